Context: an optimization exercise on an open-source flow, tuned for small area and a short achievable clock period. The choices shown serve that exercise and are no tape-out recipe.
RTL that was checked went through simulation tests only; none was proved equivalent to the original.
Order is by start time. A run may have started before the one above it ended, and the first run may already hold edits.
Some runs may be left out. An edit can pass the tests and still lose a function that they never use.
Function not checked in runs 2, 3, 11, 12, 15 to 18, 21 and 22: the RTL went through the layout flow alone.

## flow/run.sh

```bash
#!/bin/bash
# synth_recipe.tcl (not shown) runs the flow's synth.tcl, then flattens the netlist and writes it again
# the make line also repeats each setting of config.mk as NAME=value (left out here)
make -C /OpenROAD-flow-scripts/flow DESIGN_CONFIG=/design/flow/config.mk WORK_HOME=/design/flow/orfs CLKGATE_MAP_FILE= SYNTH_SCRIPT=/design/flow/synth_recipe.tcl finish
```

## flow/config.mk

```make
export PLATFORM = sky130hd
export DESIGN_NAME = alu_stage
export DESIGN_NICKNAME = alu_stage
export VERILOG_FILES = /design/flow/design.v
export SDC_FILE = /design/flow/constraint.sdc
export NUM_CORES = 4
export LEC_CHECK = 0
export CAP_MARGIN = 20
export CORE_MARGIN = 2
export CORE_UTILIZATION = 40
export SLEW_MARGIN = 20
```

## flow/constraint.sdc

```tcl
create_clock -name core_clock -period 33.0 [get_ports {clk}]
set_input_delay 6.6000 -clock core_clock [delete_from_list [all_inputs] [get_ports {clk}]]
set_output_delay 6.6000 -clock core_clock [all_outputs]
set_load 0.01 [all_outputs]
```

## flow/design.v

```verilog
module alu(input signed [15:0] a,b, input [3:0] funct,
				output reg signed [15:0] out, output reg signed [15:0] r15);
reg signed [31:0] prod;
always@(*)
begin
		prod = a * b;
		out = 16'sd0;
		r15 = 16'sd0;
		case(funct)
			4'b0000:begin
				out = a + b;
			end
			4'b0001:begin
				out = a - b;
			end
			4'b0100:begin
				out = prod[15:0];
				r15 = prod[31:16];
			end
			4'b0101:begin
				if (b == 16'sd0) begin
					out = -16'sd1;
					r15 = a;
				end else begin
					out = a / b;
					r15 = a % b;
				end
			end
			default:begin
				out = 16'sd0;
				r15 = 16'sd0;
			end
		endcase
end
endmodule
module alu_stage(input clk, input [15:0] a, b, input [3:0] funct,
				output [15:0] out, output [15:0] r15);
reg [15:0] a_q, b_q;
reg [3:0]  funct_q;
reg [15:0] out_q, r15_q;
wire [15:0] alu_out, alu_r15;
alu u_alu(.a(a_q), .b(b_q), .funct(funct_q), .out(alu_out), .r15(alu_r15));
always@(posedge clk)
begin
	a_q     <= a;
	b_q     <= b;
	funct_q <= funct;
	out_q   <= alu_out;
	r15_q   <= alu_r15;
end
assign out = out_q;
assign r15 = r15_q;
endmodule
```

==> out/results.ini, run 1 <==
[floorplan]
rows=86
die_w_um=240
initial_core_util=0.404
die-height_um=240
core_area_mm2=0.0550
die_area_mm2=0.0574
pin_count=69

[synthesis]
async_reset_ff_frac=0
yosys.cell_types.count=96
synth_seq_cells=68
ys_top_cells_by_area=fa_1 24%, ha_1 14%, dfxtp_1 6.1%
synth_area_leader_cell=fa_1
synth_top_area_share=0.238
synth_edf_count=0
synth_area_per_cell_um2=7.93
seq_area_frac_synth=0.0613
synth.cell_area_mm2=0.0222
ys.flop_type=dfxtp_1
yosysWarnings=2
netlist_instances=2801

[worst_setup_path]
start_kind=flop
worstPathMaxFanout=20
cp.arrival_ns=31.65
cp.required_ns=33.26
worstSetupEndpointType=flop
crit_top_cell=ha_1
max_stage_delay_ns=0.59
worst-setup-path-type=reg -> reg
cp_top_family=compound AO/OA/AOI/OAI gates
crit_path_top_delay_cell=or4_4
cp_num_buf_inv=15

[clock_network]
insertion_delay_ns=0.39
holdBufCountCts=0
cts.clk_slew.worst_paths_ns=0.07
clockRootBuffer=clkbuf_16
cts_tree=done
cts_buffers=9
cts_max_level=3
cts_max_path_buffers=2
cts.sinks=68

[sta]
layout_setup_ws_ns=1.61
relSlewSlack=0.270
fin_skew_ns=0.0204
setup_viol=0
max_freq_mhz=31.9
hold_viol_final=0
drv_slew=0
period_share=0.951
fin_tns_setup_ns=0
period_needed_ns=31.39
tightest_slew_ns=1.09

[global_routing]
antenna_found_initial=0
grt_pass1_wl_mm=124
grt_max_degree=49
globalRouteOverflowTotal=0
grt_usage=0.285
grt_pass1_vias=21200

[finish]
syn2layout_area_growth_pct=11.8
final_nets=3410
drive_gt1_frac=0.0870
num-fill-cells=5474
antenna_cells=0
seq_area_mm2=0.00136
multi_input_area_mm2=0.0195
mostFrequentLayoutCells=335 x inv_1, 288 x nand2_1, 264 x fa_1
final_common_cell=inv_1

[outcome]
outcome=timing/DRC/antenna clean

[routing]
drt_iter0_drc=2266
postRouteWirelength_mm=81.6
vias=21500
first_pass_iters=8
postRouteAntennaNets=0
drcViolationCount=0
via_per_inst=5.93
drt-wirelength-per-cell_um=22.5

[placement]
dp_hpwl_mm=63.5
place_ws_ns=-1.25
numPortBuffers=68
place_congestion=1.03

[run]
drv_cap=0

[min_path]
hold_path_class=reg -> reg

[per-layer routing]
metal / vias up / global-route usage / share of wire
met5: - / 0 / 0
met1: 10600 / 0.380 / 0.42
met2: 988 / 0.448 / 0.45
met4: 0 / 0.106 / 0.039
met3: 165 / 0.0641 / 0.090
li1: 9713 / - / -
[state kept, by name, indices dropped and copies added (netlist names)]
signal,count
funct_q,4
r15_q,16
a_q,16
out_q,16
b_q,16
[stage by stage]
step / cells / area [µm²] / utilization / hold slack (ns)
after floorplan: 2801 / 22200 / - / 0.534
after global placement: 3587 / 24100 / 0.438 / 0.656
after detailed placement: 3587 / 24100 / 0.438 / 0.637
after CTS: 3605 / 24400 / 0.444 / 0.657
after global routing: 3621 / 24800 / 0.452 / 0.697
final: 3621 / 24800 / 0.452 / 0.679
[Yosys cell counts, types with 11 or more instances]
library cell	instances
inv_1	337
nand2_1	293
fa_1	264
ha_1	240
nor2_1	198
a21oi_1	156
o21ai_0	121
and2_1	112
xnor2_1	105
clkbuf_1	103
xor2_1	73
nor3_1	69
dfxtp_1	68
o21a_1	60
nand3_1	51
a21o_1	49
nand2b_1	28
o211ai_1	28
a31oi_1	26
nand4_1	23
or3_1	23
o22ai_1	21
nor2b_1	19
and3_1	18
mux2i_1	17
o31ai_1	17
a21boi_0	16
a211oi_1	14
or2_2	14
nor4_1	13
o41ai_1	11
[cell families (layout without fill, tap and decap cells)]
group | after synthesis | count (layout) | share of synthesized area
XOR/XNOR | 179 | 179 | 0.0709
AND/OR/NAND/NOR | 898 | 898 | 0.196
flip-flops | 68 | 68 | 0.0613
adder cells (fa/ha/maj) | 504 | 504 | 0.373
AO/OA/AOI/OAI | 666 | 666 | 0.208
multiplexers | 25 | 25 | 0.0117
buffers and inverters | 461 | 533 | 0.0790
[path summary, 6_finish.rpt]
kind | from | endpoint | slack, ns | depth (start not counted)
setup / recovery | b_q[1] | r15_q[12] | 1.61 | 132
hold / removal | funct_q[3] | out_q[8] | 0.68 | 2
setup reg to reg | b_q[1] | r15_q[12] | 1.61 | 132
hold reg to reg | funct_q[3] | out_q[8] | 0.68 | 2
[what timing repair did]
item | 4_1_cts | 5_1_grt
buffers inserted | 2 | 14
pin swaps | 1 | 8
hold endpoints to repair | 0 | 0
setup endpoints to repair | 27 | 32
gates resized for setup | 13 | 66
gates cloned | 1 | 2
[area by class of cell]
class / instances / share of cell area
multi-input combinational: 2272 / 0.784
timing repair buffer: 178 / 0.0612
sequential: 68 / 0.0549
inverter: 338 / 0.0514
tap: 748 / 0.0377
clock buffer: 11 / 0.00977
clock inverter: 4 / 0.00106
timing repair inverter: 2 / 0.000504
[worst min-delay path, stage by stage (launching register included)]
cell,delay (ns)
dfxtp_1,0.37
nor2_1,0.11
o21a_1,0.14
Power of run 1 is not shown: the default activity estimate is doubtful for this run.
==> run 2: changes to the inputs <==
==> flow/design.v (replaced) <==
module divrow #(parameter W = 15)
	(input [W-1:0] rs, input [15:0] bx, input cin,
	 output q, output [W-1:0] r);
wire [17:0] t = {{(18-W){1'b0}}, rs} + {2'b01, bx} + {17'd0, cin};
assign q = t[17];
assign r = t[17] ? t[W-1:0] : rs;
endmodule
module mul16(input [15:0] a, input [15:0] b, output [31:0] p);
wire pp_0_0 = a[0] & b[0];
wire pp_0_1 = a[0] & b[1];
wire pp_0_2 = a[0] & b[2];
wire pp_0_3 = a[0] & b[3];
wire pp_0_4 = a[0] & b[4];
wire pp_0_5 = a[0] & b[5];
wire pp_0_6 = a[0] & b[6];
wire pp_0_7 = a[0] & b[7];
wire pp_0_8 = a[0] & b[8];
wire pp_0_9 = a[0] & b[9];
wire pp_0_10 = a[0] & b[10];
wire pp_0_11 = a[0] & b[11];
wire pp_0_12 = a[0] & b[12];
wire pp_0_13 = a[0] & b[13];
wire pp_0_14 = a[0] & b[14];
wire pp_0_15 = ~(a[0] & b[15]);
wire pp_1_0 = a[1] & b[0];
wire pp_1_1 = a[1] & b[1];
wire pp_1_2 = a[1] & b[2];
wire pp_1_3 = a[1] & b[3];
wire pp_1_4 = a[1] & b[4];
wire pp_1_5 = a[1] & b[5];
wire pp_1_6 = a[1] & b[6];
wire pp_1_7 = a[1] & b[7];
wire pp_1_8 = a[1] & b[8];
wire pp_1_9 = a[1] & b[9];
wire pp_1_10 = a[1] & b[10];
wire pp_1_11 = a[1] & b[11];
wire pp_1_12 = a[1] & b[12];
wire pp_1_13 = a[1] & b[13];
wire pp_1_14 = a[1] & b[14];
wire pp_1_15 = ~(a[1] & b[15]);
wire pp_2_0 = a[2] & b[0];
wire pp_2_1 = a[2] & b[1];
wire pp_2_2 = a[2] & b[2];
wire pp_2_3 = a[2] & b[3];
wire pp_2_4 = a[2] & b[4];
wire pp_2_5 = a[2] & b[5];
wire pp_2_6 = a[2] & b[6];
wire pp_2_7 = a[2] & b[7];
wire pp_2_8 = a[2] & b[8];
wire pp_2_9 = a[2] & b[9];
wire pp_2_10 = a[2] & b[10];
wire pp_2_11 = a[2] & b[11];
wire pp_2_12 = a[2] & b[12];
wire pp_2_13 = a[2] & b[13];
wire pp_2_14 = a[2] & b[14];
wire pp_2_15 = ~(a[2] & b[15]);
wire pp_3_0 = a[3] & b[0];
wire pp_3_1 = a[3] & b[1];
wire pp_3_2 = a[3] & b[2];
wire pp_3_3 = a[3] & b[3];
wire pp_3_4 = a[3] & b[4];
wire pp_3_5 = a[3] & b[5];
wire pp_3_6 = a[3] & b[6];
wire pp_3_7 = a[3] & b[7];
wire pp_3_8 = a[3] & b[8];
wire pp_3_9 = a[3] & b[9];
wire pp_3_10 = a[3] & b[10];
wire pp_3_11 = a[3] & b[11];
wire pp_3_12 = a[3] & b[12];
wire pp_3_13 = a[3] & b[13];
wire pp_3_14 = a[3] & b[14];
wire pp_3_15 = ~(a[3] & b[15]);
wire pp_4_0 = a[4] & b[0];
wire pp_4_1 = a[4] & b[1];
wire pp_4_2 = a[4] & b[2];
wire pp_4_3 = a[4] & b[3];
wire pp_4_4 = a[4] & b[4];
wire pp_4_5 = a[4] & b[5];
wire pp_4_6 = a[4] & b[6];
wire pp_4_7 = a[4] & b[7];
wire pp_4_8 = a[4] & b[8];
wire pp_4_9 = a[4] & b[9];
wire pp_4_10 = a[4] & b[10];
wire pp_4_11 = a[4] & b[11];
wire pp_4_12 = a[4] & b[12];
wire pp_4_13 = a[4] & b[13];
wire pp_4_14 = a[4] & b[14];
wire pp_4_15 = ~(a[4] & b[15]);
wire pp_5_0 = a[5] & b[0];
wire pp_5_1 = a[5] & b[1];
wire pp_5_2 = a[5] & b[2];
wire pp_5_3 = a[5] & b[3];
wire pp_5_4 = a[5] & b[4];
wire pp_5_5 = a[5] & b[5];
wire pp_5_6 = a[5] & b[6];
wire pp_5_7 = a[5] & b[7];
wire pp_5_8 = a[5] & b[8];
wire pp_5_9 = a[5] & b[9];
wire pp_5_10 = a[5] & b[10];
wire pp_5_11 = a[5] & b[11];
wire pp_5_12 = a[5] & b[12];
wire pp_5_13 = a[5] & b[13];
wire pp_5_14 = a[5] & b[14];
wire pp_5_15 = ~(a[5] & b[15]);
wire pp_6_0 = a[6] & b[0];
wire pp_6_1 = a[6] & b[1];
wire pp_6_2 = a[6] & b[2];
wire pp_6_3 = a[6] & b[3];
wire pp_6_4 = a[6] & b[4];
wire pp_6_5 = a[6] & b[5];
wire pp_6_6 = a[6] & b[6];
wire pp_6_7 = a[6] & b[7];
wire pp_6_8 = a[6] & b[8];
wire pp_6_9 = a[6] & b[9];
wire pp_6_10 = a[6] & b[10];
wire pp_6_11 = a[6] & b[11];
wire pp_6_12 = a[6] & b[12];
wire pp_6_13 = a[6] & b[13];
wire pp_6_14 = a[6] & b[14];
wire pp_6_15 = ~(a[6] & b[15]);
wire pp_7_0 = a[7] & b[0];
wire pp_7_1 = a[7] & b[1];
wire pp_7_2 = a[7] & b[2];
wire pp_7_3 = a[7] & b[3];
wire pp_7_4 = a[7] & b[4];
wire pp_7_5 = a[7] & b[5];
wire pp_7_6 = a[7] & b[6];
wire pp_7_7 = a[7] & b[7];
wire pp_7_8 = a[7] & b[8];
wire pp_7_9 = a[7] & b[9];
wire pp_7_10 = a[7] & b[10];
wire pp_7_11 = a[7] & b[11];
wire pp_7_12 = a[7] & b[12];
wire pp_7_13 = a[7] & b[13];
wire pp_7_14 = a[7] & b[14];
wire pp_7_15 = ~(a[7] & b[15]);
wire pp_8_0 = a[8] & b[0];
wire pp_8_1 = a[8] & b[1];
wire pp_8_2 = a[8] & b[2];
wire pp_8_3 = a[8] & b[3];
wire pp_8_4 = a[8] & b[4];
wire pp_8_5 = a[8] & b[5];
wire pp_8_6 = a[8] & b[6];
wire pp_8_7 = a[8] & b[7];
wire pp_8_8 = a[8] & b[8];
wire pp_8_9 = a[8] & b[9];
wire pp_8_10 = a[8] & b[10];
wire pp_8_11 = a[8] & b[11];
wire pp_8_12 = a[8] & b[12];
wire pp_8_13 = a[8] & b[13];
wire pp_8_14 = a[8] & b[14];
wire pp_8_15 = ~(a[8] & b[15]);
wire pp_9_0 = a[9] & b[0];
wire pp_9_1 = a[9] & b[1];
wire pp_9_2 = a[9] & b[2];
wire pp_9_3 = a[9] & b[3];
wire pp_9_4 = a[9] & b[4];
wire pp_9_5 = a[9] & b[5];
wire pp_9_6 = a[9] & b[6];
wire pp_9_7 = a[9] & b[7];
wire pp_9_8 = a[9] & b[8];
wire pp_9_9 = a[9] & b[9];
wire pp_9_10 = a[9] & b[10];
wire pp_9_11 = a[9] & b[11];
wire pp_9_12 = a[9] & b[12];
wire pp_9_13 = a[9] & b[13];
wire pp_9_14 = a[9] & b[14];
wire pp_9_15 = ~(a[9] & b[15]);
wire pp_10_0 = a[10] & b[0];
wire pp_10_1 = a[10] & b[1];
wire pp_10_2 = a[10] & b[2];
wire pp_10_3 = a[10] & b[3];
wire pp_10_4 = a[10] & b[4];
wire pp_10_5 = a[10] & b[5];
wire pp_10_6 = a[10] & b[6];
wire pp_10_7 = a[10] & b[7];
wire pp_10_8 = a[10] & b[8];
wire pp_10_9 = a[10] & b[9];
wire pp_10_10 = a[10] & b[10];
wire pp_10_11 = a[10] & b[11];
wire pp_10_12 = a[10] & b[12];
wire pp_10_13 = a[10] & b[13];
wire pp_10_14 = a[10] & b[14];
wire pp_10_15 = ~(a[10] & b[15]);
wire pp_11_0 = a[11] & b[0];
wire pp_11_1 = a[11] & b[1];
wire pp_11_2 = a[11] & b[2];
wire pp_11_3 = a[11] & b[3];
wire pp_11_4 = a[11] & b[4];
wire pp_11_5 = a[11] & b[5];
wire pp_11_6 = a[11] & b[6];
wire pp_11_7 = a[11] & b[7];
wire pp_11_8 = a[11] & b[8];
wire pp_11_9 = a[11] & b[9];
wire pp_11_10 = a[11] & b[10];
wire pp_11_11 = a[11] & b[11];
wire pp_11_12 = a[11] & b[12];
wire pp_11_13 = a[11] & b[13];
wire pp_11_14 = a[11] & b[14];
wire pp_11_15 = ~(a[11] & b[15]);
wire pp_12_0 = a[12] & b[0];
wire pp_12_1 = a[12] & b[1];
wire pp_12_2 = a[12] & b[2];
wire pp_12_3 = a[12] & b[3];
wire pp_12_4 = a[12] & b[4];
wire pp_12_5 = a[12] & b[5];
wire pp_12_6 = a[12] & b[6];
wire pp_12_7 = a[12] & b[7];
wire pp_12_8 = a[12] & b[8];
wire pp_12_9 = a[12] & b[9];
wire pp_12_10 = a[12] & b[10];
wire pp_12_11 = a[12] & b[11];
wire pp_12_12 = a[12] & b[12];
wire pp_12_13 = a[12] & b[13];
wire pp_12_14 = a[12] & b[14];
wire pp_12_15 = ~(a[12] & b[15]);
wire pp_13_0 = a[13] & b[0];
wire pp_13_1 = a[13] & b[1];
wire pp_13_2 = a[13] & b[2];
wire pp_13_3 = a[13] & b[3];
wire pp_13_4 = a[13] & b[4];
wire pp_13_5 = a[13] & b[5];
wire pp_13_6 = a[13] & b[6];
wire pp_13_7 = a[13] & b[7];
wire pp_13_8 = a[13] & b[8];
wire pp_13_9 = a[13] & b[9];
wire pp_13_10 = a[13] & b[10];
wire pp_13_11 = a[13] & b[11];
wire pp_13_12 = a[13] & b[12];
wire pp_13_13 = a[13] & b[13];
wire pp_13_14 = a[13] & b[14];
wire pp_13_15 = ~(a[13] & b[15]);
wire pp_14_0 = a[14] & b[0];
wire pp_14_1 = a[14] & b[1];
wire pp_14_2 = a[14] & b[2];
wire pp_14_3 = a[14] & b[3];
wire pp_14_4 = a[14] & b[4];
wire pp_14_5 = a[14] & b[5];
wire pp_14_6 = a[14] & b[6];
wire pp_14_7 = a[14] & b[7];
wire pp_14_8 = a[14] & b[8];
wire pp_14_9 = a[14] & b[9];
wire pp_14_10 = a[14] & b[10];
wire pp_14_11 = a[14] & b[11];
wire pp_14_12 = a[14] & b[12];
wire pp_14_13 = a[14] & b[13];
wire pp_14_14 = a[14] & b[14];
wire pp_14_15 = ~(a[14] & b[15]);
wire pp_15_0 = ~(a[15] & b[0]);
wire pp_15_1 = ~(a[15] & b[1]);
wire pp_15_2 = ~(a[15] & b[2]);
wire pp_15_3 = ~(a[15] & b[3]);
wire pp_15_4 = ~(a[15] & b[4]);
wire pp_15_5 = ~(a[15] & b[5]);
wire pp_15_6 = ~(a[15] & b[6]);
wire pp_15_7 = ~(a[15] & b[7]);
wire pp_15_8 = ~(a[15] & b[8]);
wire pp_15_9 = ~(a[15] & b[9]);
wire pp_15_10 = ~(a[15] & b[10]);
wire pp_15_11 = ~(a[15] & b[11]);
wire pp_15_12 = ~(a[15] & b[12]);
wire pp_15_13 = ~(a[15] & b[13]);
wire pp_15_14 = ~(a[15] & b[14]);
wire pp_15_15 = a[15] & b[15];
wire hs0 = pp_0_13 ^ pp_1_12;
wire hc0 = pp_0_13 & pp_1_12;
wire fs1 = pp_0_14 ^ pp_1_13 ^ pp_2_12;
wire fc1 = (pp_0_14 & pp_1_13) | (pp_2_12 & (pp_0_14 ^ pp_1_13));
wire hs2 = pp_3_11 ^ pp_4_10;
wire hc2 = pp_3_11 & pp_4_10;
wire fs3 = pp_0_15 ^ pp_1_14 ^ pp_2_13;
wire fc3 = (pp_0_15 & pp_1_14) | (pp_2_13 & (pp_0_15 ^ pp_1_14));
wire fs4 = pp_3_12 ^ pp_4_11 ^ pp_5_10;
wire fc4 = (pp_3_12 & pp_4_11) | (pp_5_10 & (pp_3_12 ^ pp_4_11));
wire hs5 = pp_6_9 ^ pp_7_8;
wire hc5 = pp_6_9 & pp_7_8;
wire fs6 = pp_1_15 ^ pp_2_14 ^ pp_3_13;
wire fc6 = (pp_1_15 & pp_2_14) | (pp_3_13 & (pp_1_15 ^ pp_2_14));
wire fs7 = pp_4_12 ^ pp_5_11 ^ pp_6_10;
wire fc7 = (pp_4_12 & pp_5_11) | (pp_6_10 & (pp_4_12 ^ pp_5_11));
wire fs8 = pp_7_9 ^ pp_8_8 ^ pp_9_7;
wire fc8 = (pp_7_9 & pp_8_8) | (pp_9_7 & (pp_7_9 ^ pp_8_8));
wire fs9 = pp_2_15 ^ pp_3_14 ^ pp_4_13;
wire fc9 = (pp_2_15 & pp_3_14) | (pp_4_13 & (pp_2_15 ^ pp_3_14));
wire fs10 = pp_5_12 ^ pp_6_11 ^ pp_7_10;
wire fc10 = (pp_5_12 & pp_6_11) | (pp_7_10 & (pp_5_12 ^ pp_6_11));
wire fs11 = pp_3_15 ^ pp_4_14 ^ pp_5_13;
wire fc11 = (pp_3_15 & pp_4_14) | (pp_5_13 & (pp_3_15 ^ pp_4_14));
wire hs12 = pp_0_9 ^ pp_1_8;
wire hc12 = pp_0_9 & pp_1_8;
wire fs13 = pp_0_10 ^ pp_1_9 ^ pp_2_8;
wire fc13 = (pp_0_10 & pp_1_9) | (pp_2_8 & (pp_0_10 ^ pp_1_9));
wire hs14 = pp_3_7 ^ pp_4_6;
wire hc14 = pp_3_7 & pp_4_6;
wire fs15 = pp_0_11 ^ pp_1_10 ^ pp_2_9;
wire fc15 = (pp_0_11 & pp_1_10) | (pp_2_9 & (pp_0_11 ^ pp_1_10));
wire fs16 = pp_3_8 ^ pp_4_7 ^ pp_5_6;
wire fc16 = (pp_3_8 & pp_4_7) | (pp_5_6 & (pp_3_8 ^ pp_4_7));
wire hs17 = pp_6_5 ^ pp_7_4;
wire hc17 = pp_6_5 & pp_7_4;
wire fs18 = pp_0_12 ^ pp_1_11 ^ pp_2_10;
wire fc18 = (pp_0_12 & pp_1_11) | (pp_2_10 & (pp_0_12 ^ pp_1_11));
wire fs19 = pp_3_9 ^ pp_4_8 ^ pp_5_7;
wire fc19 = (pp_3_9 & pp_4_8) | (pp_5_7 & (pp_3_9 ^ pp_4_8));
wire fs20 = pp_6_6 ^ pp_7_5 ^ pp_8_4;
wire fc20 = (pp_6_6 & pp_7_5) | (pp_8_4 & (pp_6_6 ^ pp_7_5));
wire hs21 = pp_9_3 ^ pp_10_2;
wire hc21 = pp_9_3 & pp_10_2;
wire fs22 = hs0 ^ pp_2_11 ^ pp_3_10;
wire fc22 = (hs0 & pp_2_11) | (pp_3_10 & (hs0 ^ pp_2_11));
wire fs23 = pp_4_9 ^ pp_5_8 ^ pp_6_7;
wire fc23 = (pp_4_9 & pp_5_8) | (pp_6_7 & (pp_4_9 ^ pp_5_8));
wire fs24 = pp_7_6 ^ pp_8_5 ^ pp_9_4;
wire fc24 = (pp_7_6 & pp_8_5) | (pp_9_4 & (pp_7_6 ^ pp_8_5));
wire fs25 = pp_10_3 ^ pp_11_2 ^ pp_12_1;
wire fc25 = (pp_10_3 & pp_11_2) | (pp_12_1 & (pp_10_3 ^ pp_11_2));
wire fs26 = hc0 ^ fs1 ^ hs2;
wire fc26 = (hc0 & fs1) | (hs2 & (hc0 ^ fs1));
wire fs27 = pp_5_9 ^ pp_6_8 ^ pp_7_7;
wire fc27 = (pp_5_9 & pp_6_8) | (pp_7_7 & (pp_5_9 ^ pp_6_8));
wire fs28 = pp_8_6 ^ pp_9_5 ^ pp_10_4;
wire fc28 = (pp_8_6 & pp_9_5) | (pp_10_4 & (pp_8_6 ^ pp_9_5));
wire fs29 = pp_11_3 ^ pp_12_2 ^ pp_13_1;
wire fc29 = (pp_11_3 & pp_12_2) | (pp_13_1 & (pp_11_3 ^ pp_12_2));
wire fs30 = fc1 ^ hc2 ^ fs3;
wire fc30 = (fc1 & hc2) | (fs3 & (fc1 ^ hc2));
wire fs31 = fs4 ^ hs5 ^ pp_8_7;
wire fc31 = (fs4 & hs5) | (pp_8_7 & (fs4 ^ hs5));
wire fs32 = pp_9_6 ^ pp_10_5 ^ pp_11_4;
wire fc32 = (pp_9_6 & pp_10_5) | (pp_11_4 & (pp_9_6 ^ pp_10_5));
wire fs33 = pp_12_3 ^ pp_13_2 ^ pp_14_1;
wire fc33 = (pp_12_3 & pp_13_2) | (pp_14_1 & (pp_12_3 ^ pp_13_2));
wire fs34 = fc3 ^ fc4 ^ hc5;
wire fc34 = (fc3 & fc4) | (hc5 & (fc3 ^ fc4));
wire fs35 = fs6 ^ fs7 ^ fs8;
wire fc35 = (fs6 & fs7) | (fs8 & (fs6 ^ fs7));
wire fs36 = pp_10_6 ^ pp_11_5 ^ pp_12_4;
wire fc36 = (pp_10_6 & pp_11_5) | (pp_12_4 & (pp_10_6 ^ pp_11_5));
wire fs37 = pp_13_3 ^ pp_14_2 ^ pp_15_1;
wire fc37 = (pp_13_3 & pp_14_2) | (pp_15_1 & (pp_13_3 ^ pp_14_2));
wire fs38 = fc6 ^ fc7 ^ fc8;
wire fc38 = (fc6 & fc7) | (fc8 & (fc6 ^ fc7));
wire fs39 = fs9 ^ fs10 ^ pp_8_9;
wire fc39 = (fs9 & fs10) | (pp_8_9 & (fs9 ^ fs10));
wire fs40 = pp_9_8 ^ pp_10_7 ^ pp_11_6;
wire fc40 = (pp_9_8 & pp_10_7) | (pp_11_6 & (pp_9_8 ^ pp_10_7));
wire fs41 = pp_12_5 ^ pp_13_4 ^ pp_14_3;
wire fc41 = (pp_12_5 & pp_13_4) | (pp_14_3 & (pp_12_5 ^ pp_13_4));
wire fs42 = fc9 ^ fc10 ^ fs11;
wire fc42 = (fc9 & fc10) | (fs11 & (fc9 ^ fc10));
wire fs43 = pp_6_12 ^ pp_7_11 ^ pp_8_10;
wire fc43 = (pp_6_12 & pp_7_11) | (pp_8_10 & (pp_6_12 ^ pp_7_11));
wire fs44 = pp_9_9 ^ pp_10_8 ^ pp_11_7;
wire fc44 = (pp_9_9 & pp_10_8) | (pp_11_7 & (pp_9_9 ^ pp_10_8));
wire fs45 = pp_12_6 ^ pp_13_5 ^ pp_14_4;
wire fc45 = (pp_12_6 & pp_13_5) | (pp_14_4 & (pp_12_6 ^ pp_13_5));
wire fs46 = fc11 ^ pp_4_15 ^ pp_5_14;
wire fc46 = (fc11 & pp_4_15) | (pp_5_14 & (fc11 ^ pp_4_15));
wire fs47 = pp_6_13 ^ pp_7_12 ^ pp_8_11;
wire fc47 = (pp_6_13 & pp_7_12) | (pp_8_11 & (pp_6_13 ^ pp_7_12));
wire fs48 = pp_9_10 ^ pp_10_9 ^ pp_11_8;
wire fc48 = (pp_9_10 & pp_10_9) | (pp_11_8 & (pp_9_10 ^ pp_10_9));
wire fs49 = pp_12_7 ^ pp_13_6 ^ pp_14_5;
wire fc49 = (pp_12_7 & pp_13_6) | (pp_14_5 & (pp_12_7 ^ pp_13_6));
wire fs50 = pp_5_15 ^ pp_6_14 ^ pp_7_13;
wire fc50 = (pp_5_15 & pp_6_14) | (pp_7_13 & (pp_5_15 ^ pp_6_14));
wire fs51 = pp_8_12 ^ pp_9_11 ^ pp_10_10;
wire fc51 = (pp_8_12 & pp_9_11) | (pp_10_10 & (pp_8_12 ^ pp_9_11));
wire fs52 = pp_11_9 ^ pp_12_8 ^ pp_13_7;
wire fc52 = (pp_11_9 & pp_12_8) | (pp_13_7 & (pp_11_9 ^ pp_12_8));
wire fs53 = pp_6_15 ^ pp_7_14 ^ pp_8_13;
wire fc53 = (pp_6_15 & pp_7_14) | (pp_8_13 & (pp_6_15 ^ pp_7_14));
wire fs54 = pp_9_12 ^ pp_10_11 ^ pp_11_10;
wire fc54 = (pp_9_12 & pp_10_11) | (pp_11_10 & (pp_9_12 ^ pp_10_11));
wire fs55 = pp_7_15 ^ pp_8_14 ^ pp_9_13;
wire fc55 = (pp_7_15 & pp_8_14) | (pp_9_13 & (pp_7_15 ^ pp_8_14));
wire hs56 = pp_0_6 ^ pp_1_5;
wire hc56 = pp_0_6 & pp_1_5;
wire fs57 = pp_0_7 ^ pp_1_6 ^ pp_2_5;
wire fc57 = (pp_0_7 & pp_1_6) | (pp_2_5 & (pp_0_7 ^ pp_1_6));
wire hs58 = pp_3_4 ^ pp_4_3;
wire hc58 = pp_3_4 & pp_4_3;
wire fs59 = pp_0_8 ^ pp_1_7 ^ pp_2_6;
wire fc59 = (pp_0_8 & pp_1_7) | (pp_2_6 & (pp_0_8 ^ pp_1_7));
wire fs60 = pp_3_5 ^ pp_4_4 ^ pp_5_3;
wire fc60 = (pp_3_5 & pp_4_4) | (pp_5_3 & (pp_3_5 ^ pp_4_4));
wire hs61 = pp_6_2 ^ pp_7_1;
wire hc61 = pp_6_2 & pp_7_1;
wire fs62 = hs12 ^ pp_2_7 ^ pp_3_6;
wire fc62 = (hs12 & pp_2_7) | (pp_3_6 & (hs12 ^ pp_2_7));
wire fs63 = pp_4_5 ^ pp_5_4 ^ pp_6_3;
wire fc63 = (pp_4_5 & pp_5_4) | (pp_6_3 & (pp_4_5 ^ pp_5_4));
wire fs64 = pp_7_2 ^ pp_8_1 ^ pp_9_0;
wire fc64 = (pp_7_2 & pp_8_1) | (pp_9_0 & (pp_7_2 ^ pp_8_1));
wire fs65 = hc12 ^ fs13 ^ hs14;
wire fc65 = (hc12 & fs13) | (hs14 & (hc12 ^ fs13));
wire fs66 = pp_5_5 ^ pp_6_4 ^ pp_7_3;
wire fc66 = (pp_5_5 & pp_6_4) | (pp_7_3 & (pp_5_5 ^ pp_6_4));
wire fs67 = pp_8_2 ^ pp_9_1 ^ pp_10_0;
wire fc67 = (pp_8_2 & pp_9_1) | (pp_10_0 & (pp_8_2 ^ pp_9_1));
wire fs68 = fc13 ^ hc14 ^ fs15;
wire fc68 = (fc13 & hc14) | (fs15 & (fc13 ^ hc14));
wire fs69 = fs16 ^ hs17 ^ pp_8_3;
wire fc69 = (fs16 & hs17) | (pp_8_3 & (fs16 ^ hs17));
wire fs70 = pp_9_2 ^ pp_10_1 ^ pp_11_0;
wire fc70 = (pp_9_2 & pp_10_1) | (pp_11_0 & (pp_9_2 ^ pp_10_1));
wire fs71 = fc15 ^ fc16 ^ hc17;
wire fc71 = (fc15 & fc16) | (hc17 & (fc15 ^ fc16));
wire fs72 = fs18 ^ fs19 ^ fs20;
wire fc72 = (fs18 & fs19) | (fs20 & (fs18 ^ fs19));
wire fs73 = hs21 ^ pp_11_1 ^ pp_12_0;
wire fc73 = (hs21 & pp_11_1) | (pp_12_0 & (hs21 ^ pp_11_1));
wire fs74 = fc18 ^ fc19 ^ fc20;
wire fc74 = (fc18 & fc19) | (fc20 & (fc18 ^ fc19));
wire fs75 = hc21 ^ fs22 ^ fs23;
wire fc75 = (hc21 & fs22) | (fs23 & (hc21 ^ fs22));
wire fs76 = fs24 ^ fs25 ^ pp_13_0;
wire fc76 = (fs24 & fs25) | (pp_13_0 & (fs24 ^ fs25));
wire fs77 = fc22 ^ fc23 ^ fc24;
wire fc77 = (fc22 & fc23) | (fc24 & (fc22 ^ fc23));
wire fs78 = fc25 ^ fs26 ^ fs27;
wire fc78 = (fc25 & fs26) | (fs27 & (fc25 ^ fs26));
wire fs79 = fs28 ^ fs29 ^ pp_14_0;
wire fc79 = (fs28 & fs29) | (pp_14_0 & (fs28 ^ fs29));
wire fs80 = fc26 ^ fc27 ^ fc28;
wire fc80 = (fc26 & fc27) | (fc28 & (fc26 ^ fc27));
wire fs81 = fc29 ^ fs30 ^ fs31;
wire fc81 = (fc29 & fs30) | (fs31 & (fc29 ^ fs30));
wire fs82 = fs32 ^ fs33 ^ pp_15_0;
wire fc82 = (fs32 & fs33) | (pp_15_0 & (fs32 ^ fs33));
wire fs83 = fc30 ^ fc31 ^ fc32;
wire fc83 = (fc30 & fc31) | (fc32 & (fc30 ^ fc31));
wire fs84 = fc33 ^ fs34 ^ fs35;
wire fc84 = (fc33 & fs34) | (fs35 & (fc33 ^ fs34));
wire fs85 = fs36 ^ fs37 ^ 1'b1;
wire fc85 = (fs36 & fs37) | (1'b1 & (fs36 ^ fs37));
wire fs86 = fc34 ^ fc35 ^ fc36;
wire fc86 = (fc34 & fc35) | (fc36 & (fc34 ^ fc35));
wire fs87 = fc37 ^ fs38 ^ fs39;
wire fc87 = (fc37 & fs38) | (fs39 & (fc37 ^ fs38));
wire fs88 = fs40 ^ fs41 ^ pp_15_2;
wire fc88 = (fs40 & fs41) | (pp_15_2 & (fs40 ^ fs41));
wire fs89 = fc38 ^ fc39 ^ fc40;
wire fc89 = (fc38 & fc39) | (fc40 & (fc38 ^ fc39));
wire fs90 = fc41 ^ fs42 ^ fs43;
wire fc90 = (fc41 & fs42) | (fs43 & (fc41 ^ fs42));
wire fs91 = fs44 ^ fs45 ^ pp_15_3;
wire fc91 = (fs44 & fs45) | (pp_15_3 & (fs44 ^ fs45));
wire fs92 = fc42 ^ fc43 ^ fc44;
wire fc92 = (fc42 & fc43) | (fc44 & (fc42 ^ fc43));
wire fs93 = fc45 ^ fs46 ^ fs47;
wire fc93 = (fc45 & fs46) | (fs47 & (fc45 ^ fs46));
wire fs94 = fs48 ^ fs49 ^ pp_15_4;
wire fc94 = (fs48 & fs49) | (pp_15_4 & (fs48 ^ fs49));
wire fs95 = fc46 ^ fc47 ^ fc48;
wire fc95 = (fc46 & fc47) | (fc48 & (fc46 ^ fc47));
wire fs96 = fc49 ^ fs50 ^ fs51;
wire fc96 = (fc49 & fs50) | (fs51 & (fc49 ^ fs50));
wire fs97 = fs52 ^ pp_14_6 ^ pp_15_5;
wire fc97 = (fs52 & pp_14_6) | (pp_15_5 & (fs52 ^ pp_14_6));
wire fs98 = fc50 ^ fc51 ^ fc52;
wire fc98 = (fc50 & fc51) | (fc52 & (fc50 ^ fc51));
wire fs99 = fs53 ^ fs54 ^ pp_12_9;
wire fc99 = (fs53 & fs54) | (pp_12_9 & (fs53 ^ fs54));
wire fs100 = pp_13_8 ^ pp_14_7 ^ pp_15_6;
wire fc100 = (pp_13_8 & pp_14_7) | (pp_15_6 & (pp_13_8 ^ pp_14_7));
wire fs101 = fc53 ^ fc54 ^ fs55;
wire fc101 = (fc53 & fc54) | (fs55 & (fc53 ^ fc54));
wire fs102 = pp_10_12 ^ pp_11_11 ^ pp_12_10;
wire fc102 = (pp_10_12 & pp_11_11) | (pp_12_10 & (pp_10_12 ^ pp_11_11));
wire fs103 = pp_13_9 ^ pp_14_8 ^ pp_15_7;
wire fc103 = (pp_13_9 & pp_14_8) | (pp_15_7 & (pp_13_9 ^ pp_14_8));
wire fs104 = fc55 ^ pp_8_15 ^ pp_9_14;
wire fc104 = (fc55 & pp_8_15) | (pp_9_14 & (fc55 ^ pp_8_15));
wire fs105 = pp_10_13 ^ pp_11_12 ^ pp_12_11;
wire fc105 = (pp_10_13 & pp_11_12) | (pp_12_11 & (pp_10_13 ^ pp_11_12));
wire fs106 = pp_13_10 ^ pp_14_9 ^ pp_15_8;
wire fc106 = (pp_13_10 & pp_14_9) | (pp_15_8 & (pp_13_10 ^ pp_14_9));
wire fs107 = pp_9_15 ^ pp_10_14 ^ pp_11_13;
wire fc107 = (pp_9_15 & pp_10_14) | (pp_11_13 & (pp_9_15 ^ pp_10_14));
wire fs108 = pp_12_12 ^ pp_13_11 ^ pp_14_10;
wire fc108 = (pp_12_12 & pp_13_11) | (pp_14_10 & (pp_12_12 ^ pp_13_11));
wire fs109 = pp_10_15 ^ pp_11_14 ^ pp_12_13;
wire fc109 = (pp_10_15 & pp_11_14) | (pp_12_13 & (pp_10_15 ^ pp_11_14));
wire hs110 = pp_0_4 ^ pp_1_3;
wire hc110 = pp_0_4 & pp_1_3;
wire fs111 = pp_0_5 ^ pp_1_4 ^ pp_2_3;
wire fc111 = (pp_0_5 & pp_1_4) | (pp_2_3 & (pp_0_5 ^ pp_1_4));
wire hs112 = pp_3_2 ^ pp_4_1;
wire hc112 = pp_3_2 & pp_4_1;
wire fs113 = hs56 ^ pp_2_4 ^ pp_3_3;
wire fc113 = (hs56 & pp_2_4) | (pp_3_3 & (hs56 ^ pp_2_4));
wire fs114 = pp_4_2 ^ pp_5_1 ^ pp_6_0;
wire fc114 = (pp_4_2 & pp_5_1) | (pp_6_0 & (pp_4_2 ^ pp_5_1));
wire fs115 = hc56 ^ fs57 ^ hs58;
wire fc115 = (hc56 & fs57) | (hs58 & (hc56 ^ fs57));
wire fs116 = pp_5_2 ^ pp_6_1 ^ pp_7_0;
wire fc116 = (pp_5_2 & pp_6_1) | (pp_7_0 & (pp_5_2 ^ pp_6_1));
wire fs117 = fc57 ^ hc58 ^ fs59;
wire fc117 = (fc57 & hc58) | (fs59 & (fc57 ^ hc58));
wire fs118 = fs60 ^ hs61 ^ pp_8_0;
wire fc118 = (fs60 & hs61) | (pp_8_0 & (fs60 ^ hs61));
wire fs119 = fc59 ^ fc60 ^ hc61;
wire fc119 = (fc59 & fc60) | (hc61 & (fc59 ^ fc60));
wire fs120 = fs62 ^ fs63 ^ fs64;
wire fc120 = (fs62 & fs63) | (fs64 & (fs62 ^ fs63));
wire fs121 = fc62 ^ fc63 ^ fc64;
wire fc121 = (fc62 & fc63) | (fc64 & (fc62 ^ fc63));
wire fs122 = fs65 ^ fs66 ^ fs67;
wire fc122 = (fs65 & fs66) | (fs67 & (fs65 ^ fs66));
wire fs123 = fc65 ^ fc66 ^ fc67;
wire fc123 = (fc65 & fc66) | (fc67 & (fc65 ^ fc66));
wire fs124 = fs68 ^ fs69 ^ fs70;
wire fc124 = (fs68 & fs69) | (fs70 & (fs68 ^ fs69));
wire fs125 = fc68 ^ fc69 ^ fc70;
wire fc125 = (fc68 & fc69) | (fc70 & (fc68 ^ fc69));
wire fs126 = fs71 ^ fs72 ^ fs73;
wire fc126 = (fs71 & fs72) | (fs73 & (fs71 ^ fs72));
wire fs127 = fc71 ^ fc72 ^ fc73;
wire fc127 = (fc71 & fc72) | (fc73 & (fc71 ^ fc72));
wire fs128 = fs74 ^ fs75 ^ fs76;
wire fc128 = (fs74 & fs75) | (fs76 & (fs74 ^ fs75));
wire fs129 = fc74 ^ fc75 ^ fc76;
wire fc129 = (fc74 & fc75) | (fc76 & (fc74 ^ fc75));
wire fs130 = fs77 ^ fs78 ^ fs79;
wire fc130 = (fs77 & fs78) | (fs79 & (fs77 ^ fs78));
wire fs131 = fc77 ^ fc78 ^ fc79;
wire fc131 = (fc77 & fc78) | (fc79 & (fc77 ^ fc78));
wire fs132 = fs80 ^ fs81 ^ fs82;
wire fc132 = (fs80 & fs81) | (fs82 & (fs80 ^ fs81));
wire fs133 = fc80 ^ fc81 ^ fc82;
wire fc133 = (fc80 & fc81) | (fc82 & (fc80 ^ fc81));
wire fs134 = fs83 ^ fs84 ^ fs85;
wire fc134 = (fs83 & fs84) | (fs85 & (fs83 ^ fs84));
wire fs135 = fc83 ^ fc84 ^ fc85;
wire fc135 = (fc83 & fc84) | (fc85 & (fc83 ^ fc84));
wire fs136 = fs86 ^ fs87 ^ fs88;
wire fc136 = (fs86 & fs87) | (fs88 & (fs86 ^ fs87));
wire fs137 = fc86 ^ fc87 ^ fc88;
wire fc137 = (fc86 & fc87) | (fc88 & (fc86 ^ fc87));
wire fs138 = fs89 ^ fs90 ^ fs91;
wire fc138 = (fs89 & fs90) | (fs91 & (fs89 ^ fs90));
wire fs139 = fc89 ^ fc90 ^ fc91;
wire fc139 = (fc89 & fc90) | (fc91 & (fc89 ^ fc90));
wire fs140 = fs92 ^ fs93 ^ fs94;
wire fc140 = (fs92 & fs93) | (fs94 & (fs92 ^ fs93));
wire fs141 = fc92 ^ fc93 ^ fc94;
wire fc141 = (fc92 & fc93) | (fc94 & (fc92 ^ fc93));
wire fs142 = fs95 ^ fs96 ^ fs97;
wire fc142 = (fs95 & fs96) | (fs97 & (fs95 ^ fs96));
wire fs143 = fc95 ^ fc96 ^ fc97;
wire fc143 = (fc95 & fc96) | (fc97 & (fc95 ^ fc96));
wire fs144 = fs98 ^ fs99 ^ fs100;
wire fc144 = (fs98 & fs99) | (fs100 & (fs98 ^ fs99));
wire fs145 = fc98 ^ fc99 ^ fc100;
wire fc145 = (fc98 & fc99) | (fc100 & (fc98 ^ fc99));
wire fs146 = fs101 ^ fs102 ^ fs103;
wire fc146 = (fs101 & fs102) | (fs103 & (fs101 ^ fs102));
wire fs147 = fc101 ^ fc102 ^ fc103;
wire fc147 = (fc101 & fc102) | (fc103 & (fc101 ^ fc102));
wire fs148 = fs104 ^ fs105 ^ fs106;
wire fc148 = (fs104 & fs105) | (fs106 & (fs104 ^ fs105));
wire fs149 = fc104 ^ fc105 ^ fc106;
wire fc149 = (fc104 & fc105) | (fc106 & (fc104 ^ fc105));
wire fs150 = fs107 ^ fs108 ^ pp_15_9;
wire fc150 = (fs107 & fs108) | (pp_15_9 & (fs107 ^ fs108));
wire fs151 = fc107 ^ fc108 ^ fs109;
wire fc151 = (fc107 & fc108) | (fs109 & (fc107 ^ fc108));
wire fs152 = pp_13_12 ^ pp_14_11 ^ pp_15_10;
wire fc152 = (pp_13_12 & pp_14_11) | (pp_15_10 & (pp_13_12 ^ pp_14_11));
wire fs153 = fc109 ^ pp_11_15 ^ pp_12_14;
wire fc153 = (fc109 & pp_11_15) | (pp_12_14 & (fc109 ^ pp_11_15));
wire fs154 = pp_13_13 ^ pp_14_12 ^ pp_15_11;
wire fc154 = (pp_13_13 & pp_14_12) | (pp_15_11 & (pp_13_13 ^ pp_14_12));
wire fs155 = pp_12_15 ^ pp_13_14 ^ pp_14_13;
wire fc155 = (pp_12_15 & pp_13_14) | (pp_14_13 & (pp_12_15 ^ pp_13_14));
wire hs156 = pp_0_3 ^ pp_1_2;
wire hc156 = pp_0_3 & pp_1_2;
wire fs157 = hs110 ^ pp_2_2 ^ pp_3_1;
wire fc157 = (hs110 & pp_2_2) | (pp_3_1 & (hs110 ^ pp_2_2));
wire fs158 = hc110 ^ fs111 ^ hs112;
wire fc158 = (hc110 & fs111) | (hs112 & (hc110 ^ fs111));
wire fs159 = fc111 ^ hc112 ^ fs113;
wire fc159 = (fc111 & hc112) | (fs113 & (fc111 ^ hc112));
wire fs160 = fc113 ^ fc114 ^ fs115;
wire fc160 = (fc113 & fc114) | (fs115 & (fc113 ^ fc114));
wire fs161 = fc115 ^ fc116 ^ fs117;
wire fc161 = (fc115 & fc116) | (fs117 & (fc115 ^ fc116));
wire fs162 = fc117 ^ fc118 ^ fs119;
wire fc162 = (fc117 & fc118) | (fs119 & (fc117 ^ fc118));
wire fs163 = fc119 ^ fc120 ^ fs121;
wire fc163 = (fc119 & fc120) | (fs121 & (fc119 ^ fc120));
wire fs164 = fc121 ^ fc122 ^ fs123;
wire fc164 = (fc121 & fc122) | (fs123 & (fc121 ^ fc122));
wire fs165 = fc123 ^ fc124 ^ fs125;
wire fc165 = (fc123 & fc124) | (fs125 & (fc123 ^ fc124));
wire fs166 = fc125 ^ fc126 ^ fs127;
wire fc166 = (fc125 & fc126) | (fs127 & (fc125 ^ fc126));
wire fs167 = fc127 ^ fc128 ^ fs129;
wire fc167 = (fc127 & fc128) | (fs129 & (fc127 ^ fc128));
wire fs168 = fc129 ^ fc130 ^ fs131;
wire fc168 = (fc129 & fc130) | (fs131 & (fc129 ^ fc130));
wire fs169 = fc131 ^ fc132 ^ fs133;
wire fc169 = (fc131 & fc132) | (fs133 & (fc131 ^ fc132));
wire fs170 = fc133 ^ fc134 ^ fs135;
wire fc170 = (fc133 & fc134) | (fs135 & (fc133 ^ fc134));
wire fs171 = fc135 ^ fc136 ^ fs137;
wire fc171 = (fc135 & fc136) | (fs137 & (fc135 ^ fc136));
wire fs172 = fc137 ^ fc138 ^ fs139;
wire fc172 = (fc137 & fc138) | (fs139 & (fc137 ^ fc138));
wire fs173 = fc139 ^ fc140 ^ fs141;
wire fc173 = (fc139 & fc140) | (fs141 & (fc139 ^ fc140));
wire fs174 = fc141 ^ fc142 ^ fs143;
wire fc174 = (fc141 & fc142) | (fs143 & (fc141 ^ fc142));
wire fs175 = fc143 ^ fc144 ^ fs145;
wire fc175 = (fc143 & fc144) | (fs145 & (fc143 ^ fc144));
wire fs176 = fc145 ^ fc146 ^ fs147;
wire fc176 = (fc145 & fc146) | (fs147 & (fc145 ^ fc146));
wire fs177 = fc147 ^ fc148 ^ fs149;
wire fc177 = (fc147 & fc148) | (fs149 & (fc147 ^ fc148));
wire fs178 = fc149 ^ fc150 ^ fs151;
wire fc178 = (fc149 & fc150) | (fs151 & (fc149 ^ fc150));
wire fs179 = fc151 ^ fc152 ^ fs153;
wire fc179 = (fc151 & fc152) | (fs153 & (fc151 ^ fc152));
wire fs180 = fc153 ^ fc154 ^ fs155;
wire fc180 = (fc153 & fc154) | (fs155 & (fc153 ^ fc154));
wire fs181 = fc155 ^ pp_13_15 ^ pp_14_14;
wire fc181 = (fc155 & pp_13_15) | (pp_14_14 & (fc155 ^ pp_13_15));
wire hs182 = pp_0_2 ^ pp_1_1;
wire hc182 = pp_0_2 & pp_1_1;
wire fs183 = hs156 ^ pp_2_1 ^ pp_3_0;
wire fc183 = (hs156 & pp_2_1) | (pp_3_0 & (hs156 ^ pp_2_1));
wire fs184 = hc156 ^ fs157 ^ pp_4_0;
wire fc184 = (hc156 & fs157) | (pp_4_0 & (hc156 ^ fs157));
wire fs185 = fc157 ^ fs158 ^ pp_5_0;
wire fc185 = (fc157 & fs158) | (pp_5_0 & (fc157 ^ fs158));
wire fs186 = fc158 ^ fs159 ^ fs114;
wire fc186 = (fc158 & fs159) | (fs114 & (fc158 ^ fs159));
wire fs187 = fc159 ^ fs160 ^ fs116;
wire fc187 = (fc159 & fs160) | (fs116 & (fc159 ^ fs160));
wire fs188 = fc160 ^ fs161 ^ fs118;
wire fc188 = (fc160 & fs161) | (fs118 & (fc160 ^ fs161));
wire fs189 = fc161 ^ fs162 ^ fs120;
wire fc189 = (fc161 & fs162) | (fs120 & (fc161 ^ fs162));
wire fs190 = fc162 ^ fs163 ^ fs122;
wire fc190 = (fc162 & fs163) | (fs122 & (fc162 ^ fs163));
wire fs191 = fc163 ^ fs164 ^ fs124;
wire fc191 = (fc163 & fs164) | (fs124 & (fc163 ^ fs164));
wire fs192 = fc164 ^ fs165 ^ fs126;
wire fc192 = (fc164 & fs165) | (fs126 & (fc164 ^ fs165));
wire fs193 = fc165 ^ fs166 ^ fs128;
wire fc193 = (fc165 & fs166) | (fs128 & (fc165 ^ fs166));
wire fs194 = fc166 ^ fs167 ^ fs130;
wire fc194 = (fc166 & fs167) | (fs130 & (fc166 ^ fs167));
wire fs195 = fc167 ^ fs168 ^ fs132;
wire fc195 = (fc167 & fs168) | (fs132 & (fc167 ^ fs168));
wire fs196 = fc168 ^ fs169 ^ fs134;
wire fc196 = (fc168 & fs169) | (fs134 & (fc168 ^ fs169));
wire fs197 = fc169 ^ fs170 ^ fs136;
wire fc197 = (fc169 & fs170) | (fs136 & (fc169 ^ fs170));
wire fs198 = fc170 ^ fs171 ^ fs138;
wire fc198 = (fc170 & fs171) | (fs138 & (fc170 ^ fs171));
wire fs199 = fc171 ^ fs172 ^ fs140;
wire fc199 = (fc171 & fs172) | (fs140 & (fc171 ^ fs172));
wire fs200 = fc172 ^ fs173 ^ fs142;
wire fc200 = (fc172 & fs173) | (fs142 & (fc172 ^ fs173));
wire fs201 = fc173 ^ fs174 ^ fs144;
wire fc201 = (fc173 & fs174) | (fs144 & (fc173 ^ fs174));
wire fs202 = fc174 ^ fs175 ^ fs146;
wire fc202 = (fc174 & fs175) | (fs146 & (fc174 ^ fs175));
wire fs203 = fc175 ^ fs176 ^ fs148;
wire fc203 = (fc175 & fs176) | (fs148 & (fc175 ^ fs176));
wire fs204 = fc176 ^ fs177 ^ fs150;
wire fc204 = (fc176 & fs177) | (fs150 & (fc176 ^ fs177));
wire fs205 = fc177 ^ fs178 ^ fs152;
wire fc205 = (fc177 & fs178) | (fs152 & (fc177 ^ fs178));
wire fs206 = fc178 ^ fs179 ^ fs154;
wire fc206 = (fc178 & fs179) | (fs154 & (fc178 ^ fs179));
wire fs207 = fc179 ^ fs180 ^ pp_15_12;
wire fc207 = (fc179 & fs180) | (pp_15_12 & (fc179 ^ fs180));
wire fs208 = fc180 ^ fs181 ^ pp_15_13;
wire fc208 = (fc180 & fs181) | (pp_15_13 & (fc180 ^ fs181));
wire fs209 = fc181 ^ pp_14_15 ^ pp_15_14;
wire fc209 = (fc181 & pp_14_15) | (pp_15_14 & (fc181 ^ pp_14_15));
wire [31:0] x = {1'b1, fc209, fc208, fc207, fc206, fc205, fc204, fc203, fc202, fc201, fc200, fc199, fc198, fc197, fc196, fc195, fc194, fc193, fc192, fc191, fc190, fc189, fc188, fc187, fc186, fc185, fc184, fc183, hc182, hs182, pp_0_1, pp_0_0};
wire [31:0] y = {1'b0, pp_15_15, fs209, fs208, fs207, fs206, fs205, fs204, fs203, fs202, fs201, fs200, fs199, fs198, fs197, fs196, fs195, fs194, fs193, fs192, fs191, fs190, fs189, fs188, fs187, fs186, fs185, fs184, fs183, pp_2_0, pp_1_0, 1'b0};
assign p = x + y;
endmodule
module alu_stage(input clk, input [15:0] a, b, input [3:0] funct,
				output [15:0] out, output [15:0] r15);
localparam J = 5;
localparam K = 12;
wire is_div = (funct == 4'b0101);
wire is_mul = (funct == 4'b0100);
wire is_add = (funct == 4'b0000);
wire is_sub = (funct == 4'b0001);
wire sa = a[15], sb = b[15];
wire [14:0] A = a[14:0] ^ {15{sa}};
wire [15:0] bx = sb ? b : ~b;
wire cin = ~sb;
wire bz = (b == 16'd0);
wire [15:0] sum = a + (is_sub ? ~b : b) + {15'd0, is_sub};
wire [14:0] r1 [0:J];
wire [14:0] q1;
assign r1[0] = 15'd0;
genvar j;
generate for (j = 1; j <= J; j = j + 1) begin : s1row
	wire [j-1:0] rr;
	wire [j-1:0] rs;
	if (j == 1) begin : first
		assign rs = A[14];
	end else begin : next
		assign rs = {r1[j-1][(j>1?j-2:0):0], A[15-j]};
	end
	divrow #(.W(j)) u(.rs(rs), .bx(bx), .cin(cin), .q(q1[15-j]), .r(rr));
	assign r1[j] = {{(15-j){1'b0}}, rr};
end endgenerate
reg [15:0] x1_q, y1_q;
reg [J-1:0] ra_q;
reg div1_q, mul1_q, sa1_q, cin1_q;
always @(posedge clk) begin
	x1_q   <= is_div ? {bz, q1[14:15-J], A[14-J:0]} :
	          is_mul ? a : ((is_add | is_sub) ? sum : 16'd0);
	y1_q   <= is_div ? bx : (is_mul ? b : 16'd0);
	ra_q   <= r1[J][J-1:0];
	div1_q <= is_div;
	mul1_q <= is_mul;
	sa1_q  <= sa;
	cin1_q <= cin;
end
wire [31:0] prod;
mul16 u_mul(.a(x1_q), .b(y1_q), .p(prod));
wire [14:0] r2 [J:K];
wire [14:0] q2;
assign r2[J] = {{(15-J){1'b0}}, ra_q};
generate for (j = J + 1; j <= K; j = j + 1) begin : s2row
	wire [j-1:0] rr;
	divrow #(.W(j)) u(.rs({r2[j-1][j-2:0], x1_q[15-j]}), .bx(y1_q), .cin(cin1_q), .q(q2[15-j]), .r(rr));
	assign r2[j] = {{(15-j){1'b0}}, rr};
end endgenerate
reg [15:0] x2_q, y2_q;
reg [14:0] rb_q;
reg div2_q, sa2_q, cin2_q;
always @(posedge clk) begin
	x2_q   <= div1_q ? {x1_q[15:15-J], q2[14-J:15-K], x1_q[14-K:0]} :
	          (mul1_q ? prod[15:0] : x1_q);
	y2_q   <= mul1_q ? prod[31:16] : y1_q;
	rb_q   <= r2[K][14:0];
	div2_q <= div1_q;
	sa2_q  <= sa1_q;
	cin2_q <= cin1_q;
end
wire [14:0] r3 [K:15];
wire [14:0] q3;
assign r3[K] = rb_q;
generate for (j = K + 1; j <= 15; j = j + 1) begin : s3row
	wire [j-1:0] rr;
	divrow #(.W(j)) u(.rs({r3[j-1][j-2:0], x2_q[15-j]}), .bx(y2_q), .cin(cin2_q), .q(q3[15-j]), .r(rr));
	assign r3[j] = {{(15-j){1'b0}}, rr};
end endgenerate
wire [15:0] qf = {x2_q[15:15-K], q3[14-K:0]};
wire [15:0] rf = {1'b0, r3[15]};
wire eq = &(rf ^ y2_q ^ {rf[14:0] & y2_q[14:0], cin2_q});
wire c  = sa2_q & eq;
wire nq = (sa2_q ^ ~cin2_q) & ~qf[15];
wire [15:0] qo = (qf ^ {16{nq}}) + {15'd0, c ^ nq};
wire [15:0] ro = (rf ^ {16{sa2_q}}) & {16{~c}};
assign out = div2_q ? qo : x2_q;
assign r15 = div2_q ? ro : y2_q;
endmodule
--- a/flow/config.mk
+++ b/flow/config.mk
@@ -6,4 +6,5 @@
 export NUM_CORES = 4
 export LEC_CHECK = 0
+export ABC_CLOCK_PERIOD_IN_PS = 13000
 export CAP_MARGIN = 20
 export CORE_MARGIN = 2
==> out/results.ini, run 2 <==
[outcome]
outcome=timing/DRC/antenna clean

[worst_setup_path]
cp_num_buf_inv=4  ; -11
r2r_start=y1_q[13]
worstPathMaxFanout=22  ; +10%
start_kind=flop
cp_top_family=compound AO/OA/AOI/OAI gates
max_stage_delay_ns=0.78  ; +0.19 ns
cp.required_ns=26.40  ; -6.86 ns
worstSetupEndpointType=output port
timing.reg2reg.setup_slack_ns=16.42  ; +14.81 ns
cp.arrival_ns=11.56  ; -20.09 ns
crit_path_top_delay_cell=a211oi_1
reg2reg_to=r3[12][5]
worst-setup-path-type=reg -> out
rr_worst_depth=58  ; -56%

[finish]
syn2layout_area_growth_pct=8.54
final_nets=2718  ; -20%
final_common_cell=inv_1
final_util=0.440  ; -0.0121
layout.cells.non_filler=2884  ; -20%
antenna_cells=0  ; unchanged
mostFrequentLayoutCells=240 x inv_1, 220 x fa_1, 209 x nand2_1
drive_gt1_frac=0.0654  ; -0.0216

[floorplan]
die-height_um=221  ; -7.7%
pin_count=69  ; unchanged
die_area_mm2=0.0489  ; -15%
initial_core_util=0.405  ; +0.00107
rows=79  ; -8.1%
core_area_mm2=0.0466  ; -15%
die_w_um=221  ; -7.7%

[synthesis]
synth_area_per_cell_um2=8.38  ; +5.7%
synthTopCellsByCount=240 x inv_1, 220 x fa_1, 209 x nand2_1, 189 x ha_1, 144 x nor2_1
netlist_instances=2250  ; -20%
async_reset_ff_frac=0  ; unchanged
synth.most_common_cell=inv_1
synth_edf_count=0  ; unchanged
synth.cell_area_mm2=0.0189  ; -15%
yosys.cell_types.count=70  ; -27%
ys_top_cells_by_area=fa_1 23%, ha_1 13%, dfxtp_1 9.3%
seq_area_frac_synth=0.0934  ; +0.0321
yosysWarnings=1  ; -1
synth_top_area_share=0.234  ; -0.00437
synth_area_leader_cell=fa_1
synth_seq_cells=88  ; +29%
ys.flop_type=dfxtp_1

[routing]
drcViolationCount=0  ; unchanged
via_per_inst=5.48  ; -7.5%
postRouteWirelength_mm=54.1  ; -34%
drt_iter0_drc=884  ; -61%
drt-wirelength-per-cell_um=18.8  ; -17%
vias=15800  ; -26%
postRouteAntennaNets=0  ; unchanged
first_pass_iters=5  ; -3

[placement]
numPortBuffers=68  ; unchanged
place_congestion=0.944  ; -8.1%
dp_hpwl_mm=42.6  ; -33%
place_ws_ns=15.18  ; +16.44 ns
placedCellCount=2868  ; -20%

[sta]
layout_setup_ws_ns=14.84  ; +13.24 ns
fin_tns_setup_ns=0  ; unchanged
max_freq_mhz=55.1  ; +73%
tightest_slew_ns=0.977  ; -0.114 ns
period_needed_ns=18.16  ; -13.24 ns
drv_slew=0  ; unchanged
hold_viol_final=0  ; unchanged
period_share=0.550  ; -0.401
relSlewSlack=0.348  ; +0.0777
setup_viol=0  ; unchanged
fin_skew_ns=0.00691  ; -0.0135 ns
rsz0062_at_grt=false

[global_routing]
grt_pass1_vias=16500  ; -22%
grt_max_degree=37  ; -24%
grt_usage=0.221  ; -0.0635
antenna_found_initial=1  ; +1
grt_pass1_wl_mm=87.7  ; -29%
globalRouteOverflowTotal=0  ; unchanged

[min_path]
hold_path_class=reg -> reg
min_to=sa2_q
hold_start=sa1_q
whs_path_depth=0  ; -2

[run]
drv_cap=0  ; unchanged

[clock_network]
insertion_delay_ns=0.35  ; -0.04 ns
cts_max_path_buffers=2  ; unchanged
post_cts_buffers=0  ; -2
holdBufCountCts=0  ; unchanged
cts.clk_slew.worst_paths_ns=0.06  ; about the same
clockRootBuffer=clkbuf_16
cts.sinks=88  ; +29%
cts_buffers=9  ; unchanged
cts_repair_resize_count=0  ; -13
cts_max_level=3  ; unchanged
cts_tree=done

## run 2: cell types whose count changed after synthesis, sizes merged, moves of 22 or more
| cell | previous run | this run |
|---|---|---|
| fa | 264 | 220 |
| ha | 240 | 189 |
| o211ai | 28 | 6 |
| mux2 | 8 | 77 |
| nor3 | 73 | 43 |
| inv | 338 | 240 |
| clkbuf | 103 | 78 |
| o21ai | 126 | 103 |
| nand2 | 293 | 209 |
| nor2 | 199 | 144 |
| o21a | 60 | 18 |
| a21oi | 156 | 129 |
## run 2: worst max path at each step
stage,endpoint,slack [ns],cells past startpoint,from
floorplan,out[14],17.26,42,cin2_q
global placement,out[13],15.25,37,y2_q[1]
detailed placement,out[13],15.18,37,y2_q[1]
CTS,out[13],14.74,37,y2_q[1]
global route,out[13],13.62,37,y2_q[1]
finish,out[13],14.84,37,y2_q[1]
## run 2: logic make-up (layout without fill, tap and decap cells)
group | count (synthesis) | in the layout | share of synthesized area
AO/OA/AOI/OAI | 446 | 446 | 0.154
XOR/XNOR | 196 | 196 | 0.0910
adder cells (fa/ha/maj) | 409 | 409 | 0.359
buffers and inverters | 326 | 353 | 0.0651
flip-flops | 88 | 88 | 0.0934
multiplexers | 107 | 107 | 0.0621
AND/OR/NAND/NOR | 678 | 678 | 0.175
## run 2: area by class of cell
cell class                      instances  area (µm²)
Fill cell                            4569       26100
Multi-Input combinational cell       1836       15900
Sequential cell                        88        1760
Inverter                              241         905
Timing Repair Buffer                   96         891
Tap cell                              607         759
Clock buffer                           10         239
Clock inverter                          6        43.8
## run 2: worst register-to-register path: cells and delay by family (launching register included)
family / cells / cell delay (ns)
AO/OA/AOI/OAI: 28 / 7.75
adder cells (fa/ha/maj): 6 / 1.58
flip-flops: 1 / 0.87
multiplexers: 6 / 2.49
AND/OR/NAND/NOR: 11 / 2.44
buffers and inverters: 7 / 1.30
## run 2: layer usage
layer | GRT usage | vias to the layer above | wire [µm]
met4 | 0.0494 | 0 | 962
met1 | 0.296 | 7696 | 24700
met5 | 0 | - | 0
li1 | - | 7608 | -
met3 | 0.0270 | 61 | 2710
met2 | 0.382 | 439 | 25700
## run 2: per-stage QoR
stage / hold WS [ns] / cell area, µm²
final: 0.420 / 20500
after CTS: 0.415 / 20500
after floorplan: 0.310 / 18900
after global placement: 0.404 / 20200
after global routing: 0.421 / 20500
after detailed placement: 0.405 / 20200
Power of run 2 is not shown: the default activity estimate is doubtful for this run.
==> run 3: changes to the inputs <==
--- a/flow/config.mk
+++ b/flow/config.mk
@@ -6,5 +6,4 @@
 export NUM_CORES = 4
 export LEC_CHECK = 0
-export ABC_CLOCK_PERIOD_IN_PS = 13000
 export CAP_MARGIN = 20
 export CORE_MARGIN = 2
==> out/results.ini, run 3 <==
[worst_setup_path]
cp.arrival_ns=11.56  ; about the same
timing.reg2reg.setup_slack_ns=16.42  ; about the same
max_stage_delay_ns=0.78  ; about the same
reg2reg_to=r3[12][5]
critPathCapture=out[13]
rr_worst_depth=58  ; unchanged
crit_path_top_delay_cell=a211oi_1
cp.required_ns=26.40  ; about the same
worst-setup-path-type=reg -> out
worstSetupEndpointType=output port
worstPathMaxFanout=22  ; unchanged
r2r_start=y1_q[13]
critPathLaunch=y2_q[1]
start_kind=flop

[sta]
relSlewSlack=0.348  ; unchanged
setup_viol=0  ; unchanged
layout_setup_ws_ns=14.84  ; unchanged
drv_slew=0  ; unchanged
fin_skew_ns=0.00691  ; unchanged
rsz0062_at_grt=false
fin_tns_setup_ns=0  ; unchanged
period_needed_ns=18.16  ; unchanged
tightest_slew_ns=0.977  ; unchanged
max_freq_mhz=55.1  ; unchanged
period_share=0.550  ; unchanged
hold_viol_final=0  ; unchanged

[floorplan]
die_w_um=221  ; unchanged
core_area_mm2=0.0466  ; unchanged
die-height_um=221  ; unchanged
pin_count=69  ; unchanged
rows=79  ; unchanged
die_area_mm2=0.0489  ; unchanged
initial_core_util=0.405  ; unchanged

[routing]
postRouteWirelength_mm=54.1  ; unchanged
drt_iter0_drc=884  ; unchanged
drcViolationCount=0  ; unchanged
postRouteAntennaNets=0  ; unchanged
vias=15800  ; unchanged
drt-wirelength-per-cell_um=18.8  ; unchanged
via_per_inst=5.48  ; unchanged
first_pass_iters=5  ; unchanged

[finish]
antenna_cells=0  ; unchanged
mostFrequentLayoutCells=240 x inv_1, 220 x fa_1, 209 x nand2_1
drive_gt1_frac=0.0654  ; unchanged
final_util=0.440  ; unchanged
final_nets=2718  ; unchanged
final_area_mm2=0.0205  ; unchanged
syn2layout_area_growth_pct=8.54  ; unchanged
final_common_cell=inv_1

[global_routing]
antenna_found_initial=1  ; unchanged
grt_max_degree=37  ; unchanged
grt_pass1_vias=16500  ; unchanged
globalRouteOverflowTotal=0  ; unchanged
grt_usage=0.221  ; unchanged
grt_pass1_wl_mm=87.7  ; unchanged

[synthesis]
synth_area_leader_cell=fa_1
yosysWarnings=1  ; unchanged
yosys.area_share.adder=0.359  ; unchanged
synth_compound_area_frac=0.154  ; unchanged
ys_top_cells_by_area=fa_1 23%, ha_1 13%, dfxtp_1 9.3%
synth_area_per_cell_um2=8.38  ; unchanged
synth_top_family_by_area=adder cells
synthTopCellsByCount=240 x inv_1, 220 x fa_1, 209 x nand2_1, 189 x ha_1, 144 x nor2_1
async_reset_ff_frac=0  ; unchanged
yosys.area_share.simple=0.175  ; unchanged
synth.cell_area_mm2=0.0189  ; unchanged
seq_area_frac_synth=0.0934  ; unchanged
muxShareOfSynthArea=0.0621  ; unchanged
ys.flop_type=dfxtp_1
yosys.cell_types.count=70  ; unchanged
netlist_instances=2250  ; unchanged
synth.most_common_cell=inv_1
synth_seq_cells=88  ; unchanged
synth-xor-area-share=0.0910  ; unchanged
synth_top_area_share=0.234  ; unchanged
synth_edf_count=0  ; unchanged

[outcome]
outcome=timing/DRC/antenna clean

[clock_network]
cts.clk_slew.worst_paths_ns=0.06  ; about the same
cts_buffers=9  ; unchanged
cts.sinks=88  ; unchanged
clockRootBuffer=clkbuf_16
holdBufCountCts=0  ; unchanged
cts_tree=done
cts_repair_resize_count=0  ; unchanged
cts_max_level=3  ; unchanged
cts_max_path_buffers=2  ; unchanged
insertion_delay_ns=0.35  ; about the same
post_cts_buffers=0  ; unchanged

[placement]
place_congestion=0.944  ; unchanged
place_ws_ns=15.18  ; unchanged
numPortBuffers=68  ; unchanged
dp_hpwl_mm=42.6  ; unchanged
dpl_cell_area_mm2=0.0202  ; unchanged

[run]
drv_cap=0  ; unchanged

[min_path]
hold_start=sa1_q
hold_path_class=reg -> reg

run 3: worst min-delay path by stage:
stage | to | slack (ns) | cells past startpoint
after floorplan | sa2_q | 0.31 | 0
after global placement | sa2_q | 0.40 | 0
after detailed placement | sa2_q | 0.40 | 0
after CTS | sa2_q | 0.42 | 0
after global routing | sa2_q | 0.42 | 0
final | sa2_q | 0.42 | 0
run 3: logic make-up after synthesis:
logic type / Yosys count
AO/OA/AOI/OAI: 446
XOR/XNOR: 196
adder cells (fa/ha/maj): 409
buffers and inverters: 326
flip-flops: 88
multiplexers: 107
AND/OR/NAND/NOR: 678
run 3: cell type report:
type | instances | area, µm²
fillers | 4569 | 26100
multi-input cells | 1836 | 15900
flip-flops and latches | 88 | 1760
inverters | 241 | 905
repair buffers | 96 | 891
well taps | 607 | 759
clock buffers | 10 | 239
clock inverters | 6 | 43.8
run 3: worst max-delay path: cells and delay by family, from the launching register on:
kind,cells,cell delay [ns]
AOI/OAI and AO/OA,14,4.69
xor gates and xnor gates,3,0.48
adders and majority gates,4,1.38
buffers and inverters,4,0.95
DFF,1,0.48
muxes,2,0.29
and+or+nand+nor,10,2.93
run 3: metal layers:
layer / share of wire / up-vias / global-route usage
li1: - / 7608 / -
met1: 0.46 / 7696 / 0.296
met2: 0.48 / 439 / 0.382
met3: 0.050 / 61 / 0.0270
met4: 0.018 / 0 / 0.0494
met5: 0 / - / 0
run 3: through the flow:
| stage | hold WS, ns | std cells |
|---|---|---|
| after floorplan | 0.310 | 2250 |
| after global placement | 0.404 | 2868 |
| after detailed placement | 0.405 | 2868 |
| after CTS | 0.415 | 2884 |
| after global routing | 0.421 | 2884 |
| final | 0.420 | 2884 |
Power of run 3 is not shown: the default activity estimate is doubtful for this run.
==> run 4: changes to the inputs <==
--- a/flow/design.v
+++ b/flow/design.v
@@ -689,6 +689,6 @@
 module alu_stage(input clk, input [15:0] a, b, input [3:0] funct,
 				output [15:0] out, output [15:0] r15);
-localparam J = 5;
-localparam K = 12;
+localparam J = 6;
+localparam K = 13;
 wire is_div = (funct == 4'b0101);
 wire is_mul = (funct == 4'b0100);
==> out/results.ini, run 4 <==
[sta]
hold_viol_final=0  ; unchanged
fin_skew_ns=0.0106  ; +0.00365 ns
setup_viol=0  ; unchanged
period_needed_ns=17.10  ; -1.05 ns
relSlewSlack=0.354  ; +0.00641
tightest_slew_ns=0.968  ; -0.00960 ns
rsz0062_at_grt=false
period_share=0.518  ; -0.0319
max_freq_mhz=58.5  ; +6.2%
drv_slew=0  ; unchanged
fin_tns_setup_ns=0  ; unchanged

[floorplan]
die-height_um=222  ; +0.23%
pin_count=69  ; unchanged
initial_core_util=0.406  ; +0.000992
rows=79  ; unchanged
core_area_mm2=0.0467  ; +0.21%
die_w_um=222  ; +0.23%
die_area_mm2=0.0491  ; +0.45%

[clock_network]
holdBufCountCts=0  ; unchanged
post_cts_buffers=0  ; unchanged
insertion_delay_ns=0.35  ; about the same
cts.sinks=90  ; +2.3%
cts_max_path_buffers=2  ; unchanged
cts_repair_resize_count=0  ; unchanged
cts_buffers=9  ; unchanged
clockRootBuffer=clkbuf_16
cts.clk_slew.worst_paths_ns=0.07  ; about the same
cts_tree=done
cts_max_level=3  ; unchanged

[run]
drv_cap=0  ; unchanged

[routing]
first_pass_iters=16  ; +11
postRouteAntennaNets=0  ; unchanged
via_per_inst=5.59  ; +2.0%
vias=16400  ; +3.5%
postRouteWirelength_mm=54.2  ; about the same
drt_iter0_drc=1170  ; +32%
drcViolationCount=0  ; unchanged
drt-wirelength-per-cell_um=18.5  ; -1.5%

[finish]
final_common_cell=nand2_1
seq_area_mm2=0.00180  ; +2.3%
drive_gt1_frac=0.0586  ; -0.00682
multi_input_area_mm2=0.0160  ; +0.52%
num-fill-cells=4616  ; +1.0%
final_nets=2760  ; +1.5%
antenna_cells=0  ; unchanged
mostFrequentLayoutCells=230 x nand2_1, 221 x inv_1, 219 x fa_1
syn2layout_area_growth_pct=8.43

[synthesis]
yosys.area_share.simple=0.186  ; +0.0112
netlist_instances=2297  ; +2.1%
yosys.area_share.adder=0.356  ; -0.00269
seq_area_frac_synth=0.0951  ; +0.00169
synth.most_common_cell=nand2_1
synth_seq_cells=90  ; +2.3%
muxShareOfSynthArea=0.0452  ; -0.0169
synth_top_area_share=0.231  ; -0.00212
ys.flop_type=dfxtp_1
synth.cell_area_mm2=0.0189  ; +0.46%
yosys.cell_types.count=80  ; +14%
synth_area_leader_cell=fa_1
synth_compound_area_frac=0.163  ; +0.00841
yosysWarnings=1  ; unchanged
synth_area_per_cell_um2=8.25  ; -1.6%
synth-xor-area-share=0.0915  ; +0.000510
async_reset_ff_frac=0  ; unchanged
ys_top_cells_by_area=fa_1 23%, ha_1 12%, dfxtp_1 9.5%
synth_edf_count=0  ; unchanged
synth_top_family_by_area=adder cells
synthTopCellsByCount=230 x nand2_1, 221 x inv_1, 219 x fa_1, 189 x ha_1, 180 x nor2_1

[global_routing]
antenna_found_initial=1  ; unchanged
grt_pass1_vias=16700  ; +1.0%
grt_max_degree=44  ; +19%
grt_pass1_wl_mm=88.5  ; +0.99%
grt_usage=0.222  ; +0.000885
globalRouteOverflowTotal=0  ; unchanged

[placement]
dp_hpwl_mm=42.2  ; -1.2%
numPortBuffers=68  ; unchanged
place_congestion=0.902  ; -4.5%

[worst_setup_path]
worstPathMaxFanout=21  ; -4.5%
worst-setup-path-type=reg -> reg
worstSetupEndpointType=flop
cp.required_ns=33.19  ; +6.79 ns
rr_worst_depth=64  ; +10%
crit_path_top_delay_cell=dfxtp_1
cp.arrival_ns=17.30  ; +5.74 ns
max_stage_delay_ns=0.78  ; about the same
start_kind=flop
crit_top_cell=o21ai_0

[outcome]
outcome=timing/DRC/antenna clean

[min_path]
whs_path_depth=0  ; unchanged
hold_path_class=reg -> reg

## run 4: cells by family after synthesis
| kind of cell | after synthesis |
|---|---|
| AOI/OAI and AO/OA | 477 |
| xor gates and xnor gates | 198 |
| DFF | 90 |
| adders and majority gates | 408 |
| and+or+nand+nor | 734 |
| buffers and inverters | 313 |
| muxes | 77 |
## run 4: final timing paths
path / startpoint / endpoint / slack [ns]
worst max-delay path: y1_q[0] / r3[13][12] / 15.90
worst min-delay path: cin1_q / cin2_q / 0.38
worst max register to register: y1_q[0] / r3[13][12] / 15.90
worst min register to register: cin1_q / cin2_q / 0.38
## run 4: layout make-up
type	instances	share of cell area
Inverter	222	0.0406
Tap cell	607	0.0370
Clock buffer	9	0.0110
Multi-Input combinational cell	1894	0.777
Clock inverter	7	0.00311
Timing Repair Buffer	98	0.0441
Sequential cell	90	0.0877
## run 4: layer usage
metal / GRT usage / up-vias / wire, µm
li1: - / 7755 / -
met1: 0.300 / 7965 / 24200
met2: 0.377 / 567 / 25500
met3: 0.0276 / 73 / 3460
met4: 0.0530 / 0 / 1010
met5: 0 / - / 0
## run 4: critical path, delay by kind of cell, from the launching register on
family,cells,cell delay [ns]
AND/OR/NAND/NOR,16,3.12
adder cells (fa/ha/maj),7,2.40
flip-flops,1,0.78
AO/OA/AOI/OAI,36,9.56
multiplexers,1,0.43
buffers and inverters,4,0.67
## run 4: per-stage QoR
step	hold slack, ns	cells	util	instance area (µm²)	worst slack (ns)
floorplan	0.310	2297	-	18900	18.73
global placement	0.337	2911	0.434	20300	16.63
detailed placement	0.363	2911	0.434	20300	16.13
CTS	0.382	2927	0.440	20500	16.10
global route	0.389	2927	0.440	20500	14.24
finish	0.379	2927	0.440	20500	15.90
Power of run 4 is not shown: the default activity estimate is doubtful for this run.
==> run 5: changes to the inputs <==
--- a/flow/config.mk
+++ b/flow/config.mk
@@ -8,4 +8,4 @@
 export CAP_MARGIN = 20
 export CORE_MARGIN = 2
-export CORE_UTILIZATION = 40
+export CORE_UTILIZATION = 60
 export SLEW_MARGIN = 20
==> out/results.ini, run 5 <==
[global_routing]
antenna_found_initial=2  ; +1
grt_usage=0.334  ; +0.112
grt_pass1_wl_mm=86.9  ; -1.8%
grt_max_degree=44  ; unchanged
grt_pass1_vias=16800  ; +0.28%
globalRouteOverflowTotal=0  ; unchanged

[run]
drv_cap=0  ; unchanged

[worst_setup_path]
cp.arrival_ns=16.98  ; -0.32 ns
crit_top_cell=o21ai_0
worst-setup-path-type=reg -> reg
max_stage_delay_ns=0.82  ; +0.04 ns
start_kind=flop
crit_path_top_delay_cell=dfxtp_1
cp.required_ns=33.22  ; +0.03 ns
worstSetupEndpointType=flop
worstPathMaxFanout=21  ; unchanged

[synthesis]
synth.cell_area_mm2=0.0189  ; unchanged
synth_top_area_share=0.231  ; unchanged
synthTopCellsByCount=230 x nand2_1, 221 x inv_1, 219 x fa_1, 189 x ha_1, 180 x nor2_1
yosysWarnings=1  ; unchanged
yosys.cell_types.count=80  ; unchanged
netlist_instances=2297  ; unchanged
async_reset_ff_frac=0  ; unchanged
seq_area_frac_synth=0.0951  ; unchanged
ys_top_cells_by_area=fa_1 23%, ha_1 12%, dfxtp_1 9.5%
synth_area_leader_cell=fa_1
synth_edf_count=0  ; unchanged
synth.most_common_cell=nand2_1
synth_seq_cells=90  ; unchanged
ys.flop_type=dfxtp_1
synth_area_per_cell_um2=8.25  ; unchanged

[clock_network]
cts.sinks=90  ; unchanged
cts.clk_slew.worst_paths_ns=0.07  ; about the same
insertion_delay_ns=0.37  ; +0.02 ns
post_cts_buffers=0  ; unchanged
cts_max_path_buffers=2  ; unchanged
cts_tree=done
cts_max_level=3  ; unchanged
clockRootBuffer=clkbuf_16
holdBufCountCts=0  ; unchanged
cts_repair_resize_count=0  ; unchanged
cts_buffers=9  ; unchanged

[finish]
num-fill-cells=2778  ; -40%
mostFrequentLayoutCells=230 x nand2_1, 221 x inv_1, 219 x fa_1
final_common_cell=nand2_1
multi_input_area_mm2=0.0160  ; unchanged
syn2layout_area_growth_pct=6.98
final_nets=2757  ; -0.11%
drive_gt1_frac=0.0574  ; -0.00122
seq_area_mm2=0.00180  ; unchanged

[outcome]
outcome=timing/DRC/antenna clean

[min_path]
hold_path_class=reg -> reg

[placement]
place_ws_ns=16.29  ; +0.161 ns
place_congestion=0.926  ; +2.6%
numPortBuffers=68  ; unchanged
dp_hpwl_mm=41.3  ; -2.1%

[sta]
relSlewSlack=0.272  ; -0.0824
hold_viol_final=0  ; unchanged
layout_setup_ws_ns=16.23  ; +0.337 ns
period_needed_ns=16.77  ; -0.337 ns
fin_tns_setup_ns=0  ; unchanged
max_freq_mhz=59.6  ; +2.0%
period_share=0.508  ; -0.0102
fin_skew_ns=0.00976  ; -0.000800 ns
rsz0062_at_grt=false
tightest_slew_ns=1.09  ; +0.123 ns
drv_slew=0  ; unchanged
setup_viol=0  ; unchanged

[routing]
postRouteAntennaNets=0  ; unchanged
via_per_inst=6.02  ; +7.8%
drcViolationCount=0  ; unchanged
drt_iter0_drc=1174  ; +0.34%
vias=16400  ; +0.14%
highest_layer=met4
first_pass_iters=5  ; -11
met2_length_mm=25.2  ; -1.1%
drt-wirelength-per-cell_um=19.5  ; +5.5%
met1_length_mm=22.5  ; -6.8%
postRouteWirelength_mm=53.1  ; -2.0%
dr_wl_met3_mm=3.54  ; +2.4%

[floorplan]
core_area_mm2=0.0313  ; -33%
die_w_um=182  ; -18%
die_area_mm2=0.0330  ; -33%
rows=65  ; -18%
initial_core_util=0.605  ; +0.199
pin_count=69  ; unchanged
die-height_um=182  ; -18%

-- run 5: stage by stage --
stage           util  area, µm²  cells  hold slack (ns)
5_1_grt        0.647      20300   2719            0.409
4_1_cts        0.647      20300   2719            0.405
6_report       0.647      20300   2720            0.416
3_3_place_gp   0.638      20000   2703            0.406
3_5_place_dp   0.638      20000   2703            0.406
2_1_floorplan      -      18900   2297            0.310
-- run 5: worst max-delay path, delay by kind of cell, from the launching register on --
family	cells	cell delay (ns)
compound gates	35	9.61
fa+ha+maj	7	2.40
buf+inv	4	0.73
flops	1	0.82
mux	1	0.40
simple gates	15	2.65
-- run 5: kinds of logic after synthesis --
kind of cell | count (synthesis) | share of synthesized area
adders and majority gates | 408 | 0.356
and+or+nand+nor | 734 | 0.186
AOI/OAI and AO/OA | 477 | 0.163
muxes | 77 | 0.0452
DFF | 90 | 0.0951
xor gates and xnor gates | 198 | 0.0915
buffers and inverters | 313 | 0.0629
-- run 5: final cells by class --
type	instances	share of cell area
Antenna cell	1	0.000123
Clock buffer	9	0.0111
Clock inverter	7	0.00327
Inverter	222	0.0411
Multi-Input combinational cell	1894	0.787
Sequential cell	90	0.0889
Tap cell	402	0.0248
Timing Repair Buffer	95	0.0436
-- run 5: path summary, 6_finish.rpt --
| check | from | endpoint | slack [ns] | cells past startpoint |
|---|---|---|---|---|
| min reg2reg | sa1_q | sa2_q | 0.42 | 0 |
| min | sa1_q | sa2_q | 0.42 | 0 |
| max reg2reg | y1_q[0] | r3[13][12] | 16.23 | 62 |
| max | y1_q[0] | r3[13][12] | 16.23 | 62 |
-- run 5: per-layer routing --
layer / GRT usage / up-vias
li1: - / 7766
met1: 0.431 / 7963
met2: 0.565 / 550
met3: 0.0552 / 104
met4: 0.127 / 0
met5: 0 / -
Power of run 5 is not shown: the default activity estimate is doubtful for this run.
==> run 6: changes to the inputs <==
==> flow/flow/run.sh (new file) <==
#!/bin/bash
# Standard layout, with the setup repair asked to over-fix so the critical
# paths get sized for speed (the clock period and constraints are unchanged).
bash standard.sh SETUP_SLACK_MARGIN=20 finish > standard.log 2>&1
==> flow/standard.sh (new file) <==
#!/bin/bash
# synth_recipe.tcl (not shown) runs the flow's synth.tcl, then flattens the netlist and writes it again
# the make line also repeats each setting of config.mk as NAME=value (left out here)
make -C /OpenROAD-flow-scripts/flow DESIGN_CONFIG=/design/flow/config.mk WORK_HOME=/design/flow/orfs CLKGATE_MAP_FILE= SYNTH_SCRIPT=/design/flow/synth_recipe.tcl "${@:-finish}"
removed: flow/run.sh
==> out/results.ini, run 6 <==
[outcome]
outcome=timing/DRC/antenna clean

[sta]
drv_slew=0  ; unchanged
tightest_slew_ns=1.15  ; +0.0639 ns
period_needed_ns=13.62  ; -3.15 ns
fin_tns_setup_ns=0  ; unchanged
max_freq_mhz=73.4  ; +23%
setup_viol=0  ; unchanged
hold_viol_final=0  ; unchanged
fin_skew_ns=0.0139  ; +0.00409 ns
rsz0062_at_grt=true
relSlewSlack=0.229  ; -0.0432
period_share=0.413  ; -0.0954

[synthesis]
ys.flop_type=dfxtp_1
synth_top_area_share=0.231  ; unchanged
seq_area_frac_synth=0.0951  ; unchanged
synthTopCellsByCount=230 x nand2_1, 221 x inv_1, 219 x fa_1, 189 x ha_1, 180 x nor2_1
synth_edf_count=0  ; unchanged
synth.most_common_cell=nand2_1
netlist_instances=2297  ; unchanged
ys_top_cells_by_area=fa_1 23%, ha_1 12%, dfxtp_1 9.5%
synth_area_leader_cell=fa_1
synth_seq_cells=90  ; unchanged
yosysWarnings=1  ; unchanged
synth_area_per_cell_um2=8.25  ; unchanged
async_reset_ff_frac=0  ; unchanged
yosys.cell_types.count=80  ; unchanged
synth.cell_area_mm2=0.0189  ; unchanged

[clock_network]
cts_max_path_buffers=2  ; unchanged
holdBufCountCts=0  ; unchanged
insertion_delay_ns=0.37  ; about the same
cts_tree=done
cts.sinks=90  ; unchanged
cts_max_level=3  ; unchanged
cts.clk_slew.worst_paths_ns=0.07  ; about the same
clockRootBuffer=clkbuf_16
cts_buffers=9  ; unchanged

[routing]
drcViolationCount=0  ; unchanged
first_pass_iters=5  ; unchanged
vias=17500  ; +7.1%
drt_iter0_drc=1153  ; -1.8%
drt-wirelength-per-cell_um=20.8  ; +6.8%
via_per_inst=6.13  ; +1.8%
postRouteAntennaNets=0  ; unchanged
postRouteWirelength_mm=59.6  ; +12%

[global_routing]
antenna_found_initial=0  ; -2
grt_max_degree=44  ; unchanged
grt_pass1_wl_mm=93.7  ; +7.8%
globalRouteOverflowTotal=0  ; unchanged
grt_usage=0.360  ; +0.0256
grt_pass1_vias=18100  ; +7.9%

[worst_setup_path]
start_kind=flop
worstPathMaxFanout=6  ; -71%
crit_path_top_delay_cell=fa_2
max_stage_delay_ns=0.41  ; -0.41 ns
worst-setup-path-type=reg -> out
worstSetupEndpointType=output port
rr_worst_depth=66  ; +6.5%
crit_top_cell=o31ai_4
cp.required_ns=26.40  ; -6.82 ns
cp.arrival_ns=7.02  ; -9.96 ns

[placement]
dp_hpwl_mm=41.9  ; +1.5%
numPortBuffers=68  ; unchanged
place_congestion=0.907  ; -2.0%

[floorplan]
die-height_um=182  ; unchanged
die_area_mm2=0.0330  ; unchanged
rows=65  ; unchanged
die_w_um=182  ; unchanged
initial_core_util=0.605  ; unchanged
core_area_mm2=0.0313  ; unchanged
pin_count=69  ; unchanged

[finish]
final_common_cell=nand2_1
mostFrequentLayoutCells=220 x nand2_1, 214 x fa_1, 211 x inv_1
drive_gt1_frac=0.217  ; +0.160
syn2layout_area_growth_pct=22.8
final_nets=2897  ; +5.1%
num-fill-cells=2299  ; -17%

[min_path]
hold_path_class=reg -> reg
whs_path_depth=0  ; unchanged

[run]
drv_cap=0  ; unchanged

==> run 6: final cells by class <==
class	count	area, µm²	share of cell area
inverters	222	853	0.0367
clock inverters	6	72.6	0.00312
multi-input cells	1897	17700	0.760
flip-flops and latches	90	1840	0.0792
diodes	1	2.50	0.000108
repair buffers	232	2080	0.0894
clock buffers	10	239	0.0103
well taps	402	503	0.0216
==> run 6: worst paths after layout <==
path	slack, ns	startpoint	endpoint
min	0.38	cin1_q	cin2_q
max reg2reg	20.32	x1_q[8]	r3[13][9]
max	19.38	cin2_q	out[13]
min reg2reg	0.38	cin1_q	cin2_q
==> run 6: worst max-delay path: cells and delay by family, from the launching register on <==
family / cells / cell delay, ns
compound gates: 10 / 1.97
xor+xnor: 2 / 0.30
fa+ha+maj: 3 / 0.90
buf+inv: 9 / 1.13
flops: 1 / 0.40
mux: 2 / 0.67
simple gates: 6 / 1.24
==> run 6: cell families after synthesis <==
| group | count (synthesis) | share of synthesized area |
|---|---|---|
| simple gates | 734 | 0.186 |
| compound gates | 477 | 0.163 |
| fa+ha+maj | 408 | 0.356 |
| buf+inv | 313 | 0.0629 |
| xor+xnor | 198 | 0.0915 |
| flops | 90 | 0.0951 |
| mux | 77 | 0.0452 |
==> run 6: stage by stage <==
stage	util	cell area (µm²)	hold slack [ns]	instances	setup slack, ns
CTS	0.702	22000	0.382	2806	19.58
detailed placement	0.643	20100	0.340	2703	17.19
global placement	0.643	20100	0.333	2703	17.66
finish	0.743	23300	0.380	2860	19.38
floorplan	-	19100	0.310	2297	19.44
global route	0.743	23300	0.392	2859	19.20
==> run 6: repair_timing <==
item,CTS,global route
resized for setup,328,191
cloned,6,1
buffers inserted,81,52
endpoints found under the setup margin,53,53
pin swaps,111,119
hold endpoints to repair,0,0
==> run 6: layer usage <==
metal	global-route usage	vias up	share of wire	wire, µm
met4	0.180	0	0.047	2790
li1	-	8071	-	-
met5	0	-	0	0
met1	0.458	8577	0.41	24300
met3	0.0503	181	0.070	4200
met2	0.602	710	0.48	28300
Power of run 6 is not shown: the default activity estimate is doubtful for this run.
==> run 7: changes to the inputs <==
==> flow/flow/run.sh (replaced) <==
#!/bin/bash
# Standard layout, with the setup repair asked to over-fix so the critical
# paths get sized for speed (the clock period and constraints are unchanged).
bash standard.sh SETUP_SLACK_MARGIN=16 finish > standard.log 2>&1
==> out/results.ini, run 7 <==
[worst_setup_path]
crit_path_top_delay_cell=clkdlybuf4s50_1
r2r_start=y1_q[0]
critPathLaunch=b[15]
cp.required_ns=33.25  ; +6.85 ns
worst-setup-path-type=in -> reg
critPathCapture=ra_q[2]
reg2reg_to=r3[13][9]
crit_top_cell=ha_1
worstSetupEndpointType=flop
cp.arrival_ns=15.95  ; +8.93 ns
max_stage_delay_ns=0.89  ; +0.48 ns
worstPathMaxFanout=15  ; +9
start_kind=primary input
timing.reg2reg.setup_slack_ns=17.68  ; -2.64 ns
rr_worst_depth=62  ; -6.1%

[sta]
max_freq_mhz=63.7  ; -13%
fin_tns_setup_ns=0  ; unchanged
period_share=0.476  ; +0.0630
tightest_slew_ns=0.960  ; -0.195 ns
setup_viol=0  ; unchanged
period_needed_ns=15.70  ; +2.08 ns
relSlewSlack=0.359  ; +0.131
hold_viol_final=0  ; unchanged
rsz0062_at_grt=false
drv_slew=0  ; unchanged
whs_ns=0.415  ; +0.0349 ns
fin_skew_ns=0.00934  ; -0.00452 ns

[floorplan]
die-height_um=182  ; unchanged
die_w_um=182  ; unchanged
initial_core_util=0.605  ; unchanged
pin_count=69  ; unchanged
die_area_mm2=0.0330  ; unchanged
core_area_mm2=0.0313  ; unchanged
rows=65  ; unchanged

[synthesis]
synth_edf_count=0  ; unchanged
synth_area_per_cell_um2=8.25  ; unchanged
yosys.cell_types.count=80  ; unchanged
synthTopCellsByCount=230 x nand2_1, 221 x inv_1, 219 x fa_1, 189 x ha_1, 180 x nor2_1
seq_area_frac_synth=0.0951  ; unchanged
netlist_instances=2297  ; unchanged
synth_top_area_share=0.231  ; unchanged
yosysWarnings=1  ; unchanged
synth.most_common_cell=nand2_1
synth_seq_cells=90  ; unchanged
ys_top_cells_by_area=fa_1 23%, ha_1 12%, dfxtp_1 9.5%
synth_area_leader_cell=fa_1
synth.cell_area_mm2=0.0189  ; unchanged
async_reset_ff_frac=0  ; unchanged
ys.flop_type=dfxtp_1

[min_path]
hold_path_class=reg -> reg
whs_path_depth=0  ; unchanged
hold_start=sa1_q

[global_routing]
grt_max_degree=44  ; unchanged
antenna_found_initial=2  ; +2
grt_usage=0.334  ; -0.0256
grt_pass1_wl_mm=86.9  ; -7.3%
grt_pass1_vias=16800  ; -7.4%
globalRouteOverflowTotal=0  ; unchanged

[clock_network]
clockRootBuffer=clkbuf_16
cts_buffers=9  ; unchanged
insertion_delay_ns=0.37  ; about the same
cts_max_level=3  ; unchanged
cts_max_path_buffers=2  ; unchanged
cts_tree=done
cts.clk_slew.worst_paths_ns=0.07  ; about the same
cts.sinks=90  ; unchanged

[routing]
dr_wl_met3_mm=3.42  ; -19%
vias=16400  ; -6.6%
highest_layer=met4
postRouteAntennaNets=0  ; unchanged
postRouteWirelength_mm=53.2  ; -11%
met2_length_mm=25.1  ; -11%
drt_iter0_drc=1113  ; -3.5%
met1_length_mm=22.8  ; -6.3%
drcViolationCount=0  ; unchanged
drt-wirelength-per-cell_um=19.5  ; -6.4%
via_per_inst=6.01  ; -1.9%
first_pass_iters=5  ; unchanged

[placement]
numPortBuffers=68  ; unchanged
place_congestion=0.926  ; +2.1%
dp_hpwl_mm=41.3  ; -1.5%

[finish]
drive_gt1_frac=0.0637  ; -0.153
final_nets=2762  ; -4.7%
syn2layout_area_growth_pct=7.40
final_common_cell=nand2_1
mostFrequentLayoutCells=229 x nand2_1, 219 x inv_1, 219 x fa_1

[outcome]
outcome=timing/DRC/antenna clean

[run]
drv_cap=0  ; unchanged

run 7: repair_timing:
| action | CTS | global route |
|---|---|---|
| setup buffers | 0 | 5 |
| endpoints found under the setup margin | 0 | 14 |
| hold buffers | 0 | 0 |
| gates resized for setup | 0 | 13 |
run 7: metrics by stage:
step / utilization / instance area (µm²) / std cells / setup WS (ns)
final: 0.650 / 20300 / 2725 / 17.30
after global routing: 0.650 / 20300 / 2724 / 16.02
after CTS: 0.647 / 20300 / 2719 / 16.23
after detailed placement: 0.638 / 20000 / 2703 / 16.29
after global placement: 0.638 / 20000 / 2703 / 16.84
after floorplan: - / 18900 / 2297 / 18.73
run 7: area by class of cell:
cell class / instances / area (µm²)
multi-input cells: 1894 / 16000
flip-flops and latches: 90 / 1800
well taps: 402 / 503
fillers: 2773 / 11000
inverters: 222 / 841
diodes: 1 / 2.50
clock buffers: 9 / 225
repair buffers: 100 / 921
clock inverters: 7 / 66.3
run 7: kinds of logic after synthesis:
kind of cell | count (synthesis) | share of synthesized area
flip-flops | 90 | 0.0951
AND/OR/NAND/NOR | 734 | 0.186
AO/OA/AOI/OAI | 477 | 0.163
adder cells (fa/ha/maj) | 408 | 0.356
XOR/XNOR | 198 | 0.0915
multiplexers | 77 | 0.0452
buffers and inverters | 313 | 0.0629
run 7: worst min-delay path by stage:
stage / slack (ns) / to
after floorplan: 0.31 / sa2_q
after global placement: 0.41 / sa2_q
after detailed placement: 0.41 / sa2_q
after CTS: 0.40 / sa2_q
after global routing: 0.41 / sa2_q
final: 0.41 / sa2_q
run 7: per-layer routing:
| metal | vias to the layer above | global-route usage |
|---|---|---|
| met3 | 118 | 0.0552 |
| met2 | 528 | 0.565 |
| li1 | 7765 | - |
| met4 | 0 | 0.127 |
| met1 | 7977 | 0.431 |
| met5 | - | 0 |
run 7: critical path, delay by kind of cell:
| kind | cells | cell delay, ns |
|---|---|---|
| compound gates | 15 | 3.23 |
| fa+ha+maj | 6 | 1.97 |
| simple gates | 9 | 1.62 |
| buf+inv | 2 | 1.07 |
| mux | 2 | 0.82 |
| xor+xnor | 2 | 0.63 |
Power of run 7 is not shown: the default activity estimate is doubtful for this run.
==> run 8: changes to the inputs <==
==> flow/flow/run.sh (replaced) <==
#!/bin/bash
# Standard layout, with the setup repair asked to over-fix so the critical
# paths get sized for speed (the clock period and constraints are unchanged).
bash standard.sh SETUP_SLACK_MARGIN=18 finish > standard.log 2>&1
==> out/results.ini, run 8 <==
[outcome]
outcome=timing/DRC/antenna clean

[sta]
drv_slew=0  ; unchanged
fin_tns_setup_ns=0  ; unchanged
tightest_slew_ns=0.906  ; -0.0533 ns
max_freq_mhz=68.1  ; +7.0%
period_needed_ns=14.68  ; -1.02 ns
period_share=0.445  ; -0.0310
relSlewSlack=0.394  ; +0.0345
setup_viol=0  ; unchanged
rsz0062_at_grt=false
hold_viol_final=0  ; unchanged
fin_skew_ns=0.00875  ; -0.000588 ns

[floorplan]
die-height_um=182  ; unchanged
die_area_mm2=0.0330  ; unchanged
die_w_um=182  ; unchanged
pin_count=69  ; unchanged
rows=65  ; unchanged
initial_core_util=0.605  ; unchanged
core_area_mm2=0.0313  ; unchanged

[synthesis]
synth_seq_cells=90  ; unchanged
netlist_instances=2297  ; unchanged
async_reset_ff_frac=0  ; unchanged
ys.flop_type=dfxtp_1
synthTopCellsByCount=230 x nand2_1, 221 x inv_1, 219 x fa_1, 189 x ha_1, 180 x nor2_1
synth.cell_area_mm2=0.0189  ; unchanged
synth_top_family_by_area=adder cells
yosys.area_share.adder=0.356  ; unchanged
yosysWarnings=1  ; unchanged
synth-xor-area-share=0.0915  ; unchanged
yosys.cell_types.count=80  ; unchanged
synth_compound_area_frac=0.163  ; unchanged
muxShareOfSynthArea=0.0452  ; unchanged
seq_area_frac_synth=0.0951  ; unchanged
synth_area_per_cell_um2=8.25  ; unchanged
synth.most_common_cell=nand2_1
synth_area_leader_cell=fa_1
yosys.area_share.simple=0.186  ; unchanged
synth_edf_count=0  ; unchanged
synth_top_area_share=0.231  ; unchanged
ys_top_cells_by_area=fa_1 23%, ha_1 12%, dfxtp_1 9.5%

[worst_setup_path]
crit_top_cell=inv_1
worstPathMaxFanout=12  ; -3
r2r_start=y1_q[15]
worstSetupEndpointType=output port
timing.reg2reg.setup_slack_ns=19.15  ; +1.47 ns
max_stage_delay_ns=0.60  ; -0.29 ns
worst-setup-path-type=reg -> out
cp.required_ns=26.40  ; -6.85 ns
start_kind=flop
rr_worst_depth=58  ; -6.5%
crit_path_top_delay_cell=clkdlybuf4s50_1
reg2reg_to=r3[13][9]
cp_top_family=compound AO/OA/AOI/OAI gates
cp.arrival_ns=8.08  ; -7.87 ns
cp_num_buf_inv=5  ; +3

[clock_network]
cts_max_level=3  ; unchanged
cts_max_path_buffers=2  ; unchanged
cts_tree=done
cts.clk_slew.worst_paths_ns=0.07  ; about the same
clockRootBuffer=clkbuf_16
insertion_delay_ns=0.37  ; about the same
cts.sinks=90  ; unchanged
holdBufCountCts=0  ; unchanged
cts_buffers=9  ; unchanged

[min_path]
min_to=sa2_q
whs_path_depth=0  ; unchanged
hold_path_class=reg -> reg
hold_start=sa1_q

[global_routing]
met2_usage=0.569  ; +0.00383
globalRouteOverflowTotal=0  ; unchanged
grt_usage=0.336  ; +0.00200
grt_busiest_layer=met2
gr-usage-met3=0.0574  ; +0.00221
grt_pass1_vias=16800  ; +0.45%
antenna_found_initial=2  ; unchanged
gr-usage-met1=0.431  ; about the same
grt_pass1_wl_mm=87.5  ; +0.59%
grt_max_degree=44  ; unchanged

[finish]
seq_area_mm2=0.00182  ; +0.69%
mostFrequentLayoutCells=229 x nand2_1, 219 x fa_1, 218 x inv_1
syn2layout_area_growth_pct=9.35
multi_input_area_mm2=0.0162  ; +1.3%
drive_gt1_frac=0.0863  ; +0.0225
final_nets=2782  ; +0.72%
final_common_cell=nand2_1
num-fill-cells=2746  ; -0.97%

[placement]
dp_hpwl_mm=41.3  ; unchanged
numPortBuffers=68  ; unchanged
place_congestion=0.926  ; unchanged

[routing]
drcViolationCount=0  ; unchanged
first_pass_iters=5  ; unchanged
via_per_inst=6.06  ; +0.80%
drt_iter0_drc=1013  ; -9.0%
vias=16600  ; +1.5%
postRouteWirelength_mm=54.3  ; +2.1%
postRouteAntennaNets=0  ; unchanged
drt-wirelength-per-cell_um=19.8  ; +1.3%

[run]
drv_cap=0  ; unchanged

==> run 8: changes by cell type in the layout (fill, tap and decap cells not counted), sizes merged <==
cell / before / now
buf: 32 / 49
a41o: 4 / 6
clkbuf: 9 / 10
clkdlybuf4s50: 68 / 67
dlygate4sd2: 0 / 1
==> run 8: worst max-delay path by stage <==
stage / slack (ns) / cells past startpoint / endpoint / from
final: 18.32 / 29 / out[15] / cin2_q
after global routing: 17.97 / 32 / out[14] / cin2_q
after CTS: 18.05 / 33 / out[14] / cin2_q
after global placement: 16.84 / 64 / r3[13][8] / y1_q[0]
after floorplan: 18.73 / 37 / ra_q[1] / b[15]
after detailed placement: 16.29 / 64 / r3[13][12] / y1_q[0]
==> run 8: per-layer routing <==
layer	part of all wire	vias up	wire length [µm]
met5	0	-	0
met4	0.036	0	1970
met3	0.070	134	3780
met2	0.47	588	25700
met1	0.42	8102	22800
li1	-	7816	-
==> run 8: logic make-up after synthesis <==
family / after synthesis
AOI/OAI and AO/OA: 477
xor gates and xnor gates: 198
muxes: 77
buffers and inverters: 313
DFF: 90
and+or+nand+nor: 734
adders and majority gates: 408
==> run 8: stage by stage <==
step           area (µm²)  hold slack [ns]  utilization  std cells  setup slack (ns)
6_report            20700            0.416        0.662       2745             18.32
5_1_grt             20700            0.409        0.662       2744             17.97
4_1_cts             20400            0.405        0.651       2722             18.05
3_5_place_dp        20000            0.406        0.638       2703             16.29
3_3_place_gp        20000            0.406        0.638       2703             16.84
2_1_floorplan       18900            0.310            -       2297             18.73
==> run 8: cell type report <==
cell class / count / area share
diodes: 1 / 0.000121
inverters: 222 / 0.0406
clock buffers: 9 / 0.0109
repair buffers: 118 / 0.0513
clock inverters: 7 / 0.00320
flip-flops and latches: 90 / 0.0877
multi-input cells: 1896 / 0.782
well taps: 402 / 0.0243
==> run 8: what timing repair did <==
item	4_1_cts	5_1_grt
pin swaps	1	14
cloned	1	2
setup buffers	2	20
setup endpoints to repair	33	33
resized for setup	30	49
Power of run 8 is not shown: the default activity estimate is doubtful for this run.
==> run 9: changes to the inputs <==
==> flow/flow/run.sh (replaced) <==
#!/bin/bash
# Standard layout, with the setup repair asked to over-fix so the critical
# paths get sized for speed (the clock period and constraints are unchanged).
bash standard.sh SETUP_SLACK_MARGIN=19 finish > standard.log 2>&1
==> out/results.ini, run 9 <==
[synthesis]
ys.flop_type=dfxtp_1
synth_area_leader_cell=fa_1
ys_top_cells_by_area=fa_1 23%, ha_1 12%, dfxtp_1 9.5%
synth_area_per_cell_um2=8.25  ; unchanged
seq_area_frac_synth=0.0951  ; unchanged
yosysWarnings=1  ; unchanged
async_reset_ff_frac=0  ; unchanged
yosys.cell_types.count=80  ; unchanged
synth.cell_area_mm2=0.0189  ; unchanged
synth.most_common_cell=nand2_1
synthTopCellsByCount=230 x nand2_1, 221 x inv_1, 219 x fa_1, 189 x ha_1, 180 x nor2_1
synth_seq_cells=90  ; unchanged
netlist_instances=2297  ; unchanged
synth_edf_count=0  ; unchanged
synth_top_area_share=0.231  ; unchanged

[worst_setup_path]
worstPathMaxFanout=7  ; -5
worst-setup-path-type=in -> reg
start_kind=primary input
max_stage_delay_ns=0.61  ; about the same
critPathLaunch=b[4]
r2r_start=x1_q[8]
cp.arrival_ns=14.14  ; +6.06 ns
cp.required_ns=33.26  ; +6.86 ns
worstSetupEndpointType=flop
crit_path_top_delay_cell=clkdlybuf4s50_1

[clock_network]
cts.clk_slew.worst_paths_ns=0.06  ; about the same
cts_buffers=9  ; unchanged
cts_tree=done
cts_max_level=3  ; unchanged
insertion_delay_ns=0.38  ; about the same
cts_max_path_buffers=2  ; unchanged
clockRootBuffer=clkbuf_16
cts.sinks=90  ; unchanged

[floorplan]
core_area_mm2=0.0313  ; unchanged
rows=65  ; unchanged
die_area_mm2=0.0330  ; unchanged
die_w_um=182  ; unchanged
initial_core_util=0.605  ; unchanged
die-height_um=182  ; unchanged
pin_count=69  ; unchanged

[global_routing]
grt_max_degree=44  ; unchanged
grt_pass1_wl_mm=87.5  ; about the same
grt_pass1_vias=16800  ; -0.39%
globalRouteOverflowTotal=0  ; unchanged
antenna_found_initial=0  ; -2
grt_usage=0.336  ; about the same

[sta]
tightest_slew_ns=0.901  ; -0.00506 ns
max_freq_mhz=72.0  ; +5.7%
setup_viol=0  ; unchanged
relSlewSlack=0.398  ; +0.00445
period_share=0.421  ; -0.0240
fin_tns_setup_ns=0  ; unchanged
hold_viol_final=0  ; unchanged
rsz0062_at_grt=true
period_needed_ns=13.88  ; -0.791 ns
drv_slew=0  ; unchanged
fin_skew_ns=0.0128  ; +0.00401 ns

[run]
drv_cap=0  ; unchanged

[finish]
final_area_mm2=0.0214  ; +3.3%
mostFrequentLayoutCells=224 x nand2_1, 216 x inv_1, 216 x fa_1
num-fill-cells=2653  ; -3.4%
antenna_cells=0  ; -1
final_util=0.684  ; +0.0221
drive_gt1_frac=0.132  ; +0.0461
syn2layout_area_growth_pct=13.0
final_common_cell=nand2_1
final_nets=2813  ; +1.1%
layout.cells.non_filler=2775  ; +1.1%

[routing]
first_pass_iters=7  ; +2
vias=16800  ; +0.82%
drcViolationCount=0  ; unchanged
drt_iter0_drc=1009  ; -0.39%
postRouteAntennaNets=0  ; unchanged
via_per_inst=6.05  ; -0.27%
postRouteWirelength_mm=55.2  ; +1.7%
drt-wirelength-per-cell_um=19.9  ; +0.63%

[min_path]
hold_start=cin1_q
hold_path_class=reg -> reg

[placement]
dpl_cell_area_mm2=0.0200  ; about the same
dp_hpwl_mm=41.0  ; -0.57%
placedCellCount=2702  ; -0.037%
place_congestion=0.929  ; +0.35%
numPortBuffers=68  ; unchanged

[outcome]
outcome=timing/DRC/antenna clean

==> run 9: changes by cell type in the layout (fill, tap and decap cells not counted), moves of 7 or more <==
cell	previous run	this run
o21ai_0	89	81
clkbuf_2	0	11
ha_1	188	179
dfxtp_2	3	10
buf_4	47	73
ha_4	0	7
a21oi_2	5	12
mux2_2	61	54
clkdlybuf4s50_1	67	46
dfxtp_1	84	76
a21oi_1	132	124
mux2_4	2	9
==> run 9: layer usage <==
| layer | vias to the layer above | share of wire | global-route usage |
|---|---|---|---|
| met5 | - | 0 | 0 |
| met4 | 0 | 0.033 | 0.123 |
| met3 | 120 | 0.063 | 0.0469 |
| met2 | 543 | 0.48 | 0.569 |
| met1 | 8219 | 0.43 | 0.440 |
| li1 | 7894 | - | - |
==> run 9: through the flow <==
stage	setup WS (ns)	hold slack, ns
global placement	17.16	0.338
floorplan	19.01	0.310
CTS	19.01	0.375
finish	19.12	0.374
detailed placement	16.57	0.338
global route	18.93	0.387
==> run 9: final cells by class <==
type	count	area, µm²	area share
multi-input cells	1897	16700	0.778
repair buffers	148	1280	0.0598
inverters	222	845	0.0395
clock inverters	7	66.3	0.00310
clock buffers	9	225	0.0105
well taps	402	503	0.0235
flip-flops and latches	90	1830	0.0854
==> run 9: final timing paths <==
| path | endpoint | slack, ns | depth (start not counted) |
|---|---|---|---|
| max | ra_q[2] | 19.12 | 35 |
| min | cin2_q | 0.37 | 0 |
| max reg2reg | r3[13][9] | 19.74 | 60 |
| min reg2reg | cin2_q | 0.37 | 0 |
==> run 9: cell families (layout without fill, tap and decap cells) <==
kind of cell             after synthesis  in the layout  synth area share
flip-flops                            90             90            0.0951
multiplexers                          77             77            0.0452
buffers and inverters                313            386            0.0629
XOR/XNOR                             198            198            0.0915
adder cells (fa/ha/maj)              408            408             0.356
AND/OR/NAND/NOR                      734            734             0.186
AO/OA/AOI/OAI                        477            480             0.163
==> run 9: critical path, delay by kind of cell <==
kind	cells	cell delay, ns
adder cells (fa/ha/maj)	5	1.65
XOR/XNOR	3	0.67
multiplexers	2	0.68
buffers and inverters	1	0.61
AO/OA/AOI/OAI	15	2.59
AND/OR/NAND/NOR	9	1.32
==> run 9: what timing repair did <==
| item | 4_1_cts | 5_1_grt |
|---|---|---|
| gates resized for setup | 100 | 138 |
| endpoints found under the setup margin | 53 | 51 |
| pin swaps | 21 | 46 |
| hold buffers | 0 | 0 |
| setup buffers | 21 | 31 |
| cloned | 3 | 2 |
Power of run 9 is not shown: the default activity estimate is doubtful for this run.
==> run 10: changes to the inputs <==
--- a/flow/config.mk
+++ b/flow/config.mk
@@ -6,4 +6,5 @@
 export NUM_CORES = 4
 export LEC_CHECK = 0
+export ABC_AREA = 1
 export CAP_MARGIN = 20
 export CORE_MARGIN = 2
==> out/results.ini, run 10 <==
[clock_network]
cts_max_level=3  ; unchanged
cts.sinks=90  ; unchanged
cts_max_path_buffers=2  ; unchanged
holdBufCountCts=0  ; unchanged
cts_buffers=9  ; unchanged
insertion_delay_ns=0.36  ; -0.02 ns
cts.clk_slew.worst_paths_ns=0.08  ; +0.02 ns
clockRootBuffer=clkbuf_16
cts_tree=done

[routing]
drt-wirelength-per-cell_um=17.9  ; -10%
postRouteAntennaNets=0  ; unchanged
first_pass_iters=5  ; -2
postRouteWirelength_mm=64.3  ; +17%
drcViolationCount=0  ; unchanged
vias=20400  ; +22%
drt_iter0_drc=1437  ; +42%
via_per_inst=5.68  ; -6.1%

[synthesis]
synth_top_area_share=0.211  ; -0.0207
yosysWarnings=1  ; unchanged
synthTopCellsByCount=885 x nand2_1, 542 x inv_1, 219 x fa_1, 210 x nand3_1, 189 x ha_1
ys.flop_type=dfxtp_1
synth.most_common_cell=nand2_1
synth.cell_area_mm2=0.0208  ; +9.8%
seq_area_frac_synth=0.0866  ; -0.00852
synth_seq_cells=90  ; unchanged
netlist_instances=3091  ; +35%
synth_area_per_cell_um2=6.73  ; -18%
async_reset_ff_frac=0  ; unchanged
synth_edf_count=0  ; unchanged
synth_area_leader_cell=fa_1
ys_top_cells_by_area=fa_1 21%, nand2_1 16%, ha_1 11%
yosys.cell_types.count=63  ; -21%

[worst_setup_path]
cp.arrival_ns=6.84  ; -7.30 ns
worstSetupEndpointType=output port
rr_worst_depth=76  ; +27%
worst-setup-path-type=reg -> out
crit_top_cell=nand2_1
worstPathMaxFanout=8  ; +1
crit_path_top_delay_cell=clkdlybuf4s50_1
start_kind=flop
max_stage_delay_ns=0.53  ; -0.08 ns
cp.required_ns=26.40  ; -6.86 ns
timing.reg2reg.setup_slack_ns=19.93  ; +0.19 ns

[global_routing]
grt_pass1_vias=19800  ; +18%
globalRouteOverflowTotal=0  ; unchanged
antenna_found_initial=0  ; unchanged
grt_pass1_wl_mm=100  ; +15%
grt_max_degree=37  ; -16%
grt_usage=0.351  ; +0.0150

[sta]
rsz0062_at_grt=true
period_needed_ns=13.44  ; -0.442 ns
fin_skew_ns=0.0169  ; +0.00415 ns
period_share=0.407  ; -0.0134
setup_viol=0  ; unchanged
max_freq_mhz=74.4  ; +3.3%
relSlewSlack=0.262  ; -0.136
drv_slew=0  ; unchanged
tightest_slew_ns=1.11  ; +0.204 ns
fin_tns_setup_ns=0  ; unchanged
hold_viol_final=0  ; unchanged

[finish]
drive_gt1_frac=0.0738  ; -0.0585
final_nets=3584  ; +27%
antenna_cells=0  ; unchanged
mostFrequentLayoutCells=879 x nand2_1, 534 x inv_1, 218 x fa_1
final_common_cell=nand2_1
syn2layout_area_growth_pct=9.65

[floorplan]
die_area_mm2=0.0362  ; +9.6%
initial_core_util=0.605  ; about the same
pin_count=69  ; unchanged
die_w_um=190  ; +4.7%
die-height_um=190  ; +4.7%
rows=68  ; +4.6%
core_area_mm2=0.0344  ; +9.8%

[min_path]
hold_path_class=reg -> reg
whs_path_depth=0  ; unchanged

[placement]
numPortBuffers=68  ; unchanged
dp_hpwl_mm=50.2  ; +22%
place_congestion=1.00  ; +7.8%

[run]
drv_cap=0  ; unchanged

[outcome]
outcome=timing/DRC/antenna clean

## run 10: changes by cell type after synthesis, sizes merged, moves of 63 or more
cell / before / now
mux2: 63 / 0
xnor2: 137 / 61
nand3: 27 / 216
inv: 221 / 552
nand2: 230 / 900
and2: 128 / 26
## run 10: timing repair
action                                  in CTS  in global routing
endpoints found under the setup margin      27                 36
gates cloned                                 1                  2
pin swaps                                    2                 14
resized for setup                            7                 72
setup buffers                                1                 40
## run 10: cell families (layout without fill, tap and decap cells)
group	Yosys count	after routing	share of synthesized area
AOI/OAI and AO/OA	384	385	0.105
xor gates and xnor gates	166	166	0.0746
adders and majority gates	408	408	0.324
buffers and inverters	655	706	0.123
DFF	90	90	0.0866
muxes	1	1	0.000481
and+or+nand+nor	1387	1388	0.287
## run 10: worst paths after layout
kind         startpoint         to
max              cin2_q    out[10]
min               sa1_q      sa2_q
max reg2reg     y1_q[0]  r3[13][3]
min reg2reg       sa1_q      sa2_q
## run 10: cell type report
cell class / instances / area [µm²]
fill: 3130 / 11600
timing repair buffer: 138 / 1280
sequential: 90 / 1810
clock buffer: 9 / 225
multi-input combinational: 2348 / 16800
clock inverter: 7 / 81.3
tap: 455 / 569
inverter: 552 / 2090
## run 10: worst max-delay path, delay by kind of cell (launching register included)
| kind | cells | cell delay [ns] |
|---|---|---|
| buf+inv | 8 | 1.28 |
| fa+ha+maj | 5 | 1.47 |
| simple gates | 23 | 2.57 |
| flops | 1 | 0.36 |
| compound gates | 3 | 0.37 |
| xor+xnor | 3 | 0.42 |
## run 10: routing by layer
| layer | vias to the layer above | routed length (µm) | track usage |
|---|---|---|---|
| met5 | - | 0 | 0 |
| met4 | 0 | 3350 | 0.175 |
| met3 | 212 | 4790 | 0.0381 |
| met2 | 899 | 30400 | 0.594 |
| met1 | 9551 | 25700 | 0.448 |
| li1 | 9765 | - | - |
## run 10: through the flow
stage	cells	util	hold slack, ns	setup WS [ns]	instance area, µm²
2_1_floorplan	3091	-	0.310	19.62	20800
3_3_place_gp	3539	0.634	0.404	18.26	21800
3_5_place_dp	3539	0.634	0.392	18.08	21800
4_1_cts	3557	0.644	0.405	19.01	22100
5_1_grt	3599	0.664	0.406	18.91	22800
6_report	3599	0.664	0.409	19.56	22800
Power of run 10 is not shown: the default activity estimate is doubtful for this run.
==> run 11: changes to the inputs <==
--- a/flow/design.v
+++ b/flow/design.v
@@ -2,7 +2,33 @@
 	(input [W-1:0] rs, input [15:0] bx, input cin,
 	 output q, output [W-1:0] r);
-wire [17:0] t = {{(18-W){1'b0}}, rs} + {2'b01, bx} + {17'd0, cin};
-assign q = t[17];
-assign r = t[17] ? t[W-1:0] : rs;
+localparam N = W + 1;
+localparam LV = $clog2(N);
+wire [W-1:0] g = rs & bx[W-1:0];
+wire [W-1:0] p = rs ^ bx[W-1:0];
+wire [N-1:0] G [0:LV];
+wire [N-1:0] P [0:LV];
+assign G[0] = {g, cin};
+assign P[0] = {p, 1'b0};
+genvar l, i;
+generate for (l = 0; l < LV; l = l + 1) begin : lvl
+	for (i = 0; i < N; i = i + 1) begin : pos
+		if (((i >> l) & 1) == 1) begin : merge
+			assign G[l+1][i] = G[l][i] | (P[l][i] & G[l][((i >> l) << l) - 1]);
+			assign P[l+1][i] = P[l][i] & P[l][((i >> l) << l) - 1];
+		end else begin : pass
+			assign G[l+1][i] = G[l][i];
+			assign P[l+1][i] = P[l][i];
+		end
+	end
+end endgenerate
+wire [W:0] c = G[LV];
+wire hi;
+if (W < 16) begin : h
+	assign hi = &bx[15:W];
+end else begin : h16
+	assign hi = 1'b1;
+end
+assign q = c[W] & hi;
+assign r = q ? (p ^ c[W-1:0]) : rs;
 endmodule
 module mul16(input [15:0] a, input [15:0] b, output [31:0] p);
@@ -751,19 +777,29 @@
 	cin2_q <= cin1_q;
 end
-wire [14:0] r3 [K:15];
+wire [14:0] r3 [K:14];
 wire [14:0] q3;
 assign r3[K] = rb_q;
-generate for (j = K + 1; j <= 15; j = j + 1) begin : s3row
+generate for (j = K + 1; j <= 14; j = j + 1) begin : s3row
 	wire [j-1:0] rr;
 	divrow #(.W(j)) u(.rs({r3[j-1][j-2:0], x2_q[15-j]}), .bx(y2_q), .cin(cin2_q), .q(q3[15-j]), .r(rr));
 	assign r3[j] = {{(15-j){1'b0}}, rr};
 end endgenerate
-wire [15:0] qf = {x2_q[15:15-K], q3[14-K:0]};
-wire [15:0] rf = {1'b0, r3[15]};
-wire eq = &(rf ^ y2_q ^ {rf[14:0] & y2_q[14:0], cin2_q});
+wire [14:0] rs15 = {r3[14][13:0], x2_q[0]};
+wire [17:0] t15 = {3'b000, rs15} + {2'b01, y2_q} + {17'd0, cin2_q};
+assign q3[0] = t15[17];
+wire [14:0] rf = t15[17] ? t15[14:0] : rs15;
+wire eq_t = &({1'b0, t15[14:0]} ^ y2_q ^ {t15[14:0] & y2_q[14:0], cin2_q});
+wire eq_s = &({1'b0, rs15} ^ y2_q ^ {rs15 & y2_q[14:0], cin2_q});
+wire eq = t15[17] ? eq_t : eq_s;
 wire c  = sa2_q & eq;
-wire nq = (sa2_q ^ ~cin2_q) & ~qf[15];
-wire [15:0] qo = (qf ^ {16{nq}}) + {15'd0, c ^ nq};
-wire [15:0] ro = (rf ^ {16{sa2_q}}) & {16{~c}};
+wire [15:0] qf = {x2_q[15:15-K], q3[14-K:0]};
+wire nq = (sa2_q ^ ~cin2_q) & ~x2_q[15];
+wire [15:0] qn = qf ^ {16{nq}};
+localparam L = 15 - K;
+wire [15-L:0] hi = qn[15:L];
+wire [15-L:0] hi_inc = hi + 1'b1;
+wire [L:0] lo = {1'b0, qn[L-1:0]} + {{L{1'b0}}, c ^ nq};
+wire [15:0] qo = {lo[L] ? hi_inc : hi, lo[L-1:0]};
+wire [15:0] ro = ({1'b0, rf} ^ {16{sa2_q}}) & {16{~c}};
 assign out = div2_q ? qo : x2_q;
 assign r15 = div2_q ? ro : y2_q;
--- a/flow/config.mk
+++ b/flow/config.mk
@@ -6,7 +6,6 @@
 export NUM_CORES = 4
 export LEC_CHECK = 0
-export ABC_AREA = 1
 export CAP_MARGIN = 20
 export CORE_MARGIN = 2
-export CORE_UTILIZATION = 60
+export CORE_UTILIZATION = 75
 export SLEW_MARGIN = 20
==> out/results.ini, run 11 <==
[synthesis]
ys_top_cells_by_area=fa_1 26%, ha_1 12%, dfxtp_1 9.4%
synth_area_per_cell_um2=8.50  ; +26%
synth_area_leader_cell=fa_1
synthTopCellsByCount=263 x inv_1, 251 x fa_1, 225 x nand2_1, 186 x ha_1, 135 x and2_1
synth_top_area_share=0.262  ; +0.0511
synth_edf_count=0  ; unchanged
ys.flop_type=dfxtp_1
synth.most_common_cell=inv_1
yosys.cell_types.count=83  ; +32%
seq_area_frac_synth=0.0939  ; +0.00729
netlist_instances=2258  ; -27%
async_reset_ff_frac=0  ; unchanged
synth_seq_cells=90  ; unchanged
yosysWarnings=15  ; +14
synth.cell_area_mm2=0.0192  ; -7.8%

[sta]
rsz0062_at_grt=true
max_freq_mhz=71.4  ; -4.0%
tightest_slew_ns=1.01  ; -0.0920 ns
period_share=0.424  ; +0.0169
hold_viol_final=0  ; unchanged
setup_viol=0  ; unchanged
drv_slew=0  ; unchanged
period_needed_ns=14.00  ; +0.558 ns
fin_tns_setup_ns=0  ; unchanged
relSlewSlack=0.319  ; +0.0572
fin_skew_ns=0.0100  ; -0.00691 ns

[global_routing]
antenna_found_initial=1  ; +1
gr-usage-met3=0.0813  ; +0.0432
met2_usage=0.715  ; +0.121
grt_busiest_layer=met2
grt_usage=0.422  ; +0.0708
grt_pass1_vias=17800  ; -9.9%
grt_max_degree=36  ; -2.7%
gr-usage-met1=0.515  ; +0.0673
globalRouteOverflowTotal=0  ; unchanged
grt_pass1_wl_mm=88.7  ; -12%

[routing]
postRouteAntennaNets=0  ; unchanged
vias=18000  ; -12%
drt-wirelength-per-cell_um=22.6  ; +26%
postRouteWirelength_mm=60.9  ; -5.4%
first_pass_iters=6  ; +1
drt_iter0_drc=2007  ; +40%
drcViolationCount=0  ; unchanged
via_per_inst=6.67  ; +18%

[clock_network]
insertion_delay_ns=0.36  ; about the same
cts_tree=done
cts_buffers=9  ; unchanged
cts.sinks=90  ; unchanged
cts_max_path_buffers=2  ; unchanged
holdBufCountCts=0  ; unchanged
cts_max_level=3  ; unchanged
cts.clk_slew.worst_paths_ns=0.06  ; -0.02 ns
clockRootBuffer=clkbuf_16

[worst_setup_path]
cp.required_ns=26.40  ; about the same
worstSetupEndpointType=output port
cp_top_family=compound AO/OA/AOI/OAI gates
start_kind=flop
crit_path_top_delay_cell=xnor2_1
max_stage_delay_ns=0.52  ; about the same
cp.arrival_ns=7.40  ; +0.56 ns
crit_top_cell=ha_1
worstPathMaxFanout=5  ; -3
cp_num_buf_inv=4  ; -4
worst-setup-path-type=reg -> out

[placement]
dp_hpwl_mm=41.1  ; -18%
placedCellCount=2596  ; -27%
numPortBuffers=68  ; unchanged
place_congestion=0.995  ; -0.66%

[finish]
layout.cells.non_filler=2696  ; -25%
drive_gt1_frac=0.139  ; +0.0657
final_common_cell=inv_1
antenna_cells=0  ; unchanged
syn2layout_area_growth_pct=15.1
mostFrequentLayoutCells=260 x inv_1, 244 x fa_1, 223 x nand2_1
final_nets=2835  ; -21%

[floorplan]
rows=58  ; -15%
initial_core_util=0.762  ; +0.157
core_area_mm2=0.0252  ; -27%
pin_count=69  ; unchanged
die_area_mm2=0.0269  ; -26%
die-height_um=164  ; -14%
die_w_um=164  ; -14%

[outcome]
outcome=timing/DRC/antenna clean

[min_path]
hold_path_class=reg -> reg

[run]
drv_cap=0  ; unchanged

-- run 11: final timing paths --
| check | to | startpoint | depth (start not counted) | slack [ns] |
|---|---|---|---|---|
| worst max register to register | r3[13][11] | y1_q[0] | 59 | 19.02 |
| worst min register to register | sa2_q | sa1_q | 0 | 0.39 |
| worst min-delay path | sa2_q | sa1_q | 0 | 0.39 |
| worst max-delay path | out[15] | y2_q[1] | 34 | 19.00 |
-- run 11: cell type report --
type	count	area [µm²]
clock buffer	11	243
clock inverter	5	85.1
fill	1281	3090
inverter	268	1010
multi-input combinational	1816	17000
sequential	90	1830
tap	330	413
timing repair buffer	176	1530
-- run 11: cells by family after synthesis --
kind of cell,count (synthesis),share of synthesized area
buffers and inverters,353,0.0702
adder cells (fa/ha/maj),437,0.383
multiplexers,97,0.0536
XOR/XNOR,184,0.0840
AND/OR/NAND/NOR,685,0.177
flip-flops,90,0.0939
AO/OA/AOI/OAI,412,0.139
-- run 11: through the flow --
stage               hold WS [ns]  utilization  instance area, µm²  setup slack [ns]
floorplan                  0.310            -               19200             19.03
global placement           0.391        0.801               20200             17.23
detailed placement         0.385        0.801               20200             16.73
CTS                        0.392        0.836               21000             19.00
global route               0.390        0.877               22100             18.42
finish                     0.392        0.877               22100             19.00
-- run 11: repair_timing --
action                                 CTS  global route
setup endpoints to repair               50            43
cloned                                   0             1
gates resized for setup                 92           134
endpoints found under the hold margin    0             0
pin swaps                               20            67
setup buffers                           31            52
-- run 11: layer usage --
layer	share of wire	vias to the layer above
met5	0	-
met4	0.066	0
met3	0.11	424
met2	0.48	1239
met1	0.35	8589
li1	-	7732
Power of run 11 is not shown: the default activity estimate is doubtful for this run.
==> run 12: changes to the inputs <==
==> flow/flow/run.sh (replaced) <==
#!/bin/bash
# Standard layout, with the setup repair asked to over-fix so the critical
# paths get sized for speed (the clock period and constraints are unchanged).
bash standard.sh SETUP_SLACK_MARGIN=18 finish > standard.log 2>&1
==> out/results.ini, run 12 <==
[floorplan]
initial_core_util=0.762  ; unchanged
rows=58  ; unchanged
core_area_mm2=0.0252  ; unchanged
die_w_um=164  ; unchanged
pin_count=69  ; unchanged
die_area_mm2=0.0269  ; unchanged
die-height_um=164  ; unchanged

[finish]
seq_area_mm2=0.00181  ; -0.82%
mostFrequentLayoutCells=263 x inv_1, 250 x fa_1, 225 x nand2_1
num-fill-cells=1525  ; +19%
multi_input_area_mm2=0.0164  ; -3.3%
layout.cells.non_filler=2644  ; -1.9%
final_nets=2783  ; -1.8%
syn2layout_area_growth_pct=9.99
final_common_cell=inv_1
antenna_cells=0  ; unchanged
drive_gt1_frac=0.0869  ; -0.0526

[sta]
drv_slew=0  ; unchanged
hold_viol_final=0  ; unchanged
layout_setup_ws_ns=18.22  ; -0.784 ns
tightest_slew_ns=1.07  ; +0.0586 ns
fin_skew_ns=0.0128  ; +0.00278 ns
max_freq_mhz=67.6  ; -5.3%
fin_tns_setup_ns=0  ; unchanged
relSlewSlack=0.285  ; -0.0349
period_needed_ns=14.78  ; +0.784 ns
setup_viol=0  ; unchanged
rsz0062_at_grt=false
period_share=0.448  ; +0.0237

[worst_setup_path]
start_kind=flop
cp.arrival_ns=8.18  ; +0.78 ns
worst-setup-path-type=reg -> out
worstSetupEndpointType=output port
crit_path_top_delay_cell=clkdlybuf4s50_1
rr_worst_depth=58  ; -1.7%
cp.required_ns=26.40  ; about the same
worstPathMaxFanout=9  ; +4
max_stage_delay_ns=0.55  ; +0.03 ns

[placement]
dp_hpwl_mm=42.1  ; +2.4%
numPortBuffers=68  ; unchanged
place_congestion=0.973  ; -2.2%
place_ws_ns=16.97  ; +0.238 ns
placedCellCount=2597  ; +0.039%

[global_routing]
grt_pass1_wl_mm=89.5  ; +0.87%
globalRouteOverflowTotal=0  ; unchanged
grt_max_degree=30  ; -17%
grt_pass1_vias=17900  ; +0.43%
antenna_found_initial=0  ; -1
grt_usage=0.426  ; +0.00352

[synthesis]
async_reset_ff_frac=0  ; unchanged
netlist_instances=2258  ; unchanged
synth_seq_cells=90  ; unchanged
synth_area_per_cell_um2=8.50  ; unchanged
synth_edf_count=0  ; unchanged
ys_top_cells_by_area=fa_1 26%, ha_1 12%, dfxtp_1 9.4%
synthTopCellsByCount=263 x inv_1, 251 x fa_1, 225 x nand2_1, 186 x ha_1, 135 x and2_1
synth.cell_area_mm2=0.0192  ; unchanged
synth_area_leader_cell=fa_1
seq_area_frac_synth=0.0939  ; unchanged
synth.most_common_cell=inv_1
synth_top_area_share=0.262  ; unchanged
ys.flop_type=dfxtp_1
yosysWarnings=15  ; unchanged
yosys.cell_types.count=83  ; unchanged

[min_path]
hold_path_class=reg -> reg
whs_path_depth=0  ; unchanged

[clock_network]
cts.sinks=90  ; unchanged
cts_buffers=9  ; unchanged
cts_max_level=3  ; unchanged
cts.clk_slew.worst_paths_ns=0.07  ; about the same
cts_tree=done
cts_max_path_buffers=2  ; unchanged
holdBufCountCts=0  ; unchanged
clockRootBuffer=clkbuf_16
insertion_delay_ns=0.36  ; about the same

[routing]
postRouteAntennaNets=0  ; unchanged
drt_iter0_drc=1922  ; -4.2%
vias=17300  ; -3.6%
drt-wirelength-per-cell_um=21.5  ; -4.7%
drcViolationCount=0  ; unchanged
postRouteWirelength_mm=56.9  ; -6.5%
via_per_inst=6.56  ; -1.7%
first_pass_iters=6  ; unchanged

[run]
drv_cap=0  ; unchanged

[outcome]
outcome=timing/DRC/antenna clean

## run 12: stage by stage
| step | hold slack (ns) | utilization | cell area [µm²] |
|---|---|---|---|
| floorplan | 0.310 | - | 19200 |
| global placement | 0.396 | 0.800 | 20100 |
| detailed placement | 0.400 | 0.800 | 20200 |
| CTS | 0.435 | 0.819 | 20600 |
| global route | 0.477 | 0.838 | 21100 |
| finish | 0.466 | 0.838 | 21100 |
## run 12: metal layers
metal / track usage / vias to the layer above / routed length, µm
li1: - / 7633 / -
met1: 0.522 / 8321 / 20800
met2: 0.725 / 1082 / 27100
met3: 0.0697 / 301 / 5580
met4: 0.222 / 0 / 3390
met5: 0 / - / 0
## run 12: timing repair
item                                    CTS  global route
resized for setup                        28            63
endpoints found under the hold margin     0             0
endpoints found under the setup margin   28            31
pin swaps                                 4            11
setup buffers                             9            22
## run 12: cells by family after synthesis
| group | count (synthesis) | synth area share |
|---|---|---|
| flops | 90 | 0.0939 |
| xor+xnor | 184 | 0.0840 |
| buf+inv | 353 | 0.0702 |
| fa+ha+maj | 437 | 0.383 |
| compound gates | 412 | 0.139 |
| mux | 97 | 0.0536 |
| simple gates | 685 | 0.177 |
## run 12: critical path, delay by kind of cell, from the launching register on
kind | cells | cell delay (ns)
XOR/XNOR | 3 | 0.66
buffers and inverters | 6 | 1.43
AO/OA/AOI/OAI | 15 | 2.37
flip-flops | 1 | 0.39
adder cells (fa/ha/maj) | 4 | 1.30
AND/OR/NAND/NOR | 6 | 1.21
multiplexers | 1 | 0.47
## run 12: area by class of cell
type | instances | area share
repair buffers | 125 | 0.0543
well taps | 330 | 0.0196
clock buffers | 11 | 0.0115
inverters | 268 | 0.0476
flip-flops and latches | 90 | 0.0859
clock inverters | 5 | 0.00290
multi-input cells | 1815 | 0.778
## run 12: path summary, 6_finish.rpt
| check | startpoint | end | slack [ns] |
|---|---|---|---|
| max | y2_q[4] | out[14] | 18.22 |
| min | sa1_q | sa2_q | 0.47 |
| max reg2reg | y1_q[0] | r3[13][2] | 18.53 |
| min reg2reg | sa1_q | sa2_q | 0.47 |
Power of run 12 is not shown: the default activity estimate is doubtful for this run.
==> run 13: changes to the inputs <==
==> flow/design.v: back to that of run 4 <==
==> flow/flow/run.sh (replaced) <==
#!/bin/bash
# Standard layout, with the setup repair asked to over-fix so the critical
# paths get sized for speed (the clock period and constraints are unchanged).
bash standard.sh SETUP_SLACK_MARGIN=18.5 finish > standard.log 2>&1
==> out/results.ini, run 13 <==
[sta]
relSlewSlack=0.353  ; +0.0687
fin_skew_ns=0.00844  ; -0.00434 ns
hold_viol_final=0  ; unchanged
max_freq_mhz=69.8  ; +3.2%
fin_tns_setup_ns=0  ; unchanged
drv_slew=0  ; unchanged
tightest_slew_ns=0.967  ; -0.105 ns
rsz0062_at_grt=false
period_share=0.434  ; -0.0138
period_needed_ns=14.33  ; -0.456 ns
setup_viol=0  ; unchanged

[clock_network]
cts_max_level=3  ; unchanged
cts_max_path_buffers=2  ; unchanged
cts_buffers=9  ; unchanged
cts_tree=done
cts.sinks=90  ; unchanged
cts.clk_slew.worst_paths_ns=0.07  ; about the same
holdBufCountCts=0  ; unchanged
insertion_delay_ns=0.36  ; about the same
clockRootBuffer=clkbuf_16

[worst_setup_path]
start_kind=flop
cp.required_ns=26.40  ; about the same
worst-setup-path-type=reg -> out
crit_path_top_delay_cell=clkdlybuf4s50_1
worstPathMaxFanout=6  ; -3
max_stage_delay_ns=0.55  ; about the same
worstSetupEndpointType=output port
cp.arrival_ns=7.73  ; -0.45 ns

[synthesis]
yosysWarnings=1  ; -14
synth.most_common_cell=nand2_1
seq_area_frac_synth=0.0951  ; +0.00123
async_reset_ff_frac=0  ; unchanged
synth_edf_count=0  ; unchanged
synth_top_area_share=0.231  ; -0.0304
synth_area_leader_cell=fa_1
synth_area_per_cell_um2=8.25  ; -3.0%
netlist_instances=2297  ; +1.7%
synthTopCellsByCount=230 x nand2_1, 221 x inv_1, 219 x fa_1, 189 x ha_1, 180 x nor2_1
ys.flop_type=dfxtp_1
ys_top_cells_by_area=fa_1 23%, ha_1 12%, dfxtp_1 9.5%
yosys.cell_types.count=80  ; -3.6%
synth.cell_area_mm2=0.0189  ; -1.3%
synth_seq_cells=90  ; unchanged

[floorplan]
initial_core_util=0.759  ; -0.00333
die_w_um=163  ; -0.63%
pin_count=69  ; unchanged
rows=58  ; unchanged
die-height_um=163  ; -0.63%
core_area_mm2=0.0250  ; -0.86%
die_area_mm2=0.0265  ; -1.3%

[routing]
postRouteAntennaNets=0  ; unchanged
drt-wirelength-per-cell_um=20.7  ; -3.9%
drt_iter0_drc=1574  ; -18%
first_pass_iters=6  ; unchanged
vias=17400  ; +0.39%
postRouteWirelength_mm=55.3  ; -2.9%
via_per_inst=6.51  ; -0.70%
drcViolationCount=0  ; unchanged

[global_routing]
gr-usage-met3=0.0761  ; +0.00644
grt_busiest_layer=met2
grt_pass1_wl_mm=87.7  ; -1.9%
grt_pass1_vias=18000  ; +0.55%
grt_max_degree=44  ; +47%
met2_usage=0.708  ; -0.0164
grt_usage=0.420  ; -0.00596
gr-usage-met1=0.507  ; -0.0144
globalRouteOverflowTotal=0  ; unchanged
antenna_found_initial=0  ; unchanged

[placement]
numPortBuffers=68  ; unchanged
dp_hpwl_mm=40.0  ; -5.0%
place_congestion=0.960  ; -1.3%

[finish]
syn2layout_area_growth_pct=10.3
final_nets=2783  ; unchanged
drive_gt1_frac=0.0960  ; +0.00917
antenna_cells=0  ; unchanged
final_common_cell=nand2_1
mostFrequentLayoutCells=227 x nand2_1, 218 x inv_1, 217 x fa_1

[min_path]
hold_path_class=reg -> reg

[run]
drv_cap=0  ; unchanged

[outcome]
outcome=timing/DRC/antenna clean

-- run 13: changes by cell type in the layout (fill, tap and decap cells not counted), sizes merged, moves of 16 or more --
cell           delta
inv              -47
a21oi            +31
fa               -32
nor2             +49
mux2             +23
mux2i            -43
clkdlybuf4s50    -17
nor2b            +19
o21ai            +16
dlymetal6s2s     +17
-- run 13: timing repair --
item                       4_1_cts  5_1_grt
resized for setup               60       71
setup endpoints to repair       51       36
pin swaps                        9       19
cloned                           3        0
setup buffers                   10       15
-- run 13: final timing paths --
kind / depth (start not counted) / slack [ns] / end / start
worst max-delay path: 31 / 18.67 / out[9] / cin2_q
worst min-delay path: 0 / 0.43 / cin2_q / cin1_q
worst max register to register: 59 / 19.34 / r3[13][12] / x1_q[8]
worst min register to register: 0 / 0.43 / cin2_q / cin1_q
-- run 13: stage by stage --
| step | area [µm²] | utilization | cells | setup WS [ns] | hold WS [ns] |
|---|---|---|---|---|---|
| finish | 20900 | 0.837 | 2673 | 18.67 | 0.425 |
| global route | 20900 | 0.837 | 2673 | 18.27 | 0.405 |
| CTS | 20600 | 0.824 | 2658 | 18.50 | 0.410 |
| detailed placement | 19900 | 0.796 | 2629 | 16.36 | 0.382 |
| global placement | 19900 | 0.796 | 2629 | 17.03 | 0.378 |
| floorplan | 18900 | - | 2297 | 18.73 | 0.310 |
-- run 13: cell type report --
type                            instances  area [µm²]
Inverter                              222         845
Timing Repair Buffer                  120        1130
Clock inverter                          7         173
Sequential cell                        90        1820
Tap cell                              330         413
Clock buffer                            9         225
Multi-Input combinational cell       1895       16300
Fill cell                            1530        4060
-- run 13: cells by family (layout without fill, tap and decap cells) --
logic type | count (synthesis) | count (layout) | share of synthesized area
and+or+nand+nor | 734 | 734 | 0.186
AOI/OAI and AO/OA | 477 | 478 | 0.163
adders and majority gates | 408 | 408 | 0.356
buffers and inverters | 313 | 358 | 0.0629
xor gates and xnor gates | 198 | 198 | 0.0915
DFF | 90 | 90 | 0.0951
muxes | 77 | 77 | 0.0452
-- run 13: metal layers --
| layer | vias up | wire (µm) |
|---|---|---|
| li1 | 7814 | - |
| met1 | 8246 | 20900 |
| met2 | 1017 | 25700 |
| met3 | 327 | 5080 |
| met4 | 0 | 3550 |
| met5 | - | 0 |
-- run 13: critical path: cells and delay by family, from the launching register on --
| family | cells | cell delay, ns |
|---|---|---|
| adder cells (fa/ha/maj) | 4 | 1.36 |
| AO/OA/AOI/OAI | 9 | 1.61 |
| multiplexers | 3 | 0.84 |
| buffers and inverters | 6 | 1.24 |
| flip-flops | 1 | 0.40 |
| AND/OR/NAND/NOR | 6 | 1.45 |
| XOR/XNOR | 3 | 0.48 |
Power of run 13 is not shown: the default activity estimate is doubtful for this run.
==> run 14: changes to the inputs <==
==> flow/flow/run.sh (replaced) <==
#!/bin/bash
# Standard layout, with the setup repair asked to over-fix so the critical
# paths get sized for speed (the clock period and constraints are unchanged).
bash standard.sh SETUP_SLACK_MARGIN=19.5 finish > standard.log 2>&1
==> out/results.ini, run 14 <==
[outcome]
outcome=timing/DRC/antenna clean

[global_routing]
antenna_found_initial=8  ; +8
globalRouteOverflowTotal=0  ; unchanged
grt_pass1_vias=18700  ; +3.7%
grt_max_degree=44  ; unchanged
grt_usage=0.458  ; +0.0384
grt_pass1_wl_mm=95.1  ; +8.3%

[worst_setup_path]
cp.required_ns=26.40  ; about the same
r2r_start=x1_q[8]
cp.arrival_ns=7.90  ; +0.17 ns
worstSetupEndpointType=output port
critPathLaunch=r3[13][9]
worst-setup-path-type=reg -> out
worstPathMaxFanout=16  ; +10
start_kind=flop

[synthesis]
seq_area_frac_synth=0.0951  ; unchanged
yosys.cell_types.count=80  ; unchanged
netlist_instances=2297  ; unchanged
ys.flop_type=dfxtp_1
yosysWarnings=1  ; unchanged
synth_seq_cells=90  ; unchanged
synthTopCellsByCount=230 x nand2_1, 221 x inv_1, 219 x fa_1, 189 x ha_1, 180 x nor2_1
async_reset_ff_frac=0  ; unchanged
synth.most_common_cell=nand2_1
synth_edf_count=0  ; unchanged
synth_area_leader_cell=fa_1
synth_top_area_share=0.231  ; unchanged
synth_area_per_cell_um2=8.25  ; unchanged
synth.cell_area_mm2=0.0189  ; unchanged
ys_top_cells_by_area=fa_1 23%, ha_1 12%, dfxtp_1 9.5%

[routing]
via_per_inst=7.15  ; +9.8%
postRouteWirelength_mm=71.9  ; +30%
first_pass_iters=10  ; +4
drt-wirelength-per-cell_um=26.1  ; +26%
drcViolationCount=0  ; unchanged
vias=19700  ; +13%
drt_iter0_drc=3249  ; +110%
postRouteAntennaNets=0  ; unchanged

[placement]
numPortBuffers=68  ; unchanged
place_congestion=0.964  ; +0.35%
dp_hpwl_mm=40.7  ; +1.7%

[clock_network]
cts.sinks=90  ; unchanged
clockRootBuffer=clkbuf_16
cts.clk_slew.worst_paths_ns=0.07  ; about the same
holdBufCountCts=0  ; unchanged
cts_max_level=3  ; unchanged
cts_tree=done
cts_buffers=9  ; unchanged
insertion_delay_ns=0.37  ; about the same
cts_max_path_buffers=2  ; unchanged

[floorplan]
rows=58  ; unchanged
die-height_um=163  ; unchanged
pin_count=69  ; unchanged
initial_core_util=0.759  ; unchanged
die_w_um=163  ; unchanged
die_area_mm2=0.0265  ; unchanged
core_area_mm2=0.0250  ; unchanged

[finish]
final_common_cell=nand2_1
mostFrequentLayoutCells=223 x nand2_1, 217 x fa_1, 212 x inv_1
final_nets=2858  ; +2.7%
drive_gt1_frac=0.177  ; +0.0810
syn2layout_area_growth_pct=17.6

[sta]
fin_tns_setup_ns=0  ; unchanged
period_share=0.439  ; +0.00532
setup_viol=0  ; unchanged
fin_skew_ns=0.0120  ; +0.00358 ns
max_freq_mhz=69.0  ; -1.2%
rsz0062_at_grt=true
period_needed_ns=14.50  ; +0.176 ns
relSlewSlack=0.218  ; -0.135
drv_slew=0  ; unchanged
hold_viol_final=0  ; unchanged
tightest_slew_ns=1.17  ; +0.206 ns

[run]
drv_cap=0  ; unchanged

[min_path]
hold_path_class=reg -> reg
hold_start=cin1_q

[run 14: cell counts after synthesis]
No cell type changed its count.
[run 14: final timing paths]
path	to	cells after the start	slack (ns)
worst max register to register	r3[13][8]	63	19.58
worst max-delay path	r15[3]	26	18.50
worst min register to register	cin2_q	0	0.38
worst min-delay path	cin2_q	0	0.38
[run 14: final cells by class]
cell class	count	area (µm²)
Inverter	222	852
Sequential cell	90	1830
Tap cell	330	413
Timing Repair Buffer	193	1660
Clock inverter	6	96.3
Antenna cell	5	12.5
Fill cell	1172	2680
Clock buffer	10	239
Multi-Input combinational cell	1897	17200
[run 14: cells by family after synthesis]
group | count (synthesis) | synth area share
buffers and inverters | 313 | 0.0629
xor gates and xnor gates | 198 | 0.0915
AOI/OAI and AO/OA | 477 | 0.163
adders and majority gates | 408 | 0.356
muxes | 77 | 0.0452
and+or+nand+nor | 734 | 0.186
DFF | 90 | 0.0951
[run 14: repair_timing]
action / CTS / global route
setup buffers: 44 / 55
pin swaps: 44 / 87
gates cloned: 4 / 1
resized for setup: 176 / 182
endpoints found under the setup margin: 53 / 53
[run 14: worst max-delay path, cell delays in order, from the launching register on]
cell,delay [ns]
dfxtp_1,0.65
ha_1,0.40
a21oi_1,0.33
a21boi_0,0.15
o21ai_0,0.22
a21oi_2,0.08
a41o_4,0.32
buf_4,0.15
buf_4,0.14
a21oi_1,0.23
ha_1,0.34
nand2_2,0.27
o21ai_4,0.11
a41oi_2,0.37
a21boi_4,0.44
buf_4,0.19
o21bai_1,0.07
xor2_1,0.15
mux2_2,0.30
ha_1,0.34
xnor2_1,0.24
nor4_2,0.08
nand4_1,0.14
nand2_1,0.38
mux2_2,0.44
a21oi_1,0.38
clkdlybuf4s50_1,0.62
[run 14: stage by stage]
step           std cells  instance area [µm²]  utilization  setup WS [ns]  hold WS, ns
2_1_floorplan       2297                19100            -          19.44        0.310
3_3_place_gp        2628                20000        0.801          17.42        0.334
3_5_place_dp        2628                20000        0.801          16.69        0.339
4_1_cts             2692                21200        0.848          19.50        0.376
5_1_grt             2752                22300        0.893          18.43        0.401
6_report            2753                22300        0.893          18.50        0.385
[run 14: metal layers]
| layer | share of wire | track usage | up-vias | wire length (µm) |
|---|---|---|---|---|
| met1 | 0.32 | 0.549 | 9227 | 23200 |
| li1 | - | - | 7996 | - |
| met2 | 0.43 | 0.751 | 1743 | 30700 |
| met3 | 0.15 | 0.103 | 700 | 10900 |
| met5 | 0.0037 | 0 | - | 265 |
| met4 | 0.094 | 0.284 | 19 | 6740 |
Power of run 14 is not shown: the default activity estimate is doubtful for this run.
==> run 15: changes to the inputs <==
--- a/flow/design.v
+++ b/flow/design.v
@@ -2,7 +2,107 @@
 	(input [W-1:0] rs, input [15:0] bx, input cin,
 	 output q, output [W-1:0] r);
-wire [17:0] t = {{(18-W){1'b0}}, rs} + {2'b01, bx} + {17'd0, cin};
-assign q = t[17];
-assign r = t[17] ? t[W-1:0] : rs;
+localparam N = W + 1;
+localparam LV = $clog2(N);
+wire [N-1:0] G [0:LV];
+wire [N-1:0] P [0:LV];
+assign G[0] = {rs & bx[W-1:0], cin};
+assign P[0] = {rs | bx[W-1:0], 1'b0};
+genvar l, i;
+generate for (l = 0; l < LV; l = l + 1) begin : lvl
+	for (i = 0; i < N; i = i + 1) begin : pos
+		if (((i >> l) & 1) == 1) begin : merge
+			assign G[l+1][i] = G[l][i] | (P[l][i] & G[l][((i >> l) << l) - 1]);
+			assign P[l+1][i] = P[l][i] & P[l][((i >> l) << l) - 1];
+		end else begin : pass
+			assign G[l+1][i] = G[l][i];
+			assign P[l+1][i] = P[l][i];
+		end
+	end
+end endgenerate
+wire [W:0] c = G[LV];
+wire hi;
+if (W < 16) begin : h
+	assign hi = &bx[15:W];
+end else begin : h16
+	assign hi = 1'b1;
+end
+assign q = c[W] & hi;
+assign r = rs ^ ({W{q}} & (bx[W-1:0] ^ c[W-1:0]));
+endmodule
+module seg1 #(parameter J = 6)
+	(input [15:0] a, b, input [3:0] funct,
+	 output [15:0] x1, y1, output [J-1:0] ra,
+	 output is_div, is_mul, sa, cin);
+assign is_div = (funct == 4'b0101);
+assign is_mul = (funct == 4'b0100);
+wire is_add = (funct == 4'b0000);
+wire is_sub = (funct == 4'b0001);
+assign sa = a[15];
+wire sb = b[15];
+wire [14:0] A = a[14:0] ^ {15{sa}};
+wire [15:0] bx = sb ? b : ~b;
+assign cin = ~sb;
+wire bz = (b == 16'd0);
+wire [15:0] sum = a + (is_sub ? ~b : b) + {15'd0, is_sub};
+wire [14:0] r1 [0:J];
+wire [14:0] q1;
+assign r1[0] = 15'd0;
+genvar j;
+generate for (j = 1; j <= J; j = j + 1) begin : row
+	wire [j-1:0] rr;
+	wire [j-1:0] rs;
+	if (j == 1) begin : first
+		assign rs = A[14];
+	end else begin : next
+		assign rs = {r1[j-1][(j>1?j-2:0):0], A[15-j]};
+	end
+	divrow #(.W(j)) u(.rs(rs), .bx(bx), .cin(cin), .q(q1[15-j]), .r(rr));
+	assign r1[j] = {{(15-j){1'b0}}, rr};
+end endgenerate
+assign x1 = is_div ? {bz, q1[14:15-J], A[14-J:0]} :
+            is_mul ? a : ((is_add | is_sub) ? sum : 16'd0);
+assign y1 = is_div ? bx : (is_mul ? b : 16'd0);
+assign ra = r1[J][J-1:0];
+endmodule
+module seg2 #(parameter J = 6, parameter K = 13)
+	(input [15:0] x1, y1, input [J-1:0] ra, input div1, mul1, cin1,
+	 output [15:0] x2, y2, output [K-1:0] rb);
+wire [31:0] prod;
+mul16 u_mul(.a(x1), .b(y1), .p(prod));
+wire [14:0] r2 [J:K];
+wire [14:0] q2;
+assign r2[J] = {{(15-J){1'b0}}, ra};
+genvar j;
+generate for (j = J + 1; j <= K; j = j + 1) begin : row
+	wire [j-1:0] rr;
+	divrow #(.W(j)) u(.rs({r2[j-1][j-2:0], x1[15-j]}), .bx(y1), .cin(cin1), .q(q2[15-j]), .r(rr));
+	assign r2[j] = {{(15-j){1'b0}}, rr};
+end endgenerate
+assign x2 = div1 ? {x1[15:15-J], q2[14-J:15-K], x1[14-K:0]} :
+            (mul1 ? prod[15:0] : x1);
+assign y2 = mul1 ? prod[31:16] : y1;
+assign rb = r2[K][K-1:0];
+endmodule
+module seg3 #(parameter K = 13)
+	(input [15:0] x2, y2, input [K-1:0] rb, input div2, sa2, cin2,
+	 output [15:0] out, r15);
+wire [14:0] r3 [K:15];
+wire [14:0] q3;
+assign r3[K] = {{(15-K){1'b0}}, rb};
+genvar j;
+generate for (j = K + 1; j <= 15; j = j + 1) begin : row
+	wire [j-1:0] rr;
+	divrow #(.W(j)) u(.rs({r3[j-1][j-2:0], x2[15-j]}), .bx(y2), .cin(cin2), .q(q3[15-j]), .r(rr));
+	assign r3[j] = {{(15-j){1'b0}}, rr};
+end endgenerate
+wire [15:0] qf = {x2[15:15-K], q3[14-K:0]};
+wire [15:0] rf = {1'b0, r3[15]};
+wire eq = &(rf ^ y2 ^ {rf[14:0] & y2[14:0], cin2});
+wire c  = sa2 & eq;
+wire nq = (sa2 ^ ~cin2) & ~qf[15];
+wire [15:0] qo = (qf ^ {16{nq}}) + {15'd0, c ^ nq};
+wire [15:0] ro = (rf ^ {16{sa2}}) & {16{~c}};
+assign out = div2 ? qo : x2;
+assign r15 = div2 ? ro : y2;
 endmodule
 module mul16(input [15:0] a, input [15:0] b, output [31:0] p);
@@ -690,81 +790,35 @@
 				output [15:0] out, output [15:0] r15);
 localparam J = 6;
-localparam K = 13;
-wire is_div = (funct == 4'b0101);
-wire is_mul = (funct == 4'b0100);
-wire is_add = (funct == 4'b0000);
-wire is_sub = (funct == 4'b0001);
-wire sa = a[15], sb = b[15];
-wire [14:0] A = a[14:0] ^ {15{sa}};
-wire [15:0] bx = sb ? b : ~b;
-wire cin = ~sb;
-wire bz = (b == 16'd0);
-wire [15:0] sum = a + (is_sub ? ~b : b) + {15'd0, is_sub};
-wire [14:0] r1 [0:J];
-wire [14:0] q1;
-assign r1[0] = 15'd0;
-genvar j;
-generate for (j = 1; j <= J; j = j + 1) begin : s1row
-	wire [j-1:0] rr;
-	wire [j-1:0] rs;
-	if (j == 1) begin : first
-		assign rs = A[14];
-	end else begin : next
-		assign rs = {r1[j-1][(j>1?j-2:0):0], A[15-j]};
-	end
-	divrow #(.W(j)) u(.rs(rs), .bx(bx), .cin(cin), .q(q1[15-j]), .r(rr));
-	assign r1[j] = {{(15-j){1'b0}}, rr};
-end endgenerate
+localparam K = 14;
+wire [15:0] x1, y1, x2, y2;
+wire [J-1:0] ra;
+wire [K-1:0] rb;
+wire is_div, is_mul, sa, cin;
 reg [15:0] x1_q, y1_q;
 reg [J-1:0] ra_q;
 reg div1_q, mul1_q, sa1_q, cin1_q;
+reg [15:0] x2_q, y2_q;
+reg [K-1:0] rb_q;
+reg div2_q, sa2_q, cin2_q;
+seg1 #(.J(J)) u_s1(.a(a), .b(b), .funct(funct), .x1(x1), .y1(y1), .ra(ra),
+	.is_div(is_div), .is_mul(is_mul), .sa(sa), .cin(cin));
+seg2 #(.J(J), .K(K)) u_s2(.x1(x1_q), .y1(y1_q), .ra(ra_q), .div1(div1_q),
+	.mul1(mul1_q), .cin1(cin1_q), .x2(x2), .y2(y2), .rb(rb));
+seg3 #(.K(K)) u_s3(.x2(x2_q), .y2(y2_q), .rb(rb_q), .div2(div2_q),
+	.sa2(sa2_q), .cin2(cin2_q), .out(out), .r15(r15));
 always @(posedge clk) begin
-	x1_q   <= is_div ? {bz, q1[14:15-J], A[14-J:0]} :
-	          is_mul ? a : ((is_add | is_sub) ? sum : 16'd0);
-	y1_q   <= is_div ? bx : (is_mul ? b : 16'd0);
-	ra_q   <= r1[J][J-1:0];
+	x1_q   <= x1;
+	y1_q   <= y1;
+	ra_q   <= ra;
 	div1_q <= is_div;
 	mul1_q <= is_mul;
 	sa1_q  <= sa;
 	cin1_q <= cin;
-end
-wire [31:0] prod;
-mul16 u_mul(.a(x1_q), .b(y1_q), .p(prod));
-wire [14:0] r2 [J:K];
-wire [14:0] q2;
-assign r2[J] = {{(15-J){1'b0}}, ra_q};
-generate for (j = J + 1; j <= K; j = j + 1) begin : s2row
-	wire [j-1:0] rr;
-	divrow #(.W(j)) u(.rs({r2[j-1][j-2:0], x1_q[15-j]}), .bx(y1_q), .cin(cin1_q), .q(q2[15-j]), .r(rr));
-	assign r2[j] = {{(15-j){1'b0}}, rr};
-end endgenerate
-reg [15:0] x2_q, y2_q;
-reg [14:0] rb_q;
-reg div2_q, sa2_q, cin2_q;
-always @(posedge clk) begin
-	x2_q   <= div1_q ? {x1_q[15:15-J], q2[14-J:15-K], x1_q[14-K:0]} :
-	          (mul1_q ? prod[15:0] : x1_q);
-	y2_q   <= mul1_q ? prod[31:16] : y1_q;
-	rb_q   <= r2[K][14:0];
+	x2_q   <= x2;
+	y2_q   <= y2;
+	rb_q   <= rb;
 	div2_q <= div1_q;
 	sa2_q  <= sa1_q;
 	cin2_q <= cin1_q;
 end
-wire [14:0] r3 [K:15];
-wire [14:0] q3;
-assign r3[K] = rb_q;
-generate for (j = K + 1; j <= 15; j = j + 1) begin : s3row
-	wire [j-1:0] rr;
-	divrow #(.W(j)) u(.rs({r3[j-1][j-2:0], x2_q[15-j]}), .bx(y2_q), .cin(cin2_q), .q(q3[15-j]), .r(rr));
-	assign r3[j] = {{(15-j){1'b0}}, rr};
-end endgenerate
-wire [15:0] qf = {x2_q[15:15-K], q3[14-K:0]};
-wire [15:0] rf = {1'b0, r3[15]};
-wire eq = &(rf ^ y2_q ^ {rf[14:0] & y2_q[14:0], cin2_q});
-wire c  = sa2_q & eq;
-wire nq = (sa2_q ^ ~cin2_q) & ~qf[15];
-wire [15:0] qo = (qf ^ {16{nq}}) + {15'd0, c ^ nq};
-wire [15:0] ro = (rf ^ {16{sa2_q}}) & {16{~c}};
-assign out = div2_q ? qo : x2_q;
-assign r15 = div2_q ? ro : y2_q;
 endmodule
==> flow/flow/run.sh (replaced) <==
#!/bin/bash
# Standard layout, with the setup repair asked to over-fix so the critical
# paths get sized for speed (the clock period and constraints are unchanged).
bash standard.sh SETUP_SLACK_MARGIN=19 finish > standard.log 2>&1
--- a/flow/config.mk
+++ b/flow/config.mk
@@ -10,2 +10,3 @@
 export CORE_UTILIZATION = 75
 export SLEW_MARGIN = 20
+export SYNTH_HIERARCHICAL = 1
==> out/results.ini, run 15 <==
[outcome]
outcome=timing/DRC/antenna clean

[sta]
whs_ns=0.413  ; +0.0283 ns
period_share=0.424  ; -0.0153
tightest_slew_ns=1.35  ; +0.178 ns
hold_viol_final=0  ; unchanged
fin_tns_setup_ns=0  ; unchanged
max_freq_mhz=71.4  ; +3.6%
fin_skew_ns=0.0127  ; +0.000717 ns
setup_viol=0  ; unchanged
rsz0062_at_grt=false
drv_slew=0  ; unchanged
relSlewSlack=0.0982  ; -0.120
period_needed_ns=14.00  ; -0.505 ns

[clock_network]
clockRootBuffer=clkbuf_16
cts.clk_slew.worst_paths_ns=0.07  ; about the same
cts_max_path_buffers=2  ; unchanged
cts_buffers=9  ; unchanged
cts_tree=done
cts.sinks=91  ; +1.1%
insertion_delay_ns=0.36  ; about the same
holdBufCountCts=0  ; unchanged
cts_max_level=3  ; unchanged

[floorplan]
die_w_um=171  ; +4.8%
die-height_um=171  ; +4.8%
core_area_mm2=0.0276  ; +10%
initial_core_util=0.757  ; -0.00228
pin_count=69  ; unchanged
rows=61  ; +5.2%
die_area_mm2=0.0291  ; +9.8%

[routing]
drcViolationCount=0  ; unchanged
via_per_inst=6.66  ; -6.9%
vias=20100  ; +1.9%
drt-wirelength-per-cell_um=21.0  ; -20%
first_pass_iters=6  ; -4
drt_iter0_drc=1882  ; -42%
postRouteAntennaNets=0  ; unchanged
postRouteWirelength_mm=63.3  ; -12%

[synthesis]
netlist_instances=2562  ; +12%
ys.flop_type=dfxtp_1
async_reset_ff_frac=0  ; unchanged
synth.cell_area_mm2=0.0208  ; +10%
synthTopCellsByCount=265 x inv_1, 218 x nand2_1, 197 x fa_1, 197 x nor2_1, 191 x and2_1
ys_top_cells_by_area=fa_1 19%, dfxtp_1 8.7%, xnor2_1 7.2%
synth_area_per_cell_um2=8.14  ; -1.3%
synth_edf_count=0  ; unchanged
synth.most_common_cell=inv_1
synth_seq_cells=91  ; +1.1%
seq_area_frac_synth=0.0874  ; -0.00772
synth_top_area_share=0.189  ; -0.0422
yosys.cell_types.count=133  ; +66%
synth_area_leader_cell=fa_1
yosysWarnings=25  ; +24

[global_routing]
grt_usage=0.405  ; -0.0531
grt_max_degree=64  ; +45%
grt_pass1_wl_mm=94.4  ; -0.73%
globalRouteOverflowTotal=0  ; unchanged
antenna_found_initial=1  ; -7
grt_pass1_vias=18900  ; +1.4%

[run]
drv_cap=0  ; unchanged

[worst_setup_path]
worstPathMaxFanout=33  ; +17
worst-setup-path-type=reg -> reg
cp.arrival_ns=14.28  ; +6.38 ns
cp.required_ns=33.28  ; +6.88 ns
crit_path_top_delay_cell=nor3_4
timing.reg2reg.setup_slack_ns=19.00  ; -0.58 ns
reg2reg_to=rb_q[12]
rr_worst_depth=59  ; -6.3%
start_kind=flop
worstSetupEndpointType=flop
critPathLaunch=y1_q[11]
r2r_start=y1_q[11]
max_stage_delay_ns=0.50  ; -0.15 ns
critPathCapture=rb_q[12]

[finish]
syn2layout_area_growth_pct=11.7
antenna_cells=0  ; -5
drive_gt1_frac=0.149  ; -0.0279
mostFrequentLayoutCells=264 x inv_1, 218 x nand2_1, 197 x fa_1
final_nets=2942  ; +2.9%
final_common_cell=inv_1
num-fill-cells=1589  ; +36%

[placement]
dp_hpwl_mm=42.4  ; +4.3%
numPortBuffers=68  ; unchanged
place_congestion=0.985  ; +2.2%

[min_path]
hold_path_class=reg -> reg

[run 15: logic make-up (layout without fill, tap and decap cells)]
kind of cell / after synthesis / after routing / share of synthesized area
simple gates: 869 / 869 / 0.218
fa+ha+maj: 314 / 314 / 0.256
other cells: 1 / 6 / 0.000180
compound gates: 540 / 541 / 0.196
mux: 71 / 71 / 0.0391
xor+xnor: 311 / 312 / 0.131
buf+inv: 365 / 431 / 0.0721
flops: 91 / 91 / 0.0874
[run 15: worst min-delay path by stage]
stage                     start  endpoint  slack (ns)  depth (start not counted)
after global routing      sa1_q     sa2_q        0.41                          0
after CTS                 sa1_q     sa2_q        0.40                          0
after detailed placement  sa1_q     sa2_q        0.38                          0
after global placement    sa1_q     sa2_q        0.39                          0
after floorplan           sa1_q     sa2_q        0.31                          0
final                     sa1_q     sa2_q        0.41                          0
[run 15: metal layers]
metal / track usage / part of all wire / vias to the layer above
met4: 0.205 / 0.058 / 2
met1: 0.501 / 0.37 / 9572
met2: 0.687 / 0.48 / 1265
met5: 0 / 0.00021 / -
met3: 0.0629 / 0.097 / 325
li1: - / - / 8893
[run 15: per-stage QoR]
step	instance area, µm²	cells	util	setup slack (ns)
after floorplan	20900	2567	-	19.48
after global placement	21800	2944	0.790	18.13
after detailed placement	21800	2944	0.790	17.58
after CTS	22200	2966	0.807	18.90
after global routing	23300	3013	0.845	18.58
final	23300	3013	0.845	19.00
[run 15: Yosys stat by module, one instance, submodules excluded, a selection]
module | copies in the design | cell area [µm²] | cells inside | flops+latches
mul16 | 1 | 7950 | 926 | 0
alu_stage | 1 | 1820 | 91 | 91
[run 15: worst max-delay path, delay by kind of cell (launching register included)]
kind,cells,cell delay (ns)
AO/OA/AOI/OAI,28,5.93
XOR/XNOR,7,2.08
buffers and inverters,5,1.15
adder cells (fa/ha/maj),2,0.76
AND/OR/NAND/NOR,17,3.60
flip-flops,1,0.34
[run 15: timing repair]
item	CTS	global route
gates cloned	0	2
endpoints found under the setup margin	22	25
setup buffers	6	45
pin swaps	2	36
gates resized for setup	25	113
hold endpoints to repair	0	0
[run 15: layout make-up]
class	count	area, µm²	share of cell area
tap	378	473	0.0203
clock buffer	9	225	0.00968
inverter	266	1000	0.0431
timing repair buffer	149	1340	0.0577
clock inverter	7	76.3	0.00328
multi-input combinational	2113	18300	0.787
sequential	91	1840	0.0789
Power of run 15 is not shown: the default activity estimate is doubtful for this run.
==> run 16: changes to the inputs <==
--- a/flow/design.v
+++ b/flow/design.v
@@ -790,5 +790,5 @@
 				output [15:0] out, output [15:0] r15);
 localparam J = 6;
-localparam K = 14;
+localparam K = 13;
 wire [15:0] x1, y1, x2, y2;
 wire [J-1:0] ra;
==> out/results.ini, run 16 <==
[placement]
numPortBuffers=68  ; unchanged
place_congestion=0.979  ; -0.63%
dp_hpwl_mm=44.2  ; +4.3%
place_ws_ns=18.06  ; +0.485 ns

[synthesis]
synth.most_common_cell=inv_1
synth_edf_count=0  ; unchanged
seq_area_frac_synth=0.0854  ; -0.00199
synthTopCellsByCount=266 x inv_1, 219 x nand2_1, 207 x nor2_1, 197 x fa_1, 191 x and2_1
synth.cell_area_mm2=0.0211  ; +1.2%
synth_top_area_share=0.187  ; -0.00224
synth_area_leader_cell=fa_1
async_reset_ff_frac=0  ; unchanged
synth_area_per_cell_um2=8.08  ; -0.74%
yosysWarnings=25  ; unchanged
ys_top_cells_by_area=fa_1 19%, dfxtp_1 8.5%, xnor2_1 6.9%
netlist_instances=2612  ; +2.0%
yosys.cell_types.count=127  ; -4.5%
synth_seq_cells=90  ; -1.1%
ys.flop_type=dfxtp_1

[floorplan]
pin_count=69  ; unchanged
core_area_mm2=0.0277  ; +0.55%
die-height_um=172  ; +0.58%
rows=61  ; unchanged
initial_core_util=0.762  ; +0.00486
die_w_um=172  ; +0.58%
die_area_mm2=0.0295  ; +1.2%

[worst_setup_path]
critPathLaunch=cin2_q
worstPathMaxFanout=6  ; -82%
worstSetupPathDepth=29  ; -51%
cp.arrival_ns=7.30  ; -6.98 ns
crit_top_cell=buf_4
timing.reg2reg.setup_slack_ns=19.93  ; +0.93 ns
cp_num_buf_inv=7  ; +2
cp.required_ns=26.40  ; -6.88 ns
start_kind=flop
r2r_start=y1_q[0]
cp_top_family=compound AO/OA/AOI/OAI gates
max_stage_delay_ns=0.48  ; -0.02 ns
worstSetupEndpointType=output port
crit_path_top_delay_cell=clkdlybuf4s50_1
worst-setup-path-type=reg -> out
reg2reg_to=rb_q[5]
rr_worst_depth=48  ; -19%
critPathCapture=out[5]

[sta]
tightest_slew_ns=1.21  ; -0.143 ns
whs_ns=0.401  ; -0.0128 ns
hold_viol_final=0  ; unchanged
max_freq_mhz=72.0  ; +0.72%
fin_tns_setup_ns=0  ; unchanged
relSlewSlack=0.194  ; +0.0953
drv_slew=0  ; unchanged
period_share=0.421  ; -0.00304
fin_skew_ns=0.0152  ; +0.00241 ns
rsz0062_at_grt=true
setup_viol=0  ; unchanged
layout_setup_ws_ns=19.10  ; +0.100 ns
period_needed_ns=13.90  ; -0.100 ns

[clock_network]
cts_tree=done
cts_max_level=3  ; unchanged
insertion_delay_ns=0.37  ; about the same
holdBufCountCts=0  ; unchanged
cts.sinks=90  ; -1.1%
cts_buffers=9  ; unchanged
cts.clk_slew.worst_paths_ns=0.06  ; about the same
cts_max_path_buffers=2  ; unchanged
clockRootBuffer=clkbuf_16

[finish]
syn2layout_area_growth_pct=9.80
final_nets=2978  ; +1.2%
mostFrequentLayoutCells=265 x inv_1, 217 x nand2_1, 205 x nor2_1
final_common_cell=inv_1
drive_gt1_frac=0.142  ; -0.00688
antenna_cells=0  ; unchanged

[global_routing]
grt_max_degree=56  ; -13%
antenna_found_initial=0  ; -1
grt_pass1_vias=19900  ; +5.3%
grt_usage=0.412  ; +0.00714
grt_pass1_wl_mm=97.1  ; +2.9%
globalRouteOverflowTotal=0  ; unchanged

[routing]
drt-wirelength-per-cell_um=20.4  ; -3.0%
drt_iter0_drc=2077  ; +10%
via_per_inst=6.66  ; about the same
postRouteAntennaNets=0  ; unchanged
postRouteWirelength_mm=62.1  ; -1.8%
first_pass_iters=6  ; unchanged
drcViolationCount=0  ; unchanged
vias=20300  ; +1.2%

[outcome]
outcome=timing/DRC/antenna clean

[min_path]
hold_path_class=reg -> reg

[run]
drv_cap=0  ; unchanged

run 16: cell count changes after synthesis, moves of 4 or more:
cell / before / now
a21oi_1: 118 / 122
o21ai_1: 13 / 8
xnor2_1: 172 / 167
o2111ai_1: 6 / 10
o21ai_0: 70 / 77
nand3_1: 38 / 45
a31oi_1: 30 / 26
nor2_1: 197 / 207
nor3_1: 32 / 38
o211ai_1: 28 / 34
run 16: kinds of logic after synthesis:
logic type | synth area share
AOI/OAI and AO/OA | 0.194
xor gates and xnor gates | 0.128
muxes | 0.0409
DFF | 0.0854
buffers and inverters | 0.0742
and+or+nand+nor | 0.224
other | 0.000178
adders and majority gates | 0.253
run 16: cell type report:
class,count,area (µm²)
Sequential cell,90,1830
Tap cell,378,473
Timing Repair Buffer,143,1260
Multi-Input combinational cell,2155,18300
Fill cell,1702,4540
Clock inverter,5,61.3
Inverter,267,1010
Clock buffer,11,253
run 16: what timing repair did:
item / in CTS / in global routing
buffers inserted: 15 / 31
gates resized for setup: 34 / 92
endpoints found under the setup margin: 39 / 53
gates cloned: 1 / 2
pin swaps: 13 / 31
run 16: modules after synthesis (local to each module, per instance), excerpt:
module	copies in the design	cells	flip-flops and latches
mul16	1	978	0
alu_stage	1	90	90
run 16: metal layers:
metal | global-route usage | vias up | share of wire
met1 | 0.494 | 9697 | 0.37
met4 | 0.240 | 0 | 0.054
met5 | 0 | - | 0
met2 | 0.697 | 1222 | 0.48
met3 | 0.0716 | 314 | 0.095
li1 | - | 9063 | -
run 16: worst min path at each step:
stage / start / cells after the start / to / slack [ns]
2_1_floorplan: sa1_q / 0 / sa2_q / 0.31
3_3_place_gp: sa1_q / 0 / sa2_q / 0.38
3_5_place_dp: sa1_q / 0 / sa2_q / 0.38
4_1_cts: sa1_q / 0 / sa2_q / 0.39
5_1_grt: sa1_q / 0 / sa2_q / 0.39
6_report: sa1_q / 0 / sa2_q / 0.40
run 16: worst register-to-register path: cells and delay by family, from the launching register on:
kind	cells	cell delay [ns]
DFF	1	0.31
adders and majority gates	1	0.44
buffers and inverters	1	0.38
and+or+nand+nor	13	2.77
AOI/OAI and AO/OA	26	6.68
xor gates and xnor gates	7	2.42
run 16: through the flow:
step	instances	area, µm²	util
2_1_floorplan	2617	21100	-
3_3_place_gp	2984	21900	0.792
3_5_place_dp	2984	21900	0.792
4_1_cts	3016	22500	0.812
5_1_grt	3049	23200	0.836
6_report	3049	23200	0.836
Power of run 16 is not shown: the default activity estimate is doubtful for this run.
==> run 17: changes to the inputs <==
--- a/flow/design.v
+++ b/flow/design.v
@@ -1,33 +1,2 @@
-module divrow #(parameter W = 15)
-	(input [W-1:0] rs, input [15:0] bx, input cin,
-	 output q, output [W-1:0] r);
-localparam N = W + 1;
-localparam LV = $clog2(N);
-wire [N-1:0] G [0:LV];
-wire [N-1:0] P [0:LV];
-assign G[0] = {rs & bx[W-1:0], cin};
-assign P[0] = {rs | bx[W-1:0], 1'b0};
-genvar l, i;
-generate for (l = 0; l < LV; l = l + 1) begin : lvl
-	for (i = 0; i < N; i = i + 1) begin : pos
-		if (((i >> l) & 1) == 1) begin : merge
-			assign G[l+1][i] = G[l][i] | (P[l][i] & G[l][((i >> l) << l) - 1]);
-			assign P[l+1][i] = P[l][i] & P[l][((i >> l) << l) - 1];
-		end else begin : pass
-			assign G[l+1][i] = G[l][i];
-			assign P[l+1][i] = P[l][i];
-		end
-	end
-end endgenerate
-wire [W:0] c = G[LV];
-wire hi;
-if (W < 16) begin : h
-	assign hi = &bx[15:W];
-end else begin : h16
-	assign hi = 1'b1;
-end
-assign q = c[W] & hi;
-assign r = rs ^ ({W{q}} & (bx[W-1:0] ^ c[W-1:0]));
-endmodule
 module seg1 #(parameter J = 6)
 	(input [15:0] a, b, input [3:0] funct,
@@ -48,5 +17,5 @@
 wire [14:0] q1;
 assign r1[0] = 15'd0;
-genvar j;
+genvar j, l, i;
 generate for (j = 1; j <= J; j = j + 1) begin : row
 	wire [j-1:0] rr;
@@ -57,5 +26,25 @@
 		assign rs = {r1[j-1][(j>1?j-2:0):0], A[15-j]};
 	end
-	divrow #(.W(j)) u(.rs(rs), .bx(bx), .cin(cin), .q(q1[15-j]), .r(rr));
+		localparam N = j + 1;
+		localparam LV = $clog2(N);
+		wire [N-1:0] G [0:LV];
+		wire [N-1:0] P [0:LV];
+		assign G[0] = {rs & bx[j-1:0], cin};
+		assign P[0] = {rs | bx[j-1:0], 1'b0};
+		for (l = 0; l < LV; l = l + 1) begin : lvl
+			for (i = 0; i < N; i = i + 1) begin : pos
+				if (((i >> l) & 1) == 1) begin : merge
+					assign G[l+1][i] = G[l][i] | (P[l][i] & G[l][((i >> l) << l) - 1]);
+					assign P[l+1][i] = P[l][i] & P[l][((i >> l) << l) - 1];
+				end else begin : pass
+					assign G[l+1][i] = G[l][i];
+					assign P[l+1][i] = P[l][i];
+				end
+			end
+		end
+		wire [j:0] c = G[LV];
+		wire hi = &bx[15:j];
+		assign q1[15-j] = c[j] & hi;
+		assign rr = rs ^ ({j{q1[15-j]}} & (bx[j-1:0] ^ c[j-1:0]));
 	assign r1[j] = {{(15-j){1'b0}}, rr};
 end endgenerate
@@ -69,42 +58,5 @@
 	 output [15:0] x2, y2, output [K-1:0] rb);
 wire [31:0] prod;
-mul16 u_mul(.a(x1), .b(y1), .p(prod));
-wire [14:0] r2 [J:K];
-wire [14:0] q2;
-assign r2[J] = {{(15-J){1'b0}}, ra};
-genvar j;
-generate for (j = J + 1; j <= K; j = j + 1) begin : row
-	wire [j-1:0] rr;
-	divrow #(.W(j)) u(.rs({r2[j-1][j-2:0], x1[15-j]}), .bx(y1), .cin(cin1), .q(q2[15-j]), .r(rr));
-	assign r2[j] = {{(15-j){1'b0}}, rr};
-end endgenerate
-assign x2 = div1 ? {x1[15:15-J], q2[14-J:15-K], x1[14-K:0]} :
-            (mul1 ? prod[15:0] : x1);
-assign y2 = mul1 ? prod[31:16] : y1;
-assign rb = r2[K][K-1:0];
-endmodule
-module seg3 #(parameter K = 13)
-	(input [15:0] x2, y2, input [K-1:0] rb, input div2, sa2, cin2,
-	 output [15:0] out, r15);
-wire [14:0] r3 [K:15];
-wire [14:0] q3;
-assign r3[K] = {{(15-K){1'b0}}, rb};
-genvar j;
-generate for (j = K + 1; j <= 15; j = j + 1) begin : row
-	wire [j-1:0] rr;
-	divrow #(.W(j)) u(.rs({r3[j-1][j-2:0], x2[15-j]}), .bx(y2), .cin(cin2), .q(q3[15-j]), .r(rr));
-	assign r3[j] = {{(15-j){1'b0}}, rr};
-end endgenerate
-wire [15:0] qf = {x2[15:15-K], q3[14-K:0]};
-wire [15:0] rf = {1'b0, r3[15]};
-wire eq = &(rf ^ y2 ^ {rf[14:0] & y2[14:0], cin2});
-wire c  = sa2 & eq;
-wire nq = (sa2 ^ ~cin2) & ~qf[15];
-wire [15:0] qo = (qf ^ {16{nq}}) + {15'd0, c ^ nq};
-wire [15:0] ro = (rf ^ {16{sa2}}) & {16{~c}};
-assign out = div2 ? qo : x2;
-assign r15 = div2 ? ro : y2;
-endmodule
-module mul16(input [15:0] a, input [15:0] b, output [31:0] p);
+wire [15:0] a = x1, b = y1;
 wire pp_0_0 = a[0] & b[0];
 wire pp_0_1 = a[0] & b[1];
@@ -785,5 +737,82 @@
 wire [31:0] x = {1'b1, fc209, fc208, fc207, fc206, fc205, fc204, fc203, fc202, fc201, fc200, fc199, fc198, fc197, fc196, fc195, fc194, fc193, fc192, fc191, fc190, fc189, fc188, fc187, fc186, fc185, fc184, fc183, hc182, hs182, pp_0_1, pp_0_0};
 wire [31:0] y = {1'b0, pp_15_15, fs209, fs208, fs207, fs206, fs205, fs204, fs203, fs202, fs201, fs200, fs199, fs198, fs197, fs196, fs195, fs194, fs193, fs192, fs191, fs190, fs189, fs188, fs187, fs186, fs185, fs184, fs183, pp_2_0, pp_1_0, 1'b0};
-assign p = x + y;
+assign prod = x + y;
+wire [14:0] r2 [J:K];
+wire [14:0] q2;
+assign r2[J] = {{(15-J){1'b0}}, ra};
+genvar j, l, i;
+generate for (j = J + 1; j <= K; j = j + 1) begin : row
+	wire [j-1:0] rr;
+	wire [j-1:0] rs = {r2[j-1][j-2:0], x1[15-j]};
+		localparam N = j + 1;
+		localparam LV = $clog2(N);
+		wire [N-1:0] G [0:LV];
+		wire [N-1:0] P [0:LV];
+		assign G[0] = {rs & y1[j-1:0], cin1};
+		assign P[0] = {rs | y1[j-1:0], 1'b0};
+		for (l = 0; l < LV; l = l + 1) begin : lvl
+			for (i = 0; i < N; i = i + 1) begin : pos
+				if (((i >> l) & 1) == 1) begin : merge
+					assign G[l+1][i] = G[l][i] | (P[l][i] & G[l][((i >> l) << l) - 1]);
+					assign P[l+1][i] = P[l][i] & P[l][((i >> l) << l) - 1];
+				end else begin : pass
+					assign G[l+1][i] = G[l][i];
+					assign P[l+1][i] = P[l][i];
+				end
+			end
+		end
+		wire [j:0] c = G[LV];
+		wire hi = &y1[15:j];
+		assign q2[15-j] = c[j] & hi;
+		assign rr = rs ^ ({j{q2[15-j]}} & (y1[j-1:0] ^ c[j-1:0]));
+	assign r2[j] = {{(15-j){1'b0}}, rr};
+end endgenerate
+assign x2 = div1 ? {x1[15:15-J], q2[14-J:15-K], x1[14-K:0]} :
+            (mul1 ? prod[15:0] : x1);
+assign y2 = mul1 ? prod[31:16] : y1;
+assign rb = r2[K][K-1:0];
+endmodule
+module seg3 #(parameter K = 13)
+	(input [15:0] x2, y2, input [K-1:0] rb, input div2, sa2, cin2,
+	 output [15:0] out, r15);
+wire [14:0] r3 [K:15];
+wire [14:0] q3;
+assign r3[K] = {{(15-K){1'b0}}, rb};
+genvar j, l, i;
+generate for (j = K + 1; j <= 15; j = j + 1) begin : row
+	wire [j-1:0] rr;
+	wire [j-1:0] rs = {r3[j-1][j-2:0], x2[15-j]};
+		localparam N = j + 1;
+		localparam LV = $clog2(N);
+		wire [N-1:0] G [0:LV];
+		wire [N-1:0] P [0:LV];
+		assign G[0] = {rs & y2[j-1:0], cin2};
+		assign P[0] = {rs | y2[j-1:0], 1'b0};
+		for (l = 0; l < LV; l = l + 1) begin : lvl
+			for (i = 0; i < N; i = i + 1) begin : pos
+				if (((i >> l) & 1) == 1) begin : merge
+					assign G[l+1][i] = G[l][i] | (P[l][i] & G[l][((i >> l) << l) - 1]);
+					assign P[l+1][i] = P[l][i] & P[l][((i >> l) << l) - 1];
+				end else begin : pass
+					assign G[l+1][i] = G[l][i];
+					assign P[l+1][i] = P[l][i];
+				end
+			end
+		end
+		wire [j:0] c = G[LV];
+		wire hi = &y2[15:j];
+		assign q3[15-j] = c[j] & hi;
+		assign rr = rs ^ ({j{q3[15-j]}} & (y2[j-1:0] ^ c[j-1:0]));
+	assign r3[j] = {{(15-j){1'b0}}, rr};
+end endgenerate
+wire [15:0] qf = {x2[15:15-K], q3[14-K:0]};
+wire [15:0] rf = {1'b0, r3[15]};
+wire eq = &(rf ^ y2 ^ {rf[14:0] & y2[14:0], cin2});
+wire c  = sa2 & eq;
+wire nq = (sa2 ^ ~cin2) & ~qf[15];
+wire [15:0] qo = (qf ^ {16{nq}}) + {15'd0, c ^ nq};
+wire [15:0] ro = (rf ^ {16{sa2}}) & {16{~c}};
+assign out = div2 ? qo : x2;
+assign r15 = div2 ? ro : y2;
 endmodule
 module alu_stage(input clk, input [15:0] a, b, input [3:0] funct,
==> flow/flow/run.sh (replaced) <==
#!/bin/bash
# Standard layout, with the setup repair asked to over-fix so the critical
# paths get sized for speed (the clock period and constraints are unchanged).
bash standard.sh SETUP_SLACK_MARGIN=20.5 finish > standard.log 2>&1
==> out/results.ini, run 17 <==
[clock_network]
cts_max_path_buffers=2  ; unchanged
insertion_delay_ns=0.38  ; about the same
cts_buffers=9  ; unchanged
holdBufCountCts=0  ; unchanged
cts_max_level=3  ; unchanged
cts.clk_slew.worst_paths_ns=0.08  ; +0.02 ns
clockRootBuffer=clkbuf_16
cts_tree=done
cts.sinks=90  ; unchanged

[synthesis]
synth_seq_cells=90  ; unchanged
ys.flop_type=dfxtp_1
synth_area_leader_cell=fa_1
synthTopCellsByCount=316 x nand2_1, 218 x inv_1, 198 x xnor2_1, 197 x fa_1, 166 x nor2_1
seq_area_frac_synth=0.0813  ; -0.00411
synth_area_per_cell_um2=7.83  ; -3.1%
yosys.cell_types.count=142  ; +12%
synth.most_common_cell=nand2_1
yosysWarnings=10  ; -60%
synth_top_area_share=0.178  ; -0.00900
synth_edf_count=0  ; unchanged
ys_top_cells_by_area=fa_1 18%, dfxtp_1 8.1%, xnor2_1 7.8%
synth.cell_area_mm2=0.0222  ; +5.1%
async_reset_ff_frac=0  ; unchanged
netlist_instances=2831  ; +8.4%

[sta]
drv_slew=0  ; unchanged
rsz0062_at_grt=true
period_share=0.412  ; -0.00956
max_freq_mhz=73.6  ; +2.3%
setup_viol=0  ; unchanged
fin_skew_ns=0.0188  ; +0.00369 ns
relSlewSlack=0.223  ; +0.0292
period_needed_ns=13.58  ; -0.316 ns
tightest_slew_ns=1.16  ; -0.0461 ns
hold_viol_final=0  ; unchanged
fin_tns_setup_ns=0  ; unchanged

[routing]
first_pass_iters=10  ; +4
drt_iter0_drc=3585  ; +73%
drt-wirelength-per-cell_um=24.4  ; +20%
vias=24100  ; +19%
via_per_inst=7.43  ; +12%
postRouteAntennaNets=0  ; unchanged
drcViolationCount=0  ; unchanged
postRouteWirelength_mm=79.3  ; +28%

[run]
drv_cap=0  ; unchanged

[global_routing]
grt_pass1_vias=23400  ; +18%
grt_max_degree=53  ; -5.4%
antenna_found_initial=2  ; +2
grt_usage=0.488  ; +0.0755
grt_pass1_wl_mm=120  ; +23%
globalRouteOverflowTotal=0  ; unchanged

[finish]
final_common_cell=nand2_1
mostFrequentLayoutCells=311 x nand2_1, 217 x inv_1, 197 x fa_1
drive_gt1_frac=0.170  ; +0.0275
syn2layout_area_growth_pct=13.0
num-fill-cells=1486  ; -13%
final_nets=3161  ; +6.1%

[worst_setup_path]
rr_worst_depth=43  ; -10%
timing.reg2reg.setup_slack_ns=20.60  ; +0.67 ns
worstSetupEndpointType=output port
start_kind=flop
worst-setup-path-type=reg -> out
worstPathMaxFanout=6  ; unchanged
cp.required_ns=26.40  ; about the same
cp.arrival_ns=6.98  ; -0.32 ns

[outcome]
outcome=timing/DRC/antenna clean

[floorplan]
rows=62  ; +1.6%
die-height_um=176  ; +2.4%
pin_count=69  ; unchanged
core_area_mm2=0.0289  ; +4.4%
initial_core_util=0.766  ; +0.00452
die_area_mm2=0.0309  ; +4.9%
die_w_um=176  ; +2.4%

[min_path]
hold_path_class=reg -> reg
whs_path_depth=0  ; unchanged

[placement]
numPortBuffers=68  ; unchanged
dp_hpwl_mm=53.2  ; +20%
place_congestion=1.00  ; +2.1%

## run 17: area by class of cell
type	count	area, µm²	share of cell area
Multi-Input combinational cell	2338	19900	0.793
Timing Repair Buffer	191	1640	0.0654
Sequential cell	90	1900	0.0760
Clock inverter	3	46.3	0.00185
Tap cell	384	480	0.0192
Antenna cell	4	10.0	0.000400
Inverter	221	833	0.0333
Clock buffer	13	260	0.0104
## run 17: cell families after synthesis
family,Yosys count,share of synthesized area
compound gates,752,0.256
xor+xnor,286,0.115
fa+ha+maj,304,0.235
buf+inv,408,0.0744
flops,90,0.0813
mux,48,0.0236
simple gates,943,0.214
## run 17: repair_timing
| action | CTS | global route |
|---|---|---|
| pin swaps | 71 | 54 |
| setup buffers | 53 | 33 |
| setup endpoints to repair | 52 | 52 |
| gates resized for setup | 219 | 115 |
| cloned | 2 | 3 |
## run 17: per-stage QoR
step                      setup WS, ns  utilization  area [µm²]  instances  hold slack (ns)
after detailed placement         18.68        0.788       22800       3133            0.318
after global routing             19.04        0.865       25000       3240            0.326
after floorplan                  20.50            -       22200       2831            0.310
after CTS                        20.24        0.836       24200       3204            0.326
final                            19.42        0.865       25000       3244            0.329
after global placement           18.97        0.788       22800       3133            0.314
## run 17: metal layers
metal	GRT usage	share of wire	up-vias
met4	0.330	0.082	2
met1	0.575	0.34	11100
met3	0.154	0.14	739
met2	0.763	0.44	2261
met5	0	0.00091	-
li1	-	-	9957
## run 17: final timing paths
check	end	start
setup / recovery	out[11]	y2_q[4]
hold / removal	sa2_q	sa1_q
setup reg to reg	rb_q[10]	y1_q[12]
hold reg to reg	sa2_q	sa1_q
## run 17: worst max-delay path, cell delays in order (launching register included)
cell,delay [ns]
dfxtp_4,0.40
a221oi_4,0.33
o32ai_4,0.16
buf_6,0.15
a22oi_2,0.18
or3b_4,0.47
a31o_4,0.26
a21o_4,0.22
o221a_4,0.13
a221oi_4,0.30
buf_6,0.16
o211ai_4,0.11
a31o_4,0.32
nand3_2,0.09
xnor2_1,0.19
ha_1,0.31
xnor2_1,0.14
nor4_2,0.34
nand2_1,0.18
nor3_2,0.21
nand2_1,0.16
nor3_4,0.25
mux2i_4,0.13
or3_1,0.53
a31oi_2,0.49
xor2_1,0.19
buf_2,0.15
Power of run 17 is not shown: the default activity estimate is doubtful for this run.
==> run 18: changes to the inputs <==
==> flow/flow/run.sh (replaced) <==
#!/bin/bash
# Standard layout, with the setup repair asked to over-fix so the critical
# paths get sized for speed (the clock period and constraints are unchanged).
bash standard.sh SETUP_SLACK_MARGIN=20 finish > standard.log 2>&1
==> out/results.ini, run 18 <==
[floorplan]
rows=62  ; unchanged
die_w_um=176  ; unchanged
initial_core_util=0.766  ; unchanged
core_area_mm2=0.0289  ; unchanged
pin_count=69  ; unchanged
die_area_mm2=0.0309  ; unchanged
die-height_um=176  ; unchanged

[routing]
drt-wirelength-per-cell_um=24.4  ; -0.25%
postRouteAntennaNets=0  ; unchanged
first_pass_iters=13  ; +3
via_per_inst=7.35  ; -1.1%
postRouteWirelength_mm=79.0  ; -0.31%
drt_iter0_drc=3724  ; +3.9%
drcViolationCount=0  ; unchanged
vias=23800  ; -1.1%

[finish]
final_common_cell=nand2_1
mostFrequentLayoutCells=313 x nand2_1, 217 x inv_1, 197 x fa_1
final_nets=3163  ; +0.063%
syn2layout_area_growth_pct=11.7
drive_gt1_frac=0.155  ; -0.0151

[sta]
tightest_slew_ns=1.17  ; +0.00719 ns
max_freq_mhz=74.8  ; +1.6%
period_share=0.405  ; -0.00631
period_needed_ns=13.37  ; -0.208 ns
rsz0062_at_grt=true
fin_tns_setup_ns=0  ; unchanged
hold_viol_final=0  ; unchanged
whs_ns=0.442  ; +0.113 ns
relSlewSlack=0.215  ; -0.00776
setup_viol=0  ; unchanged
drv_slew=0  ; unchanged
fin_skew_ns=0.0209  ; +0.00206 ns

[synthesis]
netlist_instances=2831  ; unchanged
yosysWarnings=10  ; unchanged
ys.flop_type=dfxtp_1
synth_seq_cells=90  ; unchanged
async_reset_ff_frac=0  ; unchanged
seq_area_frac_synth=0.0813  ; unchanged
synth_edf_count=0  ; unchanged
synth_area_leader_cell=fa_1
synth.most_common_cell=nand2_1
ys_top_cells_by_area=fa_1 18%, dfxtp_1 8.1%, xnor2_1 7.8%
synth.cell_area_mm2=0.0222  ; unchanged
synth_area_per_cell_um2=7.83  ; unchanged
synth_top_area_share=0.178  ; unchanged
synthTopCellsByCount=316 x nand2_1, 218 x inv_1, 198 x xnor2_1, 197 x fa_1, 166 x nor2_1
yosys.cell_types.count=142  ; unchanged

[clock_network]
cts.sinks=90  ; unchanged
cts_max_level=3  ; unchanged
insertion_delay_ns=0.39  ; about the same
cts.clk_slew.worst_paths_ns=0.08  ; about the same
clockRootBuffer=clkbuf_16
cts_max_path_buffers=2  ; unchanged
cts_buffers=9  ; unchanged
cts_tree=done
holdBufCountCts=0  ; unchanged

[placement]
dp_hpwl_mm=52.9  ; -0.58%
numPortBuffers=68  ; unchanged
place_congestion=1.00  ; about the same

[worst_setup_path]
start_kind=flop
critPathLaunch=x2_q[1]
worst-setup-path-type=reg -> out
rr_worst_depth=41  ; -4.7%
timing.reg2reg.setup_slack_ns=20.13  ; -0.47 ns
worstPathMaxFanout=7  ; +1
r2r_start=y1_q[3]
reg2reg_to=rb_q[0]
critPathCapture=out[11]
cp.arrival_ns=6.77  ; -0.21 ns
cp.required_ns=26.40  ; about the same
worstSetupEndpointType=output port

[outcome]
outcome=timing/DRC/antenna clean

[run]
drv_cap=0  ; unchanged

[global_routing]
globalRouteOverflowTotal=0  ; unchanged
grt_pass1_wl_mm=118  ; -1.3%
grt_max_degree=53  ; unchanged
antenna_found_initial=3  ; +1
grt_pass1_vias=23200  ; -1.0%
grt_usage=0.477  ; -0.0104

[min_path]
hold_path_class=reg -> reg

==> run 18: how the worst min path moves through the flow <==
stage,start,to,cells past startpoint
2_1_floorplan,sa1_q,sa2_q,0
3_3_place_gp,sa1_q,sa2_q,0
3_5_place_dp,sa1_q,sa2_q,0
4_1_cts,sa1_q,sa2_q,0
5_1_grt,sa1_q,sa2_q,0
6_report,sa1_q,sa2_q,0
==> run 18: logic make-up after synthesis <==
| family | Yosys count | synth area share |
|---|---|---|
| AND/OR/NAND/NOR | 943 | 0.214 |
| buffers and inverters | 408 | 0.0744 |
| XOR/XNOR | 286 | 0.115 |
| AO/OA/AOI/OAI | 752 | 0.256 |
| flip-flops | 90 | 0.0813 |
| adder cells (fa/ha/maj) | 304 | 0.235 |
| multiplexers | 48 | 0.0236 |
==> run 18: per-stage QoR <==
| stage | worst slack [ns] | cell area, µm² | util | cells |
|---|---|---|---|---|
| 6_report | 19.63 | 24800 | 0.856 | 3242 |
| 5_1_grt | 19.30 | 24800 | 0.856 | 3241 |
| 4_1_cts | 19.80 | 23500 | 0.813 | 3164 |
| 3_5_place_dp | 18.75 | 22800 | 0.787 | 3132 |
| 3_3_place_gp | 18.91 | 22800 | 0.787 | 3132 |
| 2_1_floorplan | 20.49 | 22200 | - | 2831 |
==> run 18: layout make-up <==
cell class                 count  area [µm²]
fill                        1578        4170
clock inverter                 5        37.5
antenna                        1        2.50
tap                          384         480
sequential                    90        1900
timing repair buffer         194        1670
multi-input combinational   2337       19600
clock buffer                  10         239
inverter                     221         833
==> run 18: repair_timing <==
item	4_1_cts	5_1_grt
setup endpoints to repair	46	45
cloned	1	3
hold endpoints to repair	0	0
resized for setup	104	138
pin swaps	14	56
setup buffers	16	73
==> run 18: critical path, stage by stage (launching register included) <==
cell and delay [ns]:
dfxtp_4 0.40, maj3_2 0.37, buf_4 0.18, o221a_2 0.13
nor4_1 0.38, nor3_2 0.14, o2bb2ai_1 0.20, or2_1 0.34
o2bb2ai_1 0.17, a22oi_2 0.29, o211a_1 0.31, mux2_1 0.36
o2111ai_2 0.11, xor2_1 0.26, ha_1 0.29, xnor2_1 0.14
nor4_2 0.21, nand2_1 0.15, nor3_2 0.23, nand2_1 0.14
nor3_2 0.31, mux2i_4 0.15, or3_1 0.41, a31oi_2 0.25
xor2_1 0.16, dlygate4sd2_1 0.28
==> run 18: routing by layer <==
layer / track usage / vias up / share of wire / routed length [µm]
li1: - / 9928 / - / -
met1: 0.564 / 11000 / 0.34 / 26800
met2: 0.757 / 2136 / 0.44 / 34900
met3: 0.141 / 766 / 0.14 / 11000
met4: 0.310 / 4 / 0.080 / 6330
met5: 0.00641 / - / 0.00038 / 30
Power of run 18 is not shown: the default activity estimate is doubtful for this run.
==> run 19: changes to the inputs <==
==> flow/design.v: back to that of run 4 <==
==> flow/flow/run.sh (replaced) <==
#!/bin/bash
# Standard layout, with the setup repair asked to over-fix so the critical
# paths get sized for speed (the clock period and constraints are unchanged).
bash standard.sh SETUP_SLACK_MARGIN=19 finish > standard.log 2>&1
--- a/flow/config.mk
+++ b/flow/config.mk
@@ -10,3 +10,2 @@
 export CORE_UTILIZATION = 75
 export SLEW_MARGIN = 20
-export SYNTH_HIERARCHICAL = 1
==> out/results.ini, run 19 <==
[routing]
drcViolationCount=0  ; unchanged
postRouteAntennaNets=0  ; unchanged
drt_iter0_drc=1835  ; -51%
first_pass_iters=6  ; -7
postRouteWirelength_mm=57.2  ; -28%
via_per_inst=6.55  ; -11%
vias=17700  ; -26%
drt-wirelength-per-cell_um=21.2  ; -13%

[worst_setup_path]
worstSetupEndpointType=output port
crit_path_top_delay_cell=or4_1
worstPathMaxFanout=8  ; +1
cp.arrival_ns=7.23  ; +0.46 ns
cp_top_family=simple AND/OR/NAND/NOR gates
start_kind=flop
cp.required_ns=26.40  ; about the same
cp_num_buf_inv=7  ; +5
worst-setup-path-type=reg -> out
max_stage_delay_ns=0.52  ; +0.11 ns
crit_top_cell=buf_4

[finish]
mostFrequentLayoutCells=225 x nand2_1, 216 x fa_1, 214 x inv_1
final_nets=2811  ; -11%
drive_gt1_frac=0.130  ; -0.0248
syn2layout_area_growth_pct=11.8  ; about the same
antenna_cells=0  ; -1
final_common_cell=nand2_1
layout.cells.non_filler=2701  ; -17%

[synthesis]
synth.cell_area_mm2=0.0189  ; -15%
yosysWarnings=1  ; -9
synth.most_common_cell=nand2_1
synth_area_per_cell_um2=8.25  ; +5.3%
synth_edf_count=0  ; unchanged
netlist_instances=2297  ; -19%
ys.flop_type=dfxtp_1
synth_top_area_share=0.231  ; +0.0535
seq_area_frac_synth=0.0951  ; +0.0138
async_reset_ff_frac=0  ; unchanged
yosys.cell_types.count=80  ; -44%
synth_seq_cells=90  ; unchanged
synth_area_leader_cell=fa_1
ys_top_cells_by_area=fa_1 23%, ha_1 12%, dfxtp_1 9.5%
synthTopCellsByCount=230 x nand2_1, 221 x inv_1, 219 x fa_1, 189 x ha_1, 180 x nor2_1

[floorplan]
die_w_um=163  ; -7.4%
pin_count=69  ; unchanged
rows=58  ; -6.5%
die_area_mm2=0.0265  ; -14%
core_area_mm2=0.0250  ; -14%
die-height_um=163  ; -7.4%
initial_core_util=0.759  ; -0.00710

[sta]
rsz0062_at_grt=true
drv_slew=0  ; unchanged
fin_tns_setup_ns=0  ; unchanged
relSlewSlack=0.370  ; +0.155
setup_viol=0  ; unchanged
fin_skew_ns=0.0104  ; -0.0105 ns
hold_viol_final=0  ; unchanged
period_needed_ns=13.83  ; +0.462 ns
period_share=0.419  ; +0.0140
max_freq_mhz=72.3  ; -3.3%
tightest_slew_ns=0.944  ; -0.225 ns

[clock_network]
holdBufCountCts=0  ; unchanged
cts.clk_slew.worst_paths_ns=0.07  ; about the same
cts.sinks=90  ; unchanged
insertion_delay_ns=0.37  ; -0.02 ns
cts_buffers=9  ; unchanged
clockRootBuffer=clkbuf_16
cts_max_path_buffers=2  ; unchanged
cts_tree=done
cts_max_level=3  ; unchanged

[placement]
dp_hpwl_mm=40.4  ; -24%
numPortBuffers=68  ; unchanged
placedCellCount=2630  ; -16%
place_congestion=0.969  ; -3.1%

[global_routing]
grt_max_degree=44  ; -17%
antenna_found_initial=1  ; -2
grt_pass1_vias=17600  ; -24%
grt_usage=0.421  ; -0.0566
globalRouteOverflowTotal=0  ; unchanged
grt_pass1_wl_mm=87.6  ; -26%

[outcome]
outcome=timing/DRC/antenna clean

[run]
drv_cap=0  ; unchanged

[min_path]
hold_path_class=reg -> reg

## run 19: cell types whose count changed after synthesis, sizes merged, moves of 24 or more
cell,change
maj3,-31
and2,-28
buf,-56
ha,+113
clkbuf,-40
o211ai,-24
o21ai,-50
nand2,-90
mux2,+35
xnor2,-65
## run 19: metal layers
layer | vias to the layer above | routed length [µm] | track usage
met5 | - | 13 | 0
met2 | 1025 | 26500 | 0.698
met3 | 300 | 5880 | 0.0876
met4 | 2 | 3640 | 0.230
li1 | 7883 | - | -
met1 | 8481 | 21200 | 0.514
## run 19: repair_timing
action,4_1_cts,5_1_grt
pin swaps,20,41
gates resized for setup,92,122
setup buffers,20,30
gates cloned,3,2
setup endpoints to repair,53,53
## run 19: through the flow
stage          cell area [µm²]  hold WS [ns]  worst slack [ns]   util
5_1_grt                  21200         0.393             18.83  0.848
2_1_floorplan            19000         0.310             19.01      -
3_5_place_dp             19900         0.373             16.61  0.797
6_report                 21200         0.403             19.17  0.848
4_1_cts                  20600         0.396             18.91  0.825
3_3_place_gp             19900         0.388             17.44  0.797
## run 19: cell families (layout without fill, tap and decap cells)
| group | Yosys count | in the layout | share of synthesized area |
|---|---|---|---|
| buffers and inverters | 313 | 384 | 0.0629 |
| AND/OR/NAND/NOR | 734 | 734 | 0.186 |
| multiplexers | 77 | 77 | 0.0452 |
| adder cells (fa/ha/maj) | 408 | 408 | 0.356 |
| AO/OA/AOI/OAI | 477 | 480 | 0.163 |
| flip-flops | 90 | 90 | 0.0951 |
| XOR/XNOR | 198 | 198 | 0.0915 |
## run 19: layout make-up
| type | count | area [µm²] |
|---|---|---|
| Clock buffer | 10 | 239 |
| Timing Repair Buffer | 146 | 1220 |
| Sequential cell | 90 | 1830 |
| Fill cell | 1506 | 3790 |
| Clock inverter | 6 | 57.6 |
| Inverter | 222 | 845 |
| Multi-Input combinational cell | 1897 | 16600 |
| Tap cell | 330 | 413 |
## run 19: worst paths after layout
check / start / endpoint / slack, ns / depth (start not counted)
worst max-delay path: x2_q[1] / out[9] / 19.17 / 30
worst min-delay path: cin1_q / cin2_q / 0.40 / 0
worst max register to register: y1_q[12] / r3[13][9] / 19.58 / 53
worst min register to register: cin1_q / cin2_q / 0.40 / 0
Power of run 19 is not shown: the default activity estimate is doubtful for this run.
==> run 20: changes to the inputs <==
--- a/flow/config.mk
+++ b/flow/config.mk
@@ -8,4 +8,4 @@
 export CAP_MARGIN = 20
 export CORE_MARGIN = 2
-export CORE_UTILIZATION = 75
+export CORE_UTILIZATION = 85
 export SLEW_MARGIN = 20
==> out/results.ini, run 20 <==
[synthesis]
synth.cell_area_mm2=0.0189  ; unchanged
async_reset_ff_frac=0  ; unchanged
synth_compound_area_frac=0.163  ; unchanged
yosys.area_share.simple=0.186  ; unchanged
ys.flop_type=dfxtp_1
netlist_instances=2297  ; unchanged
synth_edf_count=0  ; unchanged
synth_seq_cells=90  ; unchanged
synth_top_area_share=0.231  ; unchanged
synthTopCellsByCount=230 x nand2_1, 221 x inv_1, 219 x fa_1, 189 x ha_1, 180 x nor2_1
muxShareOfSynthArea=0.0452  ; unchanged
synth.most_common_cell=nand2_1
synth-xor-area-share=0.0915  ; unchanged
yosys.cell_types.count=80  ; unchanged
yosysWarnings=1  ; unchanged
synth_area_leader_cell=fa_1
synth_top_family_by_area=adder cells
ys_top_cells_by_area=fa_1 23%, ha_1 12%, dfxtp_1 9.5%
synth_area_per_cell_um2=8.25  ; unchanged
yosys.area_share.adder=0.356  ; unchanged
seq_area_frac_synth=0.0951  ; unchanged

[clock_network]
holdBufCountCts=0  ; unchanged
clockRootBuffer=clkbuf_16
cts_max_level=3  ; unchanged
cts_buffers=9  ; unchanged
cts.sinks=90  ; unchanged
cts_max_path_buffers=2  ; unchanged

[global_routing]
grt_max_degree=44
grt_usage=1.21
globalRouteOverflowTotal=4251

[floorplan]
pin_count=69  ; unchanged
initial_core_util=0.868  ; +0.109
die_w_um=153  ; -5.9%
die-height_um=153  ; -5.9%
rows=54  ; -6.9%

[outcome]
haltStage=global routing (5_1_grt)
outcome=stopped before the end
firstError=[ERROR GRT-0232] Routing congestion too high. Check the congestion heatmap in the GUI.

[sta]
worst-ep-kind=sequential cell input
worstEndpointGrtRepair=x1_q[9]$_DFF_P_/D

[placement]
dp_hpwl_mm=45.2  ; +12%
numPortBuffers=68  ; unchanged
place_congestion=0.985  ; +1.6%

[run 20: cell counts after synthesis]
Identical to the previous run, type by type.
[run 20: worst max path at each step]
| stage | from | end |
|---|---|---|
| global placement | y1_q[0] | r3[13][12] |
| CTS | cin2_q | out[9] |
| floorplan | y1_q[0] | r3[13][11] |
| detailed placement | y1_q[0] | r3[13][12] |
[run 20: logic make-up after synthesis]
group           count (synthesis)
fa+ha+maj                     408
xor+xnor                      198
buf+inv                       313
mux                            77
flops                          90
compound gates                477
simple gates                  734
[run 20: metrics by stage]
step	area, µm²	setup slack, ns	utilization	cells
after floorplan	19000	19.01	-	2297
after detailed placement	19800	16.42	0.907	2576
after CTS	20600	19.00	0.944	2616
after global placement	19800	17.42	0.907	2576
[run 20: what timing repair did]
action	CTS
buffers inserted	21
endpoints found under the setup margin	54
endpoints found under the hold margin	0
cloned	3
pin swaps	29
gates resized for setup	115
[run 20: routing by layer]
layer | overflow | GRT usage
met1 | 75 | 0.969
met2 | 3417 | 1.72
met3 | 79 | 0.900
met4 | 658 | 1.26
met5 | 22 | 0.789
==> run 21: changes to the inputs <==
--- a/flow/design.v
+++ b/flow/design.v
@@ -2,7 +2,31 @@
 	(input [W-1:0] rs, input [15:0] bx, input cin,
 	 output q, output [W-1:0] r);
-wire [17:0] t = {{(18-W){1'b0}}, rs} + {2'b01, bx} + {17'd0, cin};
-assign q = t[17];
-assign r = t[17] ? t[W-1:0] : rs;
+localparam N = W + 1;
+localparam LV = $clog2(N);
+wire [N-1:0] G [0:LV];
+wire [N-1:0] P [0:LV];
+assign G[0] = {rs & bx[W-1:0], cin};
+assign P[0] = {rs | bx[W-1:0], 1'b0};
+genvar l, i;
+generate for (l = 0; l < LV; l = l + 1) begin : lvl
+	for (i = 0; i < N; i = i + 1) begin : pos
+		if (((i >> l) & 1) == 1) begin : merge
+			assign G[l+1][i] = G[l][i] | (P[l][i] & G[l][((i >> l) << l) - 1]);
+			assign P[l+1][i] = P[l][i] & P[l][((i >> l) << l) - 1];
+		end else begin : pass
+			assign G[l+1][i] = G[l][i];
+			assign P[l+1][i] = P[l][i];
+		end
+	end
+end endgenerate
+wire [W:0] c = G[LV];
+wire hi;
+if (W < 16) begin : h
+	assign hi = &bx[15:W];
+end else begin : h16
+	assign hi = 1'b1;
+end
+assign q = c[W] & hi;
+assign r = rs ^ ({W{q}} & (bx[W-1:0] ^ c[W-1:0]));
 endmodule
 module mul16(input [15:0] a, input [15:0] b, output [31:0] p);
@@ -690,5 +714,5 @@
 				output [15:0] out, output [15:0] r15);
 localparam J = 6;
-localparam K = 13;
+localparam K = 14;
 wire is_div = (funct == 4'b0101);
 wire is_mul = (funct == 4'b0100);
--- a/flow/config.mk
+++ b/flow/config.mk
@@ -8,4 +8,4 @@
 export CAP_MARGIN = 20
 export CORE_MARGIN = 2
-export CORE_UTILIZATION = 85
+export CORE_UTILIZATION = 75
 export SLEW_MARGIN = 20
==> out/results.ini, run 21 <==
[outcome]
haltStage=global routing (5_1_grt)
outcome=stopped before the end
firstError=[ERROR GRT-0232] Routing congestion too high. Check the congestion heatmap in the GUI.

[floorplan]
pin_count=69  ; unchanged
die_w_um=168  ; +9.8%
initial_core_util=0.758  ; -0.110
rows=60  ; +11%
die-height_um=168  ; +9.8%

[synthesis]
seq_area_frac_synth=0.0899  ; -0.00521
ys_top_cells_by_area=fa_1 19%, xnor2_1 9.8%, dfxtp_1 9.0%
synth_seq_cells=91  ; +1.1%
synth_area_per_cell_um2=7.73  ; -6.3%
ys.flop_type=dfxtp_1
yosysWarnings=16  ; +15
synth_area_leader_cell=fa_1
yosys.cell_types.count=110  ; +38%
synth.cell_area_mm2=0.0203  ; +7.0%
synth.most_common_cell=nand2_1
netlist_instances=2622  ; +14%
synth_top_area_share=0.195  ; -0.0368
synth_edf_count=0  ; unchanged
async_reset_ff_frac=0  ; unchanged
synthTopCellsByCount=325 x nand2_1, 226 x xnor2_1, 209 x inv_1, 197 x fa_1, 189 x nor2_1

[clock_network]
cts_buffers=9  ; unchanged
cts_max_path_buffers=2  ; unchanged
cts_max_level=3  ; unchanged
clockRootBuffer=clkbuf_16
cts.sinks=91  ; +1.1%

[global_routing]
globalRouteOverflowTotal=55
grt_usage=0.769
grt_max_degree=49
antenna_found_initial=15

[sta]
worstEndpointGrtRepair=out[11]
worst-ep-kind=top-level output

[placement]
dp_hpwl_mm=45.5  ; +0.83%
place_congestion=0.956  ; -2.9%
numPortBuffers=68  ; unchanged

## run 21: cell types whose count changed after synthesis, moves of 21 or more
cell,delta
and2_1,+26
nand3_1,+23
xnor2_1,+89
ha_1,-113
fa_1,-22
mux2_2,-52
nor2b_1,-21
clkbuf_1,+44
nand2_1,+95
a21o_1,-23
maj3_1,+37
## run 21: per-layer routing
| metal | GRT usage | overflow |
|---|---|---|
| met1 | 0.780 | 4 |
| met2 | 0.926 | 20 |
| met3 | 0.638 | 2 |
| met4 | 0.685 | 29 |
| met5 | 0.485 | 0 |
## run 21: cells by family after synthesis
| group | share of synthesized area |
|---|---|
| muxes | 0.0178 |
| DFF | 0.0899 |
| AOI/OAI and AO/OA | 0.203 |
| and+or+nand+nor | 0.222 |
| buffers and inverters | 0.0708 |
| xor gates and xnor gates | 0.133 |
| adders and majority gates | 0.264 |
## run 21: timing repair
action,CTS
endpoints found under the setup margin,54
setup buffers,76
pin swaps,91
resized for setup,228
hold buffers,0
gates cloned,3
## run 21: worst max-delay path by stage
| stage | from | endpoint | slack, ns | cells past startpoint |
|---|---|---|---|---|
| after CTS | cin2_q | out[11] | 18.17 | 33 |
| after detailed placement | b[0] | ra_q[1] | 16.33 | 45 |
| after global placement | b[0] | ra_q[1] | 16.63 | 45 |
| after floorplan | cin2_q | out[11] | 18.67 | 32 |
## run 21: per-stage QoR
stage          setup slack (ns)  instance area [µm²]   util  std cells
4_1_cts                   18.17                22600  0.846       3000
3_5_place_dp              16.33                21200  0.795       2905
3_3_place_gp              16.63                21200  0.795       2905
2_1_floorplan             18.67                20600      -       2622
==> run 22: changes to the inputs <==
--- a/flow/design.v
+++ b/flow/design.v
@@ -714,5 +714,5 @@
 				output [15:0] out, output [15:0] r15);
 localparam J = 6;
-localparam K = 14;
+localparam K = 13;
 wire is_div = (funct == 4'b0101);
 wire is_mul = (funct == 4'b0100);
--- a/flow/config.mk
+++ b/flow/config.mk
@@ -8,4 +8,4 @@
 export CAP_MARGIN = 20
 export CORE_MARGIN = 2
-export CORE_UTILIZATION = 75
+export CORE_UTILIZATION = 65
 export SLEW_MARGIN = 20
==> out/results.ini, run 22 <==
[global_routing]
globalRouteOverflowTotal=0
grt_pass1_vias=18800
gr-usage-met1=0.470
grt_pass1_wl_mm=95.6
met2_usage=0.659
antenna_found_initial=1
gr-usage-met3=0.0617
grt_busiest_layer=met2
grt_max_degree=51
grt_usage=0.383

[finish]
final_area_mm2=0.0225
num-fill-cells=2167
final_common_cell=nand2_1
multi_input_area_mm2=0.0171
mostFrequentLayoutCells=281 x nand2_1, 198 x xnor2_1, 197 x fa_1
final_nets=2887
syn2layout_area_growth_pct=14.7
antenna_cells=0
layout.cells.non_filler=2972
drive_gt1_frac=0.180
seq_area_mm2=0.00182
final_util=0.758

[synthesis]
async_reset_ff_frac=0  ; unchanged
synth-xor-area-share=0.138  ; +0.00502
synthTopCellsByCount=287 x nand2_1, 215 x xnor2_1, 200 x inv_1, 197 x fa_1, 176 x nor2_1
synth_area_per_cell_um2=7.90  ; +2.2%
synth_area_leader_cell=fa_1
yosysWarnings=16  ; unchanged
seq_area_frac_synth=0.0920  ; +0.00212
yosys.area_share.simple=0.211  ; -0.0109
ys_top_cells_by_area=fa_1 20%, xnor2_1 9.6%, dfxtp_1 9.2%
ys.flop_type=dfxtp_1
synth.most_common_cell=nand2_1
netlist_instances=2478  ; -5.5%
muxShareOfSynthArea=0.0246  ; +0.00676
synth_top_area_share=0.201  ; +0.00680
synth.cell_area_mm2=0.0196  ; -3.4%
synth_edf_count=0  ; unchanged
synth_compound_area_frac=0.184  ; -0.0189
yosys.area_share.adder=0.278  ; +0.0138
yosys.cell_types.count=120  ; +9.1%
synth_top_family_by_area=adder cells
synth_seq_cells=90  ; -1.1%

[min_path]
hold_path_class=reg -> reg
hold_start=sa1_q

[clock_network]
insertion_delay_ns=0.37
clockRootBuffer=clkbuf_16
cts_max_level=3  ; unchanged
cts.clk_slew.worst_paths_ns=0.07
holdBufCountCts=0  ; unchanged
cts_buffers=9  ; unchanged
cts.sinks=90  ; -1.1%
cts_tree=done
cts_max_path_buffers=2  ; unchanged

[placement]
numPortBuffers=68  ; unchanged
placedCellCount=2817  ; -3.0%
dp_hpwl_mm=41.2  ; -9.6%
place_congestion=0.938  ; -1.9%
dpl_cell_area_mm2=0.0205  ; -3.4%

[sta]
setup_viol=0
rsz0062_at_grt=true
period_needed_ns=19.82
fin_skew_ns=0.0109
period_share=0.601
hold_viol_final=0
drv_slew=0
relSlewSlack=0.230
fin_tns_setup_ns=0
tightest_slew_ns=1.16
max_freq_mhz=50.5

[routing]
drt-wirelength-per-cell_um=20.9
postRouteWirelength_mm=62.2
postRouteAntennaNets=0
via_per_inst=6.41
vias=19000
drt_iter0_drc=1852
first_pass_iters=6
drcViolationCount=0

[worst_setup_path]
cp.required_ns=26.40
cp.arrival_ns=13.22
crit_top_cell=buf_4
max_stage_delay_ns=0.37
critPathLaunch=cin2_q
start_kind=flop
worst-setup-path-type=reg -> out
worstPathMaxFanout=7
worstSetupEndpointType=output port
r2r_start=y1_q[12]
crit_path_top_delay_cell=dfxtp_4

[outcome]
outcome=timing/DRC/antenna clean

[floorplan]
rows=63  ; +5.0%
die_area_mm2=0.0315
die-height_um=178  ; +5.5%
core_area_mm2=0.0296
initial_core_util=0.661  ; -0.0976
die_w_um=178  ; +5.5%
pin_count=69  ; unchanged

[run]
drv_cap=0

[run 22: cell types whose count changed after synthesis, moves of 11 or more]
cell / previous run / this run
nand2_1: 325 / 287
nor2_1: 189 / 176
nor3_1: 48 / 33
a21oi_1: 147 / 117
a211o_1: 16 / 3
and3_1: 31 / 16
o21ai_1: 8 / 19
mux2_2: 9 / 25
xnor2_1: 226 / 215
a211oi_1: 28 / 17
[run 22: final timing paths]
path | end | slack (ns) | cells after the start
max | out[12] | 13.18 | 77
min reg2reg | sa2_q | 0.43 | 0
max reg2reg | r3[13][9] | 19.47 | 44
min | sa2_q | 0.43 | 0
[run 22: what timing repair did]
| item | 4_1_cts | 5_1_grt |
|---|---|---|
| gates resized for setup | 142 | 103 |
| buffers inserted | 96 | 37 |
| pin swaps | 71 | 82 |
| endpoints found under the setup margin | 53 | 53 |
| endpoints found under the hold margin | 0 | 0 |
| gates cloned | 5 | 1 |
[run 22: cell families (layout without fill, tap and decap cells)]
logic type,count (synthesis),count (layout)
flip-flops,90,90
AND/OR/NAND/NOR,847,847
buffers and inverters,355,457
AO/OA/AOI/OAI,510,512
multiplexers,45,45
adder cells (fa/ha/maj),325,325
XOR/XNOR,306,306
[run 22: worst max-delay path: cells and delay by family, from the launching register on]
kind | cells | cell delay, ns
AO/OA/AOI/OAI | 3 | 0.41
XOR/XNOR | 5 | 1.01
adder cells (fa/ha/maj) | 13 | 4.12
buffers and inverters | 43 | 5.01
flip-flops | 1 | 0.37
multiplexers | 1 | 0.21
AND/OR/NAND/NOR | 12 | 1.65
[run 22: area by class of cell]
class / count / share of cell area
flip-flops and latches: 90 / 0.0810
inverters: 205 / 0.0347
multi-input cells: 2035 / 0.760
well taps: 390 / 0.0217
repair buffers: 236 / 0.0892
clock inverters: 6 / 0.00217
clock buffers: 10 / 0.0106
[run 22: through the flow]
stage	setup slack [ns]	hold WS, ns
floorplan	14.73	0.310
global placement	13.60	0.394
detailed placement	13.30	0.397
CTS	14.07	0.419
global route	12.92	0.428
finish	13.18	0.425
[run 22: per-layer routing]
| layer | vias to the layer above | routed length (µm) |
|---|---|---|
| met5 | - | 0 |
| met4 | 0 | 3330 |
| met3 | 253 | 4890 |
| met2 | 1017 | 29900 |
| met1 | 9244 | 24100 |
| li1 | 8532 | - |
Power of run 22 is not shown: the default activity estimate is doubtful for this run.
==> run 23: changes to the inputs <==
--- a/flow/design.v
+++ b/flow/design.v
@@ -2,31 +2,7 @@
 	(input [W-1:0] rs, input [15:0] bx, input cin,
 	 output q, output [W-1:0] r);
-localparam N = W + 1;
-localparam LV = $clog2(N);
-wire [N-1:0] G [0:LV];
-wire [N-1:0] P [0:LV];
-assign G[0] = {rs & bx[W-1:0], cin};
-assign P[0] = {rs | bx[W-1:0], 1'b0};
-genvar l, i;
-generate for (l = 0; l < LV; l = l + 1) begin : lvl
-	for (i = 0; i < N; i = i + 1) begin : pos
-		if (((i >> l) & 1) == 1) begin : merge
-			assign G[l+1][i] = G[l][i] | (P[l][i] & G[l][((i >> l) << l) - 1]);
-			assign P[l+1][i] = P[l][i] & P[l][((i >> l) << l) - 1];
-		end else begin : pass
-			assign G[l+1][i] = G[l][i];
-			assign P[l+1][i] = P[l][i];
-		end
-	end
-end endgenerate
-wire [W:0] c = G[LV];
-wire hi;
-if (W < 16) begin : h
-	assign hi = &bx[15:W];
-end else begin : h16
-	assign hi = 1'b1;
-end
-assign q = c[W] & hi;
-assign r = rs ^ ({W{q}} & (bx[W-1:0] ^ c[W-1:0]));
+wire [17:0] t = {{(18-W){1'b0}}, rs} + {2'b01, bx} + {17'd0, cin};
+assign q = t[17];
+assign r = t[17] ? t[W-1:0] : rs;
 endmodule
 module mul16(input [15:0] a, input [15:0] b, output [31:0] p);
--- a/flow/config.mk
+++ b/flow/config.mk
@@ -8,4 +8,4 @@
 export CAP_MARGIN = 20
 export CORE_MARGIN = 2
-export CORE_UTILIZATION = 65
+export CORE_UTILIZATION = 70
 export SLEW_MARGIN = 20
==> out/results.ini, run 23 <==
[placement]
numPortBuffers=68  ; unchanged
placedCellCount=2641  ; -6.2%
dp_hpwl_mm=40.6  ; -1.3%
place_congestion=0.960  ; +2.4%
dpl_cell_area_mm2=0.0199  ; -3.0%

[clock_network]
clockRootBuffer=clkbuf_16
cts.sinks=90  ; unchanged
cts.clk_slew.worst_paths_ns=0.06  ; about the same
cts_max_path_buffers=2  ; unchanged
cts_tree=done
insertion_delay_ns=0.36  ; about the same
cts_max_level=3  ; unchanged
cts_buffers=9  ; unchanged

[synthesis]
synth.most_common_cell=nand2_1
netlist_instances=2297  ; -7.3%
ys.flop_type=dfxtp_1
synth_top_area_share=0.231  ; +0.0300
yosys.cell_types.count=80  ; -33%
synth.cell_area_mm2=0.0189  ; -3.2%
yosysWarnings=1  ; -15
ys_top_cells_by_area=fa_1 23%, ha_1 12%, dfxtp_1 9.5%
seq_area_frac_synth=0.0951  ; +0.00309
synth_area_leader_cell=fa_1
async_reset_ff_frac=0  ; unchanged
synth_edf_count=0  ; unchanged
synthTopCellsByCount=230 x nand2_1, 221 x inv_1, 219 x fa_1, 189 x ha_1, 180 x nor2_1
synth_area_per_cell_um2=8.25  ; +4.4%
synth_seq_cells=90  ; unchanged

[global_routing]
grt_max_degree=44  ; -14%
grt_usage=0.388  ; +0.00498
grt_pass1_vias=17300  ; -8.3%
grt_pass1_wl_mm=87.3  ; -8.7%
antenna_found_initial=0  ; -1
globalRouteOverflowTotal=0  ; unchanged

[routing]
vias=17400  ; -8.8%
postRouteWirelength_mm=55.0  ; -12%
first_pass_iters=6  ; unchanged
postRouteAntennaNets=0  ; unchanged
drcViolationCount=0  ; unchanged
drt_iter0_drc=1656  ; -11%
via_per_inst=6.39  ; -0.23%
drt-wirelength-per-cell_um=20.3  ; -3.2%

[sta]
period_share=0.419  ; -0.182
rsz0062_at_grt=false
setup_viol=0  ; unchanged
fin_skew_ns=0.0108  ; -0.0000588 ns
fin_tns_setup_ns=0  ; unchanged
relSlewSlack=0.385  ; +0.155
hold_viol_final=0  ; unchanged
drv_slew=0  ; unchanged
tightest_slew_ns=0.921  ; -0.234 ns
max_freq_mhz=72.4  ; +43%
period_needed_ns=13.82  ; -6.00 ns

[floorplan]
initial_core_util=0.709  ; +0.0482
die-height_um=169  ; -5.1%
core_area_mm2=0.0267  ; -9.8%
rows=60  ; -4.8%
die_w_um=169  ; -5.1%
pin_count=69  ; unchanged
die_area_mm2=0.0284  ; -9.9%

[finish]
num-fill-cells=1868  ; -14%
final_common_cell=nand2_1
final_area_mm2=0.0212  ; -5.6%
layout.cells.non_filler=2717  ; -8.6%
seq_area_mm2=0.00182  ; about the same
final_nets=2816  ; -2.5%
syn2layout_area_growth_pct=11.9
antenna_cells=0  ; unchanged
mostFrequentLayoutCells=226 x nand2_1, 217 x inv_1, 217 x fa_1
drive_gt1_frac=0.131  ; -0.0488
multi_input_area_mm2=0.0165  ; -3.3%

[worst_setup_path]
worstSetupEndpointType=flop
worst-setup-path-type=in -> reg
crit_top_cell=ha_1
worstPathMaxFanout=7  ; unchanged
crit_path_top_delay_cell=clkdlybuf4s50_1
cp_top_family=compound AO/OA/AOI/OAI gates
max_stage_delay_ns=0.59  ; +0.22 ns
cp.required_ns=33.24  ; +6.84 ns
cp.arrival_ns=14.06  ; +0.84 ns
timing.reg2reg.setup_slack_ns=19.68  ; +0.21 ns
start_kind=primary input
cp_num_buf_inv=3  ; -93%

[outcome]
outcome=timing/DRC/antenna clean

[run]
drv_cap=0  ; unchanged

[min_path]
hold_path_class=reg -> reg

## run 23: kinds of logic (layout without fill, tap and decap cells)
family / count (synthesis) / count (layout) / share of synthesized area
simple gates: 734 / 734 / 0.186
compound gates: 477 / 478 / 0.163
fa+ha+maj: 408 / 408 / 0.356
buf+inv: 313 / 391 / 0.0629
xor+xnor: 198 / 198 / 0.0915
flops: 90 / 90 / 0.0951
mux: 77 / 77 / 0.0452
## run 23: area by class of cell
class | instances | share of cell area
flip-flops and latches | 90 | 0.0858
inverters | 222 | 0.0397
clock buffers | 10 | 0.0113
multi-input cells | 1895 | 0.779
clock inverters | 6 | 0.00336
repair buffers | 153 | 0.0604
well taps | 341 | 0.0201
## run 23: metrics by stage
step | hold WS [ns] | setup WS [ns] | util
6_report | 0.397 | 19.18 | 0.793
5_1_grt | 0.402 | 18.85 | 0.793
4_1_cts | 0.392 | 18.97 | 0.772
2_1_floorplan | 0.310 | 19.01 | -
3_3_place_gp | 0.338 | 17.36 | 0.745
3_5_place_dp | 0.365 | 16.46 | 0.745
## run 23: final timing paths
path | from | to | depth (start not counted)
max reg2reg | y1_q[5] | r3[13][2] | 58
min reg2reg | cin1_q | cin2_q | 0
max | b[5] | ra_q[1] | 36
min | cin1_q | cin2_q | 0
## run 23: metal layers
| metal | part of all wire | track usage | wire length (µm) |
|---|---|---|---|
| met1 | 0.40 | 0.498 | 21900 |
| met4 | 0.054 | 0.186 | 2990 |
| met5 | 0 | 0 | 0 |
| met3 | 0.085 | 0.0650 | 4690 |
| met2 | 0.46 | 0.643 | 25400 |
## run 23: what timing repair did
action,4_1_cts,5_1_grt
resized for setup,91,106
buffers inserted,23,34
pin swaps,20,40
gates cloned,3,0
hold buffers,0,0
endpoints found under the setup margin,53,44
Power of run 23 is not shown: the default activity estimate is doubtful for this run.

[port drivers added, routing unchanged]
The results above use ideal ports. As a check the final layouts listed here were re-extracted and re-timed, cells and wires unchanged.
Step 1 assumes that a clkbuf_16 drives the clock port and a buf_2 every other input.
Step 2 times the ports against the registers' clock, not the clock port: input delays grow and output delays shrink by t, the midpoint of the rising clock arrivals with the driver on.
Three values: ideal, step 1, step 2; two values: the first two.
| run | t (ns) | setup WS [ns] | worst setup path at the end | worst register clock-pin slew, ns | cell pins on the clock port's net |
|---|---|---|---|---|---|
| run 1 | 0.430 | 1.609 / 1.609 / 1.609 | register to register | 0.07 / 0.07 | 1 |
| run 2 | 0.403 | 14.844 / 14.793 / 15.195 | register to output | 0.07 / 0.07 | 1 |
| run 3 | 0.403 | 14.844 / 14.793 / 15.195 | register to output | 0.07 / 0.07 | 1 |
| run 4 | 0.396 | 15.896 / 15.896 / 15.896 | register to register | 0.08 / 0.08 | 1 |
| run 5 | 0.418 | 16.233 / 16.233 / 16.233 | register to register | 0.07 / 0.07 | 1 |
| run 6 | 0.422 | 19.381 / 19.325 / 19.155 | input to register | 0.07 / 0.07 | 1 |
| run 7 | 0.418 | 17.301 / 17.331 / 16.913 | input to register | 0.07 / 0.07 | 1 |
| run 8 | 0.419 | 18.325 / 18.269 / 18.063 | input to register | 0.07 / 0.07 | 1 |
| run 9 | 0.426 | 19.116 / 19.148 / 18.722 | input to register | 0.08 / 0.08 | 1 |
| run 10 | 0.398 | 19.558 / 19.508 / 19.308 | input to register | 0.08 / 0.08 | 1 |
| run 11 | 0.404 | 19.000 / 18.948 / 18.736 | input to register | 0.07 / 0.07 | 1 |
| run 12 | 0.400 | 18.217 / 18.166 / 18.113 | input to register | 0.07 / 0.07 | 1 |
| run 13 | 0.407 | 18.673 / 18.621 / 18.468 | input to register | 0.07 / 0.07 | 1 |
| run 14 | 0.418 | 18.497 / 18.446 / 18.558 | input to register | 0.08 / 0.08 | 1 |
| run 15 | 0.411 | 19.002 / 19.002 / 18.771 | input to register | 0.08 / 0.08 | 1 |
| run 16 | 0.408 | 19.103 / 19.056 / 18.834 | input to register | 0.07 / 0.07 | 1 |
| run 17 | 0.423 | 19.419 / 19.366 / 19.789 | register to output | 0.08 / 0.08 | 1 |
| run 18 | 0.432 | 19.627 / 19.571 / 20.004 | register to output | 0.08 / 0.08 | 1 |
| run 19 | 0.413 | 19.165 / 19.115 / 18.828 | input to register | 0.07 / 0.07 | 1 |
| run 22 | 0.420 | 13.178 / 13.123 / 13.544 | register to output | 0.07 / 0.07 | 1 |
| run 23 | 0.403 | 19.179 / 19.203 / 18.800 | input to register | 0.07 / 0.07 | 1 |
After both steps every run listed still meets setup and hold. The setup slack of run 9, which loses most, moves by +0.032 ns with the drivers and by -0.394 ns with both steps.
